This design comes from an exercise in tuning for small area on the open sky130 flow, not from production work.
Where RTL was checked, it was by simulation tests only, not by an equivalence proof against the original.
Runs are listed by start time; runs that overlapped did not see each other's results, and the first one shown may already differ from the original design.
Not every run is shown, and edits may drop behaviour that the tests do not exercise.
Function not checked in run 2: the RTL went through the layout flow alone.
No activity file was given, so power comes from the tool's default toggle rates.

==> flow/design.v <==
module mux2(
    input           sel         ,
    input   [31:0]  data0_in    ,
    input   [31:0]  data1_in    ,
    output  [31:0]  data_out    
);
assign  data_out = (sel == 1'b1) ? data1_in : data0_in;  
endmodule
module mux3(
    input           [1:0]   sel         ,
    input           [31:0]  data0_in    ,
    input           [31:0]  data1_in    ,
    input           [31:0]  data2_in    ,
    output  reg     [31:0]  data_out    
);
always @(*)begin
    case(sel)
        2'b00 : data_out = data0_in;
        2'b01 : data_out = data1_in;
        2'b10 : data_out = data2_in;
        default : data_out = 32'd0;
    endcase
end
endmodule
module alu_add(
    input           [31:0]  data0       ,
    input           [31:0]  data1       ,
    output          [31:0]  ALU_result  
);
assign  ALU_result = data0 + data1;
endmodule
module  alu_ctrl(
    input           [3:0]   data_in     ,
    input           [1:0]   ALUOp       ,
    output  reg     [4:0]   ALU_ctl     
);
localparam  ALU_ADD     = 4'b0000   ; 
localparam  ALU_SUB     = 4'b1000   ; 
localparam  ALU_SLL     = 4'b0001   ; 
localparam  ALU_SLT     = 4'b0010   ; 
localparam  ALU_SLTU    = 4'b0011   ; 
localparam  ALU_XOR     = 4'b0100   ; 
localparam  ALU_SRL     = 4'b0101   ; 
localparam  ALU_SRA     = 4'b1101   ; 
localparam  ALU_OR      = 4'b0110   ; 
localparam  ALU_AND     = 4'b0111   ; 
localparam  R_ADD       = 5'b00000  ; 
localparam  R_SUB       = 5'b01000  ; 
localparam  R_SLL       = 5'b00001  ; 
localparam  R_SLT       = 5'b00010  ; 
localparam  R_SLTU      = 5'b00011  ; 
localparam  R_XOR       = 5'b00100  ; 
localparam  R_SRL       = 5'b00101  ; 
localparam  R_SRA       = 5'b01101  ; 
localparam  R_OR        = 5'b00110  ; 
localparam  R_AND       = 5'b00111  ; 
localparam  I_ADD       = 5'b10000  ; 
localparam  I_SUB       = 5'b11000  ; 
localparam  I_SLL       = 5'b10001  ; 
localparam  I_SLT       = 5'b10010  ; 
localparam  I_SLTU      = 5'b10011  ; 
localparam  I_XOR       = 5'b10100  ; 
localparam  I_SRL       = 5'b10101  ; 
localparam  I_SRA       = 5'b11101  ; 
localparam  I_OR        = 5'b10110  ; 
localparam  I_AND       = 5'b10111  ; 
always @(*) begin
    case(ALUOp)
        2'b00 : ALU_ctl = ALU_ADD;
        2'b01 : ALU_ctl = ALU_SUB;
        2'b10 : begin
                    if      (data_in == ALU_ADD ) ALU_ctl = R_ADD ;
                    else if (data_in == ALU_SUB ) ALU_ctl = R_SUB ;
                    else if (data_in == ALU_SLL ) ALU_ctl = R_SLL ;
                    else if (data_in == ALU_SLT ) ALU_ctl = R_SLT ;
                    else if (data_in == ALU_SLTU) ALU_ctl = R_SLTU;
                    else if (data_in == ALU_XOR ) ALU_ctl = R_XOR ;
                    else if (data_in == ALU_SRL ) ALU_ctl = R_SRL ;
                    else if (data_in == ALU_SRA ) ALU_ctl = R_SRA ;
                    else if (data_in == ALU_OR  ) ALU_ctl = R_OR  ;
                    else if (data_in == ALU_AND ) ALU_ctl = R_AND ;
                    else ALU_ctl = 4'd0;
        end
        2'b11 : begin
                    if      (data_in == ALU_ADD ) ALU_ctl = I_ADD ;
                    else if (data_in == ALU_SLL ) ALU_ctl = I_SLL ;
                    else if (data_in == ALU_SLT ) ALU_ctl = I_SLT ;
                    else if (data_in == ALU_SLTU) ALU_ctl = I_SLTU;
                    else if (data_in == ALU_XOR ) ALU_ctl = I_XOR ;
                    else if (data_in == ALU_SRL ) ALU_ctl = I_SRL ;
                    else if (data_in == ALU_SRA ) ALU_ctl = I_SRA ;
                    else if (data_in == ALU_OR  ) ALU_ctl = I_OR  ;
                    else if (data_in == ALU_AND ) ALU_ctl = I_AND ;
                    else ALU_ctl = 4'd0;
        end
        default : ALU_ctl = 4'd0;
    endcase
end
endmodule
module alu_ex(
    input           [4:0]    alu_ctl    ,
    input           [31:0]  data0       ,
    input           [31:0]  data1       ,
    input           [4:0]   shamt       ,
    output  reg     [31:0]  ALU_result  ,
    output                  Zero        
);
localparam  ALU_ADD     = 4'b0000   ; 
localparam  ALU_SUB     = 4'b1000   ; 
localparam  ALU_SLL     = 4'b0001   ; 
localparam  ALU_SLT     = 4'b0010   ; 
localparam  ALU_SLTU    = 4'b0011   ; 
localparam  ALU_XOR     = 4'b0100   ; 
localparam  ALU_SRL     = 4'b0101   ; 
localparam  ALU_SRA     = 4'b1101   ; 
localparam  ALU_OR      = 4'b0110   ; 
localparam  ALU_AND     = 4'b0111   ; 
localparam  R_ADD       = 5'b00000  ; 
localparam  R_SUB       = 5'b01000  ; 
localparam  R_SLL       = 5'b00001  ; 
localparam  R_SLT       = 5'b00010  ; 
localparam  R_SLTU      = 5'b00011  ; 
localparam  R_XOR       = 5'b00100  ; 
localparam  R_SRL       = 5'b00101  ; 
localparam  R_SRA       = 5'b01101  ; 
localparam  R_OR        = 5'b00110  ; 
localparam  R_AND       = 5'b00111  ; 
localparam  I_ADD       = 5'b10000  ; 
localparam  I_SUB       = 5'b11000  ; 
localparam  I_SLL       = 5'b10001  ; 
localparam  I_SLT       = 5'b10010  ; 
localparam  I_SLTU      = 5'b10011  ; 
localparam  I_XOR       = 5'b10100  ; 
localparam  I_SRL       = 5'b10101  ; 
localparam  I_SRA       = 5'b11101  ; 
localparam  I_OR        = 5'b10110  ; 
localparam  I_AND       = 5'b10111  ; 
wire    con_flag = (data0[31] == data1[31]) ? 1'b1 : 1'b0;
always @(*)begin
    case(alu_ctl)
        R_ADD, I_ADD : ALU_result = data0 + data1;
        R_SUB, I_SUB : ALU_result = data0 - data1;
        R_SLL : ALU_result = data0 << data1[4:0];
        I_SLL : ALU_result = data0 << shamt;
        R_SLT, I_SLT : begin
                    if(con_flag == 1'b1) begin
                        if(data0[30:0] < data1[30:0])
                            ALU_result = 32'd1;
                        else
                            ALU_result = 32'd0;
                    end
                    else begin
                        if(data0[31] == 1'b1)
                            ALU_result = 32'd1;
                        else
                            ALU_result = 32'd0;
                    end
                end
        R_SLTU, I_SLTU : begin 
                    if(data0[31:0] < data1[31:0])
                        ALU_result = 32'd1;
                    else
                        ALU_result = 32'd0;
                end
        R_XOR, I_XOR : ALU_result = data0 ^ data1;
        R_SRL : ALU_result = data0 >> data1[4:0];
        I_SRL : ALU_result = data0 >> shamt;
        R_SRA : ALU_result = ($signed(data0)) >> data1[4:0];
        I_SRA : ALU_result = ($signed(data0)) >> shamt;
        R_OR, I_OR : ALU_result = data0 | data1;
        R_AND, I_AND : ALU_result = data0 & data1;
    default : ALU_result = 32'd0;
    endcase
end
assign Zero = (ALU_result == 32'd0);
endmodule
module imm_gen(
    input       [31:0]      data_in     ,
    output  reg [31:0]      data_out    
);
localparam  I_TYPE  = 7'b0010011    ;
localparam  ID_TYPE = 7'b0000011    ;    
localparam  S_TYPE  = 7'b0100011    ;    
localparam  U_TYPE  = 7'b0110111    ;    
localparam  UA_TYPE = 7'b0010111    ;    
localparam  B_TYPE  = 7'b1100011    ;
localparam  J_TYPE  = 7'b1101111    ;    
localparam  JR_TYPE = 7'b1100111    ;    
wire    [6:0]   opcode  ;
assign opcode = data_in[6:0];
always  @(*) begin
    case (opcode)
        I_TYPE, ID_TYPE : data_out = {{20{data_in[31]}}, data_in[31:20] };
        S_TYPE          : data_out = {{20{data_in[31]}}, data_in[31:25], data_in[11:7]};
        U_TYPE, UA_TYPE : data_out = {data_in[31:12], 12'd0};
        B_TYPE          : data_out = {{19{data_in[31]}}, data_in[31], data_in[7], data_in[30:25], data_in[11:8], 1'b0};
        J_TYPE          : data_out = {{11{data_in[31]}}, data_in[31], data_in[19:12],  data_in[20], data_in[30:21], 1'b0};
        JR_TYPE         : data_out = {{20{data_in[31]}}, data_in[31:20] };
        default : data_out = 32'd0;
    endcase
end
endmodule
module  main_ctrl(
    input       [6:0]   instruct_op         ,
    input       [2:0]   instruct_func3      ,
    output  reg [1:0]   imm_add_data0_sel   ,
    output  reg [1:0]   rd_data_sel         ,
    output  reg         rd_addr_sel         ,
    output  reg         reg_wr_imm          ,
    output  reg         reg_wr_wb           ,
    output  reg         mem2reg_sel         ,
    output  reg [1:0]   exAlu_op            ,
    output  reg         mem_wr              ,
    output  reg         mem_rd              ,
    output  reg [2:0]   mem_op              ,
    output  reg         exAlu_data1_sel     
);
localparam      R_OP        = 7'b0110011    ;
localparam      LD_OP       = 7'b0000011    ;
localparam      I_OP        = 7'b0010011    ;
localparam      S_OP        = 7'b0100011    ;
localparam      B_OP        = 7'b1100011    ;
localparam      JAL_OP      = 7'b1101111    ;
localparam      JALR_OP     = 7'b1100111    ;
localparam      LUI_OP      = 7'b0110111    ;
localparam      AUIPC_OP    = 7'b0010111    ;
always @(instruct_op) begin
    case(instruct_op)
        R_OP :  begin
            reg_wr_imm        = 1'b0;
            imm_add_data0_sel = 2'b00;
            rd_data_sel       = 2'b00;
            rd_addr_sel       = 1'b0;
            reg_wr_wb         = 1'b1;
            mem2reg_sel       = 1'b1;
            exAlu_op          = 2'b10;
            mem_wr            = 1'b0;
            mem_rd            = 1'b0;
            exAlu_data1_sel   = 1'b0;
        end
        LD_OP : begin
            reg_wr_imm        = 1'b0;
            imm_add_data0_sel = 2'b00;
            rd_data_sel       = 2'b00;
            rd_addr_sel       = 1'b0;
            reg_wr_wb         = 1'b1;
            mem2reg_sel       = 1'b0;
            exAlu_op          = 2'b00;
            mem_wr            = 1'b0;
            mem_rd            = 1'b1;
            exAlu_data1_sel   = 1'b1;
        end
        I_OP : begin
            reg_wr_imm        = 1'b0;
            imm_add_data0_sel = 2'b00;
            rd_data_sel       = 2'b00;
            rd_addr_sel       = 1'b0;
            reg_wr_wb         = 1'b1;
            mem2reg_sel       = 1'b1;
            exAlu_op          = 2'b11;
            mem_wr            = 1'b0;
            mem_rd            = 1'b0;
            exAlu_data1_sel   = 1'b1;
        end
        S_OP : begin
            reg_wr_imm        = 1'b0;
            imm_add_data0_sel = 2'b00;
            rd_data_sel       = 2'b00;
            rd_addr_sel       = 1'b0;
            reg_wr_wb         = 1'b0;
            mem2reg_sel       = 1'b0;
            exAlu_op          = 2'b00;
            mem_wr            = 1'b1;
            mem_rd            = 1'b0;
            exAlu_data1_sel   = 1'b1;
        end
        B_OP : begin
            reg_wr_imm        = 1'b0;
            imm_add_data0_sel = 2'b00;
            rd_data_sel       = 2'b00;
            rd_addr_sel       = 1'b0;
            reg_wr_wb         = 1'b0;
            mem2reg_sel       = 1'b0;
            exAlu_op          = 2'b01;
            mem_wr            = 1'b0;
            mem_rd            = 1'b0;
            exAlu_data1_sel   = 1'b0;
        end
        JAL_OP : begin
            reg_wr_imm        = 1'b1;
            imm_add_data0_sel = 2'b00;
            rd_data_sel       = 2'b01;
            rd_addr_sel       = 1'b1;
            reg_wr_wb         = 1'b0;
            mem2reg_sel       = 1'b0;
            exAlu_op          = 2'b00;
            mem_wr            = 1'b0;
            mem_rd            = 1'b0;
            exAlu_data1_sel   = 1'b0;
        end
        JALR_OP : begin
            reg_wr_imm        = 1'b1;
            imm_add_data0_sel = 2'b10;
            rd_data_sel       = 2'b10;
            rd_addr_sel       = 1'b1;
            reg_wr_wb         = 1'b0;
            mem2reg_sel       = 1'b0;
            exAlu_op          = 2'b00;
            mem_wr            = 1'b0;
            mem_rd            = 1'b0;
            exAlu_data1_sel   = 1'b0;
        end
        LUI_OP : begin
            reg_wr_imm        = 1'b1;
            imm_add_data0_sel = 2'b01;
            rd_data_sel       = 2'b10;
            rd_addr_sel       = 1'b1;
            reg_wr_wb         = 1'b0;
            mem2reg_sel       = 1'b0;
            exAlu_op          = 2'b00;
            mem_wr            = 1'b0;
            mem_rd            = 1'b0;
            exAlu_data1_sel   = 1'b0;
        end
        AUIPC_OP : begin
            reg_wr_imm        = 1'b1;
            imm_add_data0_sel = 2'b00;
            rd_data_sel       = 2'b10;
            rd_addr_sel       = 1'b1;
            reg_wr_wb         = 1'b0;
            mem2reg_sel       = 1'b0;
            exAlu_op          = 2'b00;
            mem_wr            = 1'b0;
            mem_rd            = 1'b0;
            exAlu_data1_sel   = 1'b0;
        end
        default : begin
            reg_wr_imm        = 1'b0;
            imm_add_data0_sel = 2'b00;
            rd_data_sel       = 2'b00;
            rd_addr_sel       = 1'b0;
            reg_wr_wb         = 1'b0;
            mem2reg_sel       = 1'b0;
            exAlu_op          = 2'b00;
            mem_wr            = 1'b0;
            mem_rd            = 1'b0;
            exAlu_data1_sel   = 1'b0;
        end
    endcase
end
always @(*)begin
    case(instruct_op)
        LD_OP,S_OP : mem_op = instruct_func3;
        default : mem_op = 3'd0;
    endcase
end
endmodule
module hazard_detec(
    input   [31:0]  rs_reg1_rdata       ,
    input   [31:0]  rs_reg2_rdata       ,
    input   [31:0]  instruct_data_in    ,
    output  reg     ctrl_mux_sel        ,
    output  reg     if_flush            ,
    output  reg     pc_mux_sel          ,
    output  reg     pc_stop             
);
localparam      J_TYPE  = 7'b1101111    ;
localparam      B_TYPE  = 7'b1100011    ;
localparam      BEQ     = 3'b000        ;
localparam      BNE     = 3'b001        ;
localparam      BLT     = 3'b100        ;
localparam      BGE     = 3'b101        ;
localparam      BLTU    = 3'b110        ;
localparam      BGEU    = 3'b111        ;
always @(*)begin
    if(instruct_data_in[6:0] == B_TYPE)begin
        case(instruct_data_in[14:12])
            BEQ : if(rs_reg1_rdata == rs_reg2_rdata)    begin
                ctrl_mux_sel = 1'b1;
                if_flush     = 1'b1;
                pc_mux_sel   = 1'b1;
                pc_stop      = 1'b1; 
            end
            else begin
                ctrl_mux_sel = 1'b0;
                if_flush     = 1'b0;
                pc_mux_sel   = 1'b0;
                pc_stop      = 1'b0;
            end
            BNE : if(rs_reg1_rdata != rs_reg2_rdata)    begin
                ctrl_mux_sel = 1'b1;
                if_flush     = 1'b1;
                pc_mux_sel   = 1'b1;
                pc_stop      = 1'b1;
            end
            else begin
                ctrl_mux_sel = 1'b0;
                if_flush     = 1'b0;
                pc_mux_sel   = 1'b0;
                pc_stop      = 1'b0;
            end
            BLT : if(rs_reg1_rdata < rs_reg2_rdata)    begin
                ctrl_mux_sel = 1'b1;
                if_flush     = 1'b1;
                pc_mux_sel   = 1'b1;
                pc_stop      = 1'b1;
            end
            else begin
                ctrl_mux_sel = 1'b0;
                if_flush     = 1'b0;
                pc_mux_sel   = 1'b0;
                pc_stop      = 1'b0;
            end
            BGE : if(rs_reg1_rdata > rs_reg2_rdata)    begin
                ctrl_mux_sel = 1'b1;
                if_flush     = 1'b1;
                pc_mux_sel   = 1'b1;
                pc_stop      = 1'b1;
            end
            else begin
                ctrl_mux_sel = 1'b0;
                if_flush     = 1'b0;
                pc_mux_sel   = 1'b0;
                pc_stop      = 1'b0;
            end
            BLTU : if(rs_reg1_rdata < rs_reg2_rdata)    begin
                ctrl_mux_sel = 1'b1;
                if_flush     = 1'b1;
                pc_mux_sel   = 1'b1;
                pc_stop      = 1'b1;
            end
            else begin
                ctrl_mux_sel = 1'b0;
                if_flush     = 1'b0;
                pc_mux_sel   = 1'b0;
                pc_stop      = 1'b0;
            end
            BGEU : if(rs_reg1_rdata > rs_reg2_rdata)    begin
                ctrl_mux_sel = 1'b1;
                if_flush     = 1'b1;
                pc_mux_sel   = 1'b1;
                pc_stop      = 1'b1;
            end
            else begin
                ctrl_mux_sel = 1'b0;
                if_flush     = 1'b0;
                pc_mux_sel   = 1'b0;
                pc_stop      = 1'b0;
            end
            default :  begin
                ctrl_mux_sel = 1'b0;
                if_flush     = 1'b0;
                pc_mux_sel   = 1'b0;
                pc_stop      = 1'b0;
            end
        endcase
    end
    else if(instruct_data_in[6:0] == J_TYPE ) begin
        ctrl_mux_sel = 1'b1;
        if_flush     = 1'b1;
        pc_mux_sel   = 1'b1;
        pc_stop      = 1'b1;
    end
    else begin
        ctrl_mux_sel = 1'b0;
        if_flush     = 1'b0;
        pc_mux_sel   = 1'b0;
        pc_stop      = 1'b0;
    end
end
endmodule
module forward_unit(
    input       [4:0]   rs_reg1_addr        ,
    input       [4:0]   rs_reg2_addr        ,
    input       [4:0]   id_ex_rs_reg1_addr  ,
    input       [4:0]   id_ex_rs_reg2_addr  ,
    input       [4:0]   ex_mem_wb_addr      ,
    input       [4:0]   mem_wb_addr         ,
    input       [31:0]  ex_mem_alu_result   ,
    input       [31:0]  mem_wb_alu_result   ,
    input               ex_mem_reg_wr       ,
    input               mem_wb_reg_wr       ,
    input               ex_mem_mem_wr       ,
    output  reg [1:0]   forwardA            ,
    output  reg [1:0]   forwardB            ,
    output  reg         forwardC            ,
    output  reg [1:0]   forwardD            
);
always @(*)begin
    if(ex_mem_reg_wr == 1'b1 && ex_mem_wb_addr != 5'd0 && ex_mem_wb_addr == id_ex_rs_reg1_addr)
        forwardA = 2'b10;
    else if(mem_wb_reg_wr == 1'b1 && mem_wb_addr != 5'd0 && 
          !(ex_mem_reg_wr == 1'b1 && (ex_mem_wb_addr != 5'd0) && (ex_mem_wb_addr == id_ex_rs_reg1_addr)) && 
          (mem_wb_addr == id_ex_rs_reg1_addr))
        forwardA = 2'b01;
    else
        forwardA = 2'b00;
end
always @(*)begin
    if(ex_mem_reg_wr == 1'b1 && ex_mem_wb_addr != 5'd0 && ex_mem_wb_addr == id_ex_rs_reg2_addr)
        forwardB = 2'b10;
    else if(mem_wb_reg_wr == 1'b1 && mem_wb_addr != 5'd0 && 
          !(ex_mem_reg_wr == 1'b1 && (ex_mem_wb_addr != 5'd0) && (ex_mem_wb_addr == id_ex_rs_reg2_addr)) && 
          (mem_wb_addr == id_ex_rs_reg2_addr))
        forwardB = 2'b01;
    else
        forwardB = 2'b00;
end
always @(*)begin
    if(ex_mem_mem_wr == 1'b1 && ex_mem_alu_result != 32'b0 && (ex_mem_alu_result == mem_wb_alu_result))
        forwardC = 1'b1;
    else
        forwardC = 1'b0;
end
always @(*)begin
    if(mem_wb_reg_wr == 1'b1 && mem_wb_addr != 5'd0)
        if(mem_wb_addr == rs_reg1_addr)
            forwardD = 2'b01;
        else if(mem_wb_addr == rs_reg2_addr)
            forwardD = 2'b10;
        else
            forwardD = 2'b00;
    else
        forwardD = 2'b00;
end
endmodule
module regfile(
   input                    clk             ,
   input                    rst_n           ,
   input                    wr_reg_en       ,
   input            [4:0]   wr_reg_addr     ,
   input            [31:0]  wr_wdata        ,
   input            [1:0]   forwardD        ,
   input            [4:0]   rs_reg1_addr    ,
   input            [4:0]   rs_reg2_addr    ,
   output   reg     [31:0]  rs_reg1_rdata   ,
   output   reg     [31:0]  rs_reg2_rdata   
);
reg [31:0]  reg_bank    [0:31]  ;
always @(posedge clk or negedge rst_n)begin
    if(!rst_n) begin
        reg_bank[0] <= 32'd0;
        reg_bank[1] <= 32'd0;
        reg_bank[2] <= 32'd0;
        reg_bank[3] <= 32'd0;
        reg_bank[4] <= 32'd0;
        reg_bank[5] <= 32'd0;
        reg_bank[6] <= 32'd0;
        reg_bank[7] <= 32'd0;
        reg_bank[8] <= 32'd0;
        reg_bank[9] <= 32'd0;
        reg_bank[10] <= 32'd0;
        reg_bank[11] <= 32'd0;
        reg_bank[12] <= 32'd0;
        reg_bank[13] <= 32'd0;
        reg_bank[14] <= 32'd0;
        reg_bank[15] <= 32'd0;
        reg_bank[16] <= 32'd0;
        reg_bank[17] <= 32'd0;
        reg_bank[18] <= 32'd0;
        reg_bank[19] <= 32'd0;
        reg_bank[20] <= 32'd0;
        reg_bank[21] <= 32'd0;
        reg_bank[22] <= 32'd0;
        reg_bank[23] <= 32'd0;
        reg_bank[24] <= 32'd0;
        reg_bank[25] <= 32'd0;
        reg_bank[26] <= 32'd0;
        reg_bank[27] <= 32'd0;
        reg_bank[28] <= 32'd0;
        reg_bank[29] <= 32'd0;
        reg_bank[30] <= 32'd0;
        reg_bank[31] <= 32'd0;
    end
    else if (wr_reg_en == 1'b1)begin
        case(wr_reg_addr)
            5'd0 : reg_bank[0] <= wr_wdata;
            5'd1 : reg_bank[1] <= wr_wdata;
            5'd2 : reg_bank[2] <= wr_wdata;
            5'd3 : reg_bank[3] <= wr_wdata;
            5'd4 : reg_bank[4] <= wr_wdata;
            5'd5 : reg_bank[5] <= wr_wdata;
            5'd6 : reg_bank[6] <= wr_wdata;
            5'd7 : reg_bank[7] <= wr_wdata;
            5'd8 : reg_bank[8] <= wr_wdata;
            5'd9 : reg_bank[9] <= wr_wdata;
            5'd10 : reg_bank[10] <= wr_wdata;
            5'd11 : reg_bank[11] <= wr_wdata;
            5'd12 : reg_bank[12] <= wr_wdata;
            5'd13 : reg_bank[13] <= wr_wdata;
            5'd14 : reg_bank[14] <= wr_wdata;
            5'd15 : reg_bank[15] <= wr_wdata;
            5'd16 : reg_bank[16] <= wr_wdata;
            5'd17 : reg_bank[17] <= wr_wdata;
            5'd18 : reg_bank[18] <= wr_wdata;
            5'd19 : reg_bank[19] <= wr_wdata;
            5'd20 : reg_bank[20] <= wr_wdata;
            5'd21 : reg_bank[21] <= wr_wdata;
            5'd22 : reg_bank[22] <= wr_wdata;
            5'd23 : reg_bank[23] <= wr_wdata;
            5'd24 : reg_bank[24] <= wr_wdata;
            5'd25 : reg_bank[25] <= wr_wdata;
            5'd26 : reg_bank[26] <= wr_wdata;
            5'd27 : reg_bank[27] <= wr_wdata;
            5'd28 : reg_bank[28] <= wr_wdata;
            5'd29 : reg_bank[29] <= wr_wdata;
            5'd30 : reg_bank[30] <= wr_wdata;
            5'd31 : reg_bank[31] <= wr_wdata;
        endcase
    end
end
always @(posedge clk or negedge rst_n)begin
    if(!rst_n) begin
        rs_reg1_rdata <= 32'd0;
    end
    else if(forwardD == 2'd1)
        rs_reg1_rdata <= wr_wdata;
    else
        rs_reg1_rdata <= reg_bank[rs_reg1_addr];
end
always @(posedge clk or negedge rst_n)begin
    if(!rst_n) begin
        rs_reg2_rdata <= 32'd0;
    end
    else if(forwardD == 2'd2)
        rs_reg2_rdata <= wr_wdata;
    else
        rs_reg2_rdata <= reg_bank[rs_reg2_addr];
end
endmodule
module if_id(
    input               clk                     ,
    input               rstn                    ,
    input               if_flush                ,
    input       [31:0]  PC_line_in              ,
    input       [31:0]  instruct_data_line_in   ,
    output  reg [31:0]  PC_line_out             ,
    output      [31:0]  instruct_data_line_out      
);
always @(posedge clk or negedge rstn) begin
    if(!rstn)
        PC_line_out <= 32'd0;
    else if(if_flush == 1'b1)
        PC_line_out <= 32'd0;
    else
        PC_line_out <= PC_line_in;
end
assign  instruct_data_line_out = instruct_data_line_in;
endmodule
module id_ex(
    input               clk                         ,
    input               rstn                        ,
    input               reg_wr_line_in              ,
    input               mem2reg_sel_line_in         ,
    input               mem_wr_line_in              ,
    input               mem_rd_line_in              ,
    input       [2:0]   mem_op_line_in              ,
    input       [1:0]   exAlu_op_line_in            ,
    input               exAlu_data1_sel_line_in     ,
    input       [31:0]  reg1_data_line_in           ,
    input       [31:0]  reg2_data_line_in           ,
    input       [31:0]  imm_gen_data_line_in        ,
    input       [3:0]   instruct_alu_ctrl_line_in   ,
    input       [4:0]   reg_wb_addr_line_in         ,
    input       [4:0]   rs_reg1_addr_line_in        ,
    input       [4:0]   rs_reg2_addr_line_in        ,
    output  reg         reg_wr_line_out             ,
    output  reg         mem2reg_sel_line_out        ,
    output  reg         mem_wr_line_out             ,
    output  reg         mem_rd_line_out             ,
    output  reg [2:0]   mem_op_line_out             ,
    output  reg [1:0]   exAlu_op_line_out           ,
    output  reg         exAlu_data1_sel_line_out    ,
    output      [31:0]  reg1_data_line_out          ,
    output      [31:0]  reg2_data_line_out          ,
    output  reg [31:0]  imm_gen_data_line_out       ,
    output  reg [3:0]   instruct_alu_ctrl_line_out  ,
    output  reg [4:0]   reg_wb_addr_line_out        ,
    output  reg [4:0]   rs_reg1_addr_line_out       ,
    output  reg [4:0]   rs_reg2_addr_line_out
);
always @(posedge clk or negedge rstn) begin
    if(!rstn) begin
        reg_wr_line_out          <= 1'd0;
        mem2reg_sel_line_out     <= 1'd0;
        mem_wr_line_out          <= 1'd0;
        mem_rd_line_out          <= 1'd0;
        mem_op_line_out          <= 3'd0;
        exAlu_op_line_out        <= 2'd0;
        exAlu_data1_sel_line_out <= 1'd0;
    end
    else begin
        reg_wr_line_out         <= reg_wr_line_in         ;
        mem2reg_sel_line_out    <= mem2reg_sel_line_in    ;
        mem_wr_line_out         <= mem_wr_line_in         ;
        mem_rd_line_out         <= mem_rd_line_in         ;
        mem_op_line_out         <= mem_op_line_in         ;
        exAlu_op_line_out       <= exAlu_op_line_in       ;
        exAlu_data1_sel_line_out<= exAlu_data1_sel_line_in;
    end
end
assign reg1_data_line_out = reg1_data_line_in;
assign reg2_data_line_out = reg2_data_line_in;
always @(posedge clk or negedge rstn) begin
    if(!rstn)
        imm_gen_data_line_out <= 32'd0;
    else
        imm_gen_data_line_out <= imm_gen_data_line_in;
end
always @(posedge clk or negedge rstn) begin
    if(!rstn)
        instruct_alu_ctrl_line_out <= 4'd0;
    else
        instruct_alu_ctrl_line_out <= instruct_alu_ctrl_line_in;
end
always @(posedge clk or negedge rstn) begin
    if(!rstn)
        reg_wb_addr_line_out <= 5'd0;
    else
        reg_wb_addr_line_out <= reg_wb_addr_line_in;
end
always @(posedge clk or negedge rstn) begin
    if(!rstn) begin
       rs_reg1_addr_line_out <= 5'd0;
       rs_reg2_addr_line_out <= 5'd0;
    end
    else begin
       rs_reg1_addr_line_out <= rs_reg1_addr_line_in;
       rs_reg2_addr_line_out <= rs_reg2_addr_line_in;
    end
end
endmodule
module ex_mem(
    input               clk                         ,
    input               rstn                        ,
    input               reg_wr_line_in              ,
    input               mem2reg_sel_line_in         ,
    input               mem_wr_line_in              ,
    input               mem_rd_line_in              ,
    input       [2:0]   mem_op_line_in              ,
    input       [31:0]  alu_ex_result_line_in       ,
    input       [31:0]  reg2_data_line_in           ,
    input       [4:0]   reg_wb_addr_line_in         ,
    output  reg         reg_wr_line_out             ,
    output  reg         mem2reg_sel_line_out        ,
    output  reg         mem_wr_line_out             ,
    output  reg         mem_rd_line_out             ,
    output  reg [2:0]   mem_op_line_out             ,
    output  reg [31:0]  alu_ex_result_line_out      ,
    output  reg [31:0]  reg2_data_line_out          ,
    output  reg [4:0]   reg_wb_addr_line_out        
);
always @(posedge clk or negedge rstn) begin
    if(!rstn) begin
        reg_wr_line_out     <= 1'd0;
        mem2reg_sel_line_out<= 1'd0;
        mem_wr_line_out     <= 1'd0;
        mem_rd_line_out     <= 1'd0;
        mem_op_line_out     <= 3'd0;
    end
    else begin
        reg_wr_line_out     <= reg_wr_line_in     ;
        mem2reg_sel_line_out<= mem2reg_sel_line_in;
        mem_wr_line_out     <= mem_wr_line_in     ;
        mem_rd_line_out     <= mem_rd_line_in     ;
        mem_op_line_out     <= mem_op_line_in     ;
    end
end
always @(posedge clk or negedge rstn) begin
    if(!rstn) begin
        alu_ex_result_line_out  <= 32'd0;
    end
    else begin
        alu_ex_result_line_out  <= alu_ex_result_line_in;
    end
end
always @(posedge clk or negedge rstn) begin
    if(!rstn)
        reg2_data_line_out <= 32'd0;
    else
        reg2_data_line_out <= reg2_data_line_in;
end
always @(posedge clk or negedge rstn) begin
    if(!rstn)
        reg_wb_addr_line_out <= 5'd0;
    else
        reg_wb_addr_line_out <= reg_wb_addr_line_in;
end
endmodule
module mem_wb(
    input               clk                         ,
    input               rstn                        ,
    input               reg_wr_line_in              ,
    input               mem2reg_sel_line_in         ,
    input       [31:0]  ram_data_out_line_in        ,
    input       [31:0]  alu_ex_result_line_in       ,
    input       [4:0]   reg_wb_addr_line_in         ,
    output  reg         reg_wr_line_out             ,
    output  reg         mem2reg_sel_line_out        ,
    output  reg [31:0]  ram_data_out_line_out       ,
    output  reg [31:0]  alu_ex_result_line_out      ,
    output  reg [4:0]   reg_wb_addr_line_out        
);
always @(posedge clk or negedge rstn) begin
    if(!rstn) begin
        reg_wr_line_out     <= 1'd0;
        mem2reg_sel_line_out<= 1'd0;
    end
    else begin
        reg_wr_line_out     <= reg_wr_line_in     ;
        mem2reg_sel_line_out<= mem2reg_sel_line_in;
    end
end
always @(*) begin
        ram_data_out_line_out <= ram_data_out_line_in;
end
always @(posedge clk or negedge rstn) begin
    if(!rstn)
        alu_ex_result_line_out <= 31'd0;
    else
        alu_ex_result_line_out <= alu_ex_result_line_in;
end
always @(posedge clk or negedge rstn) begin
    if(!rstn)
        reg_wb_addr_line_out <= 5'd0;
    else
        reg_wb_addr_line_out <= reg_wb_addr_line_in;
end
endmodule
module wrap_iram(
    input                   sclk        ,
    input                   mem_wr      ,
    input                   mem_rd      ,
    input           [31:0]  addr        ,
    input           [31:0]  wdata       ,
    output          [31:0]  rdata       ,
    output                  sram_cs     ,
    output          [11:0]  sram_addr   ,
    input           [31:0]  sram_rdata  
);
wire            ram_cs      ;
wire    [3:0]   ram_we      ;
wire    [11:0]   ram_addr   ;
wire    [31:0]  ram_wdata   ;
wire    [31:0]  ram_rdata   ;
assign  ram_cs  = mem_wr | mem_rd;
assign  ram_addr= addr[13:2];
assign  ram_we  = 4'b0000   ;
assign  rdata   = ram_rdata ;
assign ram_wdata = 32'd0;
assign  sram_cs    = ram_cs    ;
assign  sram_addr  = ram_addr  ;
assign  ram_rdata  = sram_rdata;
endmodule
module wrap_dram(
    input                   sclk        ,
    input                   rstn        ,
    input                   mem_wr      ,
    input                   mem_rd      ,
    input           [2:0]   mem_op      ,
    input           [31:0]  addr        ,
    input           [31:0]  wdata       ,
    output  reg     [31:0]  rdata       ,
    output                  sram_cs     ,
    output          [3:0]   sram_we     ,
    output          [11:0]  sram_addr   ,
    output          [31:0]  sram_wdata  ,
    input           [31:0]  sram_rdata  
);
localparam  SB_TYPE = 3'b000    ;
localparam  SH_TYPE = 3'b001    ;
localparam  SW_TYPE = 3'b010    ;
localparam  LB_TYPE = 3'b000    ;
localparam  LH_TYPE = 3'b001    ;
localparam  LW_TYPE = 3'b010    ;
localparam  LBU_TYPE = 3'b100   ;
localparam  LHU_TYPE = 3'b101   ;
wire            ram_cs      ;
reg     [3:0]   ram_we      ;
wire    [11:0]   ram_addr    ;
reg     [31:0]  ram_wdata   ;
wire    [31:0]  ram_rdata   ;
assign  ram_cs = mem_wr || mem_rd;
assign  ram_addr = addr[13:2];
always @(*)begin
    if(mem_wr)
        case(mem_op)
            SB_TYPE : ram_we = 4'b0001 << addr[1:0];
            SH_TYPE : ram_we = 4'b0011 << addr[1:0];
            SW_TYPE : ram_we = 4'b1111;
            default : ram_we = 4'b0000;
        endcase
    else
        ram_we = 4'b0000;
end
always @(*)begin
        case(mem_op)
            SB_TYPE : begin
                if(addr[1:0] == 2'b00)
                    ram_wdata = {24'd0, wdata[7:0]};
                else if(addr[1:0] == 2'b01)
                    ram_wdata = {16'd0, wdata[7:0],8'd0};
                else if(addr[1:0] == 2'b10)
                    ram_wdata = {8'd0, wdata[7:0],16'd0};
                else if(addr[1:0] == 2'b11)
                    ram_wdata = {wdata[7:0],24'd0};
                else 
                    ram_wdata = 32'd0;
            end
            SH_TYPE : begin
                if(addr[1:0] == 2'b00)
                    ram_wdata = {16'd0, wdata[15:0]};
                else if(addr[1:0] == 2'b10)
                    ram_wdata = {wdata[15:0],16'd0};
                else 
                    ram_wdata = 32'd0;
            end
            SW_TYPE : ram_wdata = wdata;
            default : ram_wdata = 32'd0;
        endcase
end
reg     [2:0]   mem_op_r    ;
reg     [1:0]   addr_low2_r ;
always @(posedge sclk or negedge rstn) begin
    if(!rstn) begin
        mem_op_r <= 3'd0;
        addr_low2_r <= 2'b0;
    end
    else begin
        mem_op_r <= mem_op;
        addr_low2_r <= addr[1:0];        
    end
end
always @(*)begin
    case(mem_op_r)
        LB_TYPE : begin
            if(addr_low2_r == 2'b00)
                rdata = {{24{ram_rdata[7]}},ram_rdata[7:0]};
            else if(addr_low2_r == 2'b01)
                rdata = {{24{ram_rdata[15]}},ram_rdata[15:8]};
            else if(addr_low2_r == 2'b10)
                rdata = {{24{ram_rdata[23]}},ram_rdata[23:16]};
            else if(addr_low2_r == 2'b11)
                rdata = {{24{ram_rdata[31]}},ram_rdata[31:24]};
            else
                rdata = 32'd0;
        end
        LH_TYPE : begin
            if(addr_low2_r == 2'b00)
                rdata = {{16{ram_rdata[15]}},ram_rdata[15:0]};
            else if(addr_low2_r == 2'b10)
                rdata = {{16{ram_rdata[31]}},ram_rdata[31:16]};
            else
                rdata = 32'd0;
        end
        LW_TYPE : rdata = ram_rdata;
        LBU_TYPE : begin
            if(addr_low2_r == 2'b00)
                rdata = {24'd0,ram_rdata[7:0]};
            else if(addr_low2_r == 2'b01)
                rdata = {24'd0,ram_rdata[15:8]};
            else if(addr_low2_r == 2'b10)
                rdata = {24'd0,ram_rdata[23:16]};
            else if(addr_low2_r == 2'b11)
                rdata = {24'd0,ram_rdata[31:24]};
            else
                rdata = 32'd0;
        end
        LHU_TYPE : begin
            if(addr_low2_r == 2'b00)
                rdata = {16'd0,ram_rdata[15:0]};
            else if(addr_low2_r == 2'b10)
                rdata = {16'd0,ram_rdata[31:16]};
            else
                rdata = 32'd0;
        end
        default : rdata = 32'd0;
    endcase
end
assign  sram_cs    = ram_cs    ;
assign  sram_we    = ram_we    ;
assign  sram_addr  = ram_addr  ;
assign  sram_wdata = ram_wdata ;
assign  ram_rdata  = sram_rdata;
endmodule
module riscv_core(
    input           sys_clk         ,
    input           sys_rst_n       ,
    output  reg     led_test        ,
    output          iram_cs         ,
    output  [11:0]  iram_addr       ,
    input   [31:0]  iram_rdata      ,
    output          dram_cs         ,
    output  [3:0]   dram_we         ,
    output  [11:0]  dram_addr       ,
    output  [31:0]  dram_wdata      ,
    input   [31:0]  dram_rdata      
);
reg     [31:0]  PC                          ;
wire    [31:0]  alu_add4_data               ; 
wire    [31:0]  pc_mux_data                 ;
wire    [31:0]  alu_imm_data                ;
wire    [31:0]  instruct_data               ;
wire    [31:0]  PC_line2_out                ;
wire    [31:0]  instruct_data_line2_out     ;
wire    [6:0]   instruct_op                 ;
wire    [2:0]   instruct_func3              ;
wire            ctrl_mux_sel                ;
wire            if_flush                    ;
wire            pc_mux_sel                  ;
wire            pc_stop                     ;
wire    [1:0]   imm_add_data0_sel           ;
wire    [1:0]   rd_data_sel                 ;
wire            rd_addr_sel                 ;
wire            reg_wr_imm                  ;
wire            reg_wr_wb                   ;
wire            mem2reg_sel                 ;
wire    [1:0]   exAlu_op                    ;
wire            mem_wr                      ;
wire            mem_rd                      ;
wire    [2:0]   mem_op                      ;
wire            exAlu_data1_sel             ;
wire            ctrl_mux_reg_wr             ;
wire            ctrl_mux_mem2reg_sel        ;
wire    [1:0]   ctrl_mux_exAlu_op           ;
wire            ctrl_mux_mem_wr             ;
wire            ctrl_mux_mem_rd             ;
wire    [2:0]   ctrl_mux_mem_op             ;
wire            ctrl_mux_exAlu_data1_sel    ;
wire    [4:0]   rs_reg1_addr                ;  
wire    [4:0]   rs_reg2_addr                ;  
wire    [31:0]  rs_reg1_rdata               ;
wire    [31:0]  rs_reg2_rdata               ;
wire    [31:0]  rd_wdata_mux                ;
wire    [4:0]   rd_addr_mux                 ;
wire            reg_wr_mux                  ;
wire    [31:0]  imm_gen_data                ;
wire    [3:0]   instruct_alu_ctrl           ;
wire    [4:0]   instruct_reg_wb_addr        ;
wire            reg_wr_line3_out            ;
wire            mem2reg_sel_line3_out       ;
wire            mem_wr_line3_out            ;
wire            mem_rd_line3_out            ;
wire    [2:0]   mem_op_line3_out            ;
wire    [1:0]   exAlu_op_line3_out          ;
wire            exAlu_data1_sel_line3_out   ;
wire    [31:0]  reg1_data_line3_out         ;
wire    [31:0]  reg2_data_line3_out         ;
wire    [31:0]  imm_gen_data_line3_out      ;
wire    [3:0]   instruct_alu_ctrl_line3_out ;
wire    [4:0]   reg_wb_addr_line3_out       ;
wire    [4:0]   rs_reg1_addr_line3_out      ;
wire    [4:0]   rs_reg2_addr_line3_out      ;
wire    [31:0]  forwardA_mux_out            ;
wire    [31:0]  forwardB_mux_out            ;
wire    [31:0]  alu_data2_mux               ;
wire    [31:0]  alu_ex_result               ;
wire    [4:0]   ALU_ctl                     ;
wire            reg_wr_line4_out            ;
wire            mem2reg_sel_line4_out       ;
wire            mem_wr_line4_out            ;
wire            mem_rd_line4_out            ;
wire    [2:0]   mem_op_line4_out            ;
wire    [31:0]  alu_ex_result_line4_out     ;
wire    [31:0]  reg2_data_line4_out         ;
wire    [4:0]   reg_wb_addr_line4_out       ;
wire    [31:0]  ram_data_out                ;
wire            reg_wr_line5_out            ;
wire            mem2reg_sel_line5_out       ;
wire    [31:0]  ram_data_out_line5_out      ;
wire    [31:0]  alu_ex_result_line5_out     ;
wire    [4:0]   reg_wb_addr_line5_out       ;
wire    [31:0]  mem2reg_data_back           ;
wire            alu_ex_zero                 ;
wire    [1:0]   forwardA                    ;
wire    [1:0]   forwardB                    ;
wire            forwardC                    ;
wire    [1:0]   forwardD                    ;
always @(posedge sys_clk or negedge sys_rst_n) begin
    if(!sys_rst_n)
        led_test <= 1'b1  ;
    else if(PC == 32'h1000)
        led_test <= ~led_test  ;
end
mux2     u_mux_imm(
    .sel                        ( pc_mux_sel                    ),
    .data0_in                   ( alu_add4_data                 ),
    .data1_in                   ( alu_imm_data                  ),
    .data_out                   ( pc_mux_data                   )
);
always @(posedge sys_clk or negedge sys_rst_n) begin
    if(!sys_rst_n)
        PC <= 32'd0;
    else
        PC <= pc_mux_data;
end
alu_add     u_alu_add_4(
    .data0                      ( 32'd4                         ),
    .data1                      ( PC                            ),
    .ALU_result                 ( alu_add4_data                 )
);
wrap_iram   u_wrap_iram(
    .sclk                       ( sys_clk                       ),
    .mem_wr                     ( 1'b0                          ),
    .mem_rd                     ( !if_flush                     ),
    .addr                       ( PC                            ),
    .wdata                      ( 32'd0                         ),
    .rdata                      ( instruct_data                 ),
    .sram_cs                    ( iram_cs                       ),
    .sram_addr                  ( iram_addr                     ),
    .sram_rdata                 ( iram_rdata                    )
);
if_id       u_if_id(
    .clk                        ( sys_clk                       ),
    .rstn                       ( sys_rst_n                     ),
    .if_flush                   ( if_flush                      ),
    .PC_line_in                 ( PC                            ),
    .instruct_data_line_in      ( instruct_data                 ),
    .PC_line_out                ( PC_line2_out                  ),
    .instruct_data_line_out     ( instruct_data_line2_out       )    
);
wire    [31:0]  imm_add_mux_data    ;        
hazard_detec        u_hazard_detec(
    .rs_reg1_rdata              ( rs_reg1_rdata                 ),
    .rs_reg2_rdata              ( rs_reg2_rdata                 ),
    .instruct_data_in           ( instruct_data_line2_out       ),
    .ctrl_mux_sel               ( ctrl_mux_sel                  ),
    .if_flush                   ( if_flush                      ),
    .pc_mux_sel                 ( pc_mux_sel                    ),
    .pc_stop                    ( pc_stop                       )
);
mux3        u_mux_imm_add(
    .sel                        ( imm_add_data0_sel             ),
    .data0_in                   ( PC_line2_out                  ),
    .data1_in                   ( 32'd0                         ),
    .data2_in                   ( rs_reg1_rdata                 ),
    .data_out                   ( imm_add_mux_data              )
);
alu_add     u_alu_add_imm(
    .data0                      ( imm_add_mux_data              ),
    .data1                      ( imm_gen_data                  ),
    .ALU_result                 ( alu_imm_data                  )
);
assign  instruct_op = instruct_data_line2_out[6:0];
assign  instruct_func3 = instruct_data_line2_out[14:12];
main_ctrl    u_main_ctrl(
    .instruct_op                ( instruct_op                   ),
    .instruct_func3             ( instruct_func3                ),
    .imm_add_data0_sel          ( imm_add_data0_sel             ),
    .rd_data_sel                ( rd_data_sel                   ),
    .rd_addr_sel                ( rd_addr_sel                   ),
    .reg_wr_imm                 ( reg_wr_imm                    ),
    .reg_wr_wb                  ( reg_wr_wb                     ),
    .mem2reg_sel                ( mem2reg_sel                   ),
    .exAlu_op                   ( exAlu_op                      ),
    .mem_wr                     ( mem_wr                        ),
    .mem_rd                     ( mem_rd                        ),
    .mem_op                     ( mem_op                        ),
    .exAlu_data1_sel            ( exAlu_data1_sel               ) 
);
wire    [31:0]  ctrl_mux_data0_in   = {22'd0,reg_wr_wb, mem2reg_sel, exAlu_op, mem_wr, mem_rd, mem_op, exAlu_data1_sel};
wire    [31:0]  ctrl_mux_data_out   ;
mux2 u_crtl_mux(
    .sel                        ( ctrl_mux_sel                  ),
    .data0_in                   ( ctrl_mux_data0_in             ),
    .data1_in                   ( 32'd0                         ),
    .data_out                   ( ctrl_mux_data_out             )
);
assign ctrl_mux_reg_wr           = ctrl_mux_data_out[9]  ;
assign ctrl_mux_mem2reg_sel      = ctrl_mux_data_out[8]  ;
assign ctrl_mux_exAlu_op         = ctrl_mux_data_out[7:6];
assign ctrl_mux_mem_wr           = ctrl_mux_data_out[5]  ;
assign ctrl_mux_mem_rd           = ctrl_mux_data_out[4]  ;
assign ctrl_mux_mem_op           = ctrl_mux_data_out[3:1];
assign ctrl_mux_exAlu_data1_sel  = ctrl_mux_data_out[0]  ;
assign rs_reg1_addr = instruct_data_line2_out[19:15];
assign rs_reg2_addr = instruct_data_line2_out[24:20];
mux3     u_mux_rd_data(
    .sel                        ( rd_data_sel               ),
    .data0_in                   ( mem2reg_data_back         ),
    .data1_in                   ( PC                        ),
    .data2_in                   ( alu_imm_data              ),
    .data_out                   ( rd_wdata_mux              )
);
assign rd_addr_mux = rd_addr_sel ? instruct_reg_wb_addr : reg_wb_addr_line5_out;
assign  reg_wr_mux = reg_wr_imm || reg_wr_line5_out;
regfile     u_regfile(
   .clk                         ( sys_clk                       ),
   .rst_n                       ( sys_rst_n                     ),
   .wr_reg_en                   ( reg_wr_mux                    ),
   .wr_reg_addr                 ( rd_addr_mux                   ),
   .wr_wdata                    ( rd_wdata_mux                  ),
   .forwardD                    ( forwardD                      ),
   .rs_reg1_addr                ( rs_reg1_addr                  ),
   .rs_reg2_addr                ( rs_reg2_addr                  ),
   .rs_reg1_rdata               ( rs_reg1_rdata                 ),
   .rs_reg2_rdata               ( rs_reg2_rdata                 )
);
imm_gen     u_imm_gen(
    .data_in                    (instruct_data_line2_out        ),
    .data_out                   (imm_gen_data                   )
);
assign  instruct_alu_ctrl   = {instruct_data_line2_out[30], instruct_data_line2_out[14:12]};
assign  instruct_reg_wb_addr= instruct_data_line2_out[11:7];
id_ex       u_id_ex(
    .clk                        ( sys_clk                       ),
    .rstn                       ( sys_rst_n                     ),
    .reg_wr_line_in             ( ctrl_mux_reg_wr               ),
    .mem2reg_sel_line_in        ( ctrl_mux_mem2reg_sel          ),
    .mem_wr_line_in             ( ctrl_mux_mem_wr               ),
    .mem_rd_line_in             ( ctrl_mux_mem_rd               ),
    .mem_op_line_in             ( ctrl_mux_mem_op               ),
    .exAlu_op_line_in           ( ctrl_mux_exAlu_op             ),
    .exAlu_data1_sel_line_in    ( ctrl_mux_exAlu_data1_sel      ),
    .reg1_data_line_in          ( rs_reg1_rdata                 ),
    .reg2_data_line_in          ( rs_reg2_rdata                 ),
    .imm_gen_data_line_in       ( imm_gen_data                  ),
    .instruct_alu_ctrl_line_in  ( instruct_alu_ctrl             ),
    .reg_wb_addr_line_in        ( instruct_reg_wb_addr          ),
    .rs_reg1_addr_line_in       ( rs_reg1_addr                  ),
    .rs_reg2_addr_line_in       ( rs_reg2_addr                  ),
    .reg_wr_line_out            ( reg_wr_line3_out              ),
    .mem2reg_sel_line_out       ( mem2reg_sel_line3_out         ),
    .mem_wr_line_out            ( mem_wr_line3_out              ),
    .mem_rd_line_out            ( mem_rd_line3_out              ),
    .mem_op_line_out            ( mem_op_line3_out              ),
    .exAlu_op_line_out          ( exAlu_op_line3_out            ),
    .exAlu_data1_sel_line_out   ( exAlu_data1_sel_line3_out     ),
    .reg1_data_line_out         ( reg1_data_line3_out           ),
    .reg2_data_line_out         ( reg2_data_line3_out           ),
    .imm_gen_data_line_out      ( imm_gen_data_line3_out        ),
    .instruct_alu_ctrl_line_out ( instruct_alu_ctrl_line3_out   ),
    .reg_wb_addr_line_out       ( reg_wb_addr_line3_out         ),
    .rs_reg1_addr_line_out      ( rs_reg1_addr_line3_out        ),
    .rs_reg2_addr_line_out      ( rs_reg2_addr_line3_out        )
);
wire    [4:0]   shamt_data = rs_reg2_addr_line3_out ;
mux3    u_forwardA_mux(
    .sel                        ( forwardA                  ),
    .data0_in                   ( reg1_data_line3_out       ),
    .data1_in                   ( mem2reg_data_back         ),
    .data2_in                   ( alu_ex_result_line4_out   ),
    .data_out                   ( forwardA_mux_out          )
);
mux3    u_forwardB_mux(
    .sel                        ( forwardB                  ),
    .data0_in                   ( reg2_data_line3_out       ),
    .data1_in                   ( mem2reg_data_back         ),
    .data2_in                   ( alu_ex_result_line4_out   ),
    .data_out                   ( forwardB_mux_out          )
);
mux2     u_mux_alu_d2(
    .sel                        ( exAlu_data1_sel_line3_out ),
    .data0_in                   ( forwardB_mux_out          ),
    .data1_in                   ( imm_gen_data_line3_out    ),
    .data_out                   ( alu_data2_mux             )
);
alu_ctrl u_alu_ctrl(
    .data_in                    ( instruct_alu_ctrl_line3_out   ),
    .ALUOp                      ( exAlu_op_line3_out            ),
    .ALU_ctl                    ( ALU_ctl                       )
);
alu_ex     u_alu_ex(
    .alu_ctl                    ( ALU_ctl                   ),
    .data0                      ( forwardA_mux_out          ),
    .data1                      ( alu_data2_mux             ),
    .shamt                      ( shamt_data                ),
    .ALU_result                 ( alu_ex_result             ),
    .Zero                       ( alu_ex_zero               )
);
ex_mem      u_ex_mem(
    .clk                        ( sys_clk                   ),
    .rstn                       ( sys_rst_n                 ),
    .reg_wr_line_in             ( reg_wr_line3_out          ),
    .mem2reg_sel_line_in        ( mem2reg_sel_line3_out     ),
    .mem_wr_line_in             ( mem_wr_line3_out          ),
    .mem_rd_line_in             ( mem_rd_line3_out          ),
    .mem_op_line_in             ( mem_op_line3_out          ),
    .alu_ex_result_line_in      ( alu_ex_result             ),
    .reg2_data_line_in          ( reg2_data_line3_out       ),
    .reg_wb_addr_line_in        ( reg_wb_addr_line3_out     ),
    .reg_wr_line_out            ( reg_wr_line4_out          ),
    .mem2reg_sel_line_out       ( mem2reg_sel_line4_out     ),
    .mem_wr_line_out            ( mem_wr_line4_out          ),
    .mem_rd_line_out            ( mem_rd_line4_out          ),
    .mem_op_line_out            ( mem_op_line4_out          ),
    .alu_ex_result_line_out     ( alu_ex_result_line4_out   ),
    .reg2_data_line_out         ( reg2_data_line4_out       ),
    .reg_wb_addr_line_out       ( reg_wb_addr_line4_out     )
);
wire    [31:0]      dram_wdata_mux  ;
mux2     u_mux_dram_wdata(
    .sel                        ( forwardC                  ),
    .data0_in                   ( reg2_data_line4_out       ),
    .data1_in                   ( mem2reg_data_back         ),
    .data_out                   ( dram_wdata_mux            )
);
wrap_dram   u_wrap_dram(
    .sclk                       ( sys_clk                   ),
    .rstn                       ( sys_rst_n                 ),
    .mem_wr                     ( mem_wr_line4_out          ),
    .mem_rd                     ( mem_rd_line4_out          ),
    .mem_op                     ( mem_op_line4_out          ),
    .addr                       ( alu_ex_result_line4_out   ),
    .wdata                      ( dram_wdata_mux            ),
    .rdata                      ( ram_data_out              ),
    .sram_cs                    ( dram_cs                   ),
    .sram_we                    ( dram_we                   ),
    .sram_addr                  ( dram_addr                 ),
    .sram_wdata                 ( dram_wdata                ),
    .sram_rdata                 ( dram_rdata                )
);
mem_wb  u_mem_wb(
    .clk                        ( sys_clk                   ),
    .rstn                       ( sys_rst_n                 ),
    .reg_wr_line_in             ( reg_wr_line4_out          ),
    .mem2reg_sel_line_in        ( mem2reg_sel_line4_out     ),
    .ram_data_out_line_in       ( ram_data_out              ),
    .alu_ex_result_line_in      ( alu_ex_result_line4_out   ),
    .reg_wb_addr_line_in        ( reg_wb_addr_line4_out     ),
    .reg_wr_line_out            ( reg_wr_line5_out          ),
    .mem2reg_sel_line_out       ( mem2reg_sel_line5_out     ),
    .ram_data_out_line_out      ( ram_data_out_line5_out    ),
    .alu_ex_result_line_out     ( alu_ex_result_line5_out   ),
    .reg_wb_addr_line_out       ( reg_wb_addr_line5_out     )
);
mux2     u_mux_mem2reg(
    .sel                        ( mem2reg_sel_line5_out     ),
    .data0_in                   ( ram_data_out_line5_out    ),
    .data1_in                   ( alu_ex_result_line5_out   ),
    .data_out                   ( mem2reg_data_back         )
);
forward_unit    u_forward_unit(
    .rs_reg1_addr               ( rs_reg1_addr              ),
    .rs_reg2_addr               ( rs_reg2_addr              ),
    .id_ex_rs_reg1_addr         ( rs_reg1_addr_line3_out    ),
    .id_ex_rs_reg2_addr         ( rs_reg2_addr_line3_out    ),
    .ex_mem_wb_addr             ( reg_wb_addr_line4_out     ),
    .mem_wb_addr                ( reg_wb_addr_line5_out     ),
    .ex_mem_alu_result          ( alu_ex_result_line4_out   ),
    .mem_wb_alu_result          ( alu_ex_result_line5_out   ),
    .ex_mem_reg_wr              ( reg_wr_line4_out          ),
    .mem_wb_reg_wr              ( reg_wr_line5_out          ),
    .ex_mem_mem_wr              ( mem_wr_line4_out          ),
    .forwardA                   ( forwardA                  ),
    .forwardB                   ( forwardB                  ),
    .forwardC                   ( forwardC                  ),
    .forwardD                   ( forwardD                  )
);
endmodule
==> flow/run.sh <==
#!/bin/bash
# synth_recipe.tcl (not shown) runs the flow's synth.tcl, then flattens the netlist and writes it again
# the make line also repeats each setting of config.mk as NAME=value (left out here)
make -C /OpenROAD-flow-scripts/flow DESIGN_CONFIG=/design/flow/config.mk WORK_HOME=/design/flow/orfs CLKGATE_MAP_FILE= SYNTH_SCRIPT=/design/flow/synth_recipe.tcl finish
==> flow/config.mk <==
export PLATFORM = sky130hd
export DESIGN_NAME = riscv_core
export DESIGN_NICKNAME = riscv_core
export VERILOG_FILES = /design/flow/design.v
export SDC_FILE = /design/flow/constraint.sdc
export NUM_CORES = 4
export LEC_CHECK = 0
export CAP_MARGIN = 20
export CELL_PAD_IN_SITES_DETAIL_PLACEMENT = 1
export CELL_PAD_IN_SITES_GLOBAL_PLACEMENT = 1
export CORE_MARGIN = 2
export CORE_UTILIZATION = 30
export GPL_ROUTABILITY_DRIVEN = 1
export PLACE_DENSITY = 0.45
export SLEW_MARGIN = 20
==> flow/constraint.sdc <==
create_clock -name core_clock -period 10.0 [get_ports {sys_clk}]
set_input_delay 2.0000 -clock core_clock [delete_from_list [all_inputs] [get_ports {sys_clk}]]
set_output_delay 2.0000 -clock core_clock [all_outputs]
set_load 0.01 [all_outputs]
==> impl_metrics.toml, run 1 <==
[power_and_ir_drop]
p_switching_mw = 6.52
vdd_drop_max_uv = 185
leakage_nw = 38.4
clkPwrFrac_pct = 37.4
p_int_mw = 10.9
switching_share_pct = 37.4
power_mw = 17.5
power.density_nw_per_um2 = 196
combPwrFrac_pct = 24.3
p_seq_share_pct = 38.4

[worst_hold_path]
whs_endpoint = "u_ex_mem.mem2reg_sel_line_out"
hp-start = "u_id_ex.mem2reg_sel_line_out"
whs_path_depth = 0
hp-class = "reg -> reg"

[placed_design]
hpwl_um = 344000
numPortBuffers = 128
gp_congestion = 0.994
placed_area_sq_um = 83100
dpl.cell_count = 11600

[final_layout]
nFillCells = 28800
fin_nets = 8632
seq_area_sq_um = 33300
fin_cells = 11900
fin_area_sq_um = 88900
area.growth.synth_to_final_pct = 16.2
multi_input_area_sq_um = 40500
drive_above_1_share_pct = 10.5

[global_routing]
use_met1_pct = 52.7
grt_max_degree = 146
gr-total-overflow = 0
use_met2_pct = 59.1
grt_antenna_before_repair = 33
grt_pass1_wl_um = 702000
grt_pass1_vias = 75900
use_met3_pct = 8.35
busiest_layer = "met2"
grt_usage_pct = 39.7

[floorplanning]
rows = 185
io_pins = 129
die_h_um = 509
die_area_sq_um = 259000
start_util_pct = 30.1
core_sq_um = 254000
die_w_um = 509

[yosys]
ys.flop_type = "dfrtp_1"
yosysWarnings = 15
synth_area_sq_um = 76500
synth_edf_count = 0
ys_seq_area_share_pct = 43.5
synth_cell_types = 101
synth_seq_cells = 1332
avgSynthCellArea_sq_um = 8.96
postSynthCellCount = 8546
async_flop_share_pct = 100

[route]
via_per_inst = 6.52
drc = 0
postRouteAntennaNets = 0
firstDrtPassIters = 6
routedWlPerCell_um = 44.2
drt_iter0_drc = 9645
num_vias = 77800
wl_um = 527000

[critical_path]
crit_type = "in -> reg"
critPathMaxFanout = 8
worstReg2RegStart = "u_mem_wb.reg_wb_addr_line_out[1]"
r2r_setup_slack_ns = 2.32
crit_arrival_ns = 8.50
r2r_cells = 20
worstSetupStartpointType = "input port"
cp-end-kind = "register"
r2r_end = "u_ex_mem.alu_ex_result_line_out[28]"
required_ns = 10.66

[timing]
period_share_pct = 78.5
maxSlewViolCount = 0
fmax_mhz = 127
finalSetupViolCount = 0
slew_headroom_pct = 18.8
finalSetupTns_ns = 0
period_needed_ns = 7.85
rsz0062_at_grt = "false"
tightestPinTransition_ns = 1.21
hold_viol_final = 0
finalClockSkew_ns = 0.0735

[cts]
clkTransAtPathRegs_ns = 0.05
cts-root-buf = "clkbuf_16"
numCtsBuffers = 169
clock-sinks = 1332
cts_tree = "done"
htree_levels = 4
worstSkewPairLatency_ns = 0.86
cts_resized = 0
post-cts-setup-buffer-count = 0
ctsHoldBuffers = 0
cts_max_path_buffers = 3

[run]
max_cap_violations = 0

[run_status]
outcome = "complete, no violations"
==> placed cells by master, fill, tap and decap left out, types with 161 or more instances in the layout <==
| master | n |
|---|---|
| nor2_1 | 1130 |
| dfrtp_1 | 1330 |
| inv_1 | 161 |
| ha_1 | 163 |
| o21ai_0 | 382 |
| nand2_1 | 517 |
| a22oi_1 | 367 |
| a21oi_1 | 1056 |
| a22o_1 | 349 |
| mux2i_1 | 344 |
| a221oi_1 | 330 |
| clkbuf_16 | 169 |
| buf_4 | 294 |
==> worst max path at each step <==
stage | endpoint | cells past startpoint | start
after global routing | u_ex_mem.alu_ex_result_line_out[28] | 20 | dram_rdata[25]
after CTS | u_ex_mem.alu_ex_result_line_out[28] | 20 | dram_rdata[25]
after global placement | u_ex_mem.alu_ex_result_line_out[28] | 20 | dram_rdata[25]
after detailed placement | u_ex_mem.alu_ex_result_line_out[28] | 20 | dram_rdata[25]
final | u_ex_mem.alu_ex_result_line_out[28] | 20 | dram_rdata[25]
after floorplan | u_regfile.reg_bank[11][30] | 23 | iram_rdata[5]
==> registers in the layout (all words and copies together), names as in the netlist, 32 cells and up <==
signal and count:
u_regfile.rs_reg1_rdata 32, u_regfile.reg_bank 1024, u_ex_mem.reg2_data_line_out 32, u_regfile.rs_reg2_rdata 32, u_mem_wb.alu_ex_result_line_out 32, u_ex_mem.alu_ex_result_line_out 32, u_if_id.PC_line_out 32, u_id_ex.imm_gen_data_line_out 32
PC 32
==> critical path: stages <==
cell and delay, ns:
clkdlybuf4s50_1 0.57, mux2i_1 0.11, a32oi_1 0.29, a32o_1 0.52, mux2i_1 0.15, o21ai_1 0.88, inv_1 0.38, fa_1 0.55
nor2_1 0.16, o311a_1 0.21, o21ai_0 0.21, a21oi_1 0.43, o2bb2ai_1 0.30, a211oi_1 0.15, buf_4 0.18, o21ai_0 0.31
a31oi_1 0.25, xnor2_1 0.20, o22ai_1 0.10, or4b_1 0.53
==> area by class of cell <==
| type | count | share of cell area [%] |
|---|---|---|
| Tap cell | 3366 | 4.74 |
| Multi-Input combinational cell | 6266 | 45.6 |
| Clock inverter | 59 | 0.962 |
| Timing Repair Buffer | 466 | 4.94 |
| Sequential cell | 1332 | 37.5 |
| Antenna cell | 22 | 0.0619 |
| Clock buffer | 251 | 5.54 |
| Inverter | 165 | 0.696 |
==> metrics by stage <==
step                utilization, %  setup slack (ns)  hold WS, ns
floorplan                        -              3.34        0.331
global placement              32.7              1.47        0.332
detailed placement            32.7              1.48        0.337
CTS                           35.0              2.33        0.349
global route                  35.0              1.97        0.358
finish                        35.0              2.15        0.346
==> power by group through the flow <==
stage | combinational (mW) | sequential [mW] | clock, mW
after floorplan | 2.29 | 6.33 | 0
after global placement | 4.08 | 6.76 | 0
after detailed placement | 4.11 | 6.76 | 0
after CTS | 4.13 | 6.67 | 6.62
after global routing | 4.43 | 6.72 | 6.82
final | 4.24 | 6.70 | 6.52
==> layer usage <==
metal / wire [um] / part of all wire (%)
met4: 37100 / 7.0
met3: 43800 / 8.3
met2: 226000 / 43
met5: 124 / 0.024
met1: 220000 / 42
==> synthesized netlist by cell type (13+ instances only) <==
master,instances,area [sq um]
dfrtp_1,1331,33300
nor2_1,1223,4590
a21oi_1,1065,5330
clkbuf_1,644,2420
nand2_1,517,1940
o21ai_0,396,1980
a22oi_1,367,2760
a22o_1,349,3060
mux2i_1,345,3450
a221oi_1,340,2980
ha_1,163,2040
inv_1,162,608
nand3_1,161,806
nand4_1,154,963
nor3_1,116,581
xor2_1,73,639
mux2_2,71,800
o32a_1,60,601
xnor2_1,58,508
a211oi_1,56,420
a21o_1,56,420
buf_2,52,260
and2_1,49,307
o22ai_1,48,300
buf_4,47,353
nand2b_1,38,238
nor2b_1,37,231
nor4_1,32,200
o21ai_1,32,160
o211ai_1,31,233
o21bai_1,31,233
buf_1,30,113
o21a_1,25,188
o221ai_1,23,201
a31oi_1,22,138
and3_1,22,138
or3_1,19,119
a221o_1,18,180
o21ai_2,16,140
a222oi_1,15,150
o31ai_1,14,105
o22a_1,13,114
==> logic make-up after synthesis <==
logic type | count (synthesis) | synth area share, %
AOI/OAI and AO/OA | 3109 | 27.4
muxes | 425 | 5.80
DFF | 1332 | 43.5
and+or+nand+nor | 2435 | 13.9
xor gates and xnor gates | 131 | 1.50
adders and majority gates | 166 | 2.74
buffers and inverters | 948 | 5.06
==> run 2: changes to the inputs <==
==> flow/design.v (replaced) <==
module fa1(input a, input b, input ci, output s, output co);
assign {co, s} = a + b + ci;
endmodule
module hm_mux2(input a0, input a1, input s, output y);
assign y = s ? a1 : a0;
endmodule
module add_rc #(parameter W = 32) (input [W-1:0] a, input [W-1:0] b, input ci, output [W-1:0] s, output co);
wire [W:0] c;
assign c[0] = ci;
genvar i;
generate for (i = 0; i < W; i = i + 1) begin : g
    fa1 u(.a(a[i]), .b(b[i]), .ci(c[i]), .s(s[i]), .co(c[i+1]));
end endgenerate
assign co = c[W];
endmodule
module add_cs #(parameter W = 32, parameter L = 16) (input [W-1:0] a, input [W-1:0] b, input ci, output [W-1:0] s, output co);
wire cl, c0, c1;
wire [W-L-1:0] s0, s1;
add_rc #(.W(L))   ul(.a(a[L-1:0]), .b(b[L-1:0]), .ci(ci), .s(s[L-1:0]), .co(cl));
add_rc #(.W(W-L)) u0(.a(a[W-1:L]), .b(b[W-1:L]), .ci(1'b0), .s(s0), .co(c0));
add_rc #(.W(W-L)) u1(.a(a[W-1:L]), .b(b[W-1:L]), .ci(1'b1), .s(s1), .co(c1));
genvar i;
generate for (i = 0; i < W-L; i = i + 1) begin : g
    hm_mux2 m(.a0(s0[i]), .a1(s1[i]), .s(cl), .y(s[L+i]));
end endgenerate
hm_mux2 mc(.a0(c0), .a1(c1), .s(cl), .y(co));
endmodule
module alu_core(
    input   [31:0]  A       ,
    input   [31:0]  B       ,
    input           sub     ,    
    input           e_sum   ,
    input           e_x     ,    
    input           e_a     ,    
    input           e_shr   ,
    input           e_shl   ,
    input           e_slt   ,
    input           e_sltu  ,
    output  [31:0]  r
);
wire [31:0] sum;
wire        co;
add_cs #(.W(32), .L(16)) u_add(.a(A), .b(B ^ {32{sub}}), .ci(sub), .s(sum), .co(co));
wire ltu = !co;
wire lts = (A[31] ^ B[31]) ? A[31] : ltu;
wire [31:0] arev;
wire [31:0] shr;
genvar i;
generate for (i = 0; i < 32; i = i + 1) begin : g
    assign arev[i] = e_shl ? A[31-i] : A[i];
end endgenerate
assign shr = arev >> B[4:0];
generate for (i = 0; i < 32; i = i + 1) begin : o
    if (i == 0) begin : b0
        assign r[i] = (e_sum & sum[i]) | (e_x & (A[i] ^ B[i])) | (e_a & A[i] & B[i]) |
                      (e_shr & shr[i]) | (e_shl & shr[31-i]) | (e_slt & lts) | (e_sltu & ltu);
    end else begin : bn
        assign r[i] = (e_sum & sum[i]) | (e_x & (A[i] ^ B[i])) | (e_a & A[i] & B[i]) |
                      (e_shr & shr[i]) | (e_shl & shr[31-i]);
    end
end endgenerate
endmodule
module hm_aoi222(input a1, input a2, input b1, input b2, input c1, input c2, output y);
assign y = ~((a1 & a2) | (b1 & b2) | (c1 & c2));
endmodule
module hm_nand4(input a, input b, input c, input d, output y);
assign y = ~(a & b & c & d);
endmodule
module hm_nand3(input a, input b, input c, output y);
assign y = ~(a & b & c);
endmodule
module hm_or3(input a, input b, input c, output y);
assign y = a | b | c;
endmodule
module rf_rdbit(input [32:0] d, input [32:0] s, output y);
wire [10:0] n;
genvar i;
generate for (i = 0; i < 11; i = i + 1) begin : g
    hm_aoi222 u(.a1(d[3*i]), .a2(s[3*i]), .b1(d[3*i+1]), .b2(s[3*i+1]),
                .c1(d[3*i+2]), .c2(s[3*i+2]), .y(n[i]));
end endgenerate
wire p0, p1, p2;
hm_nand4 u0(.a(n[0]), .b(n[1]), .c(n[2]), .d(n[3]), .y(p0));
hm_nand4 u1(.a(n[4]), .b(n[5]), .c(n[6]), .d(n[7]), .y(p1));
hm_nand3 u2(.a(n[8]), .b(n[9]), .c(n[10]), .y(p2));
hm_or3   u3(.a(p0), .b(p1), .c(p2), .y(y));
endmodule
module rf_dec(input [4:0] ra, input [31:0] valid, input fwd, output [32:0] s);
genvar i;
generate for (i = 0; i < 32; i = i + 1) begin : g
    assign s[i] = !fwd && valid[i] && ra == i;
end endgenerate
assign s[32] = fwd;
endmodule
module riscv_core(
    input               sys_clk     ,
    input               sys_rst_n   ,
    output  reg         led_test    ,
    output              iram_cs     ,
    output  [11:0]      iram_addr   ,
    input   [31:0]      iram_rdata  ,
    output              dram_cs     ,
    output  [3:0]       dram_we     ,
    output  [11:0]      dram_addr   ,
    output  [31:0]      dram_wdata  ,
    input   [31:0]      dram_rdata
);
reg  [31:0] pc;          
reg         zflag;       
reg  [31:0] bank [0:31];
reg  [31:0] valid;       
reg         bwe;
reg  [4:0]  bwa;
reg  [31:0] bwd;
reg         fwd1_r, fwd2_r;
reg  [4:0]  ra1, ra2;    
reg         memrd_3, memwr_3, m2r_3, alu0_3;
reg  [2:0]  f3_3;
reg  [6:0]  f7_3;
reg  [4:0]  rd3;
reg         memrd_4, memwr_4, m2r_4;
reg  [2:0]  mop_4;
reg  [31:0] alu4;
reg  [31:0] reg2_4;
reg  [4:0]  rd4;
reg         memrd_5, m2r_5;
reg  [31:0] alu5;
reg  [4:0]  rd5;
reg  [2:0]  mop_5;
reg  [1:0]  a_5;
wire [32:0] sel1, sel2;
wire [31:0] rs1d, rs2d;
rf_dec u_dec1(.ra(ra1), .valid(valid), .fwd(fwd1_r), .s(sel1));
rf_dec u_dec2(.ra(ra2), .valid(valid), .fwd(fwd2_r), .s(sel2));
genvar gb, gr;
generate for (gb = 0; gb < 32; gb = gb + 1) begin : rp
    wire [32:0] col;
    for (gr = 0; gr < 32; gr = gr + 1) begin : c
        assign col[gr] = bank[gr][gb];
    end
    assign col[32] = bwd[gb];
    rf_rdbit u1(.d(col), .s(sel1), .y(rs1d[gb]));
    rf_rdbit u2(.d(col), .s(sel2), .y(rs2d[gb]));
end endgenerate
wire [31:0] ins = iram_rdata;
wire [6:0]  op  = ins[6:0];
wire [2:0]  f3  = ins[14:12];
wire [4:0]  rs1 = ins[19:15];
wire [4:0]  rs2 = ins[24:20];
wire [4:0]  rd  = ins[11:7];
wire op_r     = op == 7'b0110011;
wire op_ld    = op == 7'b0000011;
wire op_i     = op == 7'b0010011;
wire op_s     = op == 7'b0100011;
wire op_b     = op == 7'b1100011;
wire op_jal   = op == 7'b1101111;
wire op_jalr  = op == 7'b1100111;
wire op_lui   = op == 7'b0110111;
wire op_auipc = op == 7'b0010111;
wire wr_imm   = op_jal | op_jalr | op_lui | op_auipc;
wire eq  = rs1d == rs2d;
wire ltu = rs1d < rs2d;
reg  cond;
always @(*) begin
    case (f3)
        3'b000 : cond = eq;
        3'b001 : cond = !eq;
        3'b100,
        3'b110 : cond = ltu;
        3'b101,
        3'b111 : cond = !ltu && !eq;
        default: cond = 1'b0;
    endcase
end
wire taken = (op_b & cond) | op_jal;
wire [31:0] imm_d = op_b    ? {{20{ins[31]}}, ins[7], ins[30:25], ins[11:8], 1'b0} :
                    op_jal  ? {{12{ins[31]}}, ins[19:12], ins[20], ins[30:21], 1'b0} :
                    op_jalr ? {{20{ins[31]}}, ins[31:20]} :
                              {ins[31:12], 12'd0};
wire [31:0] pcd   = zflag ? 32'd0 : {pc[31:2] - 30'd1, pc[1:0]};
wire [31:0] base  = op_lui ? 32'd0 : op_jalr ? rs1d : pcd;
wire [31:0] alu_imm;
wire        alu_imm_co;
add_cs #(.W(32), .L(16)) u_imm_add(.a(base), .b(imm_d), .ci(1'b0), .s(alu_imm), .co(alu_imm_co));
wire        m2r_sel;
wire [31:0] m2r;
wire        reg_wr_5 = m2r_5 | memrd_5;
wire        we = wr_imm | reg_wr_5;
wire [4:0]  wa = wr_imm ? rd : rd5;
wire [31:0] wd = op_jal ? pc : wr_imm ? alu_imm : m2r;
wire        wb_hit = reg_wr_5 && rd5 != 5'd0;
wire        fwd1 = wb_hit && rd5 == rs1;
wire        fwd2 = wb_hit && rd5 != rs1 && rd5 == rs2;
assign iram_cs   = !taken;
assign iram_addr = pc[13:2];
always @(posedge sys_clk or negedge sys_rst_n) begin
    if (!sys_rst_n) begin
        pc       <= 32'd0;
        zflag    <= 1'b1;
        led_test <= 1'b1;
    end else begin
        pc       <= taken ? alu_imm : {pc[31:2] + 30'd1, pc[1:0]};
        zflag    <= taken;
        if (pc == 32'h1000)
            led_test <= !led_test;
    end
end
always @(posedge sys_clk) begin
    if (bwe)
        bank[bwa] <= bwd;
end
always @(posedge sys_clk or negedge sys_rst_n) begin
    if (!sys_rst_n) begin
        valid  <= 32'd0;
        bwe    <= 1'b0;
        fwd1_r <= 1'b0;
        fwd2_r <= 1'b0;
    end else begin
        if (bwe)
            valid[bwa] <= 1'b1;
        bwe    <= we;
        fwd1_r <= fwd1;
        fwd2_r <= fwd2;
    end
end
always @(posedge sys_clk) begin
    bwa <= wa;
    bwd <= wd;
    ra1 <= rs1;
    ra2 <= rs2;
end
always @(posedge sys_clk or negedge sys_rst_n) begin
    if (!sys_rst_n) begin
        memrd_3 <= 1'b0;
        memwr_3 <= 1'b0;
        m2r_3   <= 1'b0;
        alu0_3  <= 1'b0;
    end else begin
        memrd_3 <= op_ld;
        memwr_3 <= op_s;
        m2r_3   <= op_r | op_i;
        alu0_3  <= op_i | (op_b & !taken);
    end
end
always @(posedge sys_clk) begin
    f3_3 <= f3;
    f7_3 <= ins[31:25];
    rd3  <= rd;
end
wire reg_wr_4 = m2r_4 | memrd_4;
wire fA2 = reg_wr_4 && rd4 != 5'd0 && rd4 == ra1;
wire fA1 = reg_wr_5 && rd5 != 5'd0 && rd5 == ra1;
wire fB2 = reg_wr_4 && rd4 != 5'd0 && rd4 == ra2;
wire fB1 = reg_wr_5 && rd5 != 5'd0 && rd5 == ra2;
wire [31:0] A  = fA2 ? alu4 : fA1 ? m2r : rs1d;
wire [31:0] Bf = fB2 ? alu4 : fB1 ? m2r : rs2d;
wire        imm_sel = memrd_3 | memwr_3 | (m2r_3 & alu0_3);
wire [31:0] imm3 = {{20{f7_3[6]}}, f7_3, memwr_3 ? rd3 : ra2};
wire [31:0] B = imm_sel ? imm3 : Bf;
wire rtype = m2r_3;              
wire i30   = f7_3[5];
wire k_sll  = rtype && !i30 && f3_3 == 3'b001;
wire k_slt  = rtype && !i30 && f3_3 == 3'b010;
wire k_sltu = rtype && !i30 && f3_3 == 3'b011;
wire k_xor  = rtype && !i30 && f3_3 == 3'b100;
wire k_srl  = rtype &&         f3_3 == 3'b101;
wire k_or   = rtype && !i30 && f3_3 == 3'b110;
wire k_and  = rtype && !i30 && f3_3 == 3'b111;
wire sub    = (!rtype && alu0_3) || (rtype && !alu0_3 && i30 && f3_3 == 3'b000) || k_slt || k_sltu;
wire [31:0] alu;
alu_core u_alu(.A(A), .B(B), .sub(sub),
    .e_sum(!(k_sll | k_slt | k_sltu | k_xor | k_srl | k_or | k_and)),
    .e_x(k_xor | k_or), .e_a(k_and | k_or), .e_shr(k_srl), .e_shl(k_sll),
    .e_slt(k_slt), .e_sltu(k_sltu), .r(alu));
always @(posedge sys_clk or negedge sys_rst_n) begin
    if (!sys_rst_n) begin
        memrd_4 <= 1'b0;
        memwr_4 <= 1'b0;
        m2r_4   <= 1'b0;
    end else begin
        memrd_4 <= memrd_3;
        memwr_4 <= memwr_3;
        m2r_4   <= m2r_3;
    end
end
always @(posedge sys_clk) begin
    mop_4  <= (memrd_3 | memwr_3) ? f3_3 : 3'd0;
    alu4   <= alu;
    reg2_4 <= rs2d;
    rd4    <= rd3;
end
wire        fwdC = memwr_4 && alu4 != 32'd0 && alu4 == alu5;
wire [31:0] sd   = fwdC ? m2r : reg2_4;
wire [1:0]  a    = alu4[1:0];
assign dram_cs   = memwr_4 | memrd_4;
assign dram_addr = alu4[13:2];
assign dram_we   = !memwr_4            ? 4'b0000 :
                   mop_4 == 3'b000     ? (4'b0001 << a) :
                   mop_4 == 3'b001     ? (4'b0011 << a) :
                   mop_4 == 3'b010     ? 4'b1111 : 4'b0000;
wire sh = mop_4 == 3'b001;
wire sw = mop_4 == 3'b010;
assign dram_wdata[7:0]   = sd[7:0];
assign dram_wdata[15:8]  = sw ? sd[15:8] : sh ? (a[0] ? 8'd0 : sd[15:8]) : sd[7:0];
assign dram_wdata[23:16] = sw ? sd[23:16] : (sh && a[0]) ? 8'd0 : sd[7:0];
assign dram_wdata[31:24] = sw ? sd[31:24] : sh ? (a[0] ? 8'd0 : sd[15:8]) : sd[7:0];
always @(posedge sys_clk or negedge sys_rst_n) begin
    if (!sys_rst_n) begin
        memrd_5 <= 1'b0;
        m2r_5   <= 1'b0;
    end else begin
        memrd_5 <= memrd_4;
        m2r_5   <= m2r_4;
    end
end
always @(posedge sys_clk) begin
    alu5  <= alu4;
    rd5   <= rd4;
    mop_5 <= mop_4;
    a_5   <= alu4[1:0];
end
reg [31:0] ld;
always @(*) begin
    case (mop_5)
        3'b000 : case (a_5)
                    2'b00 : ld = {{24{dram_rdata[7]}},  dram_rdata[7:0]};
                    2'b01 : ld = {{24{dram_rdata[15]}}, dram_rdata[15:8]};
                    2'b10 : ld = {{24{dram_rdata[23]}}, dram_rdata[23:16]};
                    default: ld = {{24{dram_rdata[31]}}, dram_rdata[31:24]};
                 endcase
        3'b001 : case (a_5)
                    2'b00 : ld = {{16{dram_rdata[15]}}, dram_rdata[15:0]};
                    2'b10 : ld = {{16{dram_rdata[31]}}, dram_rdata[31:16]};
                    default: ld = 32'd0;
                 endcase
        3'b010 : ld = dram_rdata;
        3'b100 : case (a_5)
                    2'b00 : ld = {24'd0, dram_rdata[7:0]};
                    2'b01 : ld = {24'd0, dram_rdata[15:8]};
                    2'b10 : ld = {24'd0, dram_rdata[23:16]};
                    default: ld = {24'd0, dram_rdata[31:24]};
                 endcase
        3'b101 : case (a_5)
                    2'b00 : ld = {16'd0, dram_rdata[15:0]};
                    2'b10 : ld = {16'd0, dram_rdata[31:16]};
                    default: ld = 32'd0;
                 endcase
        default: ld = 32'd0;
    endcase
end
assign m2r = m2r_5 ? alu5 : ld;
endmodule
--- a/flow/config.mk
+++ b/flow/config.mk
@@ -10,6 +10,7 @@
 export CELL_PAD_IN_SITES_GLOBAL_PLACEMENT = 1
 export CORE_MARGIN = 2
-export CORE_UTILIZATION = 30
+export CORE_UTILIZATION = 50
 export GPL_ROUTABILITY_DRIVEN = 1
-export PLACE_DENSITY = 0.45
+export PLACE_DENSITY = 0.6
 export SLEW_MARGIN = 20
+export SYNTH_HIERARCHICAL = 1
==> run 2 against run 1 <==
  * The layout now fails its checks (negative setup slack)
  * Via count is 34% lower
  * Clock power is about 20% lower
  * Combinational power down 31%
  * Synthesized area down 20%
  * Power down 14%
  * Global-route usage up 4.1 points
  * Routed wire length decreased by 47%
  * Cell area shrank 19%
  * Critical path type is now reg -> reg
  * Clock skew decreased by 0.0053 ns
  * First-iteration DRC count rose by 3.8%
  * Highest routed layer unchanged
  * Die area fell by 52%
==> impl_metrics.toml, run 2 <==
[power_and_ir_drop]
leakage_nw = 25.5
clkPwrFrac_pct = 34.6
switching_share_pct = 31.4
p_switching_mw = 4.72
vdd_drop_max_uv = 190
p_seq_share_pct = 45.9
power.density_nw_per_um2 = 208
p_int_mw = 10.3
combPwrFrac_pct = 19.5

[cts]
worstSkewPairLatency_ns = 0.81
htree_levels = 4
clkTransAtPathRegs_ns = 0.07
cts_tree = "done"
numCtsBuffers = 139
cts-root-buf = "clkbuf_16"
clock-sinks = 1276
ctsHoldBuffers = 0
cts_max_path_buffers = 3

[placed_design]
numPortBuffers = 128
gp_congestion = 1.04
hpwl_um = 188000
place_ws_ns = -1.18

[timing]
period_needed_ns = 10.21
hold_viol_final = 0
tightestPinTransition_ns = 1.19
final.hold.worst_slack_ns = 0.351
maxSlewViolCount = 0
period_share_pct = 102
fmax_mhz = 97.9
rsz0062_at_grt = "true"
worst_slack_ns = -0.215
slew_headroom_pct = 19.8
finalClockSkew_ns = 0.0682
finalSetupViolCount = 16

[global_routing]
grt_pass1_vias = 51300
grt_max_degree = 65
grt_usage_pct = 43.8
gr-total-overflow = 0
grt_antenna_before_repair = 11
grt_pass1_wl_um = 390000

[final_layout]
mostFrequentLayoutCells = "1024 x edfxtp_1, 712 x a222oi_1, 384 x buf_4"
fin_nets = 5176
area.growth.synth_to_final_pct = 18.2
largest_register_ffs = 1024
top_register = "bank"
drive_above_1_share_pct = 19.0
layout_commonest_cell = "edfxtp_1"

[run_status]
outcome = "failed layout checks"
so.violations = "negative setup slack"

[route]
routedWlPerCell_um = 41.8
via_per_inst = 7.67
num_vias = 51600
firstDrtPassIters = 13
wl_um = 281000
postRouteAntennaNets = 0
drt_iter0_drc = 10000
drc = 0

[critical_path]
crit_type = "reg -> reg"
required_ns = 10.65
crit_top_cell = "fa_2"
crit_arrival_ns = 10.86
timing.critical_path.buf_inv = 4
r2r_setup_slack_ns = -0.21
cpLargestDelayFamily = "adder cells"
slowest_delay_ns = 0.54
cp-end-kind = "register"
critPathSlowestCell = "or3_4"
worstSetupStartpointType = "register"
critPathMaxFanout = 18

[floorplanning]
die_w_um = 354
core_sq_um = 122000
die_h_um = 354
die_area_sq_um = 125000
start_util_pct = 50.3
rows = 128
io_pins = 129

[yosys]
postSynthCellCount = 4485
yosysWarnings = 7
avgSynthCellArea_sq_um = 13.6
synth_area_sq_um = 61100

[worst_hold_path]
hp-class = "reg -> reg"

[run]
max_cap_violations = 0
==> run 2: through the flow <==
step	setup TNS [ns]	instance area (sq um)	cells	power, mW	util [%]
after floorplan	-4.91	61300	4485	8.30	-
after global routing	-3.10	72200	6709	15.4	59.4
after detailed placement	-32.57	67100	6442	9.79	55.2
final	-1.80	72200	6718	15.0	59.4
after global placement	-26.62	67100	6442	9.71	55.2
after CTS	0	71800	6697	14.9	59.1
==> run 2: routing by layer <==
metal,vias to the layer above,wire length [um],track usage (%)
met1,26300,98200,55.3
met2,4054,125000,66.5
met4,2,23600,31.2
met3,868,33800,10.4
met5,-,15,0
li1,20300,-,-
==> run 2: final timing paths <==
| kind | from | endpoint | depth (start not counted) |
|---|---|---|---|
| worst min-delay path | rd3[3] | rd4[3] | 0 |
| worst max-delay path | fwd2_r | alu4[25] | 32 |
| max in group asynchronous | sys_rst_n | valid[3] | 2 |
| worst max register to register | fwd2_r | alu4[25] | 32 |
| worst min register to register | rd3[3] | rd4[3] | 0 |
| min in group asynchronous | sys_rst_n | pc[16] | 1 |
==> run 2: power by group through the flow <==
stage | Clock (mW) | Combinational (mW) | Sequential, mW
6_report | 5.21 | 2.93 | 6.90
5_1_grt | 5.40 | 3.06 | 6.92
4_1_cts | 5.20 | 2.83 | 6.87
3_5_place_dp | 0 | 2.81 | 6.98
3_3_place_gp | 0 | 2.74 | 6.97
2_1_floorplan | 0 | 1.48 | 6.82
==> run 2: final cells by class <==
cell class	instances	area, sq um
antenna	11	27.5
inverter	99	372
timing repair buffer	539	4570
fill	11600	49300
sequential	1276	36200
clock inverter	71	853
tap	1625	2030
clock buffer	181	3720
multi-input combinational	2916	24400
==> run 2: timing repair <==
item | 4_1_cts | 5_1_grt
endpoints found under the setup margin | 15 | 46
buffers inserted | 4 | 11
hold endpoints to repair | 0 | 0
cloned | 0 | 0
gates resized for setup | 42 | 82
pin swaps | 14 | 30
==> run 3: changes to the inputs <==
--- a/flow/design.v
+++ b/flow/design.v
@@ -1,8 +1,17 @@
+module hm_inv(input a, output y); assign y = ~a; endmodule
+module hm_nand2(input a, input b, output y); assign y = ~(a & b); endmodule
+module hm_nor2(input a, input b, output y); assign y = ~(a | b); endmodule
+module hm_or2(input a, input b, output y); assign y = a | b; endmodule
+module hm_and2(input a, input b, output y); assign y = a & b; endmodule
+module hm_xor2(input a, input b, output y); assign y = a ^ b; endmodule
+module hm_xnor2(input a, input b, output y); assign y = ~(a ^ b); endmodule
+module hm_a22o(input a1, input a2, input b1, input b2, output y); assign y = (a1 & a2) | (b1 & b2); endmodule
+module hm_ao222(input a1, input a2, input b1, input b2, input c1, input c2, output y); assign y = (a1 & a2) | (b1 & b2) | (c1 & c2); endmodule
+module hm_mux2i(input a0, input a1, input s, output y); assign y = ~(s ? a1 : a0); endmodule
+module hm_mux4(input a0, input a1, input a2, input a3, input s0, input s1, output y); assign y = s1 ? (s0 ? a3 : a2) : (s0 ? a1 : a0); endmodule
+module hm_ha(input a, input b, output s, output co); assign {co, s} = a + b; endmodule
 module fa1(input a, input b, input ci, output s, output co);
 assign {co, s} = a + b + ci;
 endmodule
-module hm_mux2(input a0, input a1, input s, output y);
-assign y = s ? a1 : a0;
-endmodule
 module add_rc #(parameter W = 32) (input [W-1:0] a, input [W-1:0] b, input ci, output [W-1:0] s, output co);
 wire [W:0] c;
@@ -14,15 +23,34 @@
 assign co = c[W];
 endmodule
-module add_cs #(parameter W = 32, parameter L = 16) (input [W-1:0] a, input [W-1:0] b, input ci, output [W-1:0] s, output co);
-wire cl, c0, c1;
-wire [W-L-1:0] s0, s1;
-add_rc #(.W(L))   ul(.a(a[L-1:0]), .b(b[L-1:0]), .ci(ci), .s(s[L-1:0]), .co(cl));
-add_rc #(.W(W-L)) u0(.a(a[W-1:L]), .b(b[W-1:L]), .ci(1'b0), .s(s0), .co(c0));
-add_rc #(.W(W-L)) u1(.a(a[W-1:L]), .b(b[W-1:L]), .ci(1'b1), .s(s1), .co(c1));
-genvar i;
-generate for (i = 0; i < W-L; i = i + 1) begin : g
-    hm_mux2 m(.a0(s0[i]), .a1(s1[i]), .s(cl), .y(s[L+i]));
+module add_cs #(parameter W = 32, parameter L = 10, parameter M = 11) (
+    input   [W-1:0] a   ,
+    input   [W-1:0] b   ,
+    input           ci  ,
+    output  [W-1:0] s   ,
+    output          co
+);
+localparam NB = (W - L + M - 1) / M;     
+wire [NB:0] c;                           
+add_rc #(.W(L)) ul(.a(a[L-1:0]), .b(b[L-1:0]), .ci(ci), .s(s[L-1:0]), .co(c[0]));
+genvar k, i;
+generate for (k = 0; k < NB; k = k + 1) begin : blk
+    localparam LO = L + k * M;
+    localparam HI = (LO + M > W) ? W : LO + M;
+    localparam N  = HI - LO;
+    wire [N-1:0] s0, s1;
+    wire c0, c1, cn;
+    add_rc #(.W(N)) u0(.a(a[HI-1:LO]), .b(b[HI-1:LO]), .ci(1'b0), .s(s0), .co(c0));
+    add_rc #(.W(N)) u1(.a(a[HI-1:LO]), .b(b[HI-1:LO]), .ci(1'b1), .s(s1), .co(c1));
+    hm_inv ui(.a(c[k]), .y(cn));
+    for (i = 0; i < N; i = i + 1) begin : m
+        hm_a22o u(.a1(s1[i]), .a2(c[k]), .b1(s0[i]), .b2(cn), .y(s[LO+i]));
+    end
+    hm_a22o uc(.a1(c1), .a2(c[k]), .b1(c0), .b2(cn), .y(c[k+1]));
 end endgenerate
-hm_mux2 mc(.a0(c0), .a1(c1), .s(cl), .y(co));
+assign co = c[NB];
+endmodule
+module alu_lt(input a31, input b31, input co, input slt_s, output y);
+wire ltu = !co;
+assign y = (slt_s && (a31 ^ b31)) ? a31 : ltu;
 endmodule
 module alu_core(
@@ -35,27 +63,122 @@
     input           e_shr   ,
     input           e_shl   ,
-    input           e_slt   ,
-    input           e_sltu  ,
+    input           e_lt    ,    
+    input           slt_s   ,    
     output  [31:0]  r
 );
-wire [31:0] sum;
-wire        co;
-add_cs #(.W(32), .L(16)) u_add(.a(A), .b(B ^ {32{sub}}), .ci(sub), .s(sum), .co(co));
-wire ltu = !co;
-wire lts = (A[31] ^ B[31]) ? A[31] : ltu;
-wire [31:0] arev;
-wire [31:0] shr;
+wire [31:0] bx, sum, x, g;
+wire        co, ltv;
 genvar i;
-generate for (i = 0; i < 32; i = i + 1) begin : g
-    assign arev[i] = e_shl ? A[31-i] : A[i];
+generate for (i = 0; i < 32; i = i + 1) begin : p
+    hm_xor2 ux(.a(B[i]), .b(sub), .y(bx[i]));
+    hm_ha   uh(.a(A[i]), .b(B[i]), .s(x[i]), .co(g[i]));
+end endgenerate
+add_cs #(.W(32), .L(10), .M(11)) u_add(.a(A), .b(bx), .ci(sub), .s(sum), .co(co));
+alu_lt u_lt(.a31(A[31]), .b31(B[31]), .co(co), .slt_s(slt_s), .y(ltv));
+wire [31:0] v0, v1, v2, v3, v4, v5;
+generate for (i = 0; i < 32; i = i + 1) begin : rv
+    hm_mux2i u(.a0(A[i]), .a1(A[31-i]), .s(e_shl), .y(v0[i]));      
+end endgenerate
+wire ns1, ns3;
+hm_inv ui1(.a(B[1]), .y(ns1));
+hm_inv ui3(.a(B[3]), .y(ns3));
+generate for (i = 0; i < 32; i = i + 1) begin : st
+    if (i + 1 <= 31) begin : s0m hm_mux2i u(.a0(v0[i]), .a1(v0[i+1]), .s(B[0]), .y(v1[i])); end
+    else begin : s0f hm_nor2 u(.a(B[0]), .b(v0[i]), .y(v1[i])); end
+    if (i + 2 <= 31) begin : s1m hm_mux2i u(.a0(v1[i]), .a1(v1[i+2]), .s(B[1]), .y(v2[i])); end
+    else begin : s1f hm_nand2 u(.a(ns1), .b(v1[i]), .y(v2[i])); end
+    if (i + 4 <= 31) begin : s2m hm_mux2i u(.a0(v2[i]), .a1(v2[i+4]), .s(B[2]), .y(v3[i])); end
+    else begin : s2f hm_nor2 u(.a(B[2]), .b(v2[i]), .y(v3[i])); end
+    if (i + 8 <= 31) begin : s3m hm_mux2i u(.a0(v3[i]), .a1(v3[i+8]), .s(B[3]), .y(v4[i])); end
+    else begin : s3f hm_nand2 u(.a(ns3), .b(v3[i]), .y(v4[i])); end
+    if (i + 16 <= 31) begin : s4m hm_mux2i u(.a0(v4[i]), .a1(v4[i+16]), .s(B[4]), .y(v5[i])); end
+    else begin : s4f hm_nor2 u(.a(B[4]), .b(v4[i]), .y(v5[i])); end
 end endgenerate
-assign shr = arev >> B[4:0];
 generate for (i = 0; i < 32; i = i + 1) begin : o
+    wire n1, n2;
+    hm_aoi222 u1(.a1(sum[i]), .a2(e_sum), .b1(x[i]), .b2(e_x), .c1(g[i]), .c2(e_a), .y(n1));
     if (i == 0) begin : b0
-        assign r[i] = (e_sum & sum[i]) | (e_x & (A[i] ^ B[i])) | (e_a & A[i] & B[i]) |
-                      (e_shr & shr[i]) | (e_shl & shr[31-i]) | (e_slt & lts) | (e_sltu & ltu);
+        hm_aoi222 u2(.a1(v5[i]), .a2(e_shr), .b1(v5[31-i]), .b2(e_shl), .c1(ltv), .c2(e_lt), .y(n2));
     end else begin : bn
-        assign r[i] = (e_sum & sum[i]) | (e_x & (A[i] ^ B[i])) | (e_a & A[i] & B[i]) |
-                      (e_shr & shr[i]) | (e_shl & shr[31-i]);
+        hm_aoi222 u2(.a1(v5[i]), .a2(e_shr), .b1(v5[31-i]), .b2(e_shl), .c1(v5[i]), .c2(e_shr), .y(n2));
+    end
+    hm_nand2 u3(.a(n1), .b(n2), .y(r[i]));
+end endgenerate
+endmodule
+module immgen(
+    input   [31:0]  ins     ,
+    input           s_pc    ,    
+    input           s_jr    ,    
+    input   [31:0]  pcd     ,
+    input   [31:0]  rs1d    ,
+    output  [31:0]  imm     ,
+    output  [31:0]  base
+);
+wire isU  = !ins[6];
+wire isJ  = ins[3];
+wire isB  = !ins[2];
+wire isJR = ins[6] & ins[2] & !ins[3];
+wire nU   = ins[6];
+wire sJU  = isJ | isU;
+wire sBR  = !sJU;
+wire sJJR = ins[6] & ins[2];
+genvar i;
+generate for (i = 0; i < 32; i = i + 1) begin : b
+    hm_a22o u(.a1(pcd[i]), .a2(s_pc), .b1(rs1d[i]), .b2(s_jr), .y(base[i]));
+end endgenerate
+hm_and2 u0(.a(ins[20]), .b(isJR), .y(imm[0]));
+generate for (i = 1; i < 5; i = i + 1) begin : l
+    hm_a22o u(.a1(ins[7+i]), .a2(isB), .b1(ins[20+i]), .b2(sJJR), .y(imm[i]));
+end endgenerate
+generate for (i = 5; i < 11; i = i + 1) begin : m
+    hm_and2 u(.a(ins[20+i]), .b(nU), .y(imm[i]));
+end endgenerate
+hm_ao222 u11(.a1(ins[7]), .a2(isB), .b1(ins[20]), .b2(isJ), .c1(ins[31]), .c2(isJR), .y(imm[11]));
+generate for (i = 12; i < 20; i = i + 1) begin : h
+    hm_a22o u(.a1(ins[31]), .a2(sBR), .b1(ins[i]), .b2(sJU), .y(imm[i]));
+end endgenerate
+generate for (i = 20; i < 31; i = i + 1) begin : t
+    hm_a22o u(.a1(ins[31]), .a2(nU), .b1(ins[i]), .b2(isU), .y(imm[i]));
+end endgenerate
+assign imm[31] = ins[31];
+endmodule
+module bcmp(input [31:0] a, input [31:0] b, output eq, output ltu);
+assign eq  = a == b;
+assign ltu = a < b;
+endmodule
+module fwdmux(
+    input   [31:0]  alu4    ,
+    input   [31:0]  m2r     ,
+    input   [31:0]  rs1d    ,
+    input   [31:0]  rs2d    ,
+    input           fA2     ,
+    input           fA1     ,
+    input           fB2     ,
+    input           fB1     ,
+    input           imm_sel ,
+    input   [6:0]   f7      ,
+    input   [4:0]   imm_lo  ,
+    output  [31:0]  A       ,
+    output  [31:0]  B
+);
+wire [11:0] imm = {f7, imm_lo};
+wire sA2 = fA2;
+wire sA1 = fA1 & !fA2;
+wire sA0 = !fA1 & !fA2;
+wire sB2 = fB2 & !imm_sel;
+wire sB1 = fB1 & !fB2 & !imm_sel;
+wire sB0 = !fB1 & !fB2 & !imm_sel;
+wire nsgn = !(imm_sel & f7[6]);
+genvar i;
+generate for (i = 0; i < 32; i = i + 1) begin : g
+    hm_ao222 ua(.a1(alu4[i]), .a2(sA2), .b1(m2r[i]), .b2(sA1), .c1(rs1d[i]), .c2(sA0), .y(A[i]));
+    wire n;
+    hm_aoi222 ub(.a1(alu4[i]), .a2(sB2), .b1(m2r[i]), .b2(sB1), .c1(rs2d[i]), .c2(sB0), .y(n));
+    if (i < 12) begin : lo
+        wire t;
+        hm_nand2 ut(.a(imm[i]), .b(imm_sel), .y(t));
+        hm_nand2 uo(.a(n), .b(t), .y(B[i]));
+    end else begin : hi
+        hm_nand2 uo(.a(n), .b(nsgn), .y(B[i]));
     end
 end endgenerate
@@ -93,4 +216,89 @@
 assign s[32] = fwd;
 endmodule
+module pcu(input [31:0] pc, output [31:0] pc4, output [31:0] pcm4);
+wire [29:0] x = pc[31:2];
+wire [30:0] c;
+hm_inv ui(.a(x[0]), .y(pc4[2]));
+assign c[1] = x[0];
+genvar j;
+generate for (j = 1; j < 30; j = j + 1) begin : inc
+    hm_ha u(.a(x[j]), .b(c[j]), .s(pc4[j+2]), .co(c[j+1]));
+end endgenerate
+dec30 ud(.x(x), .y(pcm4[31:2]));
+assign pc4[1:0]  = pc[1:0];
+assign pcm4[1:0] = pc[1:0];
+endmodule
+module dec30(input [29:0] x, output [29:0] y);
+assign y = x - 30'd1;
+endmodule
+module stfmt(
+    input   [31:0]  m2r     ,
+    input   [31:0]  reg2    ,
+    input           fwdC    ,
+    input   [2:0]   mop     ,
+    input   [1:0]   a       ,
+    output  [31:0]  wdata
+);
+wire [31:0] sd;
+wire nfwdC = !fwdC;
+wire sh = mop == 3'b001;
+wire sw = mop == 3'b010;
+wire c_hi  = sw | (sh & !a[0]);      
+wire c_b   = !sw & !sh;              
+wire c_lo2 = c_b | (sh & !a[0]);     
+wire c_h3  = sh & !a[0];             
+genvar i;
+generate for (i = 0; i < 32; i = i + 1) begin : s
+    hm_a22o u(.a1(m2r[i]), .a2(fwdC), .b1(reg2[i]), .b2(nfwdC), .y(sd[i]));
+end endgenerate
+generate for (i = 0; i < 8; i = i + 1) begin : w
+    assign wdata[i] = sd[i];
+    hm_a22o  u1(.a1(sd[8+i]),  .a2(c_hi), .b1(sd[i]), .b2(c_b),   .y(wdata[8+i]));
+    hm_a22o  u2(.a1(sd[16+i]), .a2(sw),   .b1(sd[i]), .b2(c_lo2), .y(wdata[16+i]));
+    hm_ao222 u3(.a1(sd[24+i]), .a2(sw),   .b1(sd[8+i]), .b2(c_h3), .c1(sd[i]), .c2(c_b), .y(wdata[24+i]));
+end endgenerate
+endmodule
+module ldfmt(
+    input   [31:0]  rdata   ,
+    input   [2:0]   mop     ,
+    input   [1:0]   a       ,
+    input           m2r_sel ,
+    input   [31:0]  alu     ,
+    output  [31:0]  m2r
+);
+wire isB  = mop[1:0] == 2'b00;
+wire isH  = mop[1:0] == 2'b01;
+wire isW  = mop == 3'b010;
+wire hv   = isH & !a[0];
+wire sgnd = !mop[2];
+wire nm   = !m2r_sel;
+wire en_lo = (isW | isB | hv) & nm;
+wire s0 = a[0] & !isW;
+wire s1 = a[1] & !isW;
+wire sgn;
+hm_mux4 us(.a0(rdata[7]), .a1(rdata[15]), .a2(rdata[23]), .a3(rdata[31]), .s0(a[0] | isH), .s1(a[1]), .y(sgn));
+wire c1  = (isW | (hv & !a[1])) & nm;        
+wire c3  = hv & a[1] & nm;                   
+wire nt1 = !(sgn & isB & sgnd & nm);         
+wire cw  = isW & nm;                         
+wire en2 = (isB | hv) & sgnd & nm;          
+genvar i;
+generate for (i = 0; i < 8; i = i + 1) begin : lo
+    wire b;
+    hm_mux4 um(.a0(rdata[i]), .a1(rdata[8+i]), .a2(rdata[16+i]), .a3(rdata[24+i]), .s0(s0), .s1(s1), .y(b));
+    hm_a22o uo(.a1(alu[i]), .a2(m2r_sel), .b1(b), .b2(en_lo), .y(m2r[i]));
+end endgenerate
+generate for (i = 8; i < 16; i = i + 1) begin : b1
+    wire n;
+    hm_aoi222 ua(.a1(rdata[i]), .a2(c1), .b1(rdata[16+i]), .b2(c3), .c1(alu[i]), .c2(m2r_sel), .y(n));
+    hm_nand2 uo(.a(n), .b(nt1), .y(m2r[i]));
+end endgenerate
+generate for (i = 16; i < 32; i = i + 1) begin : hi
+    hm_ao222 ua(.a1(rdata[i]), .a2(cw), .b1(alu[i]), .b2(m2r_sel), .c1(sgn), .c2(en2), .y(m2r[i]));
+end endgenerate
+endmodule
+module eqnz(input [31:0] a, input [31:0] b, output y);
+assign y = a == b && a != 32'd0;
+endmodule
 module riscv_core(
     input               sys_clk     ,
@@ -159,6 +367,6 @@
 wire op_auipc = op == 7'b0010111;
 wire wr_imm   = op_jal | op_jalr | op_lui | op_auipc;
-wire eq  = rs1d == rs2d;
-wire ltu = rs1d < rs2d;
+wire eq, ltu;
+bcmp u_bcmp(.a(rs1d), .b(rs2d), .eq(eq), .ltu(ltu));
 reg  cond;
 always @(*) begin
@@ -174,14 +382,11 @@
 end
 wire taken = (op_b & cond) | op_jal;
-wire [31:0] imm_d = op_b    ? {{20{ins[31]}}, ins[7], ins[30:25], ins[11:8], 1'b0} :
-                    op_jal  ? {{12{ins[31]}}, ins[19:12], ins[20], ins[30:21], 1'b0} :
-                    op_jalr ? {{20{ins[31]}}, ins[31:20]} :
-                              {ins[31:12], 12'd0};
-wire [31:0] pcd   = zflag ? 32'd0 : {pc[31:2] - 30'd1, pc[1:0]};
-wire [31:0] base  = op_lui ? 32'd0 : op_jalr ? rs1d : pcd;
+wire [31:0] imm_d, base, pcd, pc4;
+pcu u_pcu(.pc(pc), .pc4(pc4), .pcm4(pcd));
+immgen u_immgen(.ins(ins), .s_pc(!zflag && !op_lui && !op_jalr), .s_jr(op_jalr),
+    .pcd(pcd), .rs1d(rs1d), .imm(imm_d), .base(base));
 wire [31:0] alu_imm;
 wire        alu_imm_co;
-add_cs #(.W(32), .L(16)) u_imm_add(.a(base), .b(imm_d), .ci(1'b0), .s(alu_imm), .co(alu_imm_co));
-wire        m2r_sel;
+add_cs #(.W(32), .L(10), .M(11)) u_imm_add(.a(base), .b(imm_d), .ci(1'b0), .s(alu_imm), .co(alu_imm_co));
 wire [31:0] m2r;
 wire        reg_wr_5 = m2r_5 | memrd_5;
@@ -200,5 +405,5 @@
         led_test <= 1'b1;
     end else begin
-        pc       <= taken ? alu_imm : {pc[31:2] + 30'd1, pc[1:0]};
+        pc       <= taken ? alu_imm : pc4;
         zflag    <= taken;
         if (pc == 32'h1000)
@@ -253,9 +458,8 @@
 wire fB2 = reg_wr_4 && rd4 != 5'd0 && rd4 == ra2;
 wire fB1 = reg_wr_5 && rd5 != 5'd0 && rd5 == ra2;
-wire [31:0] A  = fA2 ? alu4 : fA1 ? m2r : rs1d;
-wire [31:0] Bf = fB2 ? alu4 : fB1 ? m2r : rs2d;
 wire        imm_sel = memrd_3 | memwr_3 | (m2r_3 & alu0_3);
-wire [31:0] imm3 = {{20{f7_3[6]}}, f7_3, memwr_3 ? rd3 : ra2};
-wire [31:0] B = imm_sel ? imm3 : Bf;
+wire [31:0] A, B;
+fwdmux u_fwd(.alu4(alu4), .m2r(m2r), .rs1d(rs1d), .rs2d(rs2d), .fA2(fA2), .fA1(fA1), .fB2(fB2), .fB1(fB1),
+    .imm_sel(imm_sel), .f7(f7_3), .imm_lo(memwr_3 ? rd3 : ra2), .A(A), .B(B));
 wire rtype = m2r_3;              
 wire i30   = f7_3[5];
@@ -272,5 +476,5 @@
     .e_sum(!(k_sll | k_slt | k_sltu | k_xor | k_srl | k_or | k_and)),
     .e_x(k_xor | k_or), .e_a(k_and | k_or), .e_shr(k_srl), .e_shl(k_sll),
-    .e_slt(k_slt), .e_sltu(k_sltu), .r(alu));
+    .e_lt(k_slt | k_sltu), .slt_s(k_slt), .r(alu));
 always @(posedge sys_clk or negedge sys_rst_n) begin
     if (!sys_rst_n) begin
@@ -290,6 +494,7 @@
     rd4    <= rd3;
 end
-wire        fwdC = memwr_4 && alu4 != 32'd0 && alu4 == alu5;
-wire [31:0] sd   = fwdC ? m2r : reg2_4;
+wire        fwdC_eq;
+eqnz u_fwdc(.a(alu4), .b(alu5), .y(fwdC_eq));
+wire        fwdC = memwr_4 && fwdC_eq;
 wire [1:0]  a    = alu4[1:0];
 assign dram_cs   = memwr_4 | memrd_4;
@@ -299,10 +504,5 @@
                    mop_4 == 3'b001     ? (4'b0011 << a) :
                    mop_4 == 3'b010     ? 4'b1111 : 4'b0000;
-wire sh = mop_4 == 3'b001;
-wire sw = mop_4 == 3'b010;
-assign dram_wdata[7:0]   = sd[7:0];
-assign dram_wdata[15:8]  = sw ? sd[15:8] : sh ? (a[0] ? 8'd0 : sd[15:8]) : sd[7:0];
-assign dram_wdata[23:16] = sw ? sd[23:16] : (sh && a[0]) ? 8'd0 : sd[7:0];
-assign dram_wdata[31:24] = sw ? sd[31:24] : sh ? (a[0] ? 8'd0 : sd[15:8]) : sd[7:0];
+stfmt u_stfmt(.m2r(m2r), .reg2(reg2_4), .fwdC(fwdC), .mop(mop_4), .a(a), .wdata(dram_wdata));
 always @(posedge sys_clk or negedge sys_rst_n) begin
     if (!sys_rst_n) begin
@@ -320,33 +520,4 @@
     a_5   <= alu4[1:0];
 end
-reg [31:0] ld;
-always @(*) begin
-    case (mop_5)
-        3'b000 : case (a_5)
-                    2'b00 : ld = {{24{dram_rdata[7]}},  dram_rdata[7:0]};
-                    2'b01 : ld = {{24{dram_rdata[15]}}, dram_rdata[15:8]};
-                    2'b10 : ld = {{24{dram_rdata[23]}}, dram_rdata[23:16]};
-                    default: ld = {{24{dram_rdata[31]}}, dram_rdata[31:24]};
-                 endcase
-        3'b001 : case (a_5)
-                    2'b00 : ld = {{16{dram_rdata[15]}}, dram_rdata[15:0]};
-                    2'b10 : ld = {{16{dram_rdata[31]}}, dram_rdata[31:16]};
-                    default: ld = 32'd0;
-                 endcase
-        3'b010 : ld = dram_rdata;
-        3'b100 : case (a_5)
-                    2'b00 : ld = {24'd0, dram_rdata[7:0]};
-                    2'b01 : ld = {24'd0, dram_rdata[15:8]};
-                    2'b10 : ld = {24'd0, dram_rdata[23:16]};
-                    default: ld = {24'd0, dram_rdata[31:24]};
-                 endcase
-        3'b101 : case (a_5)
-                    2'b00 : ld = {16'd0, dram_rdata[15:0]};
-                    2'b10 : ld = {16'd0, dram_rdata[31:16]};
-                    default: ld = 32'd0;
-                 endcase
-        default: ld = 32'd0;
-    endcase
-end
-assign m2r = m2r_5 ? alu5 : ld;
+ldfmt u_ldfmt(.rdata(dram_rdata), .mop(mop_5), .a(a_5), .m2r_sel(m2r_5), .alu(alu5), .m2r(m2r));
 endmodule
--- a/flow/config.mk
+++ b/flow/config.mk
@@ -10,7 +10,10 @@
 export CELL_PAD_IN_SITES_GLOBAL_PLACEMENT = 1
 export CORE_MARGIN = 2
-export CORE_UTILIZATION = 50
+export CORE_UTILIZATION = 45
+export CTS_BUF_LIST = sky130_fd_sc_hd__clkbuf_16
+export CTS_CLUSTER_DIAMETER = 60
+export CTS_CLUSTER_SIZE = 20
 export GPL_ROUTABILITY_DRIVEN = 1
-export PLACE_DENSITY = 0.6
+export PLACE_DENSITY = 0.55
 export SLEW_MARGIN = 20
 export SYNTH_HIERARCHICAL = 1
==> run 3 against run 2 <==
  * The run now finishes clean
  * Non-clock buffer count shrank 158
  * Worst setup slack gained 0.65 ns
  * Cell area shrank 3.4%
==> impl_metrics.toml, run 3 <==
[placed_design]
gp_congestion = 0.964
hpwl_um = 190000
numPortBuffers = 128

[critical_path]
r2r_end = "alu4[0]"
crit_arrival_ns = 7.57
worstSetupStartpointType = "register"
critPathMaxFanout = 15
crit_start = "ra2[0]"
required_ns = 8.00
worstReg2RegStart = "ra1[4]"
cpLargestDelayFamily = "simple AND/OR/NAND/NOR gates"
r2r_cells = 25
cp_cell_sequence = "nor2b_1 > and3_2 > buf_4 > a222oi_1 > nand4_1 > or3_1 > inv_1 > ha_1 > nand4_1 > or2_2 > nor2_1 > nand2_1 > nor3_1 > buf_4 > or3b_1 > a21oi_2 > o21ai_2 > o21ai_0 > nand2_1 > clkdlybuf4s50_1"
crit_type = "reg -> out"
slowest_delay_ns = 0.75
cp-end-kind = "primary output"
timing.critical_path.buf_inv = 4
critPathSlowestCell = "nor2b_1"
r2r_setup_slack_ns = 0.53

[global_routing]
grt_usage_pct = 39.5
grt_antenna_before_repair = 22
gr-total-overflow = 0
grt_max_degree = 66
grt_pass1_vias = 48100
grt_pass1_wl_um = 380000

[timing]
finalSetupTns_ns = 0
finalSetupViolCount = 0
tightestPinTransition_ns = 1.13
hold_viol_final = 0
slew_headroom_pct = 24.1
period_needed_ns = 9.57
maxSlewViolCount = 0
period_share_pct = 95.7
finalClockSkew_ns = 0.0714
final.hold.worst_slack_ns = 0.356
fmax_mhz = 105
rsz0062_at_grt = "false"

[cts]
ctsHoldBuffers = 0
cts_resized = 0
post-cts-setup-buffer-count = 0
cts_tree = "done"
clkTransAtPathRegs_ns = 0.08
cts-root-buf = "clkbuf_16"
numCtsBuffers = 118
cts_max_path_buffers = 3
clock-sinks = 1276
htree_levels = 3
worstSkewPairLatency_ns = 0.80

[final_layout]
largest_register_ffs = 1024
layout_commonest_cell = "edfxtp_1"
seq_area_sq_um = 36200
fin_nets = 4854
drive_above_1_share_pct = 13.4
area.growth.synth_to_final_pct = 15.9
multi_input_area_sq_um = 23500
nFillCells = 12900
mostFrequentLayoutCells = "1024 x edfxtp_1, 865 x a222oi_1, 243 x buf_4"
top_register = "bank"

[yosys]
avgSynthCellArea_sq_um = 14.5
yosysWarnings = 7
synth_area_sq_um = 60200
postSynthCellCount = 4163

[run_status]
outcome = "complete, no violations"

[power_and_ir_drop]
leakage_nw = 25.2
switching_share_pct = 30.8
combPwrFrac_pct = 15.8
p_seq_share_pct = 48.2
p_switching_mw = 4.13
p_int_mw = 9.25
power.density_nw_per_um2 = 192
vdd_drop_max_uv = 187
clkPwrFrac_pct = 36.1

[floorplanning]
io_pins = 129
rows = 134
die_h_um = 370
die_area_sq_um = 137000
start_util_pct = 45.3
core_sq_um = 133000
die_w_um = 370

[route]
routedWlPerCell_um = 42.9
via_per_inst = 7.60
wl_um = 277000
postRouteAntennaNets = 0
drc = 0
num_vias = 49200
firstDrtPassIters = 14
drt_iter0_drc = 10200

[worst_hold_path]
hp-class = "reg -> reg"
hp-start = "rd3[0]"
whs_endpoint = "rd4[0]"
whs_path_depth = 0

[run]
max_cap_violations = 0
==> run 3: cell types whose count changed in the layout (fill, tap and decap cells not counted), moves of 68 or more <==
cell / change
a222oi_1: +153
a22o_1: +153
buf_4: -141
a21oi_1: -109
mux2i_1: +80
o21ai_0: -68
==> run 3: per-layer routing <==
layer  vias to the layer above  part of all wire [%]  global-route usage [%]
met1                     25300                    36                    50.3
met2                      3632                    45                    59.9
li1                      19500                     -                       -
met5                         -                 0.012                       0
met3                       731                    11                    9.39
met4                         4                   7.5                    27.0
==> run 3: cell type report <==
class | instances | area share [%]
Clock buffer | 118 | 4.23
Multi-Input combinational cell | 2685 | 33.6
Sequential cell | 1276 | 51.9
Clock inverter | 104 | 1.66
Tap cell | 1768 | 3.17
Antenna cell | 22 | 0.0789
Timing Repair Buffer | 381 | 4.74
Inverter | 116 | 0.624
==> run 3: metrics by stage <==
step / cell area [sq um] / worst slack (ns) / power, mW / instances / utilization, %
4_1_cts: 69700 / 0.635 / 13.3 / 6447 / 52.4
2_1_floorplan: 60300 / 0.0905 / 7.52 / 4167 / -
5_1_grt: 69800 / 0.285 / 13.7 / 6457 / 52.4
6_report: 69800 / 0.435 / 13.4 / 6470 / 52.4
3_3_place_gp: 65600 / 0.443 / 8.56 / 6225 / 49.3
3_5_place_dp: 65600 / 0.327 / 8.59 / 6225 / 49.3
==> run 3: power groups by stage <==
| stage | Combinational, mW | Sequential (mW) | Clock [mW] |
|---|---|---|---|
| 6_report | 2.11 | 6.44 | 4.82 |
| 5_1_grt | 2.21 | 6.45 | 5.04 |
| 4_1_cts | 2.06 | 6.43 | 4.84 |
| 3_5_place_dp | 2.05 | 6.54 | 0 |
| 3_3_place_gp | 2.02 | 6.54 | 0 |
| 2_1_floorplan | 0.990 | 6.53 | 0 |
==> run 3: how the worst max path moves through the flow <==
stage	endpoint	slack, ns	depth (start not counted)
after CTS	iram_cs	0.63	20
final	iram_cs	0.43	20
after global routing	iram_cs	0.29	19
after floorplan	alu4[0]	0.09	23
after detailed placement	pc[21]	0.33	23
after global placement	alu4[31]	0.44	22
==> run 3: worst register-to-register path, cell delays in order (launching register included) <==
cell and delay, ns:
dfxtp_1 0.66, and4bb_1 0.33, and3_2 0.42, a222oi_1 0.49, nand4_1 0.36, or3_1 0.75
a222oi_1 0.56, inv_1 0.19, fa_1 0.48, fa_1 0.39, fa_1 0.39, fa_1 0.39
fa_1 0.39, fa_1 0.39, fa_1 0.41, fa_1 0.41, fa_1 0.42, fa_1 0.49
buf_4 0.21, a22o_1 0.26, inv_1 0.11, a22o_1 0.23, a21oi_2 0.05, a2bb2oi_2 0.13
a222oi_1 0.31, nand2_1 0.10
==> run 4: changes to the inputs <==
==> flow/flow/run.sh (new file) <==
#!/bin/bash
# The standard layout (standard.sh: standard synthesis, floorplan, power grid, tap cells,
# placement, clock tree, routing), with two changes:
#  - the input and output port buffers are buf_1 cells instead of clkdlybuf4s50_1;
#  - clock tree synthesis inserts no dummy loads.
# The clock tree settings repeat config.mk's (CTS_ARGS replaces them).
set -euo pipefail
bash standard.sh \
  "BUFFER_PORTS_ARGS=-buffer_cell sky130_fd_sc_hd__buf_1" \
  "CTS_ARGS=-sink_clustering_enable -repair_clock_nets -dont_use_dummy_load -sink_clustering_size 20 -sink_clustering_max_diameter 60 -buf_list sky130_fd_sc_hd__clkbuf_16" \
  finish > flow_make.log 2>&1
==> flow/standard.sh (new file) <==
#!/bin/bash
# synth_recipe.tcl (not shown) runs the flow's synth.tcl, then flattens the netlist and writes it again
# the make line also repeats each setting of config.mk as NAME=value (left out here)
make -C /OpenROAD-flow-scripts/flow DESIGN_CONFIG=/design/flow/config.mk WORK_HOME=/design/flow/orfs CLKGATE_MAP_FILE= SYNTH_SCRIPT=/design/flow/synth_recipe.tcl "${@:-finish}"
removed: flow/run.sh
==> run 4 against run 3 <==
  * Sequential cell count unchanged
  * First-iteration DRC count is 0.33% higher
  * Register-to-register slack worse by 0.20 ns
  * Via count is 1.3% lower
  * Die area unchanged
  * Worst setup slack worse by 0.10 ns
  * Power down 7.0%
  * Count of clock-buffer cells in the layout is 3 lower
  * Clock skew rose by 0.016 ns
  * Non-clock buffer count decreased by 20
  * Critical endpoint is now alu4[22]
  * Largest cell class unchanged
==> impl_metrics.toml, run 4 <==
[route]
drc = 0
via_per_inst = 7.63
firstDrtPassIters = 14
num_vias = 48500
wl_um = 279000
drt_iter0_drc = 10200
postRouteAntennaNets = 0
routedWlPerCell_um = 43.9

[critical_path]
worstReg2RegStart = "ra1[3]"
crit_start = "ra1[3]"
required_ns = 10.55
cp-end-kind = "register"
r2r_cells = 24
crit_type = "reg -> reg"
crit_arrival_ns = 10.22
r2r_setup_slack_ns = 0.33
worstSetupStartpointType = "register"
r2r_end = "alu4[22]"
critPathMaxFanout = 14

[worst_hold_path]
hp-class = "reg -> reg"
whs_endpoint = "rd4[2]"
hp-start = "rd3[2]"
whs_path_depth = 0

[global_routing]
grt_usage_pct = 40.0
grt_pass1_vias = 47500
grt_pass1_wl_um = 383000
grt_antenna_before_repair = 30
gr-total-overflow = 0
grt_max_degree = 92

[cts]
cts_max_path_buffers = 3
cts_tree = "done"
cts_resized = 0
numCtsBuffers = 115
cts-root-buf = "clkbuf_16"
htree_levels = 3
post-cts-setup-buffer-count = 0
ctsHoldBuffers = 0
clock-sinks = 1276
clkTransAtPathRegs_ns = 0.07
worstSkewPairLatency_ns = 0.76

[power_and_ir_drop]
leakage_nw = 24.2
combPwrFrac_pct = 16.5
p_seq_share_pct = 52.2
power_mw = 12.4
p_switching_mw = 3.66
vdd_drop_max_uv = 161
p_int_mw = 8.78
power.density_nw_per_um2 = 184
clkPwrFrac_pct = 31.2
switching_share_pct = 29.4

[final_layout]
drive_above_1_share_pct = 11.3
top_register = "bank"
fin_util_pct = 50.8
fin_nets = 4831
largest_register_ffs = 1024
mostFrequentLayoutCells = "1024 x edfxtp_1, 865 x a222oi_1, 229 x buf_4"
area.growth.synth_to_final_pct = 12.2
layout_commonest_cell = "edfxtp_1"

[floorplanning]
core_sq_um = 133000
die_w_um = 370
rows = 134
die_h_um = 370
die_area_sq_um = 137000
start_util_pct = 45.3
io_pins = 129

[timing]
finalSetupViolCount = 0
maxSlewViolCount = 0
period_share_pct = 96.7
hold_viol_final = 0
finalSetupTns_ns = 0
finalClockSkew_ns = 0.0873
period_needed_ns = 9.67
fmax_mhz = 103
final.hold.worst_slack_ns = 0.352
slew_headroom_pct = 19.8
tightestPinTransition_ns = 1.20
rsz0062_at_grt = "false"

[placed_design]
gp_congestion = 0.964
hpwl_um = 194000
numPortBuffers = 128

[yosys]
synth_area_sq_um = 60200
avgSynthCellArea_sq_um = 14.5
postSynthCellCount = 4163
yosysWarnings = 7

[run_status]
outcome = "complete, no violations"

[run]
max_cap_violations = 0
## run 4: stage by stage
step,std cells,area (sq um),setup WS [ns]
after global placement,6206,64600,0.442
after CTS,6321,67500,0.244
after detailed placement,6206,64600,0.243
final,6357,67600,0.330
after global routing,6352,67600,0.0652
after floorplan,4167,60300,0.0905
## run 4: cell type report
cell class / instances / area (sq um)
inverter: 116 / 435
antenna: 36 / 90.1
multi-input combinational: 2685 / 23500
timing repair buffer: 361 / 2290
tap: 1768 / 2210
fill: 13000 / 65500
sequential: 1276 / 36200
clock buffer: 115 / 2880
## run 4: metal layers
metal / vias to the layer above / track usage (%) / wire length (um)
met5: - / 0 / 28
met1: 25000 / 50.7 / 101000
met4: 4 / 28.9 / 24000
li1: 19300 / - / -
met2: 3500 / 60.5 / 123000
met3: 719 / 8.90 / 31700
## run 4: worst max-delay path, stage by stage, from the launching register on
cell and delay (ns):
dfxtp_1 0.67, and4bb_1 0.33, and3_2 0.36, a222oi_1 0.49, nand4_1 0.27, or3_1 0.66, a222oi_1 0.63, inv_1 0.24
fa_1 0.50, fa_1 0.40, fa_1 0.41, fa_1 0.40, fa_1 0.39, fa_1 0.41, fa_1 0.40, fa_1 0.41
fa_1 0.40, fa_1 0.62, inv_1 0.16, a22o_2 0.36, inv_1 0.11, buf_4 0.21, a22o_1 0.19, a222oi_1 0.34
nand2_1 0.10
## run 4: power by group through the flow
stage,Clock (mW),Sequential [mW],Combinational [mW]
after detailed placement,0,6.59,2.01
after floorplan,0,6.53,0.990
after global placement,0,6.59,1.97
after global routing,4.10,6.50,2.16
after CTS,3.92,6.48,2.01
final,3.88,6.50,2.06
## run 4: worst max-delay path by stage
stage | to | slack (ns) | depth (start not counted)
floorplan | alu4[0] | 0.09 | 23
global placement | alu4[21] | 0.44 | 22
detailed placement | alu4[30] | 0.24 | 22
CTS | alu4[30] | 0.24 | 24
global route | alu4[30] | 0.07 | 24
finish | alu4[22] | 0.33 | 24
==> run 5: changes to the inputs <==
--- a/flow/design.v
+++ b/flow/design.v
@@ -393,5 +393,12 @@
 wire        we = wr_imm | reg_wr_5;
 wire [4:0]  wa = wr_imm ? rd : rd5;
-wire [31:0] wd = op_jal ? pc : wr_imm ? alu_imm : m2r;
+wire [31:0] wd;
+wire        wd_pc  = op_jal;
+wire        wd_imm = wr_imm & !op_jal;
+wire        wd_m2r = !wr_imm;
+genvar gw;
+generate for (gw = 0; gw < 32; gw = gw + 1) begin : wdm
+    hm_ao222 u(.a1(pc[gw]), .a2(wd_pc), .b1(alu_imm[gw]), .b2(wd_imm), .c1(m2r[gw]), .c2(wd_m2r), .y(wd[gw]));
+end endgenerate
 wire        wb_hit = reg_wr_5 && rd5 != 5'd0;
 wire        fwd1 = wb_hit && rd5 == rs1;
==> flow/flow/run.sh (replaced) <==
#!/bin/bash
# The standard layout (standard.sh: standard synthesis, floorplan, power grid, tap cells,
# placement, clock tree, routing), with two changes:
#  - the input and output port buffers are buf_1 cells instead of clkdlybuf4s50_1;
#  - clock tree synthesis inserts no dummy loads.
# CTS_ARGS replaces the clock tree arguments, so it repeats config.mk's clustering and buffer.
set -euo pipefail
bash standard.sh \
  "BUFFER_PORTS_ARGS=-buffer_cell sky130_fd_sc_hd__buf_1" \
  "CTS_ARGS=-sink_clustering_enable -repair_clock_nets -dont_use_dummy_load -sink_clustering_size 24 -sink_clustering_max_diameter 100 -buf_list sky130_fd_sc_hd__clkbuf_16" \
  finish > flow_make.log 2>&1
--- a/flow/config.mk
+++ b/flow/config.mk
@@ -12,6 +12,6 @@
 export CORE_UTILIZATION = 45
 export CTS_BUF_LIST = sky130_fd_sc_hd__clkbuf_16
-export CTS_CLUSTER_DIAMETER = 60
-export CTS_CLUSTER_SIZE = 20
+export CTS_CLUSTER_DIAMETER = 100
+export CTS_CLUSTER_SIZE = 24
 export GPL_ROUTABILITY_DRIVEN = 1
 export PLACE_DENSITY = 0.55
==> run 5 against run 4 <==
  * Still clean
  * Sequential share of layout area increased by 1.2 points
  * Sequential cell count did not move
  * Sequential power barely moved
  * Routed wire length down 4.6%
  * Register-to-register slack better by 0.14 ns
  * Cell area fell by 2.2%
  * Via count is 2.2% lower
  * Worst setup slack gained 0.14 ns
  * Power down 3.6%
  * Non-clock buffer count down 12
  * Synthesized cell count fell by 1.8%
  * Global-route usage decreased by 1.7 points
==> impl_metrics.toml, run 5 <==
[final_layout]
area.growth.synth_to_final_pct = 10.1
layout_commonest_cell = "edfxtp_1"
drive_above_1_share_pct = 10.8
nFillCells = 13100
mostFrequentLayoutCells = "1024 x edfxtp_1, 929 x a222oi_1, 219 x buf_4"
largest_register_ffs = 1024
fin_nets = 4706
top_register = "bank"

[run]
max_cap_violations = 0

[power_and_ir_drop]
leakage_nw = 23.2
vdd_drop_max_uv = 134
p_switching_mw = 3.80
combPwrFrac_pct = 21.0
clkPwrFrac_pct = 24.7
power_mw = 12.0
switching_share_pct = 31.7
power.density_nw_per_um2 = 181
p_seq_share_pct = 54.3
p_int_mw = 8.19

[global_routing]
grt_max_degree = 71
grt_pass1_vias = 46500
grt_usage_pct = 38.3
gr-total-overflow = 0
grt_pass1_wl_um = 369000
grt_antenna_before_repair = 20

[route]
routedWlPerCell_um = 42.9
num_vias = 47400
wl_um = 266000
drt_iter0_drc = 10700
drc = 0
via_per_inst = 7.64
postRouteAntennaNets = 0
firstDrtPassIters = 15

[critical_path]
cp-end-kind = "register"
worstSetupStartpointType = "register"
slowest_delay_ns = 0.82
r2r_cells = 25
crit_start = "ra1[4]"
crit_type = "reg -> reg"
cpLargestDelayFamily = "adder cells"
timing.critical_path.buf_inv = 5
crit_arrival_ns = 10.09
critPathSlowestCell = "a222oi_1"
crit_end = "alu4[26]"
worstReg2RegStart = "ra1[4]"
r2r_end = "alu4[26]"
crit_top_cell = "fa_1"
critPathMaxFanout = 17
r2r_setup_slack_ns = 0.47
required_ns = 10.56
worstSetupPathDepth = 25

[timing]
hold_viol_final = 0
finalClockSkew_ns = 0.117
final.hold.worst_slack_ns = 0.364
period_share_pct = 95.3
finalSetupTns_ns = 0
maxSlewViolCount = 0
fmax_mhz = 105
finalSetupViolCount = 0
slew_headroom_pct = 25.9
period_needed_ns = 9.53
rsz0062_at_grt = "false"
tightestPinTransition_ns = 1.11

[placed_design]
gp_congestion = 0.968
hpwl_um = 181000
numPortBuffers = 128

[yosys]
postSynthCellCount = 4090
synth_area_sq_um = 60100
yosysWarnings = 7
avgSynthCellArea_sq_um = 14.7

[floorplanning]
rows = 134
start_util_pct = 45.2
die_h_um = 369
die_area_sq_um = 136000
io_pins = 129
core_sq_um = 133000
die_w_um = 369

[cts]
post-cts-setup-buffer-count = 0
clkTransAtPathRegs_ns = 0.10
cts-root-buf = "clkbuf_16"
cts_resized = 0
htree_levels = 3
cts_tree = "done"
worstSkewPairLatency_ns = 0.74
clock-sinks = 1276
ctsHoldBuffers = 0
cts_max_path_buffers = 3
numCtsBuffers = 68

[run_status]
outcome = "complete, no violations"

[worst_hold_path]
hp-class = "reg -> reg"
==> run 5: worst min-delay path by stage <==
stage	from	endpoint	slack [ns]	cells past startpoint
final	rd3[3]	rd4[3]	0.36	0
after global routing	rd3[3]	rd4[3]	0.37	0
after CTS	rd3[3]	rd4[3]	0.36	0
after detailed placement	rd3[0]	rd4[0]	0.34	0
after global placement	rd3[2]	rd4[2]	0.33	0
after floorplan	rd3[0]	rd4[0]	0.33	0
==> run 5: cell type report <==
cell class / instances / area, sq um / area share, %
Inverter: 174 / 653 / 0.988
Sequential cell: 1276 / 36200 / 54.8
Antenna cell: 17 / 42.5 / 0.0643
Clock buffer: 68 / 1700 / 2.57
Multi-Input combinational cell: 2561 / 23200 / 35.0
Tap cell: 1768 / 2210 / 3.35
Timing Repair Buffer: 349 / 2140 / 3.23
==> run 5: layer usage <==
metal	GRT usage, %	up-vias	share of wire, %
li1	-	19000	-
met1	50.6	24600	38
met2	58.4	3228	45
met3	8.07	554	11
met4	22.1	6	6.8
met5	0	-	0.018
==> run 5: power by group through the flow <==
stage	combinational (mW)	clock, mW	sequential (mW)
finish	2.51	2.96	6.51
floorplan	1.35	0	6.58
detailed placement	2.45	0	6.62
CTS	2.45	2.99	6.50
global route	2.67	3.14	6.53
global placement	2.39	0	6.62
==> run 5: through the flow <==
step                util (%)  area, sq um  instances  setup slack, ns
detailed placement      48.4        64400       6126            0.576
global placement        48.4        64400       6126            0.678
global route            49.7        66100       6200            0.348
CTS                     49.7        66100       6194            0.726
finish                  49.7        66100       6213            0.467
floorplan                  -        60100       4094           0.0903
==> run 6: changes to the inputs <==
--- a/flow/design.v
+++ b/flow/design.v
@@ -11,4 +11,5 @@
 module hm_mux4(input a0, input a1, input a2, input a3, input s0, input s1, output y); assign y = s1 ? (s0 ? a3 : a2) : (s0 ? a1 : a0); endmodule
 module hm_ha(input a, input b, output s, output co); assign {co, s} = a + b; endmodule
+module hm_and3(input a, input b, input c, output y); assign y = a & b & c; endmodule
 module fa1(input a, input b, input ci, output s, output co);
 assign {co, s} = a + b + ci;
@@ -210,10 +211,30 @@
 endmodule
 module rf_dec(input [4:0] ra, input [31:0] valid, input fwd, output [32:0] s);
+wire [3:0] l;
+wire [7:0] h;
+rf_pre2 ul(.we(!fwd), .a(ra[1:0]), .l(l));
+rf_pre3 uh(.a(ra[4:2]), .h(h));
 genvar i;
 generate for (i = 0; i < 32; i = i + 1) begin : g
-    assign s[i] = !fwd && valid[i] && ra == i;
+    hm_and3 u(.a(l[i % 4]), .b(h[i / 4]), .c(valid[i]), .y(s[i]));
 end endgenerate
 assign s[32] = fwd;
 endmodule
+module rf_wdec(input we, input [4:0] wa, output [31:0] en);
+wire [3:0] l;
+wire [7:0] h;
+rf_pre2 ul(.we(we), .a(wa[1:0]), .l(l));
+rf_pre3 uh(.a(wa[4:2]), .h(h));
+genvar i;
+generate for (i = 0; i < 32; i = i + 1) begin : g
+    hm_and2 u(.a(l[i % 4]), .b(h[i / 4]), .y(en[i]));
+end endgenerate
+endmodule
+module rf_pre2(input we, input [1:0] a, output [3:0] l);
+assign l = we ? (4'b0001 << a) : 4'b0000;
+endmodule
+module rf_pre3(input [2:0] a, output [7:0] h);
+assign h = 8'b00000001 << a;
+endmodule
 module pcu(input [31:0] pc, output [31:0] pc4, output [31:0] pcm4);
 wire [29:0] x = pc[31:2];
@@ -405,4 +426,9 @@
 wire        fwd2 = wb_hit && rd5 != rs1 && rd5 == rs2;
 assign iram_cs   = !taken;
+wire [31:0] pc_next;
+genvar gp;
+generate for (gp = 0; gp < 32; gp = gp + 1) begin : pcm
+    hm_a22o u(.a1(alu_imm[gp]), .a2(taken), .b1(pc4[gp]), .b2(iram_cs), .y(pc_next[gp]));
+end endgenerate
 assign iram_addr = pc[13:2];
 always @(posedge sys_clk or negedge sys_rst_n) begin
@@ -412,5 +438,5 @@
         led_test <= 1'b1;
     end else begin
-        pc       <= taken ? alu_imm : pc4;
+        pc       <= pc_next;
         zflag    <= taken;
         if (pc == 32'h1000)
@@ -418,8 +444,13 @@
     end
 end
-always @(posedge sys_clk) begin
-    if (bwe)
-        bank[bwa] <= bwd;
-end
+wire [31:0] bwen;
+rf_wdec u_wdec(.we(bwe), .wa(bwa), .en(bwen));
+genvar gk;
+generate for (gk = 0; gk < 32; gk = gk + 1) begin : bk
+    always @(posedge sys_clk) begin
+        if (bwen[gk])
+            bank[gk] <= bwd;
+    end
+end endgenerate
 always @(posedge sys_clk or negedge sys_rst_n) begin
     if (!sys_rst_n) begin
@@ -429,6 +460,5 @@
         fwd2_r <= 1'b0;
     end else begin
-        if (bwe)
-            valid[bwa] <= 1'b1;
+        valid  <= valid | bwen;
         bwe    <= we;
         fwd1_r <= fwd1;
==> run 6 against run 5 <==
  * Utilization is 0.41 points higher
  * Cell area is 1.7% lower
  * Largest power group unchanged
  * Critical path depth is 2 lower
  * Critical endpoint is now alu4[31]
  * First-iteration DRC count is 3.3% lower
  * Largest cell class unchanged
  * Still clean
  * Power is 3.0% lower
  * Routed wire length is 2.7% higher
  * Synthesized area is 2.0% lower
==> impl_metrics.toml, run 6 <==
[run_status]
outcome = "complete, no violations"

[power_and_ir_drop]
leakage_nw = 23.6
vdd_drop_max_uv = 173
power.density_nw_per_um2 = 179
power_mw = 11.6

[critical_path]
r2r_end = "alu4[31]"
worstSetupStartpointType = "register"
cpLargestDelayFamily = "adder cells"
r2r_cells = 23
slowest_delay_ns = 0.77
required_ns = 10.52
r2r_setup_slack_ns = 0.09
crit_type = "reg -> reg"
cp-end-kind = "register"
timing.critical_path.buf_inv = 1
cp_cell_sequence = "nor3_1 > and3_1 > buf_4 > a222oi_1 > nand4_1 > or3_1 > a222oi_1 > nand2_1 > xor2_1 > fa_1 > fa_1 > fa_1 > fa_1 > fa_1 > fa_1 > fa_1 > fa_1 > fa_1 > fa_1 > fa_1 > a22o_1 > a222oi_1 > nand2_1"
crit_arrival_ns = 10.43
critPathSlowestCell = "dfxtp_1"
critPathMaxFanout = 14
crit_top_cell = "fa_1"
worstReg2RegStart = "ra2[2]"

[global_routing]
grt_antenna_before_repair = 12
grt_pass1_vias = 46900
grt_max_degree = 65
gr-total-overflow = 0
grt_pass1_wl_um = 376000
grt_usage_pct = 40.3

[timing]
fmax_mhz = 101
rsz0062_at_grt = "false"
slew_headroom_pct = 6.61
finalSetupViolCount = 0
hold_viol_final = 0
finalSetupTns_ns = 0
period_needed_ns = 9.91
finalClockSkew_ns = 0.0872
maxSlewViolCount = 0
tightestPinTransition_ns = 1.40
period_share_pct = 99.1
final.hold.worst_slack_ns = 0.362

[cts]
clkTransAtPathRegs_ns = 0.10
worstSkewPairLatency_ns = 0.73
clock-sinks = 1276
cts-root-buf = "clkbuf_16"
cts_tree = "done"
post-cts-setup-buffer-count = 0
numCtsBuffers = 67
htree_levels = 3
ctsHoldBuffers = 0
cts_max_path_buffers = 3
cts_resized = 0

[placed_design]
gp_congestion = 0.973
hpwl_um = 186000
numPortBuffers = 128

[worst_hold_path]
whs_path_depth = 0
hp-start = "rd3[0]"
whs_endpoint = "rd4[0]"
hp-class = "reg -> reg"

[floorplanning]
core_sq_um = 130000
die_area_sq_um = 134000
die_h_um = 366
io_pins = 129
start_util_pct = 45.4
rows = 132
die_w_um = 366

[final_layout]
area.growth.synth_to_final_pct = 10.5
top_register = "bank"
mostFrequentLayoutCells = "1024 x edfxtp_1, 897 x a222oi_1, 234 x buf_4"
fin_nets = 4531
largest_register_ffs = 1024
layout_commonest_cell = "edfxtp_1"
drive_above_1_share_pct = 11.3

[route]
drt_iter0_drc = 10300
num_vias = 47300
routedWlPerCell_um = 45.5
postRouteAntennaNets = 0
wl_um = 274000
drc = 0
via_per_inst = 7.88
firstDrtPassIters = 17

[yosys]
yosysWarnings = 8
postSynthCellCount = 3863
avgSynthCellArea_sq_um = 15.2
synth_area_sq_um = 58800

[run]
max_cap_violations = 0
-- run 6: cell count changes in the layout (fill, tap and decap cells not counted), sizes merged, moves of 26 or more --
cell	previous run	this run
or4	39	4
a21o	30	4
nand2	160	119
nand3	109	75
inv	174	142
a222oi	929	897
or2	6	38
a22o	158	190
nor2	97	60
-- run 6: layer usage --
layer	track usage, %	vias to the layer above	part of all wire (%)	wire length (um)
met5	0	-	0.012	34
met4	29.2	6	8.8	24200
met3	9.53	855	12	32300
met2	61.4	3916	44	120000
met1	50.4	24300	35	96900
li1	-	18300	-	-
-- run 6: worst max path at each step --
stage	start	endpoint	slack (ns)	cells past startpoint
finish	ra2[2]	alu4[31]	0.09	23
global route	ra1[1]	alu4[0]	0.006	26
CTS	ra2[2]	alu4[31]	0.40	23
detailed placement	dram_rdata[31]	alu4[31]	0.22	22
global placement	dram_rdata[31]	alu4[31]	0.41	22
floorplan	iram_rdata[4]	bwd[29]	0.06	20
-- run 6: power breakdown --
group | internal [mW] | total (mW) | switching [mW] | leakage [nW]
sequential | 6.14 | 6.52 | 0.381 | 11.7
combinational | 0.740 | 2.18 | 1.44 | 11.1
clock | 1.20 | 2.93 | 1.73 | 0.826
-- run 6: final cells by class --
type,count,area (sq um)
fillers,12600,64700
flip-flops and latches,1276,36200
multi-input cells,2402,22000
repair buffers,370,2410
well taps,1742,2180
clock buffers,67,1680
inverters,142,533
diodes,9,22.5
-- run 6: through the flow --
| step | cells | area [sq um] | setup slack, ns | utilization, % |
|---|---|---|---|---|
| after CTS | 5998 | 65000 | 0.399 | 50.1 |
| after global placement | 5928 | 63200 | 0.408 | 48.8 |
| after floorplan | 3867 | 58900 | 0.0638 | - |
| after detailed placement | 5931 | 63300 | 0.217 | 48.8 |
| after global routing | 5999 | 65000 | 0.00641 | 50.1 |
| final | 6008 | 65000 | 0.0883 | 50.1 |
==> run 7: changes to the inputs <==
--- a/flow/design.v
+++ b/flow/design.v
@@ -12,4 +12,5 @@
 module hm_ha(input a, input b, output s, output co); assign {co, s} = a + b; endmodule
 module hm_and3(input a, input b, input c, output y); assign y = a & b & c; endmodule
+module hm_a21o(input a1, input a2, input b1, output y); assign y = (a1 & a2) | b1; endmodule
 module fa1(input a, input b, input ci, output s, output co);
 assign {co, s} = a + b + ci;
@@ -51,4 +52,43 @@
 assign co = c[NB];
 endmodule
+module add_pg32(
+    input   [31:0]  a   ,
+    input   [31:0]  b   ,
+    input           ci  ,
+    output  [31:0]  s   ,
+    output          co  ,
+    output  [31:0]  p   ,
+    output  [31:0]  g
+);
+genvar i;
+generate for (i = 0; i < 32; i = i + 1) begin : pg
+    hm_xor2 up(.a(a[i]), .b(b[i]), .y(p[i]));
+    hm_and2 ug(.a(a[i]), .b(b[i]), .y(g[i]));
+end endgenerate
+wire [16:0] c;
+assign c[0] = ci;
+generate for (i = 0; i < 16; i = i + 1) begin : lo
+    hm_a21o uc(.a1(p[i]), .a2(c[i]), .b1(g[i]), .y(c[i+1]));
+    hm_xor2 us(.a(p[i]), .b(c[i]), .y(s[i]));
+end endgenerate
+wire [32:16] c0, c1;
+wire [31:16] s0, s1;
+assign c0[17] = g[16];
+assign s0[16] = p[16];
+hm_or2  uc1(.a(a[16]), .b(b[16]), .y(c1[17]));
+hm_xnor2 us1(.a(a[16]), .b(b[16]), .y(s1[16]));
+generate for (i = 17; i < 32; i = i + 1) begin : hi
+    hm_a21o uc0(.a1(p[i]), .a2(c0[i]), .b1(g[i]), .y(c0[i+1]));
+    hm_a21o uc1(.a1(p[i]), .a2(c1[i]), .b1(g[i]), .y(c1[i+1]));
+    hm_xor2 us0(.a(p[i]), .b(c0[i]), .y(s0[i]));
+    hm_xor2 us1(.a(p[i]), .b(c1[i]), .y(s1[i]));
+end endgenerate
+wire cn;
+hm_inv ui(.a(c[16]), .y(cn));
+generate for (i = 16; i < 32; i = i + 1) begin : m
+    hm_a22o u(.a1(s1[i]), .a2(c[16]), .b1(s0[i]), .b2(cn), .y(s[i]));
+end endgenerate
+hm_a22o uco(.a1(c1[32]), .a2(c[16]), .b1(c0[32]), .b2(cn), .y(co));
+endmodule
 module alu_lt(input a31, input b31, input co, input slt_s, output y);
 wire ltu = !co;
@@ -73,7 +113,6 @@
 generate for (i = 0; i < 32; i = i + 1) begin : p
     hm_xor2 ux(.a(B[i]), .b(sub), .y(bx[i]));
-    hm_ha   uh(.a(A[i]), .b(B[i]), .s(x[i]), .co(g[i]));
 end endgenerate
-add_cs #(.W(32), .L(10), .M(11)) u_add(.a(A), .b(bx), .ci(sub), .s(sum), .co(co));
+add_pg32 u_add(.a(A), .b(bx), .ci(sub), .s(sum), .co(co), .p(x), .g(g));
 alu_lt u_lt(.a31(A[31]), .b31(B[31]), .co(co), .slt_s(slt_s), .y(ltv));
 wire [31:0] v0, v1, v2, v3, v4, v5;
@@ -409,5 +448,6 @@
 wire [31:0] alu_imm;
 wire        alu_imm_co;
-add_cs #(.W(32), .L(10), .M(11)) u_imm_add(.a(base), .b(imm_d), .ci(1'b0), .s(alu_imm), .co(alu_imm_co));
+wire [31:0] imm_p, imm_g;
+add_pg32 u_imm_add(.a(base), .b(imm_d), .ci(1'b0), .s(alu_imm), .co(alu_imm_co), .p(imm_p), .g(imm_g));
 wire [31:0] m2r;
 wire        reg_wr_5 = m2r_5 | memrd_5;
==> run 7 against run 6 <==
  * Clock power fell by 1%
  * Sequential cell count did not move
  * Count of clock-buffer cells in the layout fell by 1
  * Via count fell by 2.4%
  * Fmax rose by 7.6%
  * Die area fell by 0.38%
  * Cell area fell by 1.3%
  * Utilization fell by 0.50 points
  * Highest routed layer unchanged
==> impl_metrics.toml, run 7 <==
[critical_path]
crit_top_cell = "nor3_1"
cp-end-kind = "primary output"
critPathMaxFanout = 32
cp_cell_sequence = "nor3_1 > and3_2 > a222oi_1 > nand4_1 > or3_1 > inv_1 > ha_1 > nand2_1 > nor4_1 > a21boi_1 > or4b_1 > a2111oi_2 > mux2i_1 > a211oi_1 > nor3_1 > nor2_2 > buf_1"
worstSetupStartpointType = "register"
crit_type = "reg -> out"
slowest_delay_ns = 1.06
critPathSlowestCell = "and3_2"
required_ns = 8.00
crit_arrival_ns = 7.21
timing.critical_path.buf_inv = 2
cpLargestDelayFamily = "simple AND/OR/NAND/NOR gates"

[cts]
clkTransAtPathRegs_ns = 0.11
ctsHoldBuffers = 0
cts_tree = "done"
clock-sinks = 1276
cts_resized = 0
cts-root-buf = "clkbuf_16"
worstSkewPairLatency_ns = 0.73
post-cts-setup-buffer-count = 0
cts_max_path_buffers = 3
numCtsBuffers = 66
htree_levels = 3

[power_and_ir_drop]
clkPwrFrac_pct = 25.0
p_int_mw = 8.05
combPwrFrac_pct = 19.1
leakage_nw = 23.9
power.density_nw_per_um2 = 180
switching_share_pct = 30.4
p_seq_share_pct = 55.9
vdd_drop_max_uv = 175
p_switching_mw = 3.52

[route]
routedWlPerCell_um = 42.1
num_vias = 46200
drc = 0
via_per_inst = 7.58
drt_iter0_drc = 9896
wl_um = 257000
firstDrtPassIters = 14
postRouteAntennaNets = 0

[floorplanning]
die_w_um = 365
io_pins = 129
die_h_um = 365
rows = 132
start_util_pct = 45.3
core_sq_um = 129000
die_area_sq_um = 133000

[timing]
slew_headroom_pct = 23.4
maxSlewViolCount = 0
hold_viol_final = 0
period_needed_ns = 9.21
fmax_mhz = 109
finalClockSkew_ns = 0.102
rsz0062_at_grt = "false"
period_share_pct = 92.1
final.hold.worst_slack_ns = 0.356
tightestPinTransition_ns = 1.15
finalSetupViolCount = 0
finalSetupTns_ns = 0

[worst_hold_path]
hp-class = "reg -> reg"

[global_routing]
gr-total-overflow = 0
grt_usage_pct = 37.7
grt_pass1_wl_um = 352000
grt_antenna_before_repair = 13
grt_pass1_vias = 44400
grt_max_degree = 65

[yosys]
yosysWarnings = 8
postSynthCellCount = 4018
avgSynthCellArea_sq_um = 14.6
synth_area_sq_um = 58600

[run]
max_cap_violations = 0

[final_layout]
nFillCells = 12700
top_register = "bank"
layout_commonest_cell = "edfxtp_1"
fin_area_sq_um = 64200
largest_register_ffs = 1024
fin_util_pct = 49.6
area.growth.synth_to_final_pct = 9.49
fin_nets = 4472
mostFrequentLayoutCells = "1024 x edfxtp_1, 897 x a222oi_1, 254 x xor2_1"
drive_above_1_share_pct = 10.4

[run_status]
outcome = "complete, no violations"

[placed_design]
placed_area_sq_um = 62500
hpwl_um = 175000
numPortBuffers = 128
gp_congestion = 1.01
==> run 7: cell count changes in the layout (fill, tap and decap cells not counted), moves of 14 or more <==
cell,delta
and2_1,+63
and3_2,+39
and3_1,-39
fa_1,-108
a22o_1,-14
a21o_1,+90
xor2_1,+156
buf_4,-61
ha_1,-32
==> run 7: metrics by stage <==
step	cells	power, mW	worst slack [ns]
after global routing	6088	11.9	0.728
final	6098	11.6	0.787
after global placement	6013	8.70	1.59
after detailed placement	6013	8.73	1.50
after CTS	6079	11.5	0.920
after floorplan	4019	7.79	0.730
==> run 7: path summary, 6_finish.rpt <==
check	startpoint	endpoint	slack, ns	cells past startpoint
min in group asynchronous	sys_rst_n	m2r_3	1.28	1
worst max-delay path	ra2[3]	iram_cs	0.79	17
worst min register to register	rd3[2]	rd4[2]	0.36	0
worst min-delay path	rd3[2]	rd4[2]	0.36	0
worst max register to register	ra2[3]	alu4[0]	1.12	31
max in group asynchronous	sys_rst_n	valid[0]	7.53	2
==> run 7: power by group through the flow <==
stage	Combinational, mW	Sequential, mW	Clock [mW]
floorplan	1.25	6.54	0
detailed placement	2.16	6.57	0
finish	2.21	6.46	2.89
global route	2.34	6.48	3.07
CTS	2.17	6.45	2.93
global placement	2.13	6.57	0
==> run 7: metal layers <==
layer | wire length (um) | track usage (%) | vias up
met5 | 13 | 0.908 | -
met4 | 17700 | 21.6 | 2
met3 | 27200 | 8.04 | 581
met2 | 115000 | 58.9 | 3126
met1 | 96900 | 48.7 | 23800
li1 | - | - | 18700
==> run 7: area by class of cell <==
| type | count | area [sq um] | area share, % |
|---|---|---|---|
| multi-input cells | 2554 | 21800 | 33.9 |
| inverters | 140 | 526 | 0.819 |
| repair buffers | 302 | 1810 | 2.82 |
| diodes | 18 | 45.0 | 0.0702 |
| flip-flops and latches | 1276 | 36200 | 56.4 |
| clock buffers | 66 | 1650 | 2.57 |
| well taps | 1742 | 2180 | 3.40 |
==> run 7: worst reg2reg max path, delay by kind of cell (launching register included) <==
family          cells  cell delay, ns
compound gates     22            4.52
buf+inv             1            0.44
simple gates        6            2.91
flops               1            0.45
xor+xnor            2            0.37
==> run 8: changes to the inputs <==
==> flow/run.sh (new file) <==
#!/bin/bash
# synth_recipe.tcl (not shown) runs the flow's synth.tcl, then flattens the netlist and writes it again
# the make line also repeats each setting of config.mk as NAME=value (left out here)
make -C /OpenROAD-flow-scripts/flow DESIGN_CONFIG=/design/flow/config.mk WORK_HOME=/design/flow/orfs CLKGATE_MAP_FILE= SYNTH_SCRIPT=/design/flow/synth_recipe.tcl finish
removed: flow/flow/run.sh
removed: flow/standard.sh
==> run 8 against run 7 <==
  * Sequential cell count unchanged
  * Worst hold slack got worse by 0.0043 ns
  * Power increased by 4.1%
  * Sequential power increased by 0.9%
  * Synthesized cell count unchanged
  * Combinational power increased by 4%
  * Synthesized area unchanged
  * Largest cell class unchanged
  * Highest routed layer unchanged
==> impl_metrics.toml, run 8 <==
[critical_path]
cpLargestDelayFamily = "simple AND/OR/NAND/NOR gates"
cp_cell_sequence = "nor3b_1 > and3_2 > a222oi_1 > nand4_1 > or3_1 > ha_1 > nor2b_1 > o211ai_1 > a21boi_1 > or4b_1 > a2111oi_2 > mux2i_1 > a211oi_1 > nor3_1 > nor2_2 > clkdlybuf4s50_1"
crit_type = "reg -> out"
crit_start = "ra1[3]"
crit_arrival_ns = 7.62
worstSetupStartpointType = "register"
critPathMaxFanout = 32
timing.critical_path.buf_inv = 1
worstReg2RegStart = "ra1[0]"
cp-end-kind = "primary output"
required_ns = 8.00
slowest_delay_ns = 1.05
critPathSlowestCell = "and3_2"

[timing]
maxSlewViolCount = 0
tightestPinTransition_ns = 1.23
rsz0062_at_grt = "false"
slew_headroom_pct = 17.9
finalClockSkew_ns = 0.0462
finalSetupTns_ns = 0
finalSetupViolCount = 0
hold_viol_final = 0
period_share_pct = 96.2
fmax_mhz = 104
period_needed_ns = 9.62

[floorplanning]
start_util_pct = 45.3
core_sq_um = 129000
die_h_um = 365
die_area_sq_um = 133000
rows = 132
die_w_um = 365
io_pins = 129

[cts]
clock-sinks = 1276
cts_max_path_buffers = 3
worstSkewPairLatency_ns = 0.72
cts_resized = 0
cts-root-buf = "clkbuf_16"
numCtsBuffers = 69
clkTransAtPathRegs_ns = 0.11
htree_levels = 3
ctsHoldBuffers = 0
cts_tree = "done"
post-cts-setup-buffer-count = 0

[yosys]
postSynthCellCount = 4018
avgSynthCellArea_sq_um = 14.6
yosysWarnings = 8
synth_area_sq_um = 58600

[route]
drc = 0
routedWlPerCell_um = 42.4
wl_um = 259000
firstDrtPassIters = 15
via_per_inst = 7.56
postRouteAntennaNets = 0
num_vias = 46200
drt_iter0_drc = 9717

[final_layout]
drive_above_1_share_pct = 9.97
largest_register_ffs = 1024
top_register = "bank"
fin_nets = 4446
fin_cells = 6113
layout_commonest_cell = "edfxtp_1"
mostFrequentLayoutCells = "1024 x edfxtp_1, 897 x a222oi_1, 254 x xor2_1"
area.growth.synth_to_final_pct = 11.3
nFillCells = 12700

[global_routing]
gr-total-overflow = 0
grt_pass1_wl_um = 356000
grt_antenna_before_repair = 17
grt_pass1_vias = 44200
grt_max_degree = 65
grt_usage_pct = 38.1

[placed_design]
numPortBuffers = 128
gp_congestion = 1.01
hpwl_um = 171000
dpl.cell_count = 5982

[run]
max_cap_violations = 0

[power_and_ir_drop]
power.density_nw_per_um2 = 185
vdd_drop_max_uv = 127
leakage_nw = 24.4

[worst_hold_path]
hp-class = "reg -> reg"
hp-start = "rd3[1]"

[run_status]
outcome = "complete, no violations"
==> run 8: changes by cell type in the layout (fill, tap and decap cells not counted), moves of 2 or more <==
cell | before | now
and3_1 | 17 | 27
and3_2 | 54 | 44
buf_1 | 127 | 0
buf_12 | 0 | 2
buf_4 | 173 | 141
clkbuf_16 | 66 | 71
clkdlybuf4s50_1 | 0 | 127
clkinv_16 | 0 | 2
clkinv_8 | 0 | 8
inv_1 | 140 | 162
inv_6 | 0 | 3
inv_8 | 0 | 2
==> run 8: through the flow <==
stage | cell area, sq um | total power, mW | setup WS, ns | utilization, % | hold slack (ns)
after floorplan | 58600 | 7.79 | 0.730 | - | 0.326
final | 65200 | 12.0 | 0.384 | 50.4 | 0.352
after global placement | 63000 | 8.84 | 1.13 | 48.7 | 0.332
after detailed placement | 63000 | 8.86 | 1.13 | 48.7 | 0.336
after global routing | 65200 | 12.4 | 0.244 | 50.4 | 0.361
after CTS | 65100 | 12.0 | 0.454 | 50.4 | 0.357
==> run 8: area by class of cell <==
type	instances	area, sq um	share of cell area, %
Clock buffer	71	1780	2.72
Timing Repair Buffer	273	2390	3.66
Antenna cell	18	45.0	0.0691
Tap cell	1742	2180	3.34
Sequential cell	1276	36200	55.5
Multi-Input combinational cell	2554	21800	33.4
Inverter	140	526	0.806
Clock inverter	39	345	0.530
==> run 8: report_power, final <==
group | internal (mW) | switching [mW]
Clock | 1.34 | 1.88
Sequential | 6.13 | 0.390
Combinational | 0.792 | 1.51
==> run 8: worst reg2reg max path, delay by kind of cell (launching register included) <==
kind                      cells  cell delay (ns)
buffers and inverters         3             0.88
AOI/OAI and AO/OA            22             5.33
xor gates and xnor gates      1             0.25
and+or+nand+nor               5             2.14
DFF                           1             0.46
==> run 8: path summary, 6_finish.rpt <==
path | slack, ns | depth (start not counted) | to
min reg2reg | 0.35 | 0 | rd4[1]
max reg2reg | 0.84 | 31 | alu4[0]
min | 0.35 | 0 | rd4[1]
max in group asynchronous | 7.62 | 2 | valid[0]
min in group asynchronous | 1.19 | 1 | pc[4]
max | 0.38 | 16 | iram_cs
==> run 8: layer usage <==
layer  track usage [%]  vias to the layer above  share of wire [%]
met3              6.65                      558                 11
li1                  -                    18600                  -
met1              50.4                    23700                 38
met2              58.8                     3285                 45
met5                 0                        -              0.011
met4              22.7                        4                7.0
==> run 9: changes to the inputs <==
==> flow/flow/run.sh (new file) <==
#!/bin/bash
# The standard layout (standard.sh: standard synthesis, floorplan, power grid, tap cells,
# placement, clock tree, routing), with two changes:
#  - the input and output port buffers are buf_1 cells instead of clkdlybuf4s50_1;
#  - clock tree synthesis inserts no dummy loads.
# CTS_ARGS replaces the clock tree arguments, so it repeats config.mk's clustering and buffer.
set -euo pipefail
bash standard.sh \
  "BUFFER_PORTS_ARGS=-buffer_cell sky130_fd_sc_hd__buf_1" \
  "CTS_ARGS=-sink_clustering_enable -repair_clock_nets -dont_use_dummy_load -sink_clustering_size 24 -sink_clustering_max_diameter 100 -buf_list sky130_fd_sc_hd__clkbuf_16" \
  finish > flow_make.log 2>&1
==> flow/standard.sh (new file) <==
#!/bin/bash
# synth_recipe.tcl (not shown) runs the flow's synth.tcl, then flattens the netlist and writes it again
# the make line also repeats each setting of config.mk as NAME=value (left out here)
make -C /OpenROAD-flow-scripts/flow DESIGN_CONFIG=/design/flow/config.mk WORK_HOME=/design/flow/orfs CLKGATE_MAP_FILE= SYNTH_SCRIPT=/design/flow/synth_recipe.tcl "${@:-finish}"
--- a/flow/config.mk
+++ b/flow/config.mk
@@ -10,10 +10,10 @@
 export CELL_PAD_IN_SITES_GLOBAL_PLACEMENT = 1
 export CORE_MARGIN = 2
-export CORE_UTILIZATION = 45
+export CORE_UTILIZATION = 50
 export CTS_BUF_LIST = sky130_fd_sc_hd__clkbuf_16
 export CTS_CLUSTER_DIAMETER = 100
 export CTS_CLUSTER_SIZE = 24
 export GPL_ROUTABILITY_DRIVEN = 1
-export PLACE_DENSITY = 0.55
+export PLACE_DENSITY = 0.6
 export SLEW_MARGIN = 20
 export SYNTH_HIERARCHICAL = 1
removed: flow/run.sh
==> run 9 against run 8 <==
  * Highest routed layer unchanged
  * Sequential share of layout area up 1.4 points
  * Worst hold slack better by 0.011 ns
  * Critical endpoint unchanged
  * Sequential cell count unchanged
  * Final cell count down 4.5%
  * Power down 4.4%
  * Synthesized cell count unchanged
  * Critical path depth up 4
==> impl_metrics.toml, run 9 <==
[cts]
clock-sinks = 1276
htree_levels = 3
worstSkewPairLatency_ns = 0.72
cts-root-buf = "clkbuf_16"
cts_max_path_buffers = 3
ctsHoldBuffers = 0
cts_resized = 0
post-cts-setup-buffer-count = 0
clkTransAtPathRegs_ns = 0.10
cts_tree = "done"
numCtsBuffers = 66

[timing]
tightestPinTransition_ns = 1.26
finalClockSkew_ns = 0.123
finalSetupTns_ns = 0
slew_headroom_pct = 16.3
rsz0062_at_grt = "false"
worst_slack_ns = 0.361
period_needed_ns = 9.64
finalSetupViolCount = 0
fmax_mhz = 104
hold_viol_final = 0
maxSlewViolCount = 0
period_share_pct = 96.4

[critical_path]
worstSetupStartpointType = "register"
r2r_cells = 33
crit_arrival_ns = 7.64
critPathMaxFanout = 33
crit_type = "reg -> out"
required_ns = 8.00
cp-end-kind = "primary output"

[global_routing]
grt_usage_pct = 39.8
grt_pass1_wl_um = 341000
grt_pass1_vias = 44600
grt_antenna_before_repair = 7
grt_max_degree = 65
gr-total-overflow = 0

[yosys]
postSynthCellCount = 4018
synth_area_sq_um = 58600
yosysWarnings = 8
avgSynthCellArea_sq_um = 14.6

[final_layout]
layout_commonest_cell = "edfxtp_1"
nFillCells = 11200
mostFrequentLayoutCells = "1024 x edfxtp_1, 897 x a222oi_1, 254 x xor2_1"
top_register = "bank"
drive_above_1_share_pct = 9.21
largest_register_ffs = 1024
fin_nets = 4435
area.growth.synth_to_final_pct = 8.55
fin_cells = 5837

[worst_hold_path]
hp-class = "reg -> reg"
whs_path_depth = 0

[power_and_ir_drop]
power.density_nw_per_um2 = 181
vdd_drop_max_uv = 153
leakage_nw = 23.7

[placed_design]
dpl.cell_count = 5754
numPortBuffers = 128
gp_congestion = 1.00
hpwl_um = 164000
place_ws_ns = 1.23

[floorplanning]
core_sq_um = 116000
die_area_sq_um = 120000
rows = 125
die_h_um = 346
start_util_pct = 50.4
io_pins = 129
die_w_um = 346

[route]
drc = 0
via_per_inst = 7.89
postRouteAntennaNets = 0
wl_um = 245000
num_vias = 46000
routedWlPerCell_um = 42.0
firstDrtPassIters = 14
drt_iter0_drc = 10400

[run_status]
outcome = "complete, no violations"

[run]
max_cap_violations = 0
==> run 9: cell types whose count changed in the layout (fill, tap and decap cells not counted), moves of 5 or more <==
cell,previous run,this run
buf_1,0,127
clkdlybuf4s50_1,127,0
inv_1,162,140
and3_1,27,39
and3_2,44,32
buf_4,141,131
clkinv_8,8,0
and2_2,31,24
and2_4,2,9
diode_2,18,12
clkbuf_16,71,66
==> run 9: report_power, final <==
part | switching, mW | internal (mW) | total, mW | leakage, nW
Combinational | 1.43 | 0.727 | 2.15 | 11.2
Sequential | 0.346 | 6.13 | 6.48 | 11.7
Clock | 1.69 | 1.18 | 2.88 | 0.813
==> run 9: layer usage <==
metal | part of all wire (%) | track usage (%)
met3 | 12 | 9.13
met1 | 36 | 51.5
met5 | 0.011 | 0
met2 | 44 | 60.9
met4 | 7.6 | 24.4
==> run 9: critical path, stage by stage (launching register included) <==
cell	delay, ns
dfrtp_1	0.34
buf_4	0.45
inv_1	0.16
and3b_1	0.36
and3_1	0.63
buf_4	0.38
a222oi_1	0.34
nand4_1	0.36
or3_1	0.64
inv_1	0.11
ha_1	0.25
a21oi_1	0.16
nor2_1	0.07
a211o_1	0.23
or4b_1	0.52
a2111oi_2	0.61
mux2i_1	0.16
a211oi_1	0.73
nor3_1	0.16
nor2_2	0.14
buf_1	0.17
==> run 9: final timing paths <==
kind                            from       end  slack [ns]
max                           fwd2_r   iram_cs        0.36
min                           rd3[0]    rd4[0]        0.36
max reg2reg                   fwd2_r   alu4[0]        1.00
min reg2reg                   rd3[0]    rd4[0]        0.36
max in group asynchronous  sys_rst_n  valid[8]        7.53
min in group asynchronous  sys_rst_n     pc[1]        1.32
==> run 9: cell type report <==
class                           instances  area, sq um  share of cell area (%)
Timing Repair Buffer                  265         1570                    2.46
Antenna cell                           12         30.0                  0.0472
Clock buffer                           66         1650                    2.60
Sequential cell                      1276        36200                    56.9
Multi-Input combinational cell       2554        21700                    34.2
Inverter                              140          526                   0.826
Tap cell                             1524         1910                    3.00
==> run 9: stage by stage <==
step	utilization, %	hold WS (ns)	power [mW]	cell area (sq um)
floorplan	-	0.326	7.79	58600
global placement	53.2	0.347	8.63	61800
detailed placement	53.2	0.347	8.68	61900
CTS	54.7	0.365	11.5	63500
global route	54.7	0.370	11.8	63600
finish	54.8	0.363	11.5	63600

-- afterwards: timing with drivers on the ports --
How much do the figures lean on ideal ports? The routed layouts below were timed once more, with nothing changed but the port constraints. Step 1 assumes that a clkbuf_16 drives the clock port and a buf_2 every other input. Step 2 times the ports against the registers' clock, not the clock port: input delays grow and output delays shrink by t, the midpoint of the rising clock arrivals with the driver on. a / b / c = ideal / step 1 / step 2; a / b = the first two.
| run | t, ns | setup WS [ns] | clock arrival spread, ns | slew at the worst register clock pin (ns) |
|---|---|---|---|---|
| run 1 | 0.919 | 2.154 / 2.197 / 1.277 | 0.075 / 0.075 | 0.07 / 0.07 |
| run 2 | 0.865 | -0.215 / -0.215 / -0.867 | 0.068 / 0.069 | 0.07 / 0.07 |
| run 3 | 0.849 | 0.435 / 0.348 / 0.233 | 0.072 / 0.072 | 0.08 / 0.08 |
| run 4 | 0.810 | 0.330 / 0.330 / 0.330 | 0.088 / 0.088 | 0.08 / 0.08 |
| run 5 | 0.770 | 0.467 / 0.467 / 0.312 | 0.117 / 0.117 | 0.11 / 0.11 |
| run 6 | 0.765 | 0.088 / 0.088 / -0.009 | 0.111 / 0.111 | 0.11 / 0.11 |
| run 7 | 0.762 | 0.787 / 0.706 / 1.124 | 0.102 / 0.102 | 0.11 / 0.11 |
| run 8 | 0.771 | 0.384 / 0.309 / 0.838 | 0.046 / 0.046 | 0.11 / 0.11 |
| run 9 | 0.740 | 0.361 / 0.279 / 1.003 | 0.124 / 0.124 | 0.11 / 0.11 |
Met with ideal ports but missed after step 2: setup timing in run 6. The setup slack of run 1, which loses most, moves by +0.043 ns with the drivers and by -0.877 ns with both steps.
